This is an optimization exercise on Yosys and OpenROAD, whose aim is small area, a short achievable clock period and few clock cycles, not a production implementation. The RTL was checked by simulation tests, not by an equivalence proof against the original design. The runs stand in the order in which they began. Some may have run side by side, so a run need not build on the results above it, and the first need not be the original design. Not every run is shown, and edits may drop behaviour that the tests do not exercise. Power is estimated from default activity; no workload was simulated.

`flow/design.v`:
```
   module rvmyth(
      output reg [9:0] OUT,
      input CLK,
      input reset,
      output [7:0] imem_addr,
      input [31:0] imem_data,
      output dmem_wr_en,
      output [3:0] dmem_addr,
      output [31:0] dmem_wdata,
      input [31:0] dmem_rdata
   );
   wire clk = CLK;
genvar xreg;
wire [31:0] CPU_br_tgt_pc_a2;
reg  [31:0] CPU_br_tgt_pc_a3;
wire [10:0] CPU_dec_bits_a1;
wire [3:0] CPU_dmem_addr_a4;
wire [31:0] w_CPU_dmem_rd_data_a4;
reg  [31:0] CPU_dmem_rd_data_a5;
wire CPU_dmem_rd_en_a4;
wire [31:0] CPU_dmem_wr_data_a4;
wire CPU_dmem_wr_en_a4;
wire [2:0] CPU_funct3_a1;
wire CPU_funct3_valid_a1;
wire [6:0] CPU_funct7_a1;
wire CPU_funct7_valid_a1;
wire [31:0] CPU_imem_rd_addr_a0;
reg  [31:0] CPU_imem_rd_addr_a1;
wire [31:0] CPU_imem_rd_data_a1;
wire CPU_imem_rd_en_a0;
reg  CPU_imem_rd_en_a1;
wire [31:0] CPU_imm_a1;
reg  [31:0] CPU_imm_a2,
            CPU_imm_a3;
wire [31:0] CPU_inc_pc_a1;
reg  [31:0] CPU_inc_pc_a2,
            CPU_inc_pc_a3;
wire [31:0] CPU_instr_a1;
wire CPU_is_add_a1;
reg  CPU_is_add_a2,
     CPU_is_add_a3;
wire CPU_is_addi_a1;
reg  CPU_is_addi_a2,
     CPU_is_addi_a3;
wire CPU_is_and_a1;
reg  CPU_is_and_a2,
     CPU_is_and_a3;
wire CPU_is_andi_a1;
reg  CPU_is_andi_a2,
     CPU_is_andi_a3;
wire CPU_is_auipc_a1;
reg  CPU_is_auipc_a2,
     CPU_is_auipc_a3;
wire CPU_is_b_instr_a1;
wire CPU_is_beq_a1;
reg  CPU_is_beq_a2,
     CPU_is_beq_a3,
     CPU_is_beq_a4,
     CPU_is_beq_a5;
wire CPU_is_bge_a1;
reg  CPU_is_bge_a2,
     CPU_is_bge_a3,
     CPU_is_bge_a4,
     CPU_is_bge_a5;
wire CPU_is_bgeu_a1;
reg  CPU_is_bgeu_a2,
     CPU_is_bgeu_a3,
     CPU_is_bgeu_a4,
     CPU_is_bgeu_a5;
wire CPU_is_blt_a1;
reg  CPU_is_blt_a2,
     CPU_is_blt_a3,
     CPU_is_blt_a4,
     CPU_is_blt_a5;
wire CPU_is_bltu_a1;
reg  CPU_is_bltu_a2,
     CPU_is_bltu_a3,
     CPU_is_bltu_a4,
     CPU_is_bltu_a5;
wire CPU_is_bne_a1;
reg  CPU_is_bne_a2,
     CPU_is_bne_a3,
     CPU_is_bne_a4,
     CPU_is_bne_a5;
wire CPU_is_i_instr_a1;
wire CPU_is_j_instr_a1;
wire CPU_is_jal_a1;
reg  CPU_is_jal_a2,
     CPU_is_jal_a3;
wire CPU_is_jalr_a1;
reg  CPU_is_jalr_a2,
     CPU_is_jalr_a3;
wire CPU_is_jump_a1;
reg  CPU_is_jump_a2,
     CPU_is_jump_a3;
wire CPU_is_load_a1;
reg  CPU_is_load_a2,
     CPU_is_load_a3;
wire CPU_is_lui_a1;
reg  CPU_is_lui_a2,
     CPU_is_lui_a3;
wire CPU_is_or_a1;
reg  CPU_is_or_a2,
     CPU_is_or_a3;
wire CPU_is_ori_a1;
reg  CPU_is_ori_a2,
     CPU_is_ori_a3;
wire CPU_is_r_instr_a1;
wire CPU_is_s_instr_a1;
reg  CPU_is_s_instr_a2,
     CPU_is_s_instr_a3,
     CPU_is_s_instr_a4;
wire CPU_is_sb_a1;
reg  CPU_is_sb_a2,
     CPU_is_sb_a3,
     CPU_is_sb_a4,
     CPU_is_sb_a5;
wire CPU_is_sh_a1;
reg  CPU_is_sh_a2,
     CPU_is_sh_a3,
     CPU_is_sh_a4,
     CPU_is_sh_a5;
wire CPU_is_sll_a1;
reg  CPU_is_sll_a2,
     CPU_is_sll_a3;
wire CPU_is_slli_a1;
reg  CPU_is_slli_a2,
     CPU_is_slli_a3;
wire CPU_is_slt_a1;
reg  CPU_is_slt_a2,
     CPU_is_slt_a3;
wire CPU_is_slti_a1;
reg  CPU_is_slti_a2,
     CPU_is_slti_a3;
wire CPU_is_sltiu_a1;
reg  CPU_is_sltiu_a2,
     CPU_is_sltiu_a3;
wire CPU_is_sltu_a1;
reg  CPU_is_sltu_a2,
     CPU_is_sltu_a3;
wire CPU_is_sra_a1;
reg  CPU_is_sra_a2,
     CPU_is_sra_a3;
wire CPU_is_srai_a1;
reg  CPU_is_srai_a2,
     CPU_is_srai_a3;
wire CPU_is_srl_a1;
reg  CPU_is_srl_a2,
     CPU_is_srl_a3;
wire CPU_is_srli_a1;
reg  CPU_is_srli_a2,
     CPU_is_srli_a3;
wire CPU_is_sub_a1;
reg  CPU_is_sub_a2,
     CPU_is_sub_a3;
wire CPU_is_sw_a1;
reg  CPU_is_sw_a2,
     CPU_is_sw_a3,
     CPU_is_sw_a4,
     CPU_is_sw_a5;
wire CPU_is_u_instr_a1;
wire CPU_is_xor_a1;
reg  CPU_is_xor_a2,
     CPU_is_xor_a3;
wire CPU_is_xori_a1;
reg  CPU_is_xori_a2,
     CPU_is_xori_a3;
wire [31:0] CPU_jalr_tgt_pc_a2;
reg  [31:0] CPU_jalr_tgt_pc_a3;
wire [31:0] CPU_ld_data_a5;
wire [6:0] CPU_opcode_a1;
wire [31:0] CPU_pc_a0;
reg  [31:0] CPU_pc_a1,
            CPU_pc_a2,
            CPU_pc_a3;
wire [4:0] w_CPU_rd_a1;
reg  [4:0] CPU_rd_a2,
           CPU_rd_a3,
           CPU_rd_a4,
           CPU_rd_a5;
wire CPU_rd_valid_a1;
reg  CPU_rd_valid_a2,
     CPU_rd_valid_a3,
     CPU_rd_valid_a4;
wire CPU_reset_a0;
reg  CPU_reset_a1,
     CPU_reset_a2,
     CPU_reset_a3,
     CPU_reset_a4;
wire [31:0] CPU_result_a3;
reg  [5:2] CPU_result_a4;
wire [31:0] CPU_rf_rd_data1_a2;
wire [31:0] CPU_rf_rd_data2_a2;
wire CPU_rf_rd_en1_a2;
wire CPU_rf_rd_en2_a2;
wire [4:0] CPU_rf_rd_index1_a2;
wire [4:0] CPU_rf_rd_index2_a2;
wire [31:0] CPU_rf_wr_data_a3;
wire CPU_rf_wr_en_a3;
wire [4:0] CPU_rf_wr_index_a3;
wire [4:0] w_CPU_rs1_a1;
reg  [4:0] CPU_rs1_a2;
wire CPU_rs1_valid_a1;
reg  CPU_rs1_valid_a2;
wire [4:0] w_CPU_rs2_a1;
reg  [4:0] CPU_rs2_a2;
wire CPU_rs2_valid_a1;
reg  CPU_rs2_valid_a2;
wire CPU_sltiu_result_a3;
wire CPU_sltu_result_a3;
wire [31:0] CPU_src1_value_a2;
reg  [31:0] CPU_src1_value_a3;
wire [31:0] CPU_src2_value_a2;
reg  [31:0] CPU_src2_value_a3,
            CPU_src2_value_a4;
wire CPU_taken_br_a3;
wire CPU_valid_a3;
reg  CPU_valid_a4;
wire CPU_valid_jump_a3;
reg  CPU_valid_jump_a4,
     CPU_valid_jump_a5;
wire CPU_valid_load_a3;
reg  CPU_valid_load_a4,
     CPU_valid_load_a5;
wire CPU_valid_taken_br_a3;
reg  CPU_valid_taken_br_a4,
     CPU_valid_taken_br_a5;
wire [31:0] CPU_Xreg_value_a3 [31:0];
reg  [31:0] CPU_Xreg_value_a4 [31:0],
            CPU_Xreg_value_a5 [31:0];
      always @(posedge clk) CPU_br_tgt_pc_a3[31:0] <= CPU_br_tgt_pc_a2[31:0];
      always @(posedge clk) CPU_dmem_rd_data_a5[31:0] <= w_CPU_dmem_rd_data_a4[31:0];
      always @(posedge clk) CPU_imem_rd_addr_a1[31:0] <= CPU_imem_rd_addr_a0[31:0];
      always @(posedge clk) CPU_imem_rd_en_a1 <= CPU_imem_rd_en_a0;
      always @(posedge clk) CPU_imm_a2[31:0] <= CPU_imm_a1[31:0];
      always @(posedge clk) CPU_imm_a3[31:0] <= CPU_imm_a2[31:0];
      always @(posedge clk) CPU_inc_pc_a2[31:0] <= CPU_inc_pc_a1[31:0];
      always @(posedge clk) CPU_inc_pc_a3[31:0] <= CPU_inc_pc_a2[31:0];
      always @(posedge clk) CPU_is_add_a2 <= CPU_is_add_a1;
      always @(posedge clk) CPU_is_add_a3 <= CPU_is_add_a2;
      always @(posedge clk) CPU_is_addi_a2 <= CPU_is_addi_a1;
      always @(posedge clk) CPU_is_addi_a3 <= CPU_is_addi_a2;
      always @(posedge clk) CPU_is_and_a2 <= CPU_is_and_a1;
      always @(posedge clk) CPU_is_and_a3 <= CPU_is_and_a2;
      always @(posedge clk) CPU_is_andi_a2 <= CPU_is_andi_a1;
      always @(posedge clk) CPU_is_andi_a3 <= CPU_is_andi_a2;
      always @(posedge clk) CPU_is_auipc_a2 <= CPU_is_auipc_a1;
      always @(posedge clk) CPU_is_auipc_a3 <= CPU_is_auipc_a2;
      always @(posedge clk) CPU_is_beq_a2 <= CPU_is_beq_a1;
      always @(posedge clk) CPU_is_beq_a3 <= CPU_is_beq_a2;
      always @(posedge clk) CPU_is_beq_a4 <= CPU_is_beq_a3;
      always @(posedge clk) CPU_is_beq_a5 <= CPU_is_beq_a4;
      always @(posedge clk) CPU_is_bge_a2 <= CPU_is_bge_a1;
      always @(posedge clk) CPU_is_bge_a3 <= CPU_is_bge_a2;
      always @(posedge clk) CPU_is_bge_a4 <= CPU_is_bge_a3;
      always @(posedge clk) CPU_is_bge_a5 <= CPU_is_bge_a4;
      always @(posedge clk) CPU_is_bgeu_a2 <= CPU_is_bgeu_a1;
      always @(posedge clk) CPU_is_bgeu_a3 <= CPU_is_bgeu_a2;
      always @(posedge clk) CPU_is_bgeu_a4 <= CPU_is_bgeu_a3;
      always @(posedge clk) CPU_is_bgeu_a5 <= CPU_is_bgeu_a4;
      always @(posedge clk) CPU_is_blt_a2 <= CPU_is_blt_a1;
      always @(posedge clk) CPU_is_blt_a3 <= CPU_is_blt_a2;
      always @(posedge clk) CPU_is_blt_a4 <= CPU_is_blt_a3;
      always @(posedge clk) CPU_is_blt_a5 <= CPU_is_blt_a4;
      always @(posedge clk) CPU_is_bltu_a2 <= CPU_is_bltu_a1;
      always @(posedge clk) CPU_is_bltu_a3 <= CPU_is_bltu_a2;
      always @(posedge clk) CPU_is_bltu_a4 <= CPU_is_bltu_a3;
      always @(posedge clk) CPU_is_bltu_a5 <= CPU_is_bltu_a4;
      always @(posedge clk) CPU_is_bne_a2 <= CPU_is_bne_a1;
      always @(posedge clk) CPU_is_bne_a3 <= CPU_is_bne_a2;
      always @(posedge clk) CPU_is_bne_a4 <= CPU_is_bne_a3;
      always @(posedge clk) CPU_is_bne_a5 <= CPU_is_bne_a4;
      always @(posedge clk) CPU_is_jal_a2 <= CPU_is_jal_a1;
      always @(posedge clk) CPU_is_jal_a3 <= CPU_is_jal_a2;
      always @(posedge clk) CPU_is_jalr_a2 <= CPU_is_jalr_a1;
      always @(posedge clk) CPU_is_jalr_a3 <= CPU_is_jalr_a2;
      always @(posedge clk) CPU_is_jump_a2 <= CPU_is_jump_a1;
      always @(posedge clk) CPU_is_jump_a3 <= CPU_is_jump_a2;
      always @(posedge clk) CPU_is_load_a2 <= CPU_is_load_a1;
      always @(posedge clk) CPU_is_load_a3 <= CPU_is_load_a2;
      always @(posedge clk) CPU_is_lui_a2 <= CPU_is_lui_a1;
      always @(posedge clk) CPU_is_lui_a3 <= CPU_is_lui_a2;
      always @(posedge clk) CPU_is_or_a2 <= CPU_is_or_a1;
      always @(posedge clk) CPU_is_or_a3 <= CPU_is_or_a2;
      always @(posedge clk) CPU_is_ori_a2 <= CPU_is_ori_a1;
      always @(posedge clk) CPU_is_ori_a3 <= CPU_is_ori_a2;
      always @(posedge clk) CPU_is_s_instr_a2 <= CPU_is_s_instr_a1;
      always @(posedge clk) CPU_is_s_instr_a3 <= CPU_is_s_instr_a2;
      always @(posedge clk) CPU_is_s_instr_a4 <= CPU_is_s_instr_a3;
      always @(posedge clk) CPU_is_sb_a2 <= CPU_is_sb_a1;
      always @(posedge clk) CPU_is_sb_a3 <= CPU_is_sb_a2;
      always @(posedge clk) CPU_is_sb_a4 <= CPU_is_sb_a3;
      always @(posedge clk) CPU_is_sb_a5 <= CPU_is_sb_a4;
      always @(posedge clk) CPU_is_sh_a2 <= CPU_is_sh_a1;
      always @(posedge clk) CPU_is_sh_a3 <= CPU_is_sh_a2;
      always @(posedge clk) CPU_is_sh_a4 <= CPU_is_sh_a3;
      always @(posedge clk) CPU_is_sh_a5 <= CPU_is_sh_a4;
      always @(posedge clk) CPU_is_sll_a2 <= CPU_is_sll_a1;
      always @(posedge clk) CPU_is_sll_a3 <= CPU_is_sll_a2;
      always @(posedge clk) CPU_is_slli_a2 <= CPU_is_slli_a1;
      always @(posedge clk) CPU_is_slli_a3 <= CPU_is_slli_a2;
      always @(posedge clk) CPU_is_slt_a2 <= CPU_is_slt_a1;
      always @(posedge clk) CPU_is_slt_a3 <= CPU_is_slt_a2;
      always @(posedge clk) CPU_is_slti_a2 <= CPU_is_slti_a1;
      always @(posedge clk) CPU_is_slti_a3 <= CPU_is_slti_a2;
      always @(posedge clk) CPU_is_sltiu_a2 <= CPU_is_sltiu_a1;
      always @(posedge clk) CPU_is_sltiu_a3 <= CPU_is_sltiu_a2;
      always @(posedge clk) CPU_is_sltu_a2 <= CPU_is_sltu_a1;
      always @(posedge clk) CPU_is_sltu_a3 <= CPU_is_sltu_a2;
      always @(posedge clk) CPU_is_sra_a2 <= CPU_is_sra_a1;
      always @(posedge clk) CPU_is_sra_a3 <= CPU_is_sra_a2;
      always @(posedge clk) CPU_is_srai_a2 <= CPU_is_srai_a1;
      always @(posedge clk) CPU_is_srai_a3 <= CPU_is_srai_a2;
      always @(posedge clk) CPU_is_srl_a2 <= CPU_is_srl_a1;
      always @(posedge clk) CPU_is_srl_a3 <= CPU_is_srl_a2;
      always @(posedge clk) CPU_is_srli_a2 <= CPU_is_srli_a1;
      always @(posedge clk) CPU_is_srli_a3 <= CPU_is_srli_a2;
      always @(posedge clk) CPU_is_sub_a2 <= CPU_is_sub_a1;
      always @(posedge clk) CPU_is_sub_a3 <= CPU_is_sub_a2;
      always @(posedge clk) CPU_is_sw_a2 <= CPU_is_sw_a1;
      always @(posedge clk) CPU_is_sw_a3 <= CPU_is_sw_a2;
      always @(posedge clk) CPU_is_sw_a4 <= CPU_is_sw_a3;
      always @(posedge clk) CPU_is_sw_a5 <= CPU_is_sw_a4;
      always @(posedge clk) CPU_is_xor_a2 <= CPU_is_xor_a1;
      always @(posedge clk) CPU_is_xor_a3 <= CPU_is_xor_a2;
      always @(posedge clk) CPU_is_xori_a2 <= CPU_is_xori_a1;
      always @(posedge clk) CPU_is_xori_a3 <= CPU_is_xori_a2;
      always @(posedge clk) CPU_jalr_tgt_pc_a3[31:0] <= CPU_jalr_tgt_pc_a2[31:0];
      always @(posedge clk) CPU_pc_a1[31:0] <= CPU_pc_a0[31:0];
      always @(posedge clk) CPU_pc_a2[31:0] <= CPU_pc_a1[31:0];
      always @(posedge clk) CPU_pc_a3[31:0] <= CPU_pc_a2[31:0];
      always @(posedge clk) CPU_rd_a2[4:0] <= w_CPU_rd_a1[4:0];
      always @(posedge clk) CPU_rd_a3[4:0] <= CPU_rd_a2[4:0];
      always @(posedge clk) CPU_rd_a4[4:0] <= CPU_rd_a3[4:0];
      always @(posedge clk) CPU_rd_a5[4:0] <= CPU_rd_a4[4:0];
      always @(posedge clk) CPU_rd_valid_a2 <= CPU_rd_valid_a1;
      always @(posedge clk) CPU_rd_valid_a3 <= CPU_rd_valid_a2;
      always @(posedge clk) CPU_rd_valid_a4 <= CPU_rd_valid_a3;
      always @(posedge clk) CPU_reset_a1 <= CPU_reset_a0;
      always @(posedge clk) CPU_reset_a2 <= CPU_reset_a1;
      always @(posedge clk) CPU_reset_a3 <= CPU_reset_a2;
      always @(posedge clk) CPU_reset_a4 <= CPU_reset_a3;
      always @(posedge clk) CPU_result_a4[5:2] <= CPU_result_a3[5:2];
      always @(posedge clk) CPU_rs1_a2[4:0] <= w_CPU_rs1_a1[4:0];
      always @(posedge clk) CPU_rs1_valid_a2 <= CPU_rs1_valid_a1;
      always @(posedge clk) CPU_rs2_a2[4:0] <= w_CPU_rs2_a1[4:0];
      always @(posedge clk) CPU_rs2_valid_a2 <= CPU_rs2_valid_a1;
      always @(posedge clk) CPU_src1_value_a3[31:0] <= CPU_src1_value_a2[31:0];
      always @(posedge clk) CPU_src2_value_a3[31:0] <= CPU_src2_value_a2[31:0];
      always @(posedge clk) CPU_src2_value_a4[31:0] <= CPU_src2_value_a3[31:0];
      always @(posedge clk) CPU_valid_a4 <= CPU_valid_a3;
      always @(posedge clk) CPU_valid_jump_a4 <= CPU_valid_jump_a3;
      always @(posedge clk) CPU_valid_jump_a5 <= CPU_valid_jump_a4;
      always @(posedge clk) CPU_valid_load_a4 <= CPU_valid_load_a3;
      always @(posedge clk) CPU_valid_load_a5 <= CPU_valid_load_a4;
      always @(posedge clk) CPU_valid_taken_br_a4 <= CPU_valid_taken_br_a3;
      always @(posedge clk) CPU_valid_taken_br_a5 <= CPU_valid_taken_br_a4;
      generate for (xreg = 0; xreg <= 31; xreg=xreg+1) begin : L1gen_CPU_Xreg
         always @(posedge clk) CPU_Xreg_value_a4[xreg][31:0] <= CPU_Xreg_value_a3[xreg][31:0];
         always @(posedge clk) CPU_Xreg_value_a5[xreg][31:0] <= CPU_Xreg_value_a4[xreg][31:0];
      end endgenerate
         assign CPU_reset_a0 = reset;
         assign CPU_pc_a0[31:0] = (CPU_reset_a1) ? 32'd0 : 
                     (CPU_valid_taken_br_a3) ? CPU_br_tgt_pc_a3 : 
                     (CPU_valid_load_a3) ? CPU_inc_pc_a3 : 
                     (CPU_valid_jump_a3 && CPU_is_jal_a3) ? CPU_br_tgt_pc_a3 :
                     (CPU_valid_jump_a3 && CPU_is_jalr_a3) ? CPU_jalr_tgt_pc_a3 : CPU_inc_pc_a1;
         assign CPU_imem_rd_en_a0 = !CPU_reset_a0;
         assign CPU_imem_rd_addr_a0[31:0] = CPU_pc_a0[9:2];
         assign CPU_instr_a1[31:0] = CPU_imem_rd_data_a1[31:0];
         assign CPU_inc_pc_a1[31:0] = CPU_pc_a1 + 32'd4;          
         assign CPU_is_i_instr_a1 = CPU_instr_a1[6:2] == 5'b00000 ||
                       CPU_instr_a1[6:2] == 5'b00001 ||
                       CPU_instr_a1[6:2] == 5'b00100 ||
                       CPU_instr_a1[6:2] == 5'b00110 ||
                       CPU_instr_a1[6:2] == 5'b11001;
         assign CPU_is_r_instr_a1 = CPU_instr_a1[6:2] == 5'b01011 ||
                       CPU_instr_a1[6:2] == 5'b10100 ||
                       CPU_instr_a1[6:2] == 5'b01100 ||
                       CPU_instr_a1[6:2] == 5'b01101;                       
         assign CPU_is_b_instr_a1 = CPU_instr_a1[6:2] == 5'b11000;
         assign CPU_is_u_instr_a1 = CPU_instr_a1[6:2] == 5'b00101 ||
                       CPU_instr_a1[6:2] == 5'b01101;
         assign CPU_is_s_instr_a1 = CPU_instr_a1[6:2] == 5'b01000 ||
                       CPU_instr_a1[6:2] == 5'b01001;
         assign CPU_is_j_instr_a1 = CPU_instr_a1[6:2] == 5'b11011;
         assign CPU_imm_a1[31:0] = CPU_is_i_instr_a1 ? { {21{CPU_instr_a1[31]}} , CPU_instr_a1[30:20] } :
                      CPU_is_s_instr_a1 ? { {21{CPU_instr_a1[31]}} , CPU_instr_a1[30:25] , CPU_instr_a1[11:8] , CPU_instr_a1[7] } :
                      CPU_is_b_instr_a1 ? { {20{CPU_instr_a1[31]}} , CPU_instr_a1[7] , CPU_instr_a1[30:25] , CPU_instr_a1[11:8] , 1'b0} :
                      CPU_is_u_instr_a1 ? { CPU_instr_a1[31:12] , 12'b0} : 
                      CPU_is_j_instr_a1 ? { {12{CPU_instr_a1[31]}} , CPU_instr_a1[19:12] , CPU_instr_a1[20] , CPU_instr_a1[30:21] , 1'b0} : 32'b0;
         assign CPU_rs2_valid_a1 = CPU_is_r_instr_a1 || CPU_is_s_instr_a1 || CPU_is_b_instr_a1;
         assign CPU_rs1_valid_a1 = CPU_is_r_instr_a1 || CPU_is_s_instr_a1 || CPU_is_b_instr_a1 || CPU_is_i_instr_a1;
         assign CPU_rd_valid_a1 = CPU_is_r_instr_a1 || CPU_is_i_instr_a1 || CPU_is_u_instr_a1 || CPU_is_j_instr_a1;
         assign CPU_funct3_valid_a1 = CPU_is_r_instr_a1 || CPU_is_s_instr_a1 || CPU_is_b_instr_a1 || CPU_is_i_instr_a1;
         assign CPU_funct7_valid_a1 = CPU_is_r_instr_a1;
            assign w_CPU_rs2_a1[4:0] = CPU_instr_a1[24:20];
            assign w_CPU_rs1_a1[4:0] = CPU_instr_a1[19:15];
            assign w_CPU_rd_a1[4:0] = CPU_instr_a1[11:7];
            assign CPU_funct3_a1[2:0] = CPU_instr_a1[14:12];
            assign CPU_funct7_a1[6:0] = CPU_instr_a1[31:25];
         assign CPU_opcode_a1[6:0] = CPU_instr_a1[6:0];
         assign CPU_dec_bits_a1[10:0] = {CPU_funct7_a1[5],CPU_funct3_a1,CPU_opcode_a1};
         assign CPU_is_beq_a1 = CPU_dec_bits_a1[9:0] == 10'b000_1100011;
         assign CPU_is_bne_a1 = CPU_dec_bits_a1[9:0] == 10'b001_1100011;
         assign CPU_is_blt_a1 = CPU_dec_bits_a1[9:0] == 10'b100_1100011;
         assign CPU_is_bge_a1 = CPU_dec_bits_a1[9:0] == 10'b101_1100011;
         assign CPU_is_bltu_a1 = CPU_dec_bits_a1[9:0] == 10'b110_1100011;
         assign CPU_is_bgeu_a1 = CPU_dec_bits_a1[9:0] == 10'b111_1100011;
         assign CPU_is_add_a1 = CPU_dec_bits_a1 == 11'b0_000_0110011;
         assign CPU_is_addi_a1 = CPU_dec_bits_a1[9:0] == 10'b000_0010011;
         assign CPU_is_or_a1 = CPU_dec_bits_a1 == 11'b0_110_0110011;
         assign CPU_is_ori_a1 = CPU_dec_bits_a1[9:0] == 10'b110_0010011;
         assign CPU_is_xor_a1 = CPU_dec_bits_a1 == 11'b0_100_0110011;
         assign CPU_is_xori_a1 = CPU_dec_bits_a1[9:0] == 10'b100_0010011;
         assign CPU_is_and_a1 = CPU_dec_bits_a1 == 11'b0_111_0110011;
         assign CPU_is_andi_a1 = CPU_dec_bits_a1[9:0] == 10'b111_0010011;
         assign CPU_is_sub_a1 = CPU_dec_bits_a1 == 11'b1_000_0110011;
         assign CPU_is_slti_a1 = CPU_dec_bits_a1[9:0] == 10'b010_0010011;
         assign CPU_is_sltiu_a1 = CPU_dec_bits_a1[9:0] == 10'b011_0010011;
         assign CPU_is_slli_a1 = CPU_dec_bits_a1 == 11'b0_001_0010011;
         assign CPU_is_srli_a1 = CPU_dec_bits_a1 == 11'b0_101_0010011;
         assign CPU_is_srai_a1 = CPU_dec_bits_a1 == 11'b1_101_0010011;
         assign CPU_is_sll_a1 = CPU_dec_bits_a1 == 11'b0_001_0110011;
         assign CPU_is_slt_a1 = CPU_dec_bits_a1 == 11'b0_010_0110011;
         assign CPU_is_sltu_a1 = CPU_dec_bits_a1 == 11'b0_011_0110011;
         assign CPU_is_srl_a1 = CPU_dec_bits_a1 == 11'b0_101_0110011;
         assign CPU_is_sra_a1 = CPU_dec_bits_a1 == 11'b1_101_0110011;
         assign CPU_is_load_a1 = CPU_dec_bits_a1[6:0] == 7'b0000011;
         assign CPU_is_sb_a1 = CPU_dec_bits_a1[9:0] == 10'b000_0100011;
         assign CPU_is_sh_a1 = CPU_dec_bits_a1[9:0] == 10'b001_0100011;
         assign CPU_is_sw_a1 = CPU_dec_bits_a1[9:0] == 10'b010_0100011;
         assign CPU_is_lui_a1 = CPU_dec_bits_a1[6:0] == 7'b0110111;
         assign CPU_is_auipc_a1 = CPU_dec_bits_a1[6:0] == 7'b0010111;
         assign CPU_is_jal_a1 = CPU_dec_bits_a1[6:0] == 7'b1101111;
         assign CPU_is_jalr_a1 = CPU_dec_bits_a1[9:0] == 10'b000_1100111;
         assign CPU_is_jump_a1 = CPU_is_jal_a1 || CPU_is_jalr_a1;
         assign CPU_rf_rd_en1_a2 = CPU_rs1_valid_a2;
            assign CPU_rf_rd_index1_a2[4:0] = CPU_rs1_a2[4:0];
         assign CPU_rf_rd_en2_a2 = CPU_rs2_valid_a2;
            assign CPU_rf_rd_index2_a2[4:0] = CPU_rs2_a2[4:0];
         assign CPU_br_tgt_pc_a2[31:0] = CPU_pc_a2 + CPU_imm_a2;
         assign CPU_jalr_tgt_pc_a2[31:0] = CPU_src1_value_a2 + CPU_imm_a2;
         assign CPU_src1_value_a2[31:0] = (CPU_rf_wr_en_a3 && (CPU_rf_wr_index_a3 != 5'b0) && (CPU_rf_wr_index_a3 == CPU_rs1_a2)) ? CPU_rf_wr_data_a3 : CPU_rf_rd_data1_a2[31:0];
         assign CPU_src2_value_a2[31:0] = (CPU_rf_wr_en_a3 && (CPU_rf_wr_index_a3 != 5'b0) && (CPU_rf_wr_index_a3 == CPU_rs2_a2)) ? CPU_rf_wr_data_a3 : CPU_rf_rd_data2_a2[31:0];
         assign CPU_sltu_result_a3 = CPU_src1_value_a3 < CPU_src2_value_a3 ;
         assign CPU_sltiu_result_a3 = CPU_src1_value_a3 < CPU_imm_a3 ;
         assign CPU_result_a3[31:0] = CPU_is_addi_a3 ? CPU_src1_value_a3 + CPU_imm_a3 :
                         CPU_is_add_a3 ? CPU_src1_value_a3 + CPU_src2_value_a3 : 
                         CPU_is_or_a3 ? CPU_src1_value_a3 | CPU_src2_value_a3 : 
                         CPU_is_ori_a3 ? CPU_src1_value_a3 | CPU_imm_a3 :
                         CPU_is_xor_a3 ? CPU_src1_value_a3 ^ CPU_src2_value_a3 :
                         CPU_is_xori_a3 ? CPU_src1_value_a3 ^ CPU_imm_a3 :
                         CPU_is_and_a3 ? CPU_src1_value_a3 & CPU_src2_value_a3 :
                         CPU_is_andi_a3 ? CPU_src1_value_a3 & CPU_imm_a3 :
                         CPU_is_sub_a3 ? CPU_src1_value_a3 - CPU_src2_value_a3 :
                         CPU_is_slti_a3 ? ((CPU_src1_value_a3[31] == CPU_imm_a3[31]) ? CPU_sltiu_result_a3 : {31'b0,CPU_src1_value_a3[31]}) :
                         CPU_is_sltiu_a3 ? CPU_sltiu_result_a3 :
                         CPU_is_slli_a3 ? CPU_src1_value_a3 << CPU_imm_a3[5:0] :
                         CPU_is_srli_a3 ? CPU_src1_value_a3 >> CPU_imm_a3[5:0] :
                         CPU_is_srai_a3 ? ({{32{CPU_src1_value_a3[31]}}, CPU_src1_value_a3} >> CPU_imm_a3[4:0]) :
                         CPU_is_sll_a3 ? CPU_src1_value_a3 << CPU_src2_value_a3[4:0] :
                         CPU_is_slt_a3 ? ((CPU_src1_value_a3[31] == CPU_src2_value_a3[31]) ? CPU_sltu_result_a3 : {31'b0,CPU_src1_value_a3[31]}) :
                         CPU_is_sltu_a3 ? CPU_sltu_result_a3 :
                         CPU_is_srl_a3 ? CPU_src1_value_a3 >> CPU_src2_value_a3[5:0] :
                         CPU_is_sra_a3 ? ({{32{CPU_src1_value_a3[31]}}, CPU_src1_value_a3} >> CPU_src2_value_a3[4:0]) :
                         CPU_is_lui_a3 ? ({CPU_imm_a3[31:12], 12'b0}) :
                         CPU_is_auipc_a3 ? CPU_pc_a3 + CPU_imm_a3 :
                         CPU_is_jal_a3 ? CPU_pc_a3 + 4 :
                         CPU_is_jalr_a3 ? CPU_pc_a3 + 4 : 
                         (CPU_is_load_a3 || CPU_is_s_instr_a3) ? CPU_src1_value_a3 + CPU_imm_a3 : 32'b0;
         assign CPU_rf_wr_en_a3 = (CPU_rd_valid_a3 && CPU_valid_a3 && CPU_rd_a3 != 5'b0) || CPU_valid_load_a5;
            assign CPU_rf_wr_index_a3[4:0] = !CPU_valid_a3 ? CPU_rd_a5[4:0] : CPU_rd_a3[4:0];
         assign CPU_rf_wr_data_a3[31:0] = !CPU_valid_a3 ? CPU_ld_data_a5[31:0] : CPU_result_a3[31:0];
         assign CPU_taken_br_a3 = CPU_is_beq_a3 ? (CPU_src1_value_a3 == CPU_src2_value_a3) :
                     CPU_is_bne_a3 ? (CPU_src1_value_a3 != CPU_src2_value_a3) :
                     CPU_is_blt_a3 ? ((CPU_src1_value_a3 < CPU_src2_value_a3) ^ (CPU_src1_value_a3[31] != CPU_src2_value_a3[31])) :
                     CPU_is_bge_a3 ? ((CPU_src1_value_a3 >= CPU_src2_value_a3) ^ (CPU_src1_value_a3[31] != CPU_src2_value_a3[31])) :
                     CPU_is_bltu_a3 ? (CPU_src1_value_a3 < CPU_src2_value_a3) :
                     CPU_is_bgeu_a3 ? (CPU_src1_value_a3 >= CPU_src2_value_a3) : 1'b0;
         assign CPU_valid_taken_br_a3 = CPU_valid_a3 && CPU_taken_br_a3;
         assign CPU_valid_load_a3 = CPU_valid_a3 && CPU_is_load_a3;
         assign CPU_valid_a3 = !(CPU_valid_taken_br_a4 || CPU_valid_taken_br_a5 || CPU_valid_load_a4 || CPU_valid_load_a5 || CPU_valid_jump_a4 || CPU_valid_jump_a5);
         assign CPU_valid_jump_a3 = CPU_valid_a3 && CPU_is_jump_a3;
         assign CPU_dmem_rd_en_a4 = CPU_valid_load_a4;
         assign CPU_dmem_wr_en_a4 = CPU_valid_a4 && CPU_is_s_instr_a4;
         assign CPU_dmem_addr_a4[3:0] = CPU_result_a4[5:2];
         assign CPU_dmem_wr_data_a4[31:0] = CPU_src2_value_a4[31:0];
         assign CPU_ld_data_a5[31:0] = CPU_dmem_rd_data_a5[31:0];
      always @ (posedge CLK) begin
         OUT <= CPU_Xreg_value_a5[17][9:0];                
      end
               assign imem_addr = CPU_imem_rd_addr_a1[7:0];
               assign CPU_imem_rd_data_a1[31:0] = imem_data;
            generate for (xreg = 0; xreg <= 31; xreg=xreg+1) begin : L1_CPU_Xreg  
               wire L1_wr_a3;
               assign L1_wr_a3 = CPU_rf_wr_en_a3 && (CPU_rf_wr_index_a3 != 5'b0) && (CPU_rf_wr_index_a3 == xreg);
               assign CPU_Xreg_value_a3[xreg][31:0] = CPU_reset_a3 ?   xreg           :
                              L1_wr_a3        ?   CPU_rf_wr_data_a3 :
                                             CPU_Xreg_value_a4[xreg][31:0];
            end endgenerate
               assign CPU_rf_rd_data1_a2[31:0] = CPU_Xreg_value_a4[CPU_rf_rd_index1_a2];
               assign CPU_rf_rd_data2_a2[31:0] = CPU_Xreg_value_a4[CPU_rf_rd_index2_a2]; 
            assign dmem_wr_en = CPU_dmem_wr_en_a4;
            assign dmem_addr = CPU_dmem_addr_a4;
            assign dmem_wdata = CPU_dmem_wr_data_a4;
            assign w_CPU_dmem_rd_data_a4[31:0] = dmem_rdata;
   endmodule
```
`flow/run.sh`:
```
#!/bin/bash
# synth_recipe.tcl (not shown) runs the flow's synth.tcl, then flattens the netlist and writes it again
# the make line also repeats each setting of config.mk as NAME=value (left out here)
make -C /OpenROAD-flow-scripts/flow DESIGN_CONFIG=/design/flow/config.mk WORK_HOME=/design/flow/orfs CLKGATE_MAP_FILE= SYNTH_SCRIPT=/design/flow/synth_recipe.tcl finish
```
`flow/config.mk`:
```
export PLATFORM = sky130hd
export DESIGN_NAME = rvmyth
export DESIGN_NICKNAME = rvmyth
export VERILOG_FILES = /design/flow/design.v
export SDC_FILE = /design/flow/constraint.sdc
export NUM_CORES = 4
export LEC_CHECK = 0
export CAP_MARGIN = 20
export CORE_MARGIN = 2
export CORE_UTILIZATION = 20
export PLACE_DENSITY = 0.3
export SLEW_MARGIN = 20
```
`flow/constraint.sdc`:
```
create_clock -name core_clock -period 10.0 [get_ports {CLK}]
set_input_delay 2.0000 -clock core_clock [delete_from_list [all_inputs] [get_ports {CLK}]]
set_output_delay 2.0000 -clock core_clock [all_outputs]
set_load 0.01 [all_outputs]
```
==> results of run 1 <==
[synth_stat cells (all sizes together) (64+ instances only)]
library cell	n
a22o	316
nor2b	65
mux4	120
a22oi	375
nand3	451
a21o	78
o211ai	81
o21ai	805
ha	289
a221oi	349
mux2i	158
clkbuf	723
dfxtp	1567
a21oi	880
o31ai	67
o22ai	64
xnor2	147
nor3	181
nand2	1071
a31oi	70
inv	207
a211oi	261
nor2	949
buf	263
nand4	180
[flip-flops by register name, indices dropped and copies added (netlist names), 8 cells and up]
signal / count
CPU_Xreg_value_a4: 1024
CPU_br_tgt_pc_a3: 32
CPU_dmem_rd_data_a5: 32
CPU_imm_a2: 32
CPU_imm_a3: 32
CPU_inc_pc_a2: 32
CPU_inc_pc_a3: 32
CPU_jalr_tgt_pc_a3: 32
CPU_src1_value_a3: 32
CPU_src2_value_a3: 32
CPU_src2_value_a4: 32
CPU_pc_a2: 30
CPU_pc_a3: 30
CPU_pc_a1: 24
CPU_Xreg_value_a5: 10
OUT: 10
CPU_imem_rd_addr_a1: 8
[power groups by stage]
| stage | Sequential, mW | Clock, mW | Combinational [mW] |
|---|---|---|---|
| CTS | 6.64 | 8.25 | 2.29 |
| global route | 6.64 | 8.47 | 2.40 |
| global placement | 6.77 | 0 | 2.30 |
| floorplan | 6.58 | 0 | 1.27 |
| finish | 6.63 | 8.09 | 2.37 |
| detailed placement | 6.77 | 0 | 2.28 |
[layer usage]
metal,part of all wire [%],GRT usage (%)
met5,0.033,0
met1,40,38.0
met2,44,47.7
met4,7.8,19.5
met3,8.0,6.11
[cells in the final DEF (no fill, tap or decap), drive strengths merged, types with 47 or more instances in the layout]
master / Yosys / routed
a21oi: 880 / 880
a22o: 316 / 316
inv: 207 / 217
a21o: 78 / 78
xor2: 57 / 57
a211oi: 261 / 261
a31oi: 70 / 70
nor3: 181 / 181
and2: 47 / 47
a221oi: 349 / 349
a22oi: 375 / 375
o211ai: 81 / 81
o21a: 49 / 49
buf: 263 / 466
mux2i: 158 / 158
mux4: 120 / 120
clkdlybuf4s50: 0 / 120
clkbuf: 723 / 303
xnor2: 147 / 147
clkinv: 7 / 48
dfxtp: 1567 / 1567
nand2b: 52 / 52
nand3: 451 / 451
nor2b: 65 / 65
nand2: 1071 / 1071
o31ai: 67 / 67
nand4: 180 / 180
ha: 289 / 289
o22ai: 64 / 64
o21ai: 805 / 805
nor2: 949 / 949
[area by class of cell]
type | count | area, um^2
clock buffers | 302 | 6140
repair buffers | 587 | 5020
clock inverters | 76 | 1020
fillers | 47300 | 331000
flip-flops and latches | 1567 | 31400
well taps | 5734 | 7170
diodes | 31 | 77.6
inverters | 214 | 813
multi-input cells | 7847 | 52100
[logic make-up (layout without fill, tap and decap cells)]
family,Yosys count,after routing,share of synthesized area [%]
multiplexers,309,309,5.35
AO/OA/AOI/OAI,3811,3811,29.8
flip-flops,1567,1567,35.9
AND/OR/NAND/NOR,3228,3228,16.7
adder cells (fa/ha/maj),295,295,4.28
other,0,31,0
buffers and inverters,1200,1179,5.90
XOR/XNOR,204,204,2.04
[worst paths after layout]
kind,slack (ps),endpoint,startpoint
min reg2reg,320,CPU_inc_pc_a3[27],CPU_inc_pc_a2[27]
min,320,CPU_inc_pc_a3[27],CPU_inc_pc_a2[27]
max,1170,CPU_jalr_tgt_pc_a3[31],CPU_src1_value_a3[0]
max reg2reg,1170,CPU_jalr_tgt_pc_a3[31],CPU_src1_value_a3[0]
[stage by stage]
stage | utilization (%) | cells | total power, mW
2_1_floorplan | - | 10600 | 7.85
3_3_place_gp | 22.2 | 15900 | 9.07
3_5_place_dp | 22.2 | 15900 | 9.05
4_1_cts | 23.8 | 16300 | 17.2
5_1_grt | 23.8 | 16300 | 17.5
6_report | 23.9 | 16400 | 17.1
==> run notes, run 1 <==
- After detailed routing, the average wire length per cell comes to around 43 um.
- After detailed placement, the total cell area comes to 96400 um^2.
- Per report_power, the sequential group accounts for 38.8% of the total.
- The cell-internal power is 11.8 mW.
- The synthesized netlist cell count is between 10000 and 15000.
- The starting utilization of the core area is around a fifth.
- The clock-pin slew on the worst setup and hold paths is 60 ps.
- After floorplanning, the core was sized to cover approximately 430000 um^2.
- The max-slew headroom at the worst pin is roughly an eighth.
- The synthesized design spends more area on one cell type than any other, namely dfxtp_1.
- For the worst setup path, the data arrival time is 9640 ps.
- The path depth of the worst reg2reg path is 26.
- The flow ran to the end and the layout has no timing, DRC or antenna violations.
- The clock network accounts for 47.3% of the total power.
- The total negative setup slack is 0 ps.
- The quantity of hold-fixing buffers added after cts is 0.
- Setup repair after global routing left no endpoint under its margin.
- The number of distinct library cell variants in the gate-level netlist after synthesis is roughly 110.
- Power spread over the standard cell area amounts to 165 nW/um^2.
- The total routed wirelength is roughly 700 mm.
- After the first detailed-routing iteration, the DRC count stood at approximately 13000.
- The number of max-slew violations in the final report came to 0.
- The area added between synthesis and finish is 18.7%.
- The total via count in the routed design is roughly 96000.
- The number of warnings printed during yosys synthesis is 3.
- The max capacitance violation total is 0.
- The total overflow left after global routing is 0.
- The full die area is 442000 um^2.
- The buffers plus inverters on the worst setup path is 3.
- The worst hold path belongs to the class reg2reg.
- The minimum period implied by the final worst setup slack is 8830 ps.
- The logic depth of the worst setup path including buffers is 26.
- After detailed routing, the number of remaining DRC violations is 0.
- The number of nets in the finished design is around 11000.
- The tightest hold margin is 316 ps.
- The critical path required time is 10810 ps.
- The number of synthesized register bits is 1567.
- The proportion of layout cells with a drive suffix above 1 is 12.3%.
- The share of the Yosys chip area taken by registers is between 30% and 40%.
- The post-route worst setup slack is 1170 ps.
- The cell sitting at the root of the clock tree is a clkbuf_16.
- The die is ~670 um wide.
- After floorplanning, the core was divided into around 240 placement rows.
- The synthesized net count is 11000.
- The tree built by TritonCTS fans out to 1567 sinks.
- The die is 665 um tall.
- The number of flops mapped to enable cells by yosys is 0.
- Setup violations remaining at the end of the flow were counted as 0.
- The routability-driven placement congestion ratio is 1.03.
- For this design the top-level I/O count stands at between 100 and 150.
- The global router's overall resource usage is about 30%.
- The worst hold path was traced through 0 stages.
- The count of port buffers added during placement is 120.
- The share of total power dissipated in combinational logic is between 10 and 15%.
- The total iterations of the first detailed-routing run is 9.
- For the worst-skew pair, the clock arrives at the later sink with an insertion delay of 980 ps.
- The number of instances resized during post-cts repair is 0.
- In the synthesized netlist the dominant register cell turns out to be dfxtp_1.
- Ranked by total cell area, the synthesized netlist is headed by dfxtp_1, a21oi_1, nand2_1, ha_1, nor2_1.
- The largest net degree at the start of global routing is 133.
- Along the worst path, the maximum fanout reaches 11.
- OpenSTA, run right after detailed placement, puts the worst setup slack at 1610 ps.
- The switching power as a share of total power is 31.1%.
- The share of async-settable or async-resettable flops after synthesis is 0%.
- The final design area excluding fillers is 104000 um^2.
- The longest clock path from root to sink contains 4 buffers.
- The half-perimeter wire length after detailed placement is about 470 mm.
- The average cell area after synthesis is 8.23 um^2.
- The worst path uses approximately nine tenths of the clock period.
- The timing-limited maximum frequency is 113 MHz.
- Using the TritonRoute via totals, the vias-per-cell ratio works out to 5.87.
- The number of antenna violations at the first check in global routing came to 81.
- Counting the buffers created by CTS gives 209.
- The maximum resistive drop on vdd is 159 uV.
- The post-CTS setup repair buffer count is 0.
- The clock tree from TritonCTS is done.
- The post-synth design cell area is 87400 um^2.
- STA classifies the critical path endpoint as a flip-flop.
- The cell type with the highest occurrence count on the critical path is o221ai_1.
- The via count of the first global-routing pass is 89600.
- The number of hold violations in the final report is 0.
- Summed over all cells, the static leakage comes to between 30 and 40 nW.
- The maximum level of the CTS H-tree is 4.
- Summed over all nets, the switching power comes to 5.32 mW.
- In this design, the stage delay of the slowest critical-path cell is 960 ps.
- The first global-routing pass estimated 912 mm of wire.
- Among cell families on the critical path, the largest total delay comes from compound AO/OA/AOI/OAI gates.
- The slew at the pin closest to its max-slew limit is 1300 ps.
- The worst setup path is launched from a flip-flop.
- The share of Yosys cell area claimed by the top area cell type is 35.9%.
- The worst-path cell with the longest stage delay is dfxtp_1.
- The count of antenna-violating nets left after detailed routing is 0.
- Between clock sinks in the finished design, the worst skew comes to 85.7 ps.
- The critical path is of the reg2reg type.
Testbench counts, summed over its fixed seeds: cycles 114,206.
==> inputs of run 2 (changes only) <==
==> flow/design.v (replaced) <==
module rvmyth(
   output [9:0] OUT,
   input CLK,
   input reset,
   output [7:0] imem_addr,
   input [31:0] imem_data,
   output dmem_wr_en,
   output [3:0] dmem_addr,
   output [31:0] dmem_wdata,
   input [31:0] dmem_rdata
);
   wire clk = CLK;
   reg  [9:0]  pc;
   reg         ex_wr;         
   reg         ex_ld;         
   reg         ex_st;         
   reg         ex_br;         
   reg         ex_jalr;       
   reg         ex_pred;       
   reg  [2:0]  ex_f3;
   reg  [4:0]  ex_rd;
   reg  [31:0] ex_a, ex_b;
   reg  [5:0]  ex_imm;        
   reg  [9:0]  ex_pc;
   reg         ex_lui, ex_auipc, ex_link;
   reg         ex_auipc_wr;   
   reg  [9:0]  ex_npc;        
   reg         ex_sub, ex_s_add, ex_s_slt, ex_s_sltu, ex_s_xor, ex_s_or, ex_s_and;
   reg         ex_s_sll, ex_s_srl, ex_s_sra, ex_sh5;
   reg         mem_wr, mem_ld, mem_st;
   reg  [4:0]  mem_rd;
   reg  [3:0]  mem_addr;
   reg  [31:0] mem_res;
   wire [31:0] wb_data = mem_ld ? dmem_rdata : mem_res;
   wire [31:0] xr [0:31];
   assign xr[0] = 32'd0;
   genvar gi;
   generate for (gi = 1; gi < 32; gi = gi + 1) begin : g_rf
      reg [31:0] r;
      always @(posedge clk)
         if (reset) r <= gi;
         else if (mem_wr && mem_rd == gi) r <= wb_data;
      assign xr[gi] = r;
   end endgenerate
   wire [31:0] ins = imem_data;
   wire [6:0]  op  = ins[6:0];
   wire [4:0]  op5 = ins[6:2];
   wire [2:0]  f3  = ins[14:12];
   wire        f7b = ins[30];
   wire [4:0]  rd  = ins[11:7];
   wire [4:0]  rs1 = ins[19:15];
   wire [4:0]  rs2 = ins[24:20];
   wire c_i = op5 == 5'b00000 || op5 == 5'b00001 || op5 == 5'b00100 || op5 == 5'b00110 || op5 == 5'b11001;
   wire c_r = op5 == 5'b01011 || op5 == 5'b10100 || op5 == 5'b01100 || op5 == 5'b01101;
   wire c_b = op5 == 5'b11000;
   wire c_u = op5 == 5'b00101 || op5 == 5'b01101;
   wire c_s = op5 == 5'b01000 || op5 == 5'b01001;
   wire c_j = op5 == 5'b11011;
   wire [31:0] imm = c_i ? {{21{ins[31]}}, ins[30:20]} :
                     c_s ? {{21{ins[31]}}, ins[30:25], ins[11:8], ins[7]} :
                     c_b ? {{20{ins[31]}}, ins[7], ins[30:25], ins[11:8], 1'b0} :
                     c_u ? {ins[31:12], 12'b0} :
                     c_j ? {{12{ins[31]}}, ins[19:12], ins[20], ins[30:21], 1'b0} : 32'b0;
   wire is_opi  = op == 7'b0010011;
   wire is_op   = op == 7'b0110011;
   wire is_bra  = op == 7'b1100011 && f3 != 3'b010 && f3 != 3'b011;
   wire is_jal  = op == 7'b1101111;
   wire is_jalr = op == 7'b1100111 && f3 == 3'b000;
   wire is_load = op == 7'b0000011;
   wire is_lui  = op == 7'b0110111;
   wire is_auipc= op == 7'b0010111;
   wire d_add  = (is_opi && f3 == 3'b000) || (is_op && f3 == 3'b000 && ins[31:25] == 7'b0000000) ||
                 (is_op && f3 == 3'b000 && ins[31:25] == 7'b0100000) || is_load || c_s;
   wire d_sub  = is_op && f3 == 3'b000 && f7b;
   wire d_slt  = (is_opi && f3 == 3'b010) || (is_op && f3 == 3'b010 && ins[31:25] == 7'b0);
   wire d_sltu = (is_opi && f3 == 3'b011) || (is_op && f3 == 3'b011 && ins[31:25] == 7'b0);
   wire d_xor  = (is_opi && f3 == 3'b100) || (is_op && f3 == 3'b100 && ins[31:25] == 7'b0);
   wire d_or   = (is_opi && f3 == 3'b110) || (is_op && f3 == 3'b110 && ins[31:25] == 7'b0);
   wire d_and  = (is_opi && f3 == 3'b111) || (is_op && f3 == 3'b111 && ins[31:25] == 7'b0);
   wire d_sll  = (is_opi || is_op) && f3 == 3'b001 && !f7b;
   wire d_srl  = (is_opi || is_op) && f3 == 3'b101 && !f7b;
   wire d_sra  = (is_opi || is_op) && f3 == 3'b101 && f7b;
   wire d_sh5  = is_opi ? (f3 == 3'b001 || (f3 == 3'b101 && !f7b)) : (f3 == 3'b101 && !f7b);
   wire rd_valid = c_r || c_i || c_u || c_j;
   wire rs1_used = !(c_u || c_j);
   wire rs2_used = op5 == 5'b01100 || c_s || c_b;
   wire stall = ex_ld && ex_rd != 5'd0 &&
                ((rs1_used && rs1 == ex_rd) || (rs2_used && rs2 == ex_rd));
   wire [31:0] ex_res;
   wire        ex_redirect;
   wire [9:0]  ex_target;
   wire [10:0] ex_pc4 = {1'b0, ex_pc} + 11'd4;
   wire [31:0] rf1 = xr[rs1];
   wire [31:0] rf2 = xr[rs2];
   wire fa_ex  = ex_wr && ex_rd == rs1;
   wire fb_ex  = ex_wr && ex_rd == rs2;
   wire fa_mem = mem_wr && mem_rd == rs1;
   wire fb_mem = mem_wr && mem_rd == rs2;
   wire [31:0] a_val = fa_ex ? ex_res : fa_mem ? wb_data : rf1;
   wire [31:0] b_reg = fb_mem ? wb_data : rf2;
   wire        b_ex  = rs2_used && fb_ex;
   wire [31:0] b_val = b_ex ? ex_res : rs2_used ? b_reg : imm;
   wire [10:0] pc4    = {1'b0, pc} + 11'd4;
   wire [9:0]  pc_imm = pc + imm[9:0];
   wire        pred   = is_bra && ins[31];
   wire        jalr_fast = is_jalr && ex_auipc_wr && ex_rd == rs1;
   wire [9:0]  jalr_tgt  = ex_pc + ins[29:20];
   wire        fd_jump = is_jal || pred;
   wire        go     = !reset && !ex_redirect && !stall;
   always @(posedge clk) begin
      if (reset)            pc <= 10'd0;
      else if (ex_redirect) pc <= ex_target;
      else if (stall)       pc <= pc;
      else if (jalr_fast)   pc <= jalr_tgt;
      else if (fd_jump)     pc <= pc_imm;
      else                  pc <= pc4[9:0];
   end
   always @(posedge clk) begin
      ex_wr   <= go && rd_valid && rd != 5'd0;
      ex_ld   <= go && is_load;
      ex_st   <= go && c_s;
      ex_br   <= go && is_bra;
      ex_jalr <= go && is_jalr && !jalr_fast;
      ex_auipc_wr <= go && is_auipc && rd != 5'd0;
      ex_pred <= pred;
      ex_f3   <= f3;
      ex_rd   <= rd;
      ex_a    <= a_val;
      ex_b    <= b_val;
      ex_imm  <= imm[5:0];
      ex_pc   <= pc;
      ex_lui  <= is_lui;
      ex_auipc <= is_auipc;
      ex_link <= is_jal || is_jalr;
      ex_npc  <= pred ? pc4[9:0] : pc_imm;
      ex_sub  <= d_sub || d_slt || d_sltu || is_bra;
      ex_s_add <= d_add || d_sub;
      ex_s_slt <= d_slt;
      ex_s_sltu <= d_sltu;
      ex_s_xor <= d_xor;
      ex_s_or  <= d_or;
      ex_s_and <= d_and;
      ex_s_sll <= d_sll;
      ex_s_srl <= d_srl;
      ex_s_sra <= d_sra;
      ex_sh5   <= d_sh5;
   end
   wire [31:0] bx = ex_b ^ {32{ex_sub}};
   wire [32:0] sum = {1'b0, ex_a} + {1'b0, bx} + {32'd0, ex_sub};
   wire ltu = !sum[32];
   wire lt  = (ex_a[31] != ex_b[31]) ? ex_a[31] : ltu;
   wire eq  = ex_a == ex_b;
   wire [5:0] sh = {ex_sh5 & ex_b[5], ex_b[4:0]};
   wire [31:0] a_rev, shr_rev;
   genvar gb;
   generate for (gb = 0; gb < 32; gb = gb + 1) begin : g_rev
      assign a_rev[gb] = ex_a[31-gb];
      assign shr_rev[gb] = shr[31-gb];
   end endgenerate
   wire [31:0] sh_in = ex_s_sll ? a_rev : ex_a;
   wire        fill  = ex_s_sra & ex_a[31];
   wire [63:0] shr64 = {{32{fill}}, sh_in} >> sh[4:0];
   wire [31:0] shr   = sh[5] ? {32{fill}} : shr64[31:0];
   assign ex_res = ({32{ex_s_add}}  & sum[31:0]) |
                   ({32{ex_s_slt}}  & {31'd0, lt}) |
                   ({32{ex_s_sltu}} & {31'd0, ltu}) |
                   ({32{ex_s_xor}}  & (ex_a ^ ex_b)) |
                   ({32{ex_s_or}}   & (ex_a | ex_b)) |
                   ({32{ex_s_and}}  & (ex_a & ex_b)) |
                   ({32{ex_s_sll}}  & shr_rev) |
                   ({32{ex_s_srl | ex_s_sra}} & shr) |
                   ({32{ex_lui}}    & {ex_b[31:12], 12'd0}) |
                   ({32{ex_auipc}}  & {ex_b[31:12], 2'b00, ex_pc}) |
                   ({32{ex_link}}   & {21'd0, ex_pc4});
   wire taken = (ex_f3 == 3'b000) ? eq :
                (ex_f3 == 3'b001) ? !eq :
                (ex_f3 == 3'b100) ? lt :
                (ex_f3 == 3'b101) ? !lt :
                (ex_f3 == 3'b110) ? ltu : !ltu;
   assign ex_redirect = ex_jalr || (ex_br && (taken != ex_pred));
   assign ex_target   = ex_jalr ? sum[9:0] : ex_npc;
   wire [5:0] maddr = ex_a[5:0] + ex_imm;
   always @(posedge clk) begin
      mem_wr   <= !reset && ex_wr;
      mem_ld   <= ex_ld;
      mem_st   <= !reset && ex_st;
      mem_rd   <= ex_rd;
      mem_addr <= maddr[5:2];
      mem_res  <= ex_st ? ex_b : ex_res;
   end
   assign imem_addr  = pc[9:2];
   assign dmem_wr_en = mem_st;
   assign dmem_addr  = mem_addr;
   assign dmem_wdata = mem_res;
   assign OUT        = xr[17][9:0];
endmodule
==> flow/flow/run.sh (new file) <==
#!/bin/bash
set -euo pipefail
bash standard.sh SETUP_SLACK_MARGIN=6.5 finish > make_finish.log 2>&1
==> flow/standard.sh (new file) <==
#!/bin/bash
# synth_recipe.tcl (not shown) runs the flow's synth.tcl, then flattens the netlist and writes it again
# the make line also repeats each setting of config.mk as NAME=value (left out here)
make -C /OpenROAD-flow-scripts/flow DESIGN_CONFIG=/design/flow/config.mk WORK_HOME=/design/flow/orfs CLKGATE_MAP_FILE= SYNTH_SCRIPT=/design/flow/synth_recipe.tcl "${@:-finish}"
--- a/flow/config.mk
+++ b/flow/config.mk
@@ -9,4 +9,4 @@
 export CORE_MARGIN = 2
-export CORE_UTILIZATION = 20
-export PLACE_DENSITY = 0.3
+export CORE_UTILIZATION = 40
+export PLACE_DENSITY = 0.55
 export SLEW_MARGIN = 20
removed: flow/run.sh
==> run 2 against run 1 <==
Against the previous run:
- still clean on timing, DRC and antenna
- non-clock buffer count increased by 250
- global-route usage increased by 15 points
- clock skew decreased by 47 ps
- synthesized cell count decreased by 32%
- largest power group unchanged
==> run notes, run 2 <==
- The total negative setup slack came to 0 ps (unchanged).
- The total power consumption of the routed design is 11.3 mW (was 17.1 mW).
- The final setup violation count is 0 (unchanged).
- The maximum level of the CTS H-tree is 4 (unchanged).
- The number of distinct library cell variants in the gate-level netlist after synthesis is 83 (was 113).
- Most common library cells after synthesis: dfxtp_1, nor2_1, a211oi_1 (was dfxtp_1, nand2_1, nor2_1).
- The data arrival time at the worst-slack endpoint came to 4890 ps (was 9640 ps).
- The most numerous cell in the Yosys netlist is dfxtp_1 (unchanged).
- The launch instance of the worst register-to-register path is ex_a[28] (was CPU_src1_value_a3[0]).
- The minimum period implied by the final worst setup slack is 4150 ps (was 8830 ps).
- The number of synthesized register bits came to 1165 (was 1567).
- The largest incremental delay on the critical path came to 340 ps (was 960 ps).
- The final design area excluding fillers was 78300 um^2 (was 104000 um^2).
- The synthesized net count is 7385 (was 11000).
- The half-perimeter wire length after detailed placement was 206 mm (was 472 mm).
- The via count of the first global-routing pass came to 60300 (was 89600).
- The per-cell via count in the routed design was 7.12 (was 5.87).
- The total placed instance area is 63600 um^2 (was 96400 um^2).
- The power per standard cell area is 144 nW/um^2 (was 165 nW/um^2).
- The routability-driven placement congestion ratio came to 1.01 (was 1.03).
- The reg-to-reg endpoint is pc[1] (was CPU_jalr_tgt_pc_a3[31]).
- The type of the setup path with the least slack is in2reg (was reg2reg).
- The cell-internal power is 8.25 mW (was 11.8 mW).
- The clock tree from TritonCTS is done (unchanged).
- The total via count in the routed design is 67500 (was 96000).
- Most used cells in the layout excluding fill and tap cells: dfxtp_1, nor2_1, a211oi_1 (was dfxtp_1, nand2_1, nor2_1).
- The post-route worst setup slack is 5850 ps (was 1170 ps).
- The max capacitance violation total is 0 (unchanged).
- The combinational share of power came to 10.5% (was 13.9%).
- The number of rows in the core area was 141 (was 242).
- The filler cell count in the final layout is 13600 (was 47300).
- The count of boundary I/O pins came to 121 (unchanged).
- The number of flops mapped to enable cells by yosys was 0 (unchanged).
- The library cell used as clock root buffer is clkbuf_16 (unchanged).
- The number of nets in the finished design is 7616 (was 10800).
- Top cells by area in the synthesized netlist: dfxtp_1, a211oi_1, a22oi_1, nor2_1, clkbuf_1 (was dfxtp_1, a21oi_1, nand2_1, ha_1, nor2_1).
- The clock share of power is 47.2% (was 47.3%).
- The worst hold path cell count is 0 (unchanged).
- The final routed DRC violation total is 0 (unchanged).
- The total iterations of the first detailed-routing run is 12 (was 9).
- The post-synth design cell area came to 59600 um^2 (was 87400 um^2).
- The full die area is 152000 um^2 (was 442000 um^2).
- The slew at the pin closest to its max-slew limit was 1350 ps (was 1300 ps).
- The count of antenna-violating nets left after detailed routing is 0 (unchanged).
- Setup repair after global routing missed its margin: true (was false).
- The share of Yosys cell area claimed by the top area cell type came to 39.1% (was 35.9%).
- The static leakage power came to 28.1 nW (was 36.4 nW).
- The post-synthesis cell type with the largest combined area is dfxtp_1 (unchanged).
- The share of async-settable or async-resettable flops after synthesis is 0% (unchanged).
- The starting utilization of the core area came to 40.3% (was 20.1%).
- The largest net degree at the start of global routing is 115 (was 133).
- The height of the die was 390 um (was 665 um).
- The switching power is 3.03 mW (was 5.32 mW).
- The buffers plus inverters on the worst setup path is 18 (was 3).
- The clock-pin slew on the worst setup and hold paths came to 70 ps (was 60 ps).
- The class of the tightest hold or removal check is reg2reg (unchanged).
- The maximum resistive drop on vdd is 158 uV (was 159 uV).
- The cell type with the highest occurrence count on the critical path is buf_6 (was o221ai_1).
- The area added between synthesis and finish is 31.3% (was 18.7%).
- The category of the worst setup path capture point is a flip-flop (unchanged).
- The signal on the critical path passes through buf_12, mux2_4, o31ai_4, nand2_2, buf_6, buf_6, buf_6, buf_6, buf_6, buf_6, buf_6, buf_6, buf_6, buf_6, buf_6, buf_6, buf_6, buf_6, buf_6, buf_6, buf_6, nand3_4, o21a_1.
- The setup clock skew after layout is 38.4 ps (was 85.7 ps).
- The number of hold violations in the final report is 0 (unchanged).
- The final routed wire length divided by cell count came to 38.9 um (was 43.0 um).
- The total clock buffers created by CTS is 133 (was 209).
- The die width is 390 um (was 665 um).
- The count of port buffers added during placement is 120 (unchanged).
- The sequential share of power was 42.3% (was 38.8%).
- The global router's overall resource usage is 45.7% (was 30.5%).
- The timing-limited maximum frequency is 241 MHz (was 113 MHz).
- The worst slack at placement came to 3080 ps (was 1610 ps).
- The critical path required time was 10740 ps (was 10810 ps).
- The area inside the core boundary is 148000 um^2 (was 435000 um^2).
- The overflow left after global routing is 0 (unchanged).
- The kind of start point of the critical path is an input port (was flip-flop).
- The maximum clock insertion buffer count is 3 (was 4).
- The count of clock tree sinks is 1165 (was 1567).
- The number of max-slew violations in the final report is 0 (unchanged).
- The share of synthesized area occupied by flip-flops and latches is 39.1% (was 35.9%).
- The commonest register cell after synthesis was dfxtp_1 (unchanged).
- Outcome: finished clean (unchanged).
- The logic depth of the worst setup path including buffers is 23 (was 26).
- The end point of the critical path is ex_b[1] (was CPU_jalr_tgt_pc_a3[31]).
- The total routed wirelength is 369 mm (was 704 mm).
- The wire length of the first global-routing pass is 490 mm (was 912 mm).
- The critical path launch point is imem_data[4] (was CPU_src1_value_a3[0]).
- The worst-path cell with the longest stage delay is mux2_4 (was dfxtp_1).
- The number of antenna violations at the first check in global routing is 28 (was 81).
- The path depth of the worst reg2reg path is 13 (was 26).
- The number of warnings printed during yosys synthesis was 1 (was 3).
- The switching power as a share of total power is 26.8% (was 31.1%).
- The average cell area after synthesis is 8.29 um^2 (was 8.23 um^2).
- The register name with the most flops is g_rf.r (was CPU_Xreg_value_a4).
- The number of instances in the placed design is 8710 (was 15900).
- The count of routing violations after the opening detailed-route iteration was 13200 (about the same).
- The largest fanout of any net on the critical path is 5 (was 11).
- The most common library cell in the layout ignoring fill and taps is dfxtp_1 (unchanged).
- The proportion of layout cells with a drive suffix above 1 was 22.7% (was 12.3%).
- The share of the cycle needed by the critical path after routing is 41.5% (was 88.3%).
- The flop-to-flop setup slack is 6310 ps (was 1170 ps).
- The cell class contributing the biggest share of worst-path delay is buffers and inverters (was compound AO/OA/AOI/OAI gates).
- The clock network latency to the later pin of the worst-skew pair is 820 ps (was 980 ps).
- The number of flip-flops under the largest register name is 992 (was 1024).
- The max-slew headroom at the worst pin is 10.2% (was 13.3%).
- The synthesized netlist cell count is 7197 (was 10600).
- The number of cells in the finished layout apart from fillers is 9477 (was 16400).
[run 2: cell types whose count changed after synthesis, sizes merged, moves of 109 or more]
cell and change:
a211oi +668, a21oi -725, a221oi -284, a22o -268, a22oi +456, buf -176, dfxtp -402, ha -170
nand2 -451, nand3 -301, nand4 -149, nor2 +172, o21ai -670, xnor2 -109
[run 2: timing repair]
action                     in CTS  in global routing
hold buffers                    0                  0
gates resized for setup       839                373
setup endpoints to repair     607                401
pin swaps                     255                240
setup buffers                 301                168
cloned                         27                 12
[run 2: cells by family (layout without fill, tap and decap cells)]
family                   count (synthesis)  in the layout  share of synthesized area (%)
AND/OR/NAND/NOR                       2263           2269                           16.1
buffers and inverters                  860           1192                           5.61
AO/OA/AOI/OAI                         2502           2502                           31.1
adder cells (fa/ha/maj)                124            124                           2.63
multiplexers                           185            185                           4.09
other                                    0             12                              0
XOR/XNOR                                98             98                           1.44
flip-flops                            1165           1165                           39.1
[run 2: cell type report]
cell class              instances  area [um^2]  share of cell area (%)
clock inverters                47          653                   0.834
flip-flops and latches       1165        23400                    29.9
inverters                     112          424                   0.542
well taps                    1930         2410                    3.08
repair buffers                837         9750                    12.5
multi-input cells            5178        37600                    48.0
clock buffers                 195         4050                    5.17
diodes                         12         30.0                  0.0383
repair inverters                1         5.00                 0.00639
[run 2: power by group through the flow]
| stage | Sequential, mW | Clock (mW) | Combinational [mW] |
|---|---|---|---|
| 2_1_floorplan | 4.83 | 0 | 0.514 |
| 3_3_place_gp | 4.87 | 0 | 0.871 |
| 3_5_place_dp | 4.87 | 0 | 0.877 |
| 4_1_cts | 4.77 | 5.30 | 1.03 |
| 5_1_grt | 4.77 | 5.51 | 1.18 |
| 6_report | 4.77 | 5.32 | 1.18 |
[run 2: worst min path at each step]
stage	startpoint	to	slack, ps
after CTS	ex_rd[3]	mem_rd[3]	420
final	ex_rd[0]	mem_rd[0]	420
after detailed placement	ex_rd[3]	mem_rd[3]	400
after global placement	ex_rd[3]	mem_rd[3]	400
after global routing	ex_rd[3]	mem_rd[3]	430
after floorplan	ex_ld	mem_ld	330
[run 2: through the flow]
stage | util, % | hold WS (ps)
floorplan | - | 331
global placement | 42.9 | 403
detailed placement | 43.0 | 401
CTS | 50.5 | 419
global route | 52.9 | 427
finish | 53.0 | 417
[run 2: layer usage]
metal  GRT usage, %  vias up  wire length, um
met1           54.3    31900           128000
met5              0        -              469
met2           64.5     5913           145000
met4           37.6       30            41200
li1               -    27500                -
met3           18.4     2143            54300
[run 2: worst reg2reg max path: cells and delay by family (launching register included)]
| family | cells | cell delay, ps |
|---|---|---|
| AOI/OAI and AO/OA | 5 | 1050 |
| adders and majority gates | 1 | 320 |
| buffers and inverters | 3 | 500 |
| DFF | 1 | 620 |
| muxes | 1 | 200 |
| and+or+nand+nor | 3 | 860 |
Testbench counts for the RTL of run 2, summed over its fixed seeds: cycles 92,338.
==> inputs of run 3 (changes only) <==
--- a/flow/design.v
+++ b/flow/design.v
@@ -21,4 +21,5 @@
    reg  [4:0]  ex_rd;
-   reg  [31:0] ex_a, ex_b;
-   reg  [5:0]  ex_imm;        
+   reg  [31:0] ex_a;
+   reg  [31:0] ex_b;          
+   reg  [3:0]  ex_maddr;      
    reg  [9:0]  ex_pc;
@@ -29,7 +30,4 @@
    reg         ex_s_sll, ex_s_srl, ex_s_sra, ex_sh5;
-   reg         mem_wr, mem_ld, mem_st;
-   reg  [4:0]  mem_rd;
-   reg  [3:0]  mem_addr;
-   reg  [31:0] mem_res;
-   wire [31:0] wb_data = mem_ld ? dmem_rdata : mem_res;
+   wire [31:0] ex_res;
+   wire [31:0] wb_data = ex_ld ? dmem_rdata : ex_res;
    wire [31:0] xr [0:31];
@@ -41,3 +39,3 @@
          if (reset) r <= gi;
-         else if (mem_wr && mem_rd == gi) r <= wb_data;
+         else if (ex_wr && ex_rd == gi) r <= wb_data;
       assign xr[gi] = r;
@@ -84,10 +82,5 @@
    wire rd_valid = c_r || c_i || c_u || c_j;
-   wire rs1_used = !(c_u || c_j);
    wire rs2_used = op5 == 5'b01100 || c_s || c_b;
-   wire stall = ex_ld && ex_rd != 5'd0 &&
-                ((rs1_used && rs1 == ex_rd) || (rs2_used && rs2 == ex_rd));
-   wire [31:0] ex_res;
    wire        ex_redirect;
    wire [9:0]  ex_target;
-   wire [10:0] ex_pc4 = {1'b0, ex_pc} + 11'd4;
    wire [31:0] rf1 = xr[rs1];
@@ -96,10 +89,11 @@
    wire fb_ex  = ex_wr && ex_rd == rs2;
-   wire fa_mem = mem_wr && mem_rd == rs1;
-   wire fb_mem = mem_wr && mem_rd == rs2;
-   wire [31:0] a_val = fa_ex ? ex_res : fa_mem ? wb_data : rf1;
-   wire [31:0] b_reg = fb_mem ? wb_data : rf2;
+   wire [31:0] a_val = fa_ex ? wb_data : rf1;
    wire        b_ex  = rs2_used && fb_ex;
-   wire [31:0] b_val = b_ex ? ex_res : rs2_used ? b_reg : imm;
+   wire [31:0] b_val = b_ex ? wb_data : rs2_used ? rf2 : imm;
+   wire        fd_sub = d_sub || d_slt || d_sltu || is_bra;
+   wire        stall = (is_load || c_s) && fa_ex;
+   wire [5:0]  maddr = rf1[5:0] + imm[5:0];
    wire [10:0] pc4    = {1'b0, pc} + 11'd4;
-   wire [9:0]  pc_imm = pc + imm[9:0];
+   wire [9:0]  tgt_b  = pc + {ins[29:25], ins[11:8], 1'b0};
+   wire [9:0]  tgt_j  = pc + {ins[29:21], 1'b0};
    wire        pred   = is_bra && ins[31];
@@ -107,3 +101,2 @@
    wire [9:0]  jalr_tgt  = ex_pc + ins[29:20];
-   wire        fd_jump = is_jal || pred;
    wire        go     = !reset && !ex_redirect && !stall;
@@ -114,3 +107,4 @@
       else if (jalr_fast)   pc <= jalr_tgt;
-      else if (fd_jump)     pc <= pc_imm;
+      else if (is_jal)      pc <= tgt_j;
+      else if (pred)        pc <= tgt_b;
       else                  pc <= pc4[9:0];
@@ -128,4 +122,4 @@
       ex_a    <= a_val;
-      ex_b    <= b_val;
-      ex_imm  <= imm[5:0];
+      ex_b    <= b_val ^ {32{fd_sub}};
+      ex_maddr <= maddr[5:2];
       ex_pc   <= pc;
@@ -134,4 +128,4 @@
       ex_link <= is_jal || is_jalr;
-      ex_npc  <= pred ? pc4[9:0] : pc_imm;
-      ex_sub  <= d_sub || d_slt || d_sltu || is_bra;
+      ex_npc  <= pred ? pc4[9:0] : tgt_b;
+      ex_sub  <= fd_sub;
       ex_s_add <= d_add || d_sub;
@@ -147,7 +141,7 @@
    end
-   wire [31:0] bx = ex_b ^ {32{ex_sub}};
-   wire [32:0] sum = {1'b0, ex_a} + {1'b0, bx} + {32'd0, ex_sub};
+   wire [10:0] ex_pc4 = {1'b0, ex_pc} + 11'd4;
+   wire [32:0] sum = {1'b0, ex_a} + {1'b0, ex_b} + {32'd0, ex_sub};
    wire ltu = !sum[32];
-   wire lt  = (ex_a[31] != ex_b[31]) ? ex_a[31] : ltu;
-   wire eq  = ex_a == ex_b;
+   wire lt  = (ex_a[31] == ex_b[31]) ? ex_a[31] : ltu;
+   wire eq  = &(ex_a ^ ex_b);
    wire [5:0] sh = {ex_sh5 & ex_b[5], ex_b[4:0]};
@@ -181,15 +175,6 @@
    assign ex_target   = ex_jalr ? sum[9:0] : ex_npc;
-   wire [5:0] maddr = ex_a[5:0] + ex_imm;
-   always @(posedge clk) begin
-      mem_wr   <= !reset && ex_wr;
-      mem_ld   <= ex_ld;
-      mem_st   <= !reset && ex_st;
-      mem_rd   <= ex_rd;
-      mem_addr <= maddr[5:2];
-      mem_res  <= ex_st ? ex_b : ex_res;
-   end
    assign imem_addr  = pc[9:2];
-   assign dmem_wr_en = mem_st;
-   assign dmem_addr  = mem_addr;
-   assign dmem_wdata = mem_res;
+   assign dmem_wr_en = ex_st;
+   assign dmem_addr  = ex_maddr;
+   assign dmem_wdata = ex_b;
    assign OUT        = xr[17][9:0];
==> flow/flow/run.sh (replaced) <==
#!/bin/bash
set -euo pipefail
bash standard.sh SETUP_SLACK_MARGIN=6.0 MATCH_CELL_FOOTPRINT=0 \
  "BUFFER_PORTS_ARGS=-buffer_cell sky130_fd_sc_hd__buf_4" finish > make_finish.log 2>&1
--- a/flow/config.mk
+++ b/flow/config.mk
@@ -9,4 +9,4 @@
 export CORE_MARGIN = 2
-export CORE_UTILIZATION = 40
-export PLACE_DENSITY = 0.55
+export CORE_UTILIZATION = 30
+export PLACE_DENSITY = 0.45
 export SLEW_MARGIN = 20
==> run 3 against run 2 <==
Against the previous run:
- clock power fell by 2%
- total power decreased by 4.6%
- utilization shrank 17 points
- maximum frequency fell by 2.9%
- synthesized area is 2.4% lower
- global-route usage down 7.3 points
- sequential share of layout area increased by 2.3 points
- sequential power is 4% lower
- count of clock-buffer cells in the layout rose by 3
- critical path type unchanged
- critical endpoint is now ex_a[13]
==> run notes, run 3 <==
- Outcome: finished clean (unchanged).
- The count of clock tree sinks is 1118 (was 1165).
- The maximum level of the CTS H-tree is 4 (unchanged).
- Top cells by area in the synthesized netlist: dfxtp_1, nand2_1, a22oi_1, a21oi_1, clkbuf_1 (was dfxtp_1, a211oi_1, a22oi_1, nor2_1, clkbuf_1).
- Critical path cell sequence: buf_16, buf_4, nand3_4, nor2_4, buf_4, a22o_1, a221oi_1, nand3_1, nor4_1, o2bb2ai_1 (was buf_12, mux2_4, o31ai_4, nand2_2, buf_6, buf_6, buf_6, buf_6, buf_6, buf_6, buf_6, buf_6, buf_6, buf_6, buf_6, buf_6, buf_6, buf_6, buf_6, buf_6, buf_6, nand3_4, o21a_1).
- The number of flops mapped to enable cells by yosys is 0 (unchanged).
- The buffers plus inverters on the worst setup path is 3 (was 18).
- The register name with the most flops is g_rf.r (unchanged).
- The wire length of the first global-routing pass is 529 mm (was 490 mm).
- The flop-to-flop setup slack is 6020 ps (was 6310 ps).
- The cell type with the highest occurrence count on the critical path is buf_4 (was buf_6).
- The endpoint of the worst hold-timing path is ex_npc[0] (was mem_rd[0]).
- The share of async-settable or async-resettable flops after synthesis is 0% (unchanged).
- The largest incremental delay on the critical path came to 1130 ps (was 340 ps).
- The overflow left after global routing came to 0 (unchanged).
- The final setup violation count was 0 (unchanged).
- The setup clock skew after layout came to 36.1 ps (was 38.4 ps).
- The count of routing violations after the opening detailed-route iteration is 12000 (was 13200).
- The total routed wirelength was 399 mm (was 369 mm).
- The proportion of layout cells with a drive suffix above 1 is 14.6% (was 22.7%).
- The share of the cycle needed by the critical path after routing is 42.7% (was 41.5%).
- The share of synthesized area occupied by flip-flops and latches is 38.4% (was 39.1%).
- The number of hold violations in the final report is 0 (unchanged).
- The share of Yosys cell area claimed by the top area cell type was 38.4% (was 39.1%).
- The number of antenna violations at the first check in global routing is 28 (unchanged).
- The final routed wire length divided by cell count is 39.6 um (was 38.9 um).
- The launch instance of the worst register-to-register path is ex_b[3] (was ex_a[28]).
- The kind of start point of the critical path is an input port (unchanged).
- The number of nets in the finished design is 7616 (unchanged).
- The full die area is 198000 um^2 (was 152000 um^2).
- Most common library cells after synthesis: nand2_1, dfxtp_1, a21oi_1 (was dfxtp_1, nor2_1, a211oi_1).
- The maximum clock insertion buffer count is 3 (unchanged).
- The type of the setup path with the least slack was in2reg (unchanged).
- The number of warnings printed during yosys synthesis is 1 (unchanged).
- The path depth of the worst reg2reg path is 14 (was 13).
- The average cell area after synthesis is 7.69 um^2 (was 8.29 um^2).
- The cell class contributing the biggest share of worst-path delay is simple AND/OR/NAND/NOR gates (was buffers and inverters).
- The slew at the pin closest to its max-slew limit is 1360 ps (was 1350 ps).
- The routability-driven placement congestion ratio is 0.984 (was 1.01).
- The count of antenna-violating nets left after detailed routing is 0 (unchanged).
- The maximum resistive drop on vdd came to 152 uV (was 158 uV).
- The library cell used as clock root buffer is clkbuf_16 (unchanged).
- The total via count in the routed design came to 67200 (was 67500).
- Setup repair after global routing missed its margin: true (unchanged).
- The data arrival time at the worst-slack endpoint was 4890 ps (about the same).
- The clock network latency to the later pin of the worst-skew pair is 820 ps (about the same).
- The via count of the first global-routing pass was 60400 (was 60300).
- The total clock buffers created by CTS is 134 (was 133).
- The max capacitance violation total is 0 (unchanged).
- The count of port buffers added during placement is 120 (unchanged).
- The worst hold path cell count is 0 (unchanged).
- The count of boundary I/O pins is 121 (unchanged).
- The total iterations of the first detailed-routing run is 15 (was 12).
- Most used cells in the layout excluding fill and tap cells: nand2_1, dfxtp_1, a21oi_1 (was dfxtp_1, nor2_1, a211oi_1).
- The category of the worst setup path capture point is a flip-flop (unchanged).
- The post-synth design cell area is 58200 um^2 (was 59600 um^2).
- The area added between synthesis and finish came to 19.8% (was 31.3%).
- The largest registers in the layout are g_rf.r x992, ex_a x32, ex_b x32.
- The final routed DRC violation total came to 0 (unchanged).
- The most common library cell in the layout ignoring fill and taps is nand2_1 (was dfxtp_1).
- The clock-pin slew on the worst setup and hold paths is 60 ps (was 70 ps).
- The minimum period implied by the final worst setup slack is 4270 ps (was 4150 ps).
- The reg-to-reg endpoint is ex_b[9] (was pc[1]).
- The number of max-slew violations in the final report is 0 (unchanged).
- The die width was 445 um (was 390 um).
- The number of rows in the core area is 161 (was 141).
- The clock tree from TritonCTS is done (unchanged).
- The number of synthesized register bits is 1118 (was 1165).
- The synthesized net count was 7732 (was 7385).
- The total negative setup slack is 0 ps (unchanged).
- The critical path required time is 10620 ps (was 10740 ps).
- The commonest register cell after synthesis is dfxtp_1 (unchanged).
- The starting utilization of the core area is 30.2% (was 40.3%).
- The most numerous cell in the Yosys netlist is nand2_1 (was dfxtp_1).
- The power per standard cell area is 154 nW/um^2 (was 144 nW/um^2).
- The global router's overall resource usage is 38.5% (was 45.7%).
- The per-cell via count in the routed design came to 6.65 (was 7.12).
- The worst-path cell with the longest stage delay was nor4_1 (was mux2_4).
- The tightest hold margin is 351 ps (was 417 ps).
- The synthesized netlist cell count came to 7570 (was 7197).
- The class of the tightest hold or removal check is reg2reg (unchanged).
- The final design area excluding fillers is 69800 um^2 (was 78300 um^2).
- The max-slew headroom at the worst pin is 8.56% (was 10.2%).
- The number of distinct library cell variants in the gate-level netlist after synthesis came to 92 (was 83).
- The static leakage power is 23.3 nW (was 28.1 nW).
- The area inside the core boundary is 193000 um^2 (was 148000 um^2).
- The post-synthesis cell type with the largest combined area was dfxtp_1 (unchanged).
- The total placed instance area is 62200 um^2 (was 63600 um^2).
- The largest fanout of any net on the critical path is 20 (was 5).
- The number of flip-flops under the largest register name is 992 (unchanged).
- The total power consumption of the routed design was 10.7 mW (was 11.3 mW).
- The half-perimeter wire length after detailed placement is 230 mm (was 206 mm).
- The height of the die is 445 um (was 390 um).
- The timing-limited maximum frequency is 234 MHz (was 241 MHz).
- The start point of the worst min-delay path was pc[0] (was ex_rd[0]).
- The largest net degree at the start of global routing came to 213 (was 115).
-- run 3: worst register-to-register path: stages (launching register included) --
cell	delay, ps
dfxtp_1	430
buf_12	230
clkinvlp_4	140
ha_1	410
and3_1	270
a221oi_4	420
o21ai_1	190
a2111oi_2	420
nor2_1	200
a221o_1	320
a21oi_1	150
nor2_2	50
buf_4	260
a21oi_1	280
xnor2_1	80
-- run 3: layout make-up --
class / count / area (um^2)
Sequential cell: 1118 / 22400
Clock inverter: 45 / 541
Tap cell: 2526 / 3160
Timing Repair Buffer: 478 / 4780
Inverter: 104 / 409
Antenna cell: 10 / 25.0
Multi-Input combinational cell: 5617 / 34400
Timing Repair inverter: 1 / 5.00
Fill cell: 19800 / 123000
Clock buffer: 198 / 4030
-- run 3: worst max-delay path by stage --
stage                     slack [ps]     endpoint  depth (start not counted)     startpoint
after floorplan                 5740  ex_maddr[3]                         13  imem_data[18]
after global placement          3880     ex_b[20]                          9   imem_data[4]
after detailed placement        3990     ex_b[21]                         12        ex_b[4]
after CTS                       6000  ex_maddr[1]                         13  imem_data[17]
after global routing            5900  ex_maddr[3]                         14  imem_data[19]
final                           5730     ex_a[13]                         10  imem_data[18]
-- run 3: per-stage QoR --
stage,worst slack [ps],instances,util [%]
2_1_floorplan,5740,7570,-
3_3_place_gp,3880,9689,32.2
3_5_place_dp,3990,9694,32.3
4_1_cts,6000,10000,35.5
5_1_grt,5900,10100,36.2
6_report,5730,10100,36.2
-- run 3: layer usage --
| layer | routed length, um | GRT usage (%) |
|---|---|---|
| met1 | 147000 | 47.4 |
| met2 | 161000 | 55.4 |
| met3 | 56100 | 15.1 |
| met4 | 34600 | 24.8 |
| met5 | 688 | 1.22 |
-- run 3: what timing repair did --
action	CTS	global route
pin swaps	45	37
cloned	6	10
hold buffers	0	0
buffers inserted	71	62
resized for setup	220	135
endpoints found under the setup margin	1033	454
-- run 3: where the power goes --
part	switching [mW]	internal, mW
Sequential	0.0799	4.49
Combinational	0.683	0.303
Clock	2.15	3.04
-- run 3: cell families (layout without fill, tap and decap cells) --
group | after synthesis | count (layout) | synth area share (%)
xor+xnor | 98 | 98 | 1.47
mux | 93 | 93 | 2.74
other cells | 0 | 10 | 0
flops | 1118 | 1118 | 38.4
compound gates | 2551 | 2554 | 29.3
buf+inv | 839 | 826 | 5.85
simple gates | 2774 | 2775 | 20.0
fa+ha+maj | 97 | 97 | 2.14
Testbench counts for the RTL of run 3, summed over its fixed seeds: cycles 91,774.
==> inputs of run 4 (changes only) <==
==> flow/flow/run.sh (replaced) <==
#!/bin/bash
set -euo pipefail
bash standard.sh SETUP_SLACK_MARGIN=6.3 MATCH_CELL_FOOTPRINT=0 \
  "BUFFER_PORTS_ARGS=-buffer_cell sky130_fd_sc_hd__buf_4" finish > make_finish.log 2>&1
==> run 4 against run 3 <==
Against the previous run:
- count of clock-buffer cells in the layout fell by 13
- synthesized area did not move
- worst hold slack better by 9.8 ps
- first-iteration DRC count is 3.8% higher
- final area rose by 6.3%
- register-to-register slack improved by 270 ps
- die area unchanged
- critical path depth is 3 higher
- still clean on timing, DRC and antenna
- clock power is 1% lower
- combinational power is 14% higher
==> run notes, run 4 <==
- Most common library cells after synthesis: nand2_1, dfxtp_1, a21oi_1 (unchanged).
- The clock network latency to the later pin of the worst-skew pair is 840 ps (was 820 ps).
- The library cell used as clock root buffer is clkbuf_16 (unchanged).
- The routing usage on met1 is 47.5% (was 47.4%).
- The clock tree from TritonCTS is done (unchanged).
- The kind of start point of the critical path is an input port (unchanged).
- The wire length of the first global-routing pass was 534 mm (was 529 mm).
- The power per standard cell area was 146 nW/um^2 (was 154 nW/um^2).
- The quantity of hold-fixing buffers added after cts is 0 (unchanged).
- The category of the worst setup path capture point is a flip-flop (unchanged).
- The number of synthesized register bits is 1118 (unchanged).
- The die width is 445 um (unchanged).
- The global router's overall resource usage is 38.9% (was 38.5%).
- The count of antenna-violating nets left after detailed routing was 0 (unchanged).
- The final setup violation count is 0 (unchanged).
- Setup repair after global routing missed its margin: true (unchanged).
- The area inside the core boundary was 193000 um^2 (unchanged).
- The register name with the most flops is g_rf.r (unchanged).
- Most used cells in the layout excluding fill and tap cells: nand2_1, dfxtp_1, a21oi_1 (unchanged).
- The cell class contributing the biggest share of worst-path delay is simple AND/OR/NAND/NOR gates (unchanged).
- The overflow left after global routing came to 0 (unchanged).
- The post-synth design cell area was 58200 um^2 (unchanged).
- The critical path launch point was imem_data[16] (was imem_data[18]).
- The maximum level of the CTS H-tree is 4 (unchanged).
- The number of instances in the placed design came to 9704 (was 9694).
- The class of the tightest hold or removal check is reg2reg (unchanged).
- The data arrival time at the worst-slack endpoint is 4740 ps (was 4890 ps).
- The maximum clock insertion buffer count came to 3 (unchanged).
- The synthesized net count is 7732 (unchanged).
- The number of flip-flops under the largest register name is 992 (unchanged).
- The post-synthesis cell type with the largest combined area was dfxtp_1 (unchanged).
- The start point of the worst min-delay path was pc[0] (unchanged).
- The launch instance of the worst register-to-register path is ex_b[0] (was ex_b[3]).
- The number of rows in the core area is 161 (unchanged).
- The clock-pin slew on the worst setup and hold paths came to 60 ps (about the same).
- The number of distinct library cell variants in the gate-level netlist after synthesis is 92 (unchanged).
- The count of clock tree sinks is 1118 (unchanged).
- The average cell area after synthesis came to 7.69 um^2 (unchanged).
- The via count of the first global-routing pass is 60800 (was 60400).
- The share of synthesized area occupied by flip-flops and latches is 38.4% (unchanged).
- The count of port buffers added during placement was 120 (unchanged).
- The total clock buffers created by CTS is 135 (was 134).
- The number of warnings printed during yosys synthesis is 1 (unchanged).
- The total power consumption of the routed design is 10.8 mW (was 10.7 mW).
- The post-route worst setup slack came to 5990 ps (was 5730 ps).
- The slew at the pin closest to its max-slew limit was 1300 ps (was 1360 ps).
- The met2 usage is 55.7% (was 55.4%).
- The area added between synthesis and finish is 27.4% (was 19.8%).
- The timing-limited maximum frequency is 250 MHz (was 234 MHz).
- The minimum period implied by the final worst setup slack came to 4010 ps (was 4270 ps).
- The total via count in the routed design is 68600 (was 67200).
- The static leakage power is 25.1 nW (was 23.3 nW).
- Largest registers: g_rf.r x992, ex_a x32, ex_b x32 (unchanged).
- The number of nets in the finished design is 7843 (was 7616).
- The total iterations of the first detailed-routing run was 14 (was 15).
- The total routed wirelength was 410 mm (was 399 mm).
- The total negative setup slack is 0 ps (unchanged).
- The max capacitance violation total came to 0 (unchanged).
- The largest incremental delay on the critical path was 500 ps (was 1130 ps).
- The buffers plus inverters on the worst setup path came to 3 (unchanged).
- The starting utilization of the core area came to 30.2% (unchanged).
- The total placed instance area is 62400 um^2 (was 62200 um^2).
- The height of the die is 445 um (unchanged).
- The number of antenna violations at the first check in global routing is 24 (was 28).
- The worst slack at placement is 4210 ps (was 3990 ps).
- The final routed DRC violation total is 0 (unchanged).
- The largest fanout of any net on the critical path is 24 (was 20).
- The worst-path cell with the longest stage delay is buf_8 (was nor4_1).
- The most crowded layer after global routing is met2 (unchanged).
- The half-perimeter wire length after detailed placement came to 233 mm (was 230 mm).
- The number of cells in the finished layout apart from fillers is 10300 (was 10100).
- Top cells by area in the synthesized netlist: dfxtp_1, nand2_1, a22oi_1, a21oi_1, clkbuf_1 (unchanged).
- The largest net degree at the start of global routing came to 202 (was 213).
- The share of the cycle needed by the critical path after routing is 40.1% (was 42.7%).
- The share of async-settable or async-resettable flops after synthesis is 0% (unchanged).
- The utilization of the core after routing came to 38.5% (was 36.2%).
- The critical path required time is 10730 ps (was 10620 ps).
- The final routed wire length divided by cell count was 39.7 um (was 39.6 um).
- The count of boundary I/O pins is 121 (unchanged).
- Outcome: finished clean (unchanged).
- The number of flops mapped to enable cells by yosys came to 0 (unchanged).
- The commonest register cell after synthesis is dfxtp_1 (unchanged).
- The count of routing violations after the opening detailed-route iteration is 12500 (was 12000).
- The final design area excluding fillers was 74200 um^2 (was 69800 um^2).
- The maximum resistive drop on vdd is 181 uV (was 152 uV).
- The most numerous cell in the Yosys netlist is nand2_1 (unchanged).
- The full die area was 198000 um^2 (unchanged).
- The tightest hold margin is 361 ps (was 351 ps).
- The number of hold violations in the final report is 0 (unchanged).
- The proportion of layout cells with a drive suffix above 1 is 19.6% (was 14.6%).
- Critical path cell sequence: buf_12, inv_4, nand3_4, nor2_4, buf_8, a22oi_1, nand4_1, or3_4, ha_4, a31oi_4, o21ai_4, a21oi_2, xnor2_1 (was buf_16, buf_4, nand3_4, nor2_4, buf_4, a22o_1, a221oi_1, nand3_1, nor4_1, o2bb2ai_1).
- The most common library cell in the layout ignoring fill and taps is nand2_1 (unchanged).
- The number of max-slew violations in the final report was 0 (unchanged).
- The type of the setup path with the least slack was in2reg (unchanged).
- The filler cell count in the final layout is 19500 (was 19800).
- The per-cell via count in the routed design was 6.65 (about the same).
- The routability-driven placement congestion ratio was 0.999 (was 0.984).
- The synthesized netlist cell count was 7570 (unchanged).
- The max-slew headroom at the worst pin was 13.1% (was 8.56%).
- The fraction of met3 tracks used by global routing was 14.9% (was 15.1%).
- The share of Yosys cell area claimed by the top area cell type is 38.4% (unchanged).
- The setup clock skew after layout was 48.3 ps (was 36.1 ps).
[run 4: path summary, 6_finish.rpt]
kind	to	slack, ps	depth (start not counted)
setup / recovery	ex_maddr[3]	5990	13
hold / removal	ex_npc[0]	360	0
setup reg to reg	ex_b[11]	6290	12
hold reg to reg	ex_npc[0]	360	0
[run 4: repair_timing]
item,CTS,global route
pin swaps,94,141
gates cloned,21,22
setup buffers,170,152
endpoints found under the setup margin,1080,753
gates resized for setup,482,345
[run 4: cells by family after synthesis]
kind of cell / synth area share (%)
multiplexers: 2.74
AO/OA/AOI/OAI: 29.3
flip-flops: 38.4
buffers and inverters: 5.85
AND/OR/NAND/NOR: 20.0
XOR/XNOR: 1.47
adder cells (fa/ha/maj): 2.14
[run 4: layout make-up]
| class | count | area (um^2) | area share (%) |
|---|---|---|---|
| Multi-Input combinational cell | 5619 | 35600 | 48.0 |
| Clock inverter | 48 | 592 | 0.798 |
| Inverter | 104 | 414 | 0.558 |
| Tap cell | 2526 | 3160 | 4.26 |
| Sequential cell | 1118 | 22500 | 30.3 |
| Timing Repair inverter | 2 | 10.0 | 0.0135 |
| Clock buffer | 185 | 3840 | 5.18 |
| Antenna cell | 22 | 55.1 | 0.0742 |
| Timing Repair Buffer | 701 | 8000 | 10.8 |
[run 4: worst register-to-register path, delay by kind of cell, from the launching register on]
family                 cells  cell delay, ps
flip-flops                 1             440
AND/OR/NAND/NOR            1             160
buffers and inverters      3             680
AO/OA/AOI/OAI              3             940
XOR/XNOR                   2             440
multiplexers               3             960
[run 4: power breakdown]
part           internal [mW]  switching [mW]
clock                   2.97            2.17
combinational          0.382           0.737
sequential              4.49          0.0708
total                   7.84            2.97
[run 4: metal layers]
metal / vias up / wire (um)
li1: 27600 / -
met1: 33100 / 151000
met2: 6029 / 165000
met3: 1926 / 57400
met4: 18 / 36200
met5: - / 547
==> inputs of run 5 (changes only) <==
--- a/flow/design.v
+++ b/flow/design.v
@@ -16,6 +16,4 @@
    reg         ex_st;         
-   reg         ex_br;         
+   reg         ex_r_eq, ex_r_ne, ex_r_lt, ex_r_ge, ex_r_ltu, ex_r_geu;  
    reg         ex_jalr;       
-   reg         ex_pred;       
-   reg  [2:0]  ex_f3;
    reg  [4:0]  ex_rd;
@@ -27,2 +25,3 @@
    reg         ex_auipc_wr;   
+   reg         ex_kill;       
    reg  [9:0]  ex_npc;        
@@ -31,2 +30,5 @@
    wire [31:0] ex_res;
+   wire        ex_wr_v = ex_wr && !ex_kill;
+   wire        ex_st_v = ex_st && !ex_kill;
+   wire        ex_auipc_wr_v = ex_auipc_wr && !ex_kill;
    wire [31:0] wb_data = ex_ld ? dmem_rdata : ex_res;
@@ -39,3 +41,3 @@
          if (reset) r <= gi;
-         else if (ex_wr && ex_rd == gi) r <= wb_data;
+         else if (ex_wr_v && ex_rd == gi) r <= wb_data;
       assign xr[gi] = r;
@@ -87,4 +89,4 @@
    wire [31:0] rf2 = xr[rs2];
-   wire fa_ex  = ex_wr && ex_rd == rs1;
-   wire fb_ex  = ex_wr && ex_rd == rs2;
+   wire fa_ex  = ex_wr_v && ex_rd == rs1;
+   wire fb_ex  = ex_wr_v && ex_rd == rs2;
    wire [31:0] a_val = fa_ex ? wb_data : rf1;
@@ -94,10 +96,58 @@
    wire        stall = (is_load || c_s) && fa_ex;
-   wire [5:0]  maddr = rf1[5:0] + imm[5:0];
-   wire [10:0] pc4    = {1'b0, pc} + 11'd4;
-   wire [9:0]  tgt_b  = pc + {ins[29:25], ins[11:8], 1'b0};
-   wire [9:0]  tgt_j  = pc + {ins[29:21], 1'b0};
+   wire [5:0] maddr_a = rf1[5:0];
+   wire [5:0] maddr_b = (c_s ? {ins[25], ins[11:7]} : ins[25:20]);
+   wire [5:0] maddr_g0 = maddr_a & maddr_b;
+   wire [5:0] maddr_p0 = maddr_a ^ maddr_b;
+   wire [5:0] maddr_g1 = {(maddr_g0[5] | (maddr_p0[5] & maddr_g0[4])), (maddr_g0[4] | (maddr_p0[4] & maddr_g0[3])), (maddr_g0[3] | (maddr_p0[3] & maddr_g0[2])), (maddr_g0[2] | (maddr_p0[2] & maddr_g0[1])), (maddr_g0[1] | (maddr_p0[1] & maddr_g0[0])), (maddr_g0[0])};
+   wire [5:0] maddr_p1 = {(maddr_p0[5] & maddr_p0[4]), (maddr_p0[4] & maddr_p0[3]), (maddr_p0[3] & maddr_p0[2]), (maddr_p0[2] & maddr_p0[1]), (maddr_p0[1] & maddr_p0[0]), (maddr_p0[0])};
+   wire [5:0] maddr_g2 = {(maddr_g1[5] | (maddr_p1[5] & maddr_g1[3])), (maddr_g1[4] | (maddr_p1[4] & maddr_g1[2])), (maddr_g1[3] | (maddr_p1[3] & maddr_g1[1])), (maddr_g1[2] | (maddr_p1[2] & maddr_g1[0])), (maddr_g1[1]), (maddr_g1[0])};
+   wire [5:0] maddr_p2 = {(maddr_p1[5] & maddr_p1[3]), (maddr_p1[4] & maddr_p1[2]), (maddr_p1[3] & maddr_p1[1]), (maddr_p1[2] & maddr_p1[0]), (maddr_p1[1]), (maddr_p1[0])};
+   wire [5:0] maddr_g3 = {(maddr_g2[5] | (maddr_p2[5] & maddr_g2[1])), (maddr_g2[4] | (maddr_p2[4] & maddr_g2[0])), (maddr_g2[3]), (maddr_g2[2]), (maddr_g2[1]), (maddr_g2[0])};
+   wire [5:0] maddr_p3 = {(maddr_p2[5] & maddr_p2[1]), (maddr_p2[4] & maddr_p2[0]), (maddr_p2[3]), (maddr_p2[2]), (maddr_p2[1]), (maddr_p2[0])};
+   wire [5:0] maddr = maddr_p0 ^ {maddr_g3[4:0], 1'b0};
+   wire [7:0] pc_inc_a = pc[9:2];
+   wire [8:0] pc_inc = {(&pc_inc_a[7:0]), (pc_inc_a[7] ^ (&pc_inc_a[6:0])), (pc_inc_a[6] ^ (&pc_inc_a[5:0])), (pc_inc_a[5] ^ (&pc_inc_a[4:0])), (pc_inc_a[4] ^ (&pc_inc_a[3:0])), (pc_inc_a[3] ^ (&pc_inc_a[2:0])), (pc_inc_a[2] ^ (&pc_inc_a[1:0])), (pc_inc_a[1] ^ (&pc_inc_a[0:0])), ~pc_inc_a[0]};
+   wire [10:0] pc4    = {pc_inc, pc[1:0]};
+   wire [9:0] tgt_b_a = pc;
+   wire [9:0] tgt_b_b = {ins[29:25], ins[11:8], 1'b0};
+   wire [9:0] tgt_b_g0 = tgt_b_a & tgt_b_b;
+   wire [9:0] tgt_b_p0 = tgt_b_a ^ tgt_b_b;
+   wire [9:0] tgt_b_g1 = {(tgt_b_g0[9] | (tgt_b_p0[9] & tgt_b_g0[8])), (tgt_b_g0[8] | (tgt_b_p0[8] & tgt_b_g0[7])), (tgt_b_g0[7] | (tgt_b_p0[7] & tgt_b_g0[6])), (tgt_b_g0[6] | (tgt_b_p0[6] & tgt_b_g0[5])), (tgt_b_g0[5] | (tgt_b_p0[5] & tgt_b_g0[4])), (tgt_b_g0[4] | (tgt_b_p0[4] & tgt_b_g0[3])), (tgt_b_g0[3] | (tgt_b_p0[3] & tgt_b_g0[2])), (tgt_b_g0[2] | (tgt_b_p0[2] & tgt_b_g0[1])), (tgt_b_g0[1] | (tgt_b_p0[1] & tgt_b_g0[0])), (tgt_b_g0[0])};
+   wire [9:0] tgt_b_p1 = {(tgt_b_p0[9] & tgt_b_p0[8]), (tgt_b_p0[8] & tgt_b_p0[7]), (tgt_b_p0[7] & tgt_b_p0[6]), (tgt_b_p0[6] & tgt_b_p0[5]), (tgt_b_p0[5] & tgt_b_p0[4]), (tgt_b_p0[4] & tgt_b_p0[3]), (tgt_b_p0[3] & tgt_b_p0[2]), (tgt_b_p0[2] & tgt_b_p0[1]), (tgt_b_p0[1] & tgt_b_p0[0]), (tgt_b_p0[0])};
+   wire [9:0] tgt_b_g2 = {(tgt_b_g1[9] | (tgt_b_p1[9] & tgt_b_g1[7])), (tgt_b_g1[8] | (tgt_b_p1[8] & tgt_b_g1[6])), (tgt_b_g1[7] | (tgt_b_p1[7] & tgt_b_g1[5])), (tgt_b_g1[6] | (tgt_b_p1[6] & tgt_b_g1[4])), (tgt_b_g1[5] | (tgt_b_p1[5] & tgt_b_g1[3])), (tgt_b_g1[4] | (tgt_b_p1[4] & tgt_b_g1[2])), (tgt_b_g1[3] | (tgt_b_p1[3] & tgt_b_g1[1])), (tgt_b_g1[2] | (tgt_b_p1[2] & tgt_b_g1[0])), (tgt_b_g1[1]), (tgt_b_g1[0])};
+   wire [9:0] tgt_b_p2 = {(tgt_b_p1[9] & tgt_b_p1[7]), (tgt_b_p1[8] & tgt_b_p1[6]), (tgt_b_p1[7] & tgt_b_p1[5]), (tgt_b_p1[6] & tgt_b_p1[4]), (tgt_b_p1[5] & tgt_b_p1[3]), (tgt_b_p1[4] & tgt_b_p1[2]), (tgt_b_p1[3] & tgt_b_p1[1]), (tgt_b_p1[2] & tgt_b_p1[0]), (tgt_b_p1[1]), (tgt_b_p1[0])};
+   wire [9:0] tgt_b_g3 = {(tgt_b_g2[9] | (tgt_b_p2[9] & tgt_b_g2[5])), (tgt_b_g2[8] | (tgt_b_p2[8] & tgt_b_g2[4])), (tgt_b_g2[7] | (tgt_b_p2[7] & tgt_b_g2[3])), (tgt_b_g2[6] | (tgt_b_p2[6] & tgt_b_g2[2])), (tgt_b_g2[5] | (tgt_b_p2[5] & tgt_b_g2[1])), (tgt_b_g2[4] | (tgt_b_p2[4] & tgt_b_g2[0])), (tgt_b_g2[3]), (tgt_b_g2[2]), (tgt_b_g2[1]), (tgt_b_g2[0])};
+   wire [9:0] tgt_b_p3 = {(tgt_b_p2[9] & tgt_b_p2[5]), (tgt_b_p2[8] & tgt_b_p2[4]), (tgt_b_p2[7] & tgt_b_p2[3]), (tgt_b_p2[6] & tgt_b_p2[2]), (tgt_b_p2[5] & tgt_b_p2[1]), (tgt_b_p2[4] & tgt_b_p2[0]), (tgt_b_p2[3]), (tgt_b_p2[2]), (tgt_b_p2[1]), (tgt_b_p2[0])};
+   wire [9:0] tgt_b_g4 = {(tgt_b_g3[9] | (tgt_b_p3[9] & tgt_b_g3[1])), (tgt_b_g3[8] | (tgt_b_p3[8] & tgt_b_g3[0])), (tgt_b_g3[7]), (tgt_b_g3[6]), (tgt_b_g3[5]), (tgt_b_g3[4]), (tgt_b_g3[3]), (tgt_b_g3[2]), (tgt_b_g3[1]), (tgt_b_g3[0])};
+   wire [9:0] tgt_b_p4 = {(tgt_b_p3[9] & tgt_b_p3[1]), (tgt_b_p3[8] & tgt_b_p3[0]), (tgt_b_p3[7]), (tgt_b_p3[6]), (tgt_b_p3[5]), (tgt_b_p3[4]), (tgt_b_p3[3]), (tgt_b_p3[2]), (tgt_b_p3[1]), (tgt_b_p3[0])};
+   wire [9:0] tgt_b = tgt_b_p0 ^ {tgt_b_g4[8:0], 1'b0};
+   wire [9:0] tgt_j_a = pc;
+   wire [9:0] tgt_j_b = {ins[29:21], 1'b0};
+   wire [9:0] tgt_j_g0 = tgt_j_a & tgt_j_b;
+   wire [9:0] tgt_j_p0 = tgt_j_a ^ tgt_j_b;
+   wire [9:0] tgt_j_g1 = {(tgt_j_g0[9] | (tgt_j_p0[9] & tgt_j_g0[8])), (tgt_j_g0[8] | (tgt_j_p0[8] & tgt_j_g0[7])), (tgt_j_g0[7] | (tgt_j_p0[7] & tgt_j_g0[6])), (tgt_j_g0[6] | (tgt_j_p0[6] & tgt_j_g0[5])), (tgt_j_g0[5] | (tgt_j_p0[5] & tgt_j_g0[4])), (tgt_j_g0[4] | (tgt_j_p0[4] & tgt_j_g0[3])), (tgt_j_g0[3] | (tgt_j_p0[3] & tgt_j_g0[2])), (tgt_j_g0[2] | (tgt_j_p0[2] & tgt_j_g0[1])), (tgt_j_g0[1] | (tgt_j_p0[1] & tgt_j_g0[0])), (tgt_j_g0[0])};
+   wire [9:0] tgt_j_p1 = {(tgt_j_p0[9] & tgt_j_p0[8]), (tgt_j_p0[8] & tgt_j_p0[7]), (tgt_j_p0[7] & tgt_j_p0[6]), (tgt_j_p0[6] & tgt_j_p0[5]), (tgt_j_p0[5] & tgt_j_p0[4]), (tgt_j_p0[4] & tgt_j_p0[3]), (tgt_j_p0[3] & tgt_j_p0[2]), (tgt_j_p0[2] & tgt_j_p0[1]), (tgt_j_p0[1] & tgt_j_p0[0]), (tgt_j_p0[0])};
+   wire [9:0] tgt_j_g2 = {(tgt_j_g1[9] | (tgt_j_p1[9] & tgt_j_g1[7])), (tgt_j_g1[8] | (tgt_j_p1[8] & tgt_j_g1[6])), (tgt_j_g1[7] | (tgt_j_p1[7] & tgt_j_g1[5])), (tgt_j_g1[6] | (tgt_j_p1[6] & tgt_j_g1[4])), (tgt_j_g1[5] | (tgt_j_p1[5] & tgt_j_g1[3])), (tgt_j_g1[4] | (tgt_j_p1[4] & tgt_j_g1[2])), (tgt_j_g1[3] | (tgt_j_p1[3] & tgt_j_g1[1])), (tgt_j_g1[2] | (tgt_j_p1[2] & tgt_j_g1[0])), (tgt_j_g1[1]), (tgt_j_g1[0])};
+   wire [9:0] tgt_j_p2 = {(tgt_j_p1[9] & tgt_j_p1[7]), (tgt_j_p1[8] & tgt_j_p1[6]), (tgt_j_p1[7] & tgt_j_p1[5]), (tgt_j_p1[6] & tgt_j_p1[4]), (tgt_j_p1[5] & tgt_j_p1[3]), (tgt_j_p1[4] & tgt_j_p1[2]), (tgt_j_p1[3] & tgt_j_p1[1]), (tgt_j_p1[2] & tgt_j_p1[0]), (tgt_j_p1[1]), (tgt_j_p1[0])};
+   wire [9:0] tgt_j_g3 = {(tgt_j_g2[9] | (tgt_j_p2[9] & tgt_j_g2[5])), (tgt_j_g2[8] | (tgt_j_p2[8] & tgt_j_g2[4])), (tgt_j_g2[7] | (tgt_j_p2[7] & tgt_j_g2[3])), (tgt_j_g2[6] | (tgt_j_p2[6] & tgt_j_g2[2])), (tgt_j_g2[5] | (tgt_j_p2[5] & tgt_j_g2[1])), (tgt_j_g2[4] | (tgt_j_p2[4] & tgt_j_g2[0])), (tgt_j_g2[3]), (tgt_j_g2[2]), (tgt_j_g2[1]), (tgt_j_g2[0])};
+   wire [9:0] tgt_j_p3 = {(tgt_j_p2[9] & tgt_j_p2[5]), (tgt_j_p2[8] & tgt_j_p2[4]), (tgt_j_p2[7] & tgt_j_p2[3]), (tgt_j_p2[6] & tgt_j_p2[2]), (tgt_j_p2[5] & tgt_j_p2[1]), (tgt_j_p2[4] & tgt_j_p2[0]), (tgt_j_p2[3]), (tgt_j_p2[2]), (tgt_j_p2[1]), (tgt_j_p2[0])};
+   wire [9:0] tgt_j_g4 = {(tgt_j_g3[9] | (tgt_j_p3[9] & tgt_j_g3[1])), (tgt_j_g3[8] | (tgt_j_p3[8] & tgt_j_g3[0])), (tgt_j_g3[7]), (tgt_j_g3[6]), (tgt_j_g3[5]), (tgt_j_g3[4]), (tgt_j_g3[3]), (tgt_j_g3[2]), (tgt_j_g3[1]), (tgt_j_g3[0])};
+   wire [9:0] tgt_j_p4 = {(tgt_j_p3[9] & tgt_j_p3[1]), (tgt_j_p3[8] & tgt_j_p3[0]), (tgt_j_p3[7]), (tgt_j_p3[6]), (tgt_j_p3[5]), (tgt_j_p3[4]), (tgt_j_p3[3]), (tgt_j_p3[2]), (tgt_j_p3[1]), (tgt_j_p3[0])};
+   wire [9:0] tgt_j = tgt_j_p0 ^ {tgt_j_g4[8:0], 1'b0};
    wire        pred   = is_bra && ins[31];
-   wire        jalr_fast = is_jalr && ex_auipc_wr && ex_rd == rs1;
-   wire [9:0]  jalr_tgt  = ex_pc + ins[29:20];
-   wire        go     = !reset && !ex_redirect && !stall;
+   wire        jalr_fast = is_jalr && ex_auipc_wr_v && ex_rd == rs1;
+   wire [9:0] jalr_tgt_a = ex_pc;
+   wire [9:0] jalr_tgt_b = ins[29:20];
+   wire [9:0] jalr_tgt_g0 = jalr_tgt_a & jalr_tgt_b;
+   wire [9:0] jalr_tgt_p0 = jalr_tgt_a ^ jalr_tgt_b;
+   wire [9:0] jalr_tgt_g1 = {(jalr_tgt_g0[9] | (jalr_tgt_p0[9] & jalr_tgt_g0[8])), (jalr_tgt_g0[8] | (jalr_tgt_p0[8] & jalr_tgt_g0[7])), (jalr_tgt_g0[7] | (jalr_tgt_p0[7] & jalr_tgt_g0[6])), (jalr_tgt_g0[6] | (jalr_tgt_p0[6] & jalr_tgt_g0[5])), (jalr_tgt_g0[5] | (jalr_tgt_p0[5] & jalr_tgt_g0[4])), (jalr_tgt_g0[4] | (jalr_tgt_p0[4] & jalr_tgt_g0[3])), (jalr_tgt_g0[3] | (jalr_tgt_p0[3] & jalr_tgt_g0[2])), (jalr_tgt_g0[2] | (jalr_tgt_p0[2] & jalr_tgt_g0[1])), (jalr_tgt_g0[1] | (jalr_tgt_p0[1] & jalr_tgt_g0[0])), (jalr_tgt_g0[0])};
+   wire [9:0] jalr_tgt_p1 = {(jalr_tgt_p0[9] & jalr_tgt_p0[8]), (jalr_tgt_p0[8] & jalr_tgt_p0[7]), (jalr_tgt_p0[7] & jalr_tgt_p0[6]), (jalr_tgt_p0[6] & jalr_tgt_p0[5]), (jalr_tgt_p0[5] & jalr_tgt_p0[4]), (jalr_tgt_p0[4] & jalr_tgt_p0[3]), (jalr_tgt_p0[3] & jalr_tgt_p0[2]), (jalr_tgt_p0[2] & jalr_tgt_p0[1]), (jalr_tgt_p0[1] & jalr_tgt_p0[0]), (jalr_tgt_p0[0])};
+   wire [9:0] jalr_tgt_g2 = {(jalr_tgt_g1[9] | (jalr_tgt_p1[9] & jalr_tgt_g1[7])), (jalr_tgt_g1[8] | (jalr_tgt_p1[8] & jalr_tgt_g1[6])), (jalr_tgt_g1[7] | (jalr_tgt_p1[7] & jalr_tgt_g1[5])), (jalr_tgt_g1[6] | (jalr_tgt_p1[6] & jalr_tgt_g1[4])), (jalr_tgt_g1[5] | (jalr_tgt_p1[5] & jalr_tgt_g1[3])), (jalr_tgt_g1[4] | (jalr_tgt_p1[4] & jalr_tgt_g1[2])), (jalr_tgt_g1[3] | (jalr_tgt_p1[3] & jalr_tgt_g1[1])), (jalr_tgt_g1[2] | (jalr_tgt_p1[2] & jalr_tgt_g1[0])), (jalr_tgt_g1[1]), (jalr_tgt_g1[0])};
+   wire [9:0] jalr_tgt_p2 = {(jalr_tgt_p1[9] & jalr_tgt_p1[7]), (jalr_tgt_p1[8] & jalr_tgt_p1[6]), (jalr_tgt_p1[7] & jalr_tgt_p1[5]), (jalr_tgt_p1[6] & jalr_tgt_p1[4]), (jalr_tgt_p1[5] & jalr_tgt_p1[3]), (jalr_tgt_p1[4] & jalr_tgt_p1[2]), (jalr_tgt_p1[3] & jalr_tgt_p1[1]), (jalr_tgt_p1[2] & jalr_tgt_p1[0]), (jalr_tgt_p1[1]), (jalr_tgt_p1[0])};
+   wire [9:0] jalr_tgt_g3 = {(jalr_tgt_g2[9] | (jalr_tgt_p2[9] & jalr_tgt_g2[5])), (jalr_tgt_g2[8] | (jalr_tgt_p2[8] & jalr_tgt_g2[4])), (jalr_tgt_g2[7] | (jalr_tgt_p2[7] & jalr_tgt_g2[3])), (jalr_tgt_g2[6] | (jalr_tgt_p2[6] & jalr_tgt_g2[2])), (jalr_tgt_g2[5] | (jalr_tgt_p2[5] & jalr_tgt_g2[1])), (jalr_tgt_g2[4] | (jalr_tgt_p2[4] & jalr_tgt_g2[0])), (jalr_tgt_g2[3]), (jalr_tgt_g2[2]), (jalr_tgt_g2[1]), (jalr_tgt_g2[0])};
+   wire [9:0] jalr_tgt_p3 = {(jalr_tgt_p2[9] & jalr_tgt_p2[5]), (jalr_tgt_p2[8] & jalr_tgt_p2[4]), (jalr_tgt_p2[7] & jalr_tgt_p2[3]), (jalr_tgt_p2[6] & jalr_tgt_p2[2]), (jalr_tgt_p2[5] & jalr_tgt_p2[1]), (jalr_tgt_p2[4] & jalr_tgt_p2[0]), (jalr_tgt_p2[3]), (jalr_tgt_p2[2]), (jalr_tgt_p2[1]), (jalr_tgt_p2[0])};
+   wire [9:0] jalr_tgt_g4 = {(jalr_tgt_g3[9] | (jalr_tgt_p3[9] & jalr_tgt_g3[1])), (jalr_tgt_g3[8] | (jalr_tgt_p3[8] & jalr_tgt_g3[0])), (jalr_tgt_g3[7]), (jalr_tgt_g3[6]), (jalr_tgt_g3[5]), (jalr_tgt_g3[4]), (jalr_tgt_g3[3]), (jalr_tgt_g3[2]), (jalr_tgt_g3[1]), (jalr_tgt_g3[0])};
+   wire [9:0] jalr_tgt_p4 = {(jalr_tgt_p3[9] & jalr_tgt_p3[1]), (jalr_tgt_p3[8] & jalr_tgt_p3[0]), (jalr_tgt_p3[7]), (jalr_tgt_p3[6]), (jalr_tgt_p3[5]), (jalr_tgt_p3[4]), (jalr_tgt_p3[3]), (jalr_tgt_p3[2]), (jalr_tgt_p3[1]), (jalr_tgt_p3[0])};
+   wire [9:0] jalr_tgt = jalr_tgt_p0 ^ {jalr_tgt_g4[8:0], 1'b0};
+   wire        go     = !reset && !stall;
    always @(posedge clk) begin
@@ -115,7 +165,11 @@
       ex_st   <= go && c_s;
-      ex_br   <= go && is_bra;
+      ex_r_eq  <= go && is_bra && (pred ? f3 == 3'b001 : f3 == 3'b000);
+      ex_r_ne  <= go && is_bra && (pred ? f3 == 3'b000 : f3 == 3'b001);
+      ex_r_lt  <= go && is_bra && (pred ? f3 == 3'b101 : f3 == 3'b100);
+      ex_r_ge  <= go && is_bra && (pred ? f3 == 3'b100 : f3 == 3'b101);
+      ex_r_ltu <= go && is_bra && (pred ? f3 == 3'b111 : f3 == 3'b110);
+      ex_r_geu <= go && is_bra && (pred ? f3 == 3'b110 : f3 == 3'b111);
       ex_jalr <= go && is_jalr && !jalr_fast;
       ex_auipc_wr <= go && is_auipc && rd != 5'd0;
-      ex_pred <= pred;
-      ex_f3   <= f3;
+      ex_kill <= ex_redirect;
       ex_rd   <= rd;
@@ -141,3 +195,5 @@
    end
-   wire [10:0] ex_pc4 = {1'b0, ex_pc} + 11'd4;
+   wire [7:0] ex_pc_inc_a = ex_pc[9:2];
+   wire [8:0] ex_pc_inc = {(&ex_pc_inc_a[7:0]), (ex_pc_inc_a[7] ^ (&ex_pc_inc_a[6:0])), (ex_pc_inc_a[6] ^ (&ex_pc_inc_a[5:0])), (ex_pc_inc_a[5] ^ (&ex_pc_inc_a[4:0])), (ex_pc_inc_a[4] ^ (&ex_pc_inc_a[3:0])), (ex_pc_inc_a[3] ^ (&ex_pc_inc_a[2:0])), (ex_pc_inc_a[2] ^ (&ex_pc_inc_a[1:0])), (ex_pc_inc_a[1] ^ (&ex_pc_inc_a[0:0])), ~ex_pc_inc_a[0]};
+   wire [10:0] ex_pc4 = {ex_pc_inc, ex_pc[1:0]};
    wire [32:0] sum = {1'b0, ex_a} + {1'b0, ex_b} + {32'd0, ex_sub};
@@ -168,11 +224,7 @@
                    ({32{ex_link}}   & {21'd0, ex_pc4});
-   wire taken = (ex_f3 == 3'b000) ? eq :
-                (ex_f3 == 3'b001) ? !eq :
-                (ex_f3 == 3'b100) ? lt :
-                (ex_f3 == 3'b101) ? !lt :
-                (ex_f3 == 3'b110) ? ltu : !ltu;
-   assign ex_redirect = ex_jalr || (ex_br && (taken != ex_pred));
+   assign ex_redirect = !ex_kill && (ex_jalr || (ex_r_eq && eq) || (ex_r_ne && !eq) || (ex_r_lt && lt) ||
+                        (ex_r_ge && !lt) || (ex_r_ltu && ltu) || (ex_r_geu && !ltu));
    assign ex_target   = ex_jalr ? sum[9:0] : ex_npc;
    assign imem_addr  = pc[9:2];
-   assign dmem_wr_en = ex_st;
+   assign dmem_wr_en = ex_st_v;
    assign dmem_addr  = ex_maddr;
==> run 5 against run 4 <==
Against the previous run:
- utilization about the same
- still clean
- critical path depth decreased by 1
- register-to-register slack got worse by 50 ps
- final cell count grew 6.3%
- synthesized area up 4.9%
- routed wire length increased by 13%
- via count is 8.4% higher
- count of clock-buffer cells in the layout up 10
- largest cell class unchanged
- first-iteration DRC count up 18%
- die area grew 4.9%
- final area is 5.1% higher
- sequential power is essentially flat
==> run notes, run 5 <==
- The cell-internal power is 7.96 mW (was 7.84 mW).
- The combinational share of power was 11.1% (was 10.3%).
- The area added between synthesis and finish is 27.6% (was 27.4%).
- The largest incremental delay on the critical path is 810 ps (was 500 ps).
- The power per standard cell area is 143 nW/um^2 (was 146 nW/um^2).
- The number of flip-flops under the largest register name is 992 (unchanged).
- The post-synth design cell area came to 61100 um^2 (was 58200 um^2).
- The final routed wire length divided by cell count is 42.3 um (was 39.7 um).
- The kind of start point of the critical path is an input port (unchanged).
- The share of async-settable or async-resettable flops after synthesis came to 0% (unchanged).
- The number of flops mapped to enable cells by yosys is 0 (unchanged).
- The critical path required time is 10720 ps (was 10730 ps).
- The synthesized netlist cell count was 8100 (was 7570).
- Largest registers: g_rf.r x992, ex_a x32, ex_b x32 (unchanged).
- The total routed wirelength came to 464 mm (was 410 mm).
- The max capacitance violation total is 0 (unchanged).
- The library cell used as clock root buffer is clkbuf_16 (unchanged).
- The post-synthesis cell type with the largest combined area is dfxtp_1 (unchanged).
- The category of the worst setup path capture point was a flip-flop (unchanged).
- The timing-limited maximum frequency came to 246 MHz (was 250 MHz).
- The static leakage power is 27.4 nW (was 25.1 nW).
- The data arrival time at the worst-slack endpoint is 4790 ps (was 4740 ps).
- The global router's overall resource usage is 42.6% (was 38.9%).
- The worst-path cell with the longest stage delay is nor4_1 (was buf_8).
- The type of the setup path with the least slack is in2reg (unchanged).
- The number of distinct library cell variants in the gate-level netlist after synthesis is 97 (was 92).
- The proportion of layout cells with a drive suffix above 1 is 19.5% (was 19.6%).
- Top cells by area in the synthesized netlist: dfxtp_1, nand2_1, a22oi_1, a21oi_1, clkbuf_1 (unchanged).
- The largest fanout of any net on the critical path is 8 (was 24).
- The max-slew headroom at the worst pin is 17.1% (was 13.1%).
- The number of max-slew violations in the final report came to 0 (unchanged).
- Setup repair after global routing missed its margin: true (unchanged).
- The quantity of hold-fixing buffers added after cts is 0 (unchanged).
- The number of hold violations in the final report is 0 (unchanged).
- The half-perimeter wire length after detailed placement is 271 mm (was 233 mm).
- Critical path cell sequence: buf_16, or3b_4, buf_12, nor2_4, buf_4, buf_4, a22oi_1, nand2_1, nor4_1, nand2_1, xor2_1, xnor2_1 (was buf_12, inv_4, nand3_4, nor2_4, buf_8, a22oi_1, nand4_1, or3_4, ha_4, a31oi_4, o21ai_4, a21oi_2, xnor2_1).
- The sequential share of power came to 41.2% (was 42.2%).
- The maximum clock insertion buffer count was 3 (unchanged).
- The overflow left after global routing is 0 (unchanged).
- The starting utilization of the core area is 30.2% (about the same).
- The average cell area after synthesis is 7.54 um^2 (was 7.69 um^2).
- The maximum level of the CTS H-tree is 4 (unchanged).
- The full die area was 207000 um^2 (was 198000 um^2).
- The switching power was 3.16 mW (was 2.97 mW).
- The number of synthesized register bits is 1120 (was 1118).
- Most common library cells after synthesis: nand2_1, dfxtp_1, a21oi_1 (unchanged).
- The per-cell via count in the routed design is 6.78 (was 6.65).
- The total power consumption of the routed design was 11.1 mW (was 10.8 mW).
- The height of the die was 455 um (was 445 um).
- The die width is 455 um (was 445 um).
- The share of synthesized area occupied by flip-flops and latches is 36.7% (was 38.4%).
- The total via count in the routed design is 74400 (was 68600).
- The number of nets in the finished design is 8340 (was 7843).
- The clock network latency to the later pin of the worst-skew pair was 840 ps (about the same).
- The routability-driven placement congestion ratio is 1.00 (was 0.999).
- The count of boundary I/O pins is 121 (unchanged).
- The register name with the most flops is g_rf.r (unchanged).
- The class of the tightest hold or removal check is reg2reg (unchanged).
- The most common library cell in the layout ignoring fill and taps is nand2_1 (unchanged).
- The wire length of the first global-routing pass came to 604 mm (was 534 mm).
- The number of warnings printed during yosys synthesis is 1 (unchanged).
- The count of port buffers added during placement is 120 (unchanged).
- The count of routing violations after the opening detailed-route iteration is 14700 (was 12500).
- Most used cells in the layout excluding fill and tap cells: nand2_1, dfxtp_1, a21oi_1 (unchanged).
- The share of Yosys cell area claimed by the top area cell type is 36.7% (was 38.4%).
- The final design area excluding fillers was 77900 um^2 (was 74200 um^2).
- The via count of the first global-routing pass is 66600 (was 60800).
- The switching power as a share of total power is 28.4% (was 27.5%).
- The count of antenna-violating nets left after detailed routing came to 0 (unchanged).
- The slew at the pin closest to its max-slew limit was 1240 ps (was 1300 ps).
- The clock-pin slew on the worst setup and hold paths was 60 ps (about the same).
- The minimum period implied by the final worst setup slack is 4070 ps (was 4010 ps).
- The maximum resistive drop on vdd was 193 uV (was 181 uV).
- The total clock buffers created by CTS is 138 (was 135).
- The buffers plus inverters on the worst setup path is 4 (was 3).
- The total iterations of the first detailed-routing run is 13 (was 14).
- The clock tree from TritonCTS is done (unchanged).
- The number of antenna violations at the first check in global routing is 42 (was 24).
- The total negative setup slack is 0 ps (unchanged).
- The area inside the core boundary is 202000 um^2 (was 193000 um^2).
- The number of rows in the core area is 165 (was 161).
- The final setup violation count came to 0 (unchanged).
- Outcome: finished clean (unchanged).
- The clock share of power is 47.7% (was 47.5%).
- The setup clock skew after layout is 39.1 ps (was 48.3 ps).
- The cell class contributing the biggest share of worst-path delay is simple AND/OR/NAND/NOR gates (unchanged).
- The synthesized net count is 8266 (was 7732).
- The total placed instance area is 66000 um^2 (was 62400 um^2).
- The largest net degree at the start of global routing is 193 (was 202).
- The commonest register cell after synthesis is dfxtp_1 (unchanged).
- The most numerous cell in the Yosys netlist is nand2_1 (unchanged).
- The final routed DRC violation total is 0 (unchanged).
- The filler cell count in the final layout came to 20700 (was 19500).
- The share of the cycle needed by the critical path after routing is 40.7% (was 40.1%).
- The count of clock tree sinks is 1120 (was 1118).
[run 5: power by group through the flow]
stage               Combinational (mW)  Clock (mW)  Sequential [mW]
finish                            1.24        5.30             4.58
global route                      1.25        5.49             4.58
CTS                               1.09        5.32             4.57
detailed placement               0.962           0             4.67
global placement                 0.959           0             4.67
floorplan                        0.548           0             4.63
[run 5: worst register-to-register path: cells and delay by family (launching register included)]
family,cells,cell delay (ps)
xor gates and xnor gates,1,120
DFF,1,360
and+or+nand+nor,2,300
AOI/OAI and AO/OA,5,1520
adders and majority gates,2,620
buffers and inverters,4,700
[run 5: worst paths after layout]
check | startpoint | cells past startpoint | slack [ps] | endpoint
worst max-delay path | imem_data[17] | 12 | 5930 | ex_maddr[3]
worst min-delay path | pc[0] | 0 | 380 | ex_npc[0]
worst max register to register | ex_b[0] | 14 | 6240 | ex_b[4]
worst min register to register | pc[0] | 0 | 380 | ex_npc[0]
[run 5: final cells by class]
cell class | instances | area [um^2] | share of cell area, %
Clock inverter | 50 | 648 | 0.832
Clock buffer | 195 | 4020 | 5.16
Sequential cell | 1120 | 22500 | 28.9
Inverter | 120 | 502 | 0.644
Antenna cell | 25 | 62.6 | 0.0803
Timing Repair Buffer | 716 | 7830 | 10.0
Tap cell | 2672 | 3340 | 4.29
Multi-Input combinational cell | 6078 | 39000 | 50.1
[run 5: routing by layer]
layer,GRT usage (%),wire length [um]
met1,51.5,167000
met5,0,230
met3,15.0,62900
met2,60.7,187000
met4,34.3,46700
[run 5: logic make-up after synthesis]
group,Yosys count,synth area share (%)
and+or+nand+nor,3174,22.8
AOI/OAI and AO/OA,2589,28.0
DFF,1120,36.7
buffers and inverters,908,5.90
muxes,131,3.36
adders and majority gates,101,2.13
xor gates and xnor gates,77,1.10
[run 5: repair_timing]
item / CTS / global route
resized for setup: 501 / 308
buffers inserted: 209 / 109
setup endpoints to repair: 1086 / 661
cloned: 22 / 17
endpoints found under the hold margin: 0 / 0
pin swaps: 99 / 131
[run 5: per-stage QoR]
stage | hold slack [ps] | util [%] | setup slack [ps] | std cells
floorplan | 350 | - | 5700 | 8100
global placement | 360 | 32.6 | 4070 | 10300
detailed placement | 366 | 32.6 | 4170 | 10300
CTS | 384 | 37.1 | 6140 | 10800
global route | 398 | 38.5 | 5950 | 11000
finish | 378 | 38.5 | 5930 | 11000
Testbench counts for the RTL of run 5, summed over its fixed seeds: cycles 91,774.
==> inputs of run 6 (changes only) <==
==> flow/flow/run.sh (replaced) <==
#!/bin/bash
set -euo pipefail
bash standard.sh SETUP_SLACK_MARGIN=6.0 MATCH_CELL_FOOTPRINT=0 \
  "BUFFER_PORTS_ARGS=-buffer_cell sky130_fd_sc_hd__buf_4" \
  "CTS_ARGS=-sink_clustering_enable -repair_clock_nets -dont_use_dummy_load -buf_list {sky130_fd_sc_hd__clkbuf_4 sky130_fd_sc_hd__clkbuf_8}" \
  finish > make_finish.log 2>&1
==> run 6 against run 5 <==
Against the previous run:
- highest routed layer unchanged
- worst setup slack got worse by 220 ps
- via count fell by 3.4%
- clock skew increased by 95 ps
- critical path type unchanged
- register-to-register slack worse by 300 ps
- routed wire length down 5.3%
- final area is 9.5% lower
==> run notes, run 6 <==
- The critical path required time was 10810 ps (was 10720 ps).
- The complex-gate fraction of the synthesized area is 28.0% (unchanged).
- The count of clock tree sinks is 1120 (unchanged).
- The share of Yosys cell area claimed by the top area cell type is 36.7% (unchanged).
- The total via count in the routed design came to 71900 (was 74400).
- The clock network latency to the later pin of the worst-skew pair is 1020 ps (was 840 ps).
- The area of combinational cells with multiple inputs is 37100 um^2 (was 39000 um^2).
- The starting utilization of the core area is 30.2% (unchanged).
- The simple logic cell fraction of the synthesized area is 22.8% (unchanged).
- The number of synthesized register bits is 1120 (unchanged).
- The overflow left after global routing was 0 (unchanged).
- Setup repair after global routing missed its margin: true (unchanged).
- The power per standard cell area is 133 nW/um^2 (was 143 nW/um^2).
- The timing-limited maximum frequency is 233 MHz (was 246 MHz).
- The kind of start point of the critical path is an input port (unchanged).
- The slew at the pin closest to its max-slew limit came to 1250 ps (was 1240 ps).
- The final routed DRC violation total is 0 (unchanged).
- The commonest register cell after synthesis was dfxtp_1 (unchanged).
- The flop-to-flop setup slack is 5940 ps (was 6240 ps).
- The post-synth design cell area is 61100 um^2 (unchanged).
- The number of rows in the core area came to 165 (unchanged).
- The max capacitance violation total is 0 (unchanged).
- The filler cell count in the final layout was 21200 (was 20700).
- The worst-path cell with the longest stage delay was nor4_1 (unchanged).
- The combinational family with the most area after synthesis is compound AO/OA/AOI/OAI gates (unchanged).
- The adder and majority cell fraction of the synthesized area is 2.13% (unchanged).
- The data arrival time at the worst-slack endpoint is 5110 ps (was 4790 ps).
- The count of routing violations after the opening detailed-route iteration is 12800 (was 14700).
- The area added between synthesis and finish came to 15.4% (was 27.6%).
- The routability-driven placement congestion ratio came to 0.992 (was 1.00).
- The tightest hold margin is 386 ps (was 378 ps).
- The cell-internal power is 6.59 mW (was 7.96 mW).
- The library cell used as clock root buffer was clkbuf_8 (was clkbuf_16).
- The share of async-settable or async-resettable flops after synthesis was 0% (unchanged).
- The per-cell via count in the routed design is 6.73 (was 6.78).
- The share of synthesized area occupied by flip-flops and latches is 36.7% (unchanged).
- The number of cells in the finished layout apart from fillers is 10700 (was 11000).
- The area inside the core boundary was 202000 um^2 (unchanged).
- Largest registers: g_rf.r x992, ex_a x32, ex_b x32 (unchanged).
- The switching power as a share of total power was 29.7% (was 28.4%).
- The via count of the first global-routing pass is 65300 (was 66600).
- The clock-pin slew on the worst setup and hold paths is 60 ps (about the same).
- The largest net degree at the start of global routing is 180 (was 193).
- The number of distinct library cell variants in the gate-level netlist after synthesis is 97 (unchanged).
- The number of nets in the finished design is 8165 (was 8340).
- The maximum resistive drop on vdd is 144 uV (was 193 uV).
- The maximum clock insertion buffer count is 3 (unchanged).
- The share of synthesized area spent on multiplexers is 3.36% (unchanged).
- The max-slew headroom at the worst pin is 16.3% (was 17.1%).
- The most common library cell in the layout ignoring fill and taps is nand2_1 (unchanged).
- The count of boundary I/O pins came to 121 (unchanged).
- The synthesized net count is 8266 (unchanged).
- The class of the tightest hold or removal check is reg2reg (unchanged).
- The wire length of the first global-routing pass is 581 mm (was 604 mm).
- The number of flip-flops under the largest register name is 992 (unchanged).
- The total routed wirelength came to 440 mm (was 464 mm).
- The number of hold violations in the final report is 0 (unchanged).
- Critical path cell sequence: buf_4, or3b_4, nor2_4, buf_4, buf_6, a22oi_1, nand2_1, nor4_1, a21oi_1, a21oi_1, xnor2_1 (was buf_16, or3b_4, buf_12, nor2_4, buf_4, buf_4, a22oi_1, nand2_1, nor4_1, nand2_1, xor2_1, xnor2_1).
- The final setup violation count was 0 (unchanged).
- The static leakage power came to 24.4 nW (was 27.4 nW).
- The worst slack at placement is 4260 ps (was 4170 ps).
- The average cell area after synthesis came to 7.54 um^2 (unchanged).
- The count of port buffers added during placement was 120 (unchanged).
- The path depth of the worst reg2reg path is 11 (was 14).
- Most common library cells after synthesis: nand2_1, dfxtp_1, a21oi_1 (unchanged).
- The setup clock skew after layout is 134 ps (was 39.1 ps).
- Top cells by area in the synthesized netlist: dfxtp_1, nand2_1, a22oi_1, a21oi_1, clkbuf_1 (unchanged).
- The total clock buffers created by CTS is 206 (was 138).
- The number of max-slew violations in the final report came to 0 (unchanged).
- The half-perimeter wire length after detailed placement came to 268 mm (was 271 mm).
- The post-synthesis xor/xnor area fraction is 1.10% (unchanged).
- The full die area is 207000 um^2 (unchanged).
- The global router's overall resource usage came to 40.7% (was 42.6%).
- The post-synthesis cell type with the largest combined area was dfxtp_1 (unchanged).
- The switching power came to 2.78 mW (was 3.16 mW).
- The most numerous cell in the Yosys netlist is nand2_1 (unchanged).
- The maximum level of the CTS H-tree came to 4 (unchanged).
- The launch instance of the worst register-to-register path is ex_b[19] (was ex_b[0]).
- The count of antenna-violating nets left after detailed routing is 0 (unchanged).
- The footprint of the flip-flops and latches is 22400 um^2 (was 22500 um^2).
- The combinational share of power is 11.4% (was 11.1%).
- The critical path launch point is imem_data[23] (was imem_data[17]).
- The proportion of layout cells with a drive suffix above 1 is 13.8% (was 19.5%).
- The end point of the critical path is ex_b[26] (was ex_maddr[3]).
- The die width is 455 um (unchanged).
- The clock share of power is 39.8% (was 47.7%).
- The number of antenna violations at the first check in global routing came to 36 (was 42).
- The clock tree from TritonCTS was done (unchanged).
- The number of instances in the placed design is 10400 (was 10300).
- Most used cells in the layout excluding fill and tap cells: nand2_1, dfxtp_1, a21oi_1 (unchanged).
- The final design area excluding fillers is 70500 um^2 (was 77900 um^2).
- The type of the setup path with the least slack is in2reg (unchanged).
- The synthesized netlist cell count is 8100 (unchanged).
- The total iterations of the first detailed-routing run is 9 (was 13).
- The reg-to-reg endpoint is ex_b[22] (was ex_b[4]).
- The largest fanout of any net on the critical path is 21 (was 8).
- The number of flops mapped to enable cells by yosys is 0 (unchanged).
- The total negative setup slack was 0 ps (unchanged).
- The post-route worst setup slack came to 5700 ps (was 5930 ps).
- The sequential share of power came to 48.9% (was 41.2%).
- The category of the worst setup path capture point was a flip-flop (unchanged).
- The height of the die is 455 um (unchanged).
- Outcome: finished clean (unchanged).
- The total placed instance area is 65600 um^2 (was 66000 um^2).
- The number of warnings printed during yosys synthesis was 1 (unchanged).
- The final routed wire length divided by cell count is 41.2 um (was 42.3 um).
- The minimum period implied by the final worst setup slack is 4300 ps (was 4070 ps).
- The largest incremental delay on the critical path is 950 ps (was 810 ps).
- The register name with the most flops is g_rf.r (unchanged).
- The share of the cycle needed by the critical path after routing came to 43.0% (was 40.7%).
## run 6: changes by cell type in the layout (fill, tap and decap cells not counted), sizes merged, moves of 9 or more
cell | before | now
buf | 682 | 472
bufinv | 9 | 0
clkbuf | 229 | 211
clkinv | 24 | 1
clkinvlp | 10 | 1
diode | 25 | 15
inv | 127 | 118
## run 6: per-layer routing
| layer | share of wire, % | track usage (%) |
|---|---|---|
| met1 | 37 | 49.5 |
| met2 | 41 | 58.3 |
| met3 | 13 | 14.4 |
| met4 | 9.6 | 31.2 |
| met5 | 0.073 | 0.712 |
## run 6: power groups by stage
stage	clock, mW	combinational [mW]	sequential (mW)
after CTS	3.74	0.994	4.58
after detailed placement	0	0.961	4.67
after floorplan	0	0.529	4.63
final	3.73	1.06	4.58
after global placement	0	0.959	4.67
after global routing	3.91	1.08	4.58
## run 6: how the worst min path moves through the flow
stage / from / to / slack (ps) / depth (start not counted)
after detailed placement: pc[0] / ex_npc[0] / 370 / 0
after CTS: pc[0] / ex_npc[0] / 380 / 0
final: pc[0] / ex_npc[0] / 390 / 0
after global routing: pc[0] / ex_npc[0] / 400 / 0
after floorplan: pc[9] / ex_pc[9] / 350 / 0
after global placement: pc[0] / ex_npc[0] / 360 / 0
## run 6: layout make-up
class | instances | share of cell area, %
Timing Repair Buffer | 477 | 6.02
Multi-Input combinational cell | 6074 | 52.7
Tap cell | 2672 | 4.74
Sequential cell | 1120 | 31.8
Clock buffer | 206 | 4.02
Inverter | 120 | 0.666
Antenna cell | 15 | 0.0532
## run 6: repair_timing
action / 4_1_cts / 5_1_grt
gates resized for setup: 148 / 130
hold buffers: 0 / 0
buffers inserted: 76 / 30
pin swaps: 31 / 19
setup endpoints to repair: 916 / 543
cloned: 1 / 2
## run 6: logic make-up after synthesis
| family | after synthesis |
|---|---|
| AND/OR/NAND/NOR | 3174 |
| multiplexers | 131 |
| AO/OA/AOI/OAI | 2589 |
| adder cells (fa/ha/maj) | 101 |
| XOR/XNOR | 77 |
| buffers and inverters | 908 |
| flip-flops | 1120 |
## run 6: through the flow
step           total power [mW]  util (%)
4_1_cts                    9.31      34.4
6_report                   9.37      34.8
2_1_floorplan              5.16         -
3_5_place_dp               5.63      32.4
5_1_grt                    9.57      34.8
3_3_place_gp               5.63      32.4
## run 6: worst max-delay path, delay by kind of cell
kind	cells	cell delay (ps)
AO/OA/AOI/OAI	3	660
buffers and inverters	3	890
XOR/XNOR	1	90
AND/OR/NAND/NOR	4	1350
==> inputs of run 7 (changes only) <==
--- a/flow/flow/run.sh
+++ b/flow/flow/run.sh
@@ -2,3 +2,3 @@
 set -euo pipefail
-bash standard.sh SETUP_SLACK_MARGIN=6.0 MATCH_CELL_FOOTPRINT=0 \
+bash standard.sh SETUP_SLACK_MARGIN=6.5 MATCH_CELL_FOOTPRINT=0 \
   "BUFFER_PORTS_ARGS=-buffer_cell sky130_fd_sc_hd__buf_4" \
==> run 7 against run 6 <==
Against the previous run:
- critical path type unchanged
- still clean on timing, DRC and antenna
- maximum frequency increased by 9.3%
- global-route usage increased by 1.5 points
- count of clock-buffer cells in the layout decreased by 2
- worst hold slack got worse by 8.2 ps
- critical path depth increased by 3
- worst setup slack improved by 360 ps
- final area increased by 19%
- clock skew decreased by 21 ps
- final cell count increased by 4.7%
- largest power group unchanged
- utilization increased by 6.8 points
- highest routed layer unchanged
- via count increased by 8.5%
==> run notes, run 7 <==
- Outcome: finished clean (unchanged).
- Top cells by area in the synthesized netlist: dfxtp_1, nand2_1, a22oi_1, a21oi_1, clkbuf_1 (unchanged).
- The max-slew headroom at the worst pin is 13.2% (was 16.3%).
- The worst-path cell with the longest stage delay is nor2_4 (was nor4_1).
- The quantity of hold-fixing buffers added after cts was 0 (unchanged).
- The area added between synthesis and finish was 37.8% (was 15.4%).
- The share of the cycle needed by the critical path after routing is 39.3% (was 43.0%).
- The buffers plus inverters on the worst setup path is 3 (unchanged).
- The fraction of met3 tracks used by global routing is 16.3% (was 14.4%).
- The number of nets in the finished design is 8654 (was 8165).
- The post-synth design cell area is 61100 um^2 (unchanged).
- The maximum clock insertion buffer count was 3 (unchanged).
- The share of async-settable or async-resettable flops after synthesis is 0% (unchanged).
- The share of Yosys cell area claimed by the top area cell type was 36.7% (unchanged).
- The maximum resistive drop on vdd is 169 uV (was 144 uV).
- The count of port buffers added during placement is 120 (unchanged).
- The number of synthesized register bits is 1120 (unchanged).
- The clock tree from TritonCTS is done (unchanged).
- The total negative setup slack is 0 ps (unchanged).
- The routability-driven placement congestion ratio came to 1.02 (was 0.992).
- The static leakage power was 32.0 nW (was 24.4 nW).
- Most used cells in the layout excluding fill and tap cells: nand2_1, dfxtp_1, a22oi_1 (was nand2_1, dfxtp_1, a21oi_1).
- The slew at the pin closest to its max-slew limit was 1300 ps (was 1250 ps).
- The clock network latency to the later pin of the worst-skew pair is 1040 ps (was 1020 ps).
- The number of flip-flops under the largest register name came to 992 (unchanged).
- The number of hold violations in the final report is 0 (unchanged).
- The overflow left after global routing is 0 (unchanged).
- The total routed wirelength is 482 mm (was 440 mm).
- The area inside the core boundary was 202000 um^2 (unchanged).
- The kind of start point of the critical path is an input port (unchanged).
- The count of antenna-violating nets left after detailed routing was 0 (unchanged).
- The total via count in the routed design was 78000 (was 71900).
- The number of max-slew violations in the final report is 0 (unchanged).
- The class of the tightest hold or removal check is reg2reg (unchanged).
- The most crowded layer after global routing is met2 (unchanged).
- The total power consumption of the routed design came to 9.76 mW (was 9.37 mW).
- The power per standard cell area is 116 nW/um^2 (was 133 nW/um^2).
- The number of antenna violations at the first check in global routing is 45 (was 36).
- Setup repair after global routing missed its margin: true (unchanged).
- The total iterations of the first detailed-routing run is 10 (was 9).
- The count of clock tree sinks is 1120 (unchanged).
- The share of synthesized area occupied by flip-flops and latches is 36.7% (unchanged).
- Critical path cell sequence: buf_12, or2_4, buf_4, nor2_4, buf_12, a22oi_1, nand4_1, or4_4, ha_4, and3_4, a21oi_2, o21ai_2, o22ai_2, xnor2_1 (was buf_4, or3b_4, nor2_4, buf_4, buf_6, a22oi_1, nand2_1, nor4_1, a21oi_1, a21oi_1, xnor2_1).
- The final setup violation count is 0 (unchanged).
- The largest fanout of any net on the critical path is 24 (was 21).
- The synthesized netlist cell count is 8100 (unchanged).
- The minimum period implied by the final worst setup slack is 3930 ps (was 4300 ps).
- The largest net degree at the start of global routing is 196 (was 180).
- The final routed wire length divided by cell count is 43.1 um (was 41.2 um).
- The average cell area after synthesis is 7.54 um^2 (unchanged).
- Most common library cells after synthesis: nand2_1, dfxtp_1, a21oi_1 (unchanged).
- The total clock buffers created by CTS was 204 (was 206).
- The most numerous cell in the Yosys netlist is nand2_1 (unchanged).
- The register name with the most flops was g_rf.r (unchanged).
- The half-perimeter wire length after detailed placement is 266 mm (was 268 mm).
- The setup clock skew after layout was 114 ps (was 134 ps).
- The largest incremental delay on the critical path came to 450 ps (was 950 ps).
- The data arrival time at the worst-slack endpoint is 4880 ps (was 5110 ps).
- The max capacitance violation total was 0 (unchanged).
- The count of routing violations after the opening detailed-route iteration was 14400 (was 12800).
- The timing-limited maximum frequency is 254 MHz (was 233 MHz).
- The critical path required time came to 10950 ps (was 10810 ps).
- The die width is 455 um (unchanged).
- The height of the die is 455 um (unchanged).
- The library cell used as clock root buffer is clkbuf_8 (unchanged).
- The proportion of layout cells with a drive suffix above 1 was 30.1% (was 13.8%).
- The global router's overall resource usage came to 42.2% (was 40.7%).
- The wire length of the first global-routing pass was 601 mm (was 581 mm).
- The post-synthesis cell type with the largest combined area is dfxtp_1 (unchanged).
- The per-cell via count in the routed design came to 6.97 (was 6.73).
- The maximum level of the CTS H-tree is 4 (unchanged).
- The met2 usage was 59.9% (was 58.3%).
- The category of the worst setup path capture point is a flip-flop (unchanged).
- The routing usage on met1 was 51.1% (was 49.5%).
- The synthesized net count is 8266 (unchanged).
- The commonest register cell after synthesis is dfxtp_1 (unchanged).
- The full die area is 207000 um^2 (unchanged).
- The most common library cell in the layout ignoring fill and taps is nand2_1 (unchanged).
- The cell type with the highest occurrence count on the critical path is buf_12.
- The final routed DRC violation total is 0 (unchanged).
- The number of warnings printed during yosys synthesis is 1 (unchanged).
- The count of boundary I/O pins is 121 (unchanged).
- The type of the setup path with the least slack was in2reg (unchanged).
- The number of flops mapped to enable cells by yosys is 0 (unchanged).
- The number of distinct library cell variants in the gate-level netlist after synthesis was 97 (unchanged).
- The clock-pin slew on the worst setup and hold paths is 50 ps (was 60 ps).
- The cell class contributing the biggest share of worst-path delay is simple AND/OR/NAND/NOR gates (unchanged).
- The via count of the first global-routing pass is 67400 (was 65300).
- The number of rows in the core area came to 165 (unchanged).
- The starting utilization of the core area came to 30.2% (unchanged).
- Largest registers: g_rf.r x992, ex_a x32, ex_b x32 (unchanged).
## run 7: cell counts after synthesis
No cell type changed its count.
## run 7: layout make-up
class	instances	area [um^2]
Timing Repair inverter	1	8.76
Inverter	120	498
Multi-Input combinational cell	6074	42900
Sequential cell	1120	22700
Fill cell	20200	118000
Timing Repair Buffer	967	11900
Antenna cell	31	77.6
Clock buffer	204	2810
Tap cell	2672	3340
## run 7: report_power, final
| part | total [mW] | internal, mW | switching [mW] |
|---|---|---|---|
| Combinational | 1.46 | 0.519 | 0.938 |
| Clock | 3.73 | 1.78 | 1.96 |
| Sequential | 4.57 | 4.50 | 0.0654 |
| Total | 9.76 | 6.80 | 2.96 |
## run 7: routing by layer
layer	up-vias	wire [um]
met1	38000	171000
met2	7394	188000
li1	30100	-
met3	2456	74600
met4	14	48100
met5	-	176
## run 7: final timing paths
path | start | to | slack [ps] | depth (start not counted)
worst max-delay path | imem_data[16] | ex_maddr[3] | 6070 | 14
worst min-delay path | pc[0] | ex_npc[0] | 380 | 0
worst max register to register | ex_s_sll | ex_a[23] | 6200 | 12
worst min register to register | pc[0] | ex_npc[0] | 380 | 0
## run 7: what timing repair did
action,in CTS,in global routing
resized for setup,755,1336
gates cloned,38,77
pin swaps,126,464
buffers inserted,278,214
endpoints found under the setup margin,1129,973
## run 7: metrics by stage
| step | instances | cell area [um^2] | hold WS, ps | utilization [%] | worst slack, ps |
|---|---|---|---|---|---|
| finish | 11200 | 84200 | 378 | 41.6 | 6070 |
| global route | 11200 | 84100 | 391 | 41.6 | 6000 |
| CTS | 10900 | 75000 | 380 | 37.1 | 6270 |
| detailed placement | 10300 | 66000 | 365 | 32.6 | 4170 |
| global placement | 10300 | 66000 | 357 | 32.6 | 4190 |
| floorplan | 8100 | 62900 | 350 | - | 5700 |
## run 7: cells by family (layout without fill, tap and decap cells)
group / count (synthesis) / after routing / synth area share (%)
AO/OA/AOI/OAI: 2589 / 2591 / 28.0
XOR/XNOR: 77 / 77 / 1.10
adder cells (fa/ha/maj): 101 / 101 / 2.13
buffers and inverters: 908 / 1292 / 5.90
flip-flops: 1120 / 1120 / 36.7
multiplexers: 131 / 131 / 3.36
other: 0 / 31 / 0
AND/OR/NAND/NOR: 3174 / 3174 / 22.8
==> inputs of run 8 (changes only) <==
==> flow/design.v (replaced) <==
module rvmyth(
   output [9:0] OUT,
   input CLK,
   input reset,
   output [7:0] imem_addr,
   input [31:0] imem_data,
   output dmem_wr_en,
   output [3:0] dmem_addr,
   output [31:0] dmem_wdata,
   input [31:0] dmem_rdata
);
   wire clk = CLK;
   reg  [9:0]  pc;
   reg         ex_wr;         
   reg         ex_ld;         
   reg         ex_st;         
   reg         ex_br;         
   reg         ex_jalr;       
   reg         ex_pred;       
   reg  [2:0]  ex_f3;
   reg  [4:0]  ex_rd;
   reg  [31:0] ex_a;
   reg  [31:0] ex_b;          
   reg  [3:0]  ex_maddr;      
   reg  [9:0]  ex_pc;
   reg         ex_lui, ex_auipc, ex_link;
   reg         ex_auipc_wr;   
   reg         ex_addz;       
   reg  [9:0]  ex_npc;        
   reg         ex_sub, ex_s_add, ex_s_slt, ex_s_sltu, ex_s_xor, ex_s_or, ex_s_and;
   reg         ex_s_sll, ex_s_srl, ex_s_sra, ex_sh5;
   wire [31:0] ex_res;
   wire [31:0] wb_data = ex_ld ? dmem_rdata : ex_res;
   wire [31:0] xr [0:31];
   assign xr[0] = 32'd0;
   genvar gi;
   generate for (gi = 1; gi < 32; gi = gi + 1) begin : g_rf
      reg [31:0] r;
      always @(posedge clk)
         if (reset) r <= gi;
         else if (ex_wr && ex_rd == gi) r <= wb_data;
      assign xr[gi] = r;
   end endgenerate
   wire [31:0] ins = imem_data;
   wire [6:0]  op  = ins[6:0];
   wire [4:0]  op5 = ins[6:2];
   wire [2:0]  f3  = ins[14:12];
   wire        f7b = ins[30];
   wire [4:0]  rd  = ins[11:7];
   wire [4:0]  rs1 = ins[19:15];
   wire [4:0]  rs2 = ins[24:20];
   wire c_i = op5 == 5'b00000 || op5 == 5'b00001 || op5 == 5'b00100 || op5 == 5'b00110 || op5 == 5'b11001;
   wire c_r = op5 == 5'b01011 || op5 == 5'b10100 || op5 == 5'b01100 || op5 == 5'b01101;
   wire c_b = op5 == 5'b11000;
   wire c_u = op5 == 5'b00101 || op5 == 5'b01101;
   wire c_s = op5 == 5'b01000 || op5 == 5'b01001;
   wire c_j = op5 == 5'b11011;
   wire [31:0] imm = c_i ? {{21{ins[31]}}, ins[30:20]} :
                     c_s ? {{21{ins[31]}}, ins[30:25], ins[11:8], ins[7]} :
                     c_b ? {{20{ins[31]}}, ins[7], ins[30:25], ins[11:8], 1'b0} :
                     c_u ? {ins[31:12], 12'b0} :
                     c_j ? {{12{ins[31]}}, ins[19:12], ins[20], ins[30:21], 1'b0} : 32'b0;
   wire is_opi  = op == 7'b0010011;
   wire is_op   = op == 7'b0110011;
   wire is_bra  = op == 7'b1100011 && f3 != 3'b010 && f3 != 3'b011;
   wire is_jal  = op == 7'b1101111;
   wire is_jalr = op == 7'b1100111 && f3 == 3'b000;
   wire is_load = op == 7'b0000011;
   wire is_lui  = op == 7'b0110111;
   wire is_auipc= op == 7'b0010111;
   wire d_add  = (is_opi && f3 == 3'b000) || (is_op && f3 == 3'b000 && ins[31:25] == 7'b0000000) ||
                 (is_op && f3 == 3'b000 && ins[31:25] == 7'b0100000) || is_load || c_s;
   wire d_sub  = is_op && f3 == 3'b000 && f7b;
   wire d_slt  = (is_opi && f3 == 3'b010) || (is_op && f3 == 3'b010 && ins[31:25] == 7'b0);
   wire d_sltu = (is_opi && f3 == 3'b011) || (is_op && f3 == 3'b011 && ins[31:25] == 7'b0);
   wire d_xor  = (is_opi && f3 == 3'b100) || (is_op && f3 == 3'b100 && ins[31:25] == 7'b0);
   wire d_or   = (is_opi && f3 == 3'b110) || (is_op && f3 == 3'b110 && ins[31:25] == 7'b0);
   wire d_and  = (is_opi && f3 == 3'b111) || (is_op && f3 == 3'b111 && ins[31:25] == 7'b0);
   wire d_sll  = (is_opi || is_op) && f3 == 3'b001 && !f7b;
   wire d_srl  = (is_opi || is_op) && f3 == 3'b101 && !f7b;
   wire d_sra  = (is_opi || is_op) && f3 == 3'b101 && f7b;
   wire d_sh5  = is_opi ? (f3 == 3'b001 || (f3 == 3'b101 && !f7b)) : (f3 == 3'b101 && !f7b);
   wire rd_valid = c_r || c_i || c_u || c_j;
   wire rs2_used = op5 == 5'b01100 || c_s || c_b;
   wire        ex_redirect;
   wire [9:0]  ex_target;
   wire [31:0] rf1 = xr[rs1];
   wire [31:0] rf2 = xr[rs2];
   wire fa_ex  = ex_wr && ex_rd == rs1;
   wire fb_ex  = ex_wr && ex_rd == rs2;
   wire [31:0] a_val = fa_ex ? wb_data : rf1;
   wire        b_ex  = rs2_used && fb_ex;
   wire [31:0] b_val = b_ex ? wb_data : rs2_used ? rf2 : imm;
   wire        fd_sub = d_sub || d_slt || d_sltu || is_bra;
   wire        stall = (is_load || c_s) && fa_ex;
   wire [5:0]  maddr = rf1[5:0] + imm[5:0];
   wire [10:0] pc4    = {1'b0, pc} + 11'd4;
   wire [9:0]  tgt_b  = pc + {ins[29:25], ins[11:8], 1'b0};
   wire [9:0]  tgt_j  = pc + {ins[29:21], 1'b0};
   wire        pred   = is_bra && ins[31];
   wire        jalr_fast = is_jalr && ex_auipc_wr && ex_rd == rs1;
   wire        ex_sum_zero = (ex_a ^ ex_b) == {ex_a[30:0] | ex_b[30:0], 1'b0};
   wire        br_fast   = is_bra && f3[2:1] == 2'b00 && rs2 == 5'd0 && ex_addz && ex_rd == rs1;
   wire        br_fast_t = f3[0] ^ ex_sum_zero;
   wire [9:0]  jalr_tgt  = ex_pc + ins[29:20];
   wire        go     = !reset && !ex_redirect && !stall;
   always @(posedge clk) begin
      if (reset)            pc <= 10'd0;
      else if (ex_redirect) pc <= ex_target;
      else if (stall)       pc <= pc;
      else if (jalr_fast)   pc <= jalr_tgt;
      else if (is_jal)      pc <= tgt_j;
      else if (br_fast)     pc <= br_fast_t ? tgt_b : pc4[9:0];
      else if (pred)        pc <= tgt_b;
      else                  pc <= pc4[9:0];
   end
   always @(posedge clk) begin
      ex_wr   <= go && rd_valid && rd != 5'd0;
      ex_ld   <= go && is_load;
      ex_st   <= go && c_s;
      ex_br   <= go && is_bra && !br_fast;
      ex_jalr <= go && is_jalr && !jalr_fast;
      ex_auipc_wr <= go && is_auipc && rd != 5'd0;
      ex_addz <= go && rd != 5'd0 && ((is_opi && f3 == 3'b000) || (is_op && f3 == 3'b000 && ins[31:25] == 7'b0));
      ex_pred <= pred;
      ex_f3   <= f3;
      ex_rd   <= rd;
      ex_a    <= a_val;
      ex_b    <= b_val ^ {32{fd_sub}};
      ex_maddr <= maddr[5:2];
      ex_pc   <= pc;
      ex_lui  <= is_lui;
      ex_auipc <= is_auipc;
      ex_link <= is_jal || is_jalr;
      ex_npc  <= pred ? pc4[9:0] : tgt_b;
      ex_sub  <= fd_sub;
      ex_s_add <= d_add || d_sub;
      ex_s_slt <= d_slt;
      ex_s_sltu <= d_sltu;
      ex_s_xor <= d_xor;
      ex_s_or  <= d_or;
      ex_s_and <= d_and;
      ex_s_sll <= d_sll;
      ex_s_srl <= d_srl;
      ex_s_sra <= d_sra;
      ex_sh5   <= d_sh5;
   end
   wire [10:0] ex_pc4 = {1'b0, ex_pc} + 11'd4;
   wire [32:0] sum = {1'b0, ex_a} + {1'b0, ex_b} + {32'd0, ex_sub};
   wire ltu = !sum[32];
   wire lt  = (ex_a[31] == ex_b[31]) ? ex_a[31] : ltu;
   wire eq  = &(ex_a ^ ex_b);
   wire [5:0] sh = {ex_sh5 & ex_b[5], ex_b[4:0]};
   wire [31:0] a_rev, shr_rev;
   genvar gb;
   generate for (gb = 0; gb < 32; gb = gb + 1) begin : g_rev
      assign a_rev[gb] = ex_a[31-gb];
      assign shr_rev[gb] = shr[31-gb];
   end endgenerate
   wire [31:0] sh_in = ex_s_sll ? a_rev : ex_a;
   wire        fill  = ex_s_sra & ex_a[31];
   wire [63:0] shr64 = {{32{fill}}, sh_in} >> sh[4:0];
   wire [31:0] shr   = sh[5] ? {32{fill}} : shr64[31:0];
   assign ex_res = ({32{ex_s_add}}  & sum[31:0]) |
                   ({32{ex_s_slt}}  & {31'd0, lt}) |
                   ({32{ex_s_sltu}} & {31'd0, ltu}) |
                   ({32{ex_s_xor}}  & (ex_a ^ ex_b)) |
                   ({32{ex_s_or}}   & (ex_a | ex_b)) |
                   ({32{ex_s_and}}  & (ex_a & ex_b)) |
                   ({32{ex_s_sll}}  & shr_rev) |
                   ({32{ex_s_srl | ex_s_sra}} & shr) |
                   ({32{ex_lui}}    & {ex_b[31:12], 12'd0}) |
                   ({32{ex_auipc}}  & {ex_b[31:12], 2'b00, ex_pc}) |
                   ({32{ex_link}}   & {21'd0, ex_pc4});
   wire taken = (ex_f3 == 3'b000) ? eq :
                (ex_f3 == 3'b001) ? !eq :
                (ex_f3 == 3'b100) ? lt :
                (ex_f3 == 3'b101) ? !lt :
                (ex_f3 == 3'b110) ? ltu : !ltu;
   assign ex_redirect = ex_jalr || (ex_br && (taken != ex_pred));
   assign ex_target   = ex_jalr ? sum[9:0] : ex_npc;
   assign imem_addr  = pc[9:2];
   assign dmem_wr_en = ex_st;
   assign dmem_addr  = ex_maddr;
   assign dmem_wdata = ex_b;
   assign OUT        = xr[17][9:0];
endmodule
--- a/flow/flow/run.sh
+++ b/flow/flow/run.sh
@@ -2,3 +2,3 @@
 set -euo pipefail
-bash standard.sh SETUP_SLACK_MARGIN=6.5 MATCH_CELL_FOOTPRINT=0 \
+bash standard.sh SETUP_SLACK_MARGIN=6.0 MATCH_CELL_FOOTPRINT=0 \
   "BUFFER_PORTS_ARGS=-buffer_cell sky130_fd_sc_hd__buf_4" \
==> run 8 against run 7 <==
Against the previous run:
- still clean on timing, DRC and antenna
- synthesized area fell by 1.4%
- clock power hardly changed
- count of clock-buffer cells in the layout rose by 1
- sequential power about the same
- final area shrank 17%
==> run notes, run 8 <==
- Outcome: finished clean (unchanged).
- The wire length on met1 is 160 mm (was 171 mm).
- The path depth of the worst reg2reg path is 11 (was 12).
- The count of routing violations after the opening detailed-route iteration is 12800 (was 14400).
- The post-synth design cell area is 60300 um^2 (was 61100 um^2).
- The largest net degree at the start of global routing came to 204 (was 196).
- The routed wire length on met3 was 58.6 mm (was 74.6 mm).
- The quantity of hold-fixing buffers added after cts is 0 (unchanged).
- The met2 layer wire length in the routed design came to 175 mm (was 188 mm).
- The most common library cell in the layout ignoring fill and taps is nand2_1 (unchanged).
- The half-perimeter wire length after detailed placement is 270 mm (was 266 mm).
- The final design area excluding fillers is 70100 um^2 (was 84200 um^2).
- The buffers plus inverters on the worst setup path is 2 (was 3).
- The slew at the pin closest to its max-slew limit is 1320 ps (was 1300 ps).
- Setup repair after global routing missed its margin: true (unchanged).
- The timing-limited maximum frequency was 244 MHz (was 254 MHz).
- The synthesized netlist cell count came to 7633 (was 8100).
- The footprint of the flip-flops and latches is 22500 um^2 (was 22700 um^2).
- The maximum level of the CTS H-tree came to 4 (unchanged).
- The height of the die was 452 um (was 455 um).
- The count of clock tree sinks came to 1119 (was 1120).
- The final routed DRC violation total is 0 (unchanged).
- The number of distinct library cell variants in the gate-level netlist after synthesis was 102 (was 97).
- The synthesized net count was 7795 (was 8266).
- The count of boundary I/O pins was 121 (unchanged).
- The area inside the core boundary is 200000 um^2 (was 202000 um^2).
- The max-slew headroom at the worst pin is 11.1% (was 13.2%).
- The number of flops mapped to enable cells by yosys is 0 (unchanged).
- The largest fanout of any net on the critical path is 23 (was 24).
- The post-synthesis cell type with the largest combined area is dfxtp_1 (unchanged).
- The critical path required time is 10820 ps (was 10950 ps).
- The filler cell count in the final layout is 20800 (was 20200).
- The number of rows in the core area is 164 (was 165).
- The overflow left after global routing was 0 (unchanged).
- The routability-driven placement congestion ratio is 0.992 (was 1.02).
- The reg-to-reg endpoint is ex_b[29] (was ex_a[23]).
- The total via count in the routed design is 69300 (was 78000).
- The maximum resistive drop on vdd was 162 uV (was 169 uV).
- The average cell area after synthesis is 7.90 um^2 (was 7.54 um^2).
- The type of the setup path with the least slack is in2reg (unchanged).
- The highest signal layer in the routed design is met5 (unchanged).
- The maximum clock insertion buffer count is 3 (unchanged).
- The worst hold path cell count was 0 (unchanged).
- The clock network latency to the later pin of the worst-skew pair is 1050 ps (was 1040 ps).
- The worst-path cell with the longest stage delay is or3b_2 (was nor2_4).
- The share of the cycle needed by the critical path after routing came to 41.0% (was 39.3%).
- Critical path cell sequence: buf_6, or3b_2, nor2_4, buf_6, a22oi_1, nand2_1, nor4_1, a21oi_2, a21o_1, mux2i_1, xnor2_1 (was buf_12, or2_4, buf_4, nor2_4, buf_12, a22oi_1, nand4_1, or4_4, ha_4, and3_4, a21oi_2, o21ai_2, o22ai_2, xnor2_1).
- The total clock buffers created by CTS is 205 (was 204).
- The number of synthesized register bits came to 1119 (was 1120).
- The largest incremental delay on the critical path is 600 ps (was 450 ps).
- The combinational share of power is 12.3% (was 14.9%).
- The number of max-slew violations in the final report is 0 (unchanged).
- The final setup violation count is 0 (unchanged).
- The full die area is 204000 um^2 (was 207000 um^2).
- The cell class contributing the biggest share of worst-path delay is simple AND/OR/NAND/NOR gates (unchanged).
- The area of combinational cells with multiple inputs is 36500 um^2 (was 42900 um^2).
- Most used cells in the layout excluding fill and tap cells: nand2_1, dfxtp_1, a21oi_1 (was nand2_1, dfxtp_1, a22oi_1).
- The area added between synthesis and finish is 16.3% (was 37.8%).
- The kind of start point of the critical path is an input port (unchanged).
- The share of Yosys cell area claimed by the top area cell type is 37.2% (was 36.7%).
- The launch instance of the worst register-to-register path is ex_b[0] (was ex_s_sll).
- The per-cell via count in the routed design was 6.75 (was 6.97).
- The library cell used as clock root buffer is clkbuf_8 (unchanged).
- The power per standard cell area is 135 nW/um^2 (was 116 nW/um^2).
- The number of warnings printed during yosys synthesis is 1 (unchanged).
- The count of port buffers added during placement was 120 (unchanged).
- The share of async-settable or async-resettable flops after synthesis came to 0% (unchanged).
- The data arrival time at the worst-slack endpoint is 4920 ps (was 4880 ps).
- The final routed wire length divided by cell count came to 42.1 um (was 43.1 um).
- The proportion of layout cells with a drive suffix above 1 is 16.0% (was 30.1%).
- The register name with the most flops is g_rf.r (unchanged).
- The global router's overall resource usage is 40.4% (was 42.2%).
- The commonest register cell after synthesis is dfxtp_1 (unchanged).
- Largest registers: g_rf.r x992, ex_a x32, ex_b x32 (unchanged).
- The number of nets in the finished design is 7740 (was 8654).
- The wire length of the first global-routing pass was 570 mm (was 601 mm).
- The number of instances in the placed design is 9885 (was 10300).
- The static leakage power is 23.4 nW (was 32.0 nW).
- The number of flip-flops under the largest register name is 992 (unchanged).
- The cell-internal power is 6.65 mW (was 6.80 mW).
- Most common library cells after synthesis: nand2_1, dfxtp_1, a21oi_1 (unchanged).
- The starting utilization of the core area is 30.2% (about the same).
- The clock-pin slew on the worst setup and hold paths was 50 ps (about the same).
- The start point of the worst min-delay path was pc[0] (unchanged).
- The total iterations of the first detailed-routing run is 10 (unchanged).
- The minimum period implied by the final worst setup slack is 4100 ps (was 3930 ps).
- The number of hold violations in the final report came to 0 (unchanged).
- The total placed instance area is 64300 um^2 (was 66000 um^2).
- The class of the tightest hold or removal check is reg2reg (unchanged).
- Top cells by area in the synthesized netlist: dfxtp_1, nand2_1, a22oi_1, a21oi_1, nand3b_1 (was dfxtp_1, nand2_1, a22oi_1, a21oi_1, clkbuf_1).
- The most numerous cell in the Yosys netlist is nand2_1 (unchanged).
- The sequential share of power is 48.5% (was 46.8%).
- The flop-to-flop setup slack is 5990 ps (was 6200 ps).
- The switching power as a share of total power is 29.8% (was 30.3%).
- The setup clock skew after layout is 119 ps (was 114 ps).
- The endpoint of the worst hold-timing path is ex_npc[0] (unchanged).
- The clock tree from TritonCTS is done (unchanged).
- The number of antenna violations at the first check in global routing is 34 (was 45).
- The total power consumption of the routed design is 9.47 mW (was 9.76 mW).
- The number of cells in the finished layout apart from fillers is 10300 (was 11200).
- The max capacitance violation total is 0 (unchanged).
- The share of synthesized area occupied by flip-flops and latches is 37.2% (was 36.7%).
- The category of the worst setup path capture point is a flip-flop (unchanged).
- The via count of the first global-routing pass is 63200 (was 67400).
- The total routed wirelength is 431 mm (was 482 mm).
- The total negative setup slack is 0 ps (unchanged).
- The count of antenna-violating nets left after detailed routing was 0 (unchanged).
- The clock share of power is 39.3% (was 38.3%).
- The die width came to 452 um (was 455 um).
- The cell type with the highest occurrence count on the critical path is buf_6 (was buf_12).
- The switching power was 2.83 mW (was 2.96 mW).
[run 8: layer usage]
layer,up-vias,track usage [%]
met1,33800,49.7
met3,1809,15.6
li1,27700,-
met5,-,0
met2,5997,58.2
met4,18,27.0
[run 8: final cells by class]
cell class                      count  area share [%]
Inverter                          119           0.643
Clock buffer                      205            4.03
Timing Repair Buffer              484            6.42
Tap cell                         2656            4.74
Antenna cell                       24          0.0857
Sequential cell                  1119            32.1
Multi-Input combinational cell   5649            52.0
[run 8: cells by family (layout without fill, tap and decap cells)]
logic type / Yosys count / after routing / share of synthesized area (%)
other cells: 0 / 24 / 0
simple gates: 2740 / 2742 / 21.3
flops: 1119 / 1119 / 37.2
mux: 123 / 124 / 3.34
fa+ha+maj: 97 / 97 / 2.07
xor+xnor: 117 / 117 / 1.70
buf+inv: 870 / 808 / 5.92
compound gates: 2567 / 2569 / 28.5
[run 8: worst max-delay path by stage]
stage | from | endpoint | slack [ps] | cells after the start
after floorplan | imem_data[24] | pc[7] | 5560 | 10
after global placement | imem_data[15] | ex_a[16] | 3780 | 9
after detailed placement | imem_data[21] | ex_b[8] | 4090 | 12
after CTS | ex_b[5] | pc[1] | 5960 | 11
after global routing | ex_b[1] | ex_b[18] | 5940 | 10
final | imem_data[23] | ex_b[9] | 5900 | 11
[run 8: power groups by stage]
stage / sequential (mW) / clock [mW] / combinational [mW]
5_1_grt: 4.59 / 3.91 / 1.17
2_1_floorplan: 4.63 / 0 / 0.550
4_1_cts: 4.59 / 3.74 / 1.08
3_5_place_dp: 4.68 / 0 / 1.00
3_3_place_gp: 4.68 / 0 / 1.01
6_report: 4.59 / 3.72 / 1.16
[run 8: stage by stage]
step,util (%),setup WS (ps),hold slack (ps)
after global routing,35.1,5940,358
final,35.1,5900,352
after floorplan,-,5560,331
after detailed placement,32.2,4090,347
after global placement,32.2,3780,337
after CTS,34.6,5960,353
[run 8: worst reg2reg max path, cell delays in order, from the launching register on]
cell	delay [ps]
dfxtp_4	390
buf_12	130
buf_4	180
mux4_2	570
mux4_2	530
and3_1	210
a311oi_2	420
o221ai_1	420
o22ai_2	260
buf_6	330
o22ai_1	200
xor2_1	180
[run 8: what timing repair did]
| action | 4_1_cts | 5_1_grt |
|---|---|---|
| endpoints found under the setup margin | 1014 | 361 |
| resized for setup | 262 | 115 |
| cloned | 5 | 4 |
| pin swaps | 53 | 25 |
| setup buffers | 94 | 38 |
Testbench counts for the RTL of run 8, summed over its fixed seeds: cycles 90,365.
==> inputs of run 9 (changes only) <==
--- a/flow/flow/run.sh
+++ b/flow/flow/run.sh
@@ -2,3 +2,3 @@
 set -euo pipefail
-bash standard.sh SETUP_SLACK_MARGIN=6.0 MATCH_CELL_FOOTPRINT=0 \
+bash standard.sh SETUP_SLACK_MARGIN=6.4 MATCH_CELL_FOOTPRINT=0 \
   "BUFFER_PORTS_ARGS=-buffer_cell sky130_fd_sc_hd__buf_4" \
==> run 9 against run 8 <==
Against the previous run:
- still clean on timing, DRC and antenna
- utilization increased by 3.5 points
- sequential power barely moved
- clock skew is 40 ps higher
- global-route usage grew 0.73 points
- first-iteration DRC count up 4.6%
- critical path depth increased by 6
- final area rose by 10%
- total power rose by 2.1%
- final cell count is 2.8% higher
- sequential share of layout area fell by 2.7 points
- register-to-register slack gained 120 ps
- synthesized cell count is the same
- critical endpoint is now g_rf[28].r[26]
- highest routed layer unchanged
==> run notes, run 9 <==
- The minimum period implied by the final worst setup slack is 3890 ps (was 4100 ps).
- The total via count in the routed design came to 72100 (was 69300).
- The wire length of the first global-routing pass is 580 mm (was 570 mm).
- The number of flops mapped to enable cells by yosys is 0 (unchanged).
- The switching power as a share of total power was 29.9% (was 29.8%).
- The class of the tightest hold or removal check is reg2reg (unchanged).
- The maximum clock insertion buffer count is 3 (unchanged).
- The number of synthesized register bits is 1119 (unchanged).
- The cell-internal power is 6.78 mW (was 6.65 mW).
- The count of routing violations after the opening detailed-route iteration is 13400 (was 12800).
- The max capacitance violation total is 0 (unchanged).
- The tightest hold margin is 363 ps (was 352 ps).
- The maximum level of the CTS H-tree is 4 (unchanged).
- The total routed wirelength was 452 mm (was 431 mm).
- The final setup violation count came to 0 (unchanged).
- The slew at the pin closest to its max-slew limit is 1280 ps (was 1320 ps).
- The routability-driven placement congestion ratio is 1.02 (was 0.992).
- The area inside the core boundary is 200000 um^2 (unchanged).
- The final routed wire length divided by cell count is 42.8 um (was 42.1 um).
- The switching power came to 2.89 mW (was 2.83 mW).
- The number of rows in the core area was 164 (unchanged).
- The number of flip-flops under the largest register name is 992 (unchanged).
- The half-perimeter wire length after detailed placement came to 271 mm (was 270 mm).
- The average cell area after synthesis came to 7.90 um^2 (unchanged).
- The overflow left after global routing came to 0 (unchanged).
- The path depth of the worst reg2reg path was 17 (was 11).
- Largest registers: g_rf.r x992, ex_a x32, ex_b x32 (unchanged).
- The library cell used as clock root buffer is clkbuf_8 (unchanged).
- Outcome: finished clean (unchanged).
- The data arrival time at the worst-slack endpoint is 4710 ps (was 4920 ps).
- The clock tree from TritonCTS is done (unchanged).
- The most numerous cell in the Yosys netlist is nand2_1 (unchanged).
- The utilization of the core after routing is 38.6% (was 35.1%).
- Top cells by area in the synthesized netlist: dfxtp_1, nand2_1, a22oi_1, a21oi_1, nand3b_1 (unchanged).
- The count of clock tree sinks was 1119 (unchanged).
- The clock-pin slew on the worst setup and hold paths is 60 ps (was 50 ps).
- The count of boundary I/O pins is 121 (unchanged).
- The global router's overall resource usage is 41.2% (was 40.4%).
- The static leakage power came to 26.5 nW (was 23.4 nW).
- The final design area excluding fillers came to 77100 um^2 (was 70100 um^2).
- The total clock buffers created by CTS is 204 (was 205).
- The share of async-settable or async-resettable flops after synthesis is 0% (unchanged).
- The starting utilization of the core area is 30.2% (unchanged).
- The kind of start point of the critical path is a flip-flop (was input port).
- The proportion of layout cells with a drive suffix above 1 was 23.3% (was 16.0%).
- The largest fanout of any net on the critical path is 8 (was 23).
- The count of antenna-violating nets left after detailed routing is 0 (unchanged).
- The synthesized netlist cell count is 7633 (unchanged).
- The timing-limited maximum frequency is 257 MHz (was 244 MHz).
- The via count of the first global-routing pass is 64600 (was 63200).
- Setup repair after global routing missed its margin: true (unchanged).
- The number of warnings printed during yosys synthesis is 1 (unchanged).
- Most used cells in the layout excluding fill and tap cells: nand2_1, dfxtp_1, a22oi_1 (was nand2_1, dfxtp_1, a21oi_1).
- The total placed instance area is 64400 um^2 (was 64300 um^2).
- The most common library cell in the layout ignoring fill and taps was nand2_1 (unchanged).
- The total negative setup slack is 0 ps (unchanged).
- The post-synthesis cell type with the largest combined area was dfxtp_1 (unchanged).
- The number of distinct library cell variants in the gate-level netlist after synthesis is 102 (unchanged).
- The setup clock skew after layout was 159 ps (was 119 ps).
- The commonest register cell after synthesis is dfxtp_1 (unchanged).
- The share of Yosys cell area claimed by the top area cell type came to 37.2% (unchanged).
- The combinational share of power was 14.3% (was 12.3%).
- The number of nets in the finished design came to 8013 (was 7740).
- The clock network latency to the later pin of the worst-skew pair is 1060 ps (was 1050 ps).
- The number of antenna violations at the first check in global routing is 36 (was 34).
- Most common library cells after synthesis: nand2_1, dfxtp_1, a21oi_1 (unchanged).
- The flop-to-flop setup slack is 6110 ps (was 5990 ps).
- The per-cell via count in the routed design is 6.84 (was 6.75).
- The critical path required time is 10820 ps (about the same).
- The share of the cycle needed by the critical path after routing is 38.9% (was 41.0%).
- The final routed DRC violation total came to 0 (unchanged).
- The synthesized net count is 7795 (unchanged).
- The maximum resistive drop on vdd is 154 uV (was 162 uV).
- The share of synthesized area occupied by flip-flops and latches is 37.2% (unchanged).
- The height of the die is 452 um (unchanged).
- The count of port buffers added during placement was 120 (unchanged).
- The post-synth design cell area is 60300 um^2 (unchanged).
- The number of hold violations in the final report is 0 (unchanged).
- The worst hold path cell count came to 0 (unchanged).
- The clock share of power was 38.2% (was 39.3%).
- The category of the worst setup path capture point is a flip-flop (unchanged).
- The total iterations of the first detailed-routing run is 10 (unchanged).
- The type of the setup path with the least slack is reg2reg (was in2reg).
- The number of max-slew violations in the final report is 0 (unchanged).
- The area added between synthesis and finish is 28.0% (was 16.3%).
- The die width is 452 um (unchanged).
- The largest net degree at the start of global routing came to 236 (was 204).
- The max-slew headroom at the worst pin is 14.8% (was 11.1%).
- The full die area is 204000 um^2 (unchanged).
- The total power consumption of the routed design is 9.67 mW (was 9.47 mW).
- The sequential share of power is 47.5% (was 48.5%).
- The register name with the most flops is g_rf.r (unchanged).
- The power per standard cell area was 125 nW/um^2 (was 135 nW/um^2).
## run 9: cell counts after synthesis
No cell type changed its count.
## run 9: worst max-delay path: stages (launching register included)
cell,delay [ps]
dfxtp_4,350
buf_12,140
buf_12,120
fa_2,380
inv_2,70
fa_2,190
nand2b_4,160
a211oi_4,80
o31ai_4,370
buf_4,190
a21oi_2,50
buf_6,150
o211ai_1,460
o311ai_4,220
o22ai_4,280
buf_12,190
clkbuf_16,190
o21ai_0,90
## run 9: final timing paths
kind,start,end
worst max register to register,ex_b[0],g_rf[28].r[26]
worst max-delay path,ex_b[0],g_rf[28].r[26]
worst min-delay path,pc[0],ex_npc[0]
worst min register to register,pc[0],ex_npc[0]
## run 9: power by group through the flow
stage | logic (mW) | registers [mW] | clock network, mW
detailed placement | 1.00 | 4.69 | 0
global route | 1.39 | 4.59 | 3.88
finish | 1.38 | 4.59 | 3.70
floorplan | 0.578 | 4.63 | 0
global placement | 1.00 | 4.69 | 0
CTS | 1.17 | 4.59 | 3.71
## run 9: area by class of cell
type                            count  area (um^2)
Antenna cell                       37         92.6
Clock buffer                      204         2810
Fill cell                       20300       123000
Inverter                          119          467
Multi-Input combinational cell   5650        38700
Sequential cell                  1119        22600
Tap cell                         2656         3320
Timing Repair Buffer              757         9090
## run 9: logic make-up after synthesis
| group | Yosys count | synth area share, % |
|---|---|---|
| compound gates | 2567 | 28.5 |
| flops | 1119 | 37.2 |
| fa+ha+maj | 97 | 2.07 |
| simple gates | 2740 | 21.3 |
| buf+inv | 870 | 5.92 |
| xor+xnor | 117 | 1.70 |
| mux | 123 | 3.34 |
## run 9: timing repair
item / 4_1_cts / 5_1_grt
pin swaps: 113 / 256
buffers inserted: 207 / 152
hold buffers: 0 / 0
setup endpoints to repair: 1122 / 713
resized for setup: 654 / 728
gates cloned: 27 / 38
## run 9: metal layers
metal,track usage (%),wire (um),vias up
li1,-,-,28300
met1,50.2,166000,35100
met2,58.9,179000,6602
met3,16.0,64700,2108
met4,28.8,41700,22
met5,1.00,442,-
## run 9: stage by stage
stage | instances | setup slack, ps
floorplan | 7633 | 5560
global placement | 9871 | 4060
detailed placement | 9876 | 4050
CTS | 10300 | 6190
global route | 10500 | 6090
finish | 10500 | 6110
==> inputs of run 10 (changes only) <==
==> flow/flow/run.sh (replaced) <==
#!/bin/bash
set -euo pipefail
bash standard.sh SETUP_SLACK_MARGIN=6.3 MATCH_CELL_FOOTPRINT=0 \
  "BUFFER_PORTS_ARGS=-buffer_cell sky130_fd_sc_hd__buf_4" finish > make_finish.log 2>&1
==> run 10 against run 9 <==
Against the previous run:
- still clean on timing, DRC and antenna
- count of clock-buffer cells in the layout shrank 12
- final cell count grew 0.86%
- die area is the same
- total power grew 16%
- combinational power is essentially flat
- first-iteration DRC count grew 2.6%
- register-to-register slack lost 30 ps
- global-route usage grew 0.057 points
- utilization grew 0.62 points
- sequential cell count is the same
- critical path type is now in2reg
- largest cell class unchanged
- largest power group is now the clock network
==> run notes, run 10 <==
- Outcome: finished clean (unchanged).
- The library cell used as clock root buffer is clkbuf_16 (was clkbuf_8).
- The max-slew headroom at the worst pin came to 14.3% (was 14.8%).
- The clock share of power is 47.0% (was 38.2%).
- The area inside the core boundary is 200000 um^2 (unchanged).
- The synthesized net count came to 7795 (unchanged).
- The maximum level of the CTS H-tree is 4 (unchanged).
- The combinational share of power is 12.0% (was 14.3%).
- The switching power is 3.17 mW (was 2.89 mW).
- Setup repair after global routing missed its margin: true (unchanged).
- The post-synth design cell area came to 60300 um^2 (unchanged).
- The clock network latency to the later pin of the worst-skew pair is 870 ps (was 1060 ps).
- The static leakage power was 27.1 nW (was 26.5 nW).
- The total negative setup slack is 0 ps (unchanged).
- The number of warnings printed during yosys synthesis came to 1 (unchanged).
- The final routed wire length divided by cell count is 42.4 um (was 42.8 um).
- The launch instance of the worst register-to-register path is ex_b[16] (was ex_b[0]).
- The category of the worst setup path capture point is a flip-flop (unchanged).
- The number of max-slew violations in the final report was 0 (unchanged).
- The count of boundary I/O pins is 121 (unchanged).
- The largest incremental delay on the critical path came to 630 ps (was 460 ps).
- The kind of start point of the critical path is an input port (was flip-flop).
- The count of routing violations after the opening detailed-route iteration is 13800 (was 13400).
- The total via count in the routed design came to 72600 (was 72100).
- The flop-to-flop setup slack is 6080 ps (was 6110 ps).
- The share of Yosys cell area claimed by the top area cell type is 37.2% (unchanged).
- The utilization of the core after routing is 39.3% (was 38.6%).
- Top cells by area in the synthesized netlist: dfxtp_1, nand2_1, a22oi_1, a21oi_1, nand3b_1 (unchanged).
- The critical path required time is 10770 ps (was 10820 ps).
- The per-cell via count in the routed design is 6.83 (was 6.84).
- The start point of the worst min-delay path is pc[0] (unchanged).
- Most used cells in the layout excluding fill and tap cells: nand2_1, dfxtp_1, a22oi_1 (unchanged).
- The height of the die was 452 um (unchanged).
- The maximum clock insertion buffer count is 3 (unchanged).
- The via count of the first global-routing pass came to 64100 (was 64600).
- The type of the setup path with the least slack is in2reg (was reg2reg).
- The total routed wirelength came to 451 mm (was 452 mm).
- The switching power as a share of total power is 28.3% (was 29.9%).
- The clock tree from TritonCTS was done (unchanged).
- The maximum resistive drop on vdd is 221 uV (was 154 uV).
- The number of distinct library cell variants in the gate-level netlist after synthesis came to 102 (unchanged).
- The average cell area after synthesis came to 7.90 um^2 (unchanged).
- The count of clock tree sinks is 1119 (unchanged).
- The overflow left after global routing was 0 (unchanged).
- The class of the tightest hold or removal check was reg2reg (unchanged).
- The total clock buffers created by CTS came to 135 (was 204).
- The max capacitance violation total came to 0 (unchanged).
- The largest net degree at the start of global routing is 187 (was 236).
- The number of synthesized register bits is 1119 (unchanged).
- The starting utilization of the core area is 30.2% (unchanged).
- The routability-driven placement congestion ratio is 1.01 (was 1.02).
- The share of the cycle needed by the critical path after routing is 40.4% (was 38.9%).
- The most common library cell in the layout ignoring fill and taps was nand2_1 (unchanged).
- The number of instances in the placed design was 9891 (was 9876).
- The wire length of the first global-routing pass is 580 mm (about the same).
- The proportion of layout cells with a drive suffix above 1 was 22.4% (was 23.3%).
- The sequential share of power is 40.9% (was 47.5%).
- The quantity of hold-fixing buffers added after cts came to 0 (unchanged).
- The count of antenna-violating nets left after detailed routing came to 0 (unchanged).
- The final setup violation count is 0 (unchanged).
- The setup clock skew after layout is 47.3 ps (was 159 ps).
- The total iterations of the first detailed-routing run is 10 (unchanged).
- The number of rows in the core area was 164 (unchanged).
- The largest fanout of any net on the critical path is 6 (was 8).
- The area added between synthesis and finish came to 30.0% (was 28.0%).
- The synthesized netlist cell count is 7633 (unchanged).
- The number of hold violations in the final report is 0 (unchanged).
- The post-synthesis cell type with the largest combined area is dfxtp_1 (unchanged).
- The commonest register cell after synthesis was dfxtp_1 (unchanged).
- The endpoint of the worst hold-timing path is ex_npc[0] (unchanged).
- The total placed instance area was 64500 um^2 (was 64400 um^2).
- The data arrival time at the worst-slack endpoint is 4800 ps (was 4710 ps).
- The reg-to-reg endpoint was pc[1] (was g_rf[28].r[26]).
- Largest registers: g_rf.r x992, ex_a x32, ex_b x32 (unchanged).
- The timing-limited maximum frequency is 248 MHz (was 257 MHz).
- The half-perimeter wire length after detailed placement was 265 mm (was 271 mm).
- The share of async-settable or async-resettable flops after synthesis is 0% (unchanged).
- Most common library cells after synthesis: nand2_1, dfxtp_1, a21oi_1 (unchanged).
- The count of port buffers added during placement is 120 (unchanged).
- The slew at the pin closest to its max-slew limit is 1290 ps (was 1280 ps).
- The full die area is 204000 um^2 (unchanged).
- The clock-pin slew on the worst setup and hold paths is 60 ps (about the same).
- Critical path cell sequence: buf_16, or3b_4, buf_6, nor2_4, buf_12, buf_4, a22oi_2, nand3_1, or4_4, ha_4, a21oi_4, o21bai_1, xor2_1 (was buf_12, buf_12, fa_2, inv_2, fa_2, nand2b_4, a211oi_4, o31ai_4, buf_4, a21oi_2, buf_6, o211ai_1, o311ai_4, o22ai_4, buf_12, clkbuf_16, o21ai_0).
- The most numerous cell in the Yosys netlist is nand2_1 (unchanged).
- The number of antenna violations at the first check in global routing came to 40 (was 36).
- The worst hold path cell count is 0 (unchanged).
- The path depth of the worst reg2reg path is 12 (was 17).
- The worst-path cell with the longest stage delay was or4_4 (was o211ai_1).
- The filler cell count in the final layout is 20000 (was 20300).
- The number of flip-flops under the largest register name is 992 (unchanged).
- The number of nets in the finished design is 8009 (was 8013).
- The final design area excluding fillers is 78400 um^2 (was 77100 um^2).
- The number of cells in the finished layout apart from fillers is 10600 (was 10500).
- The cell-internal power is 8.04 mW (was 6.78 mW).
- The power per standard cell area is 143 nW/um^2 (was 125 nW/um^2).
- The register name with the most flops is g_rf.r (unchanged).
- The number of flops mapped to enable cells by yosys is 0 (unchanged).
- The global router's overall resource usage is 41.2% (about the same).
- The die width is 452 um (unchanged).
- The minimum period implied by the final worst setup slack came to 4040 ps (was 3890 ps).
- The final routed DRC violation total is 0 (unchanged).
- The share of synthesized area occupied by flip-flops and latches is 37.2% (unchanged).
## run 10: cell counts after synthesis
Identical to the previous run, type by type.
## run 10: kinds of logic (layout without fill, tap and decap cells)
logic type | count (synthesis) | after routing | synth area share, %
fa+ha+maj | 97 | 97 | 2.07
mux | 123 | 123 | 3.34
other cells | 0 | 24 | 0
flops | 1119 | 1119 | 37.2
compound gates | 2567 | 2568 | 28.5
simple gates | 2740 | 2748 | 21.3
buf+inv | 870 | 1181 | 5.92
xor+xnor | 117 | 117 | 1.70
## run 10: repair_timing
item	CTS	global route
buffers inserted	260	162
gates cloned	32	21
gates resized for setup	614	350
endpoints found under the setup margin	1088	451
pin swaps	123	183
## run 10: how the worst max path moves through the flow
stage	startpoint	endpoint	slack [ps]	cells after the start
after global routing	imem_data[17]	ex_maddr[2]	6000	14
after floorplan	imem_data[24]	pc[7]	5560	10
after CTS	imem_data[23]	pc[1]	6060	10
after detailed placement	imem_data[15]	ex_maddr[3]	4150	13
after global placement	imem_data[15]	ex_a[18]	3810	9
final	imem_data[16]	ex_maddr[2]	5960	13
## run 10: per-stage QoR
| step | power, mW | hold WS, ps | setup slack, ps |
|---|---|---|---|
| after global placement | 5.69 | 337 | 3810 |
| after floorplan | 5.20 | 331 | 5560 |
| after detailed placement | 5.68 | 350 | 4150 |
| after global routing | 11.4 | 379 | 6000 |
| final | 11.2 | 365 | 5960 |
| after CTS | 11.1 | 365 | 6060 |
## run 10: routing by layer
layer / track usage [%] / vias up / wire [um]
met2: 58.7 / 6649 / 179000
met5: 0 / - / 333
met3: 16.6 / 2135 / 65000
met4: 29.2 / 26 / 42400
met1: 50.1 / 35400 / 164000
li1: - / 28400 / -
## run 10: area by class of cell
cell class	instances	area, um^2	area share, %
clock inverter	51	672	0.857
inverter	119	460	0.588
timing repair buffer	819	9450	12.1
tap	2656	3320	4.24
clock buffer	192	3900	4.97
antenna	24	60.1	0.0766
sequential	1119	22500	28.7
multi-input combinational	5653	38000	48.5
## run 10: power groups by stage
stage	Combinational [mW]	Clock [mW]	Sequential, mW
finish	1.35	5.27	4.58
global route	1.35	5.44	4.58
CTS	1.19	5.28	4.58
detailed placement	1.00	0	4.68
global placement	1.01	0	4.68
floorplan	0.567	0	4.63
## run 10: critical path, delay by kind of cell
family | cells | cell delay, ps
xor+xnor | 1 | 220
buf+inv | 4 | 580
compound gates | 3 | 550
simple gates | 4 | 1100
fa+ha+maj | 1 | 330
==> inputs of run 11 (changes only) <==
==> flow/flow/run.sh (replaced) <==
#!/bin/bash
set -euo pipefail
bash standard.sh SETUP_SLACK_MARGIN=6.2 MATCH_CELL_FOOTPRINT=0 \
  "BUFFER_PORTS_ARGS=-buffer_cell sky130_fd_sc_hd__buf_4" \
  "CTS_ARGS=-sink_clustering_enable -repair_clock_nets -dont_use_dummy_load -buf_list {sky130_fd_sc_hd__clkbuf_4 sky130_fd_sc_hd__clkbuf_8}" \
  finish > make_finish.log 2>&1
==> run 11 against run 10 <==
Against the previous run:
- final cell count shrank 2.9%
- sequential power is essentially flat
- maximum frequency grew 2.0%
- critical endpoint is now pc[7]
- synthesized cell count is the same
- clock power shrank about 30%
- non-clock buffer count shrank 257
- highest routed layer unchanged
- worst setup slack gained 80 ps
==> run notes, run 11 <==
- The launch instance of the worst register-to-register path is ex_a[15] (was ex_b[16]).
- The overflow left after global routing is 0 (unchanged).
- Outcome: finished clean (unchanged).
- The logic depth of the worst setup path including buffers was 11 (was 13).
- The number of synthesized register bits was 1119 (unchanged).
- The adder and majority cell fraction of the synthesized area came to 2.07% (unchanged).
- The final design area excluding fillers is 72000 um^2 (was 78400 um^2).
- The buffers plus inverters on the worst setup path was 2 (was 4).
- Most used cells in the layout excluding fill and tap cells: nand2_1, dfxtp_1, a21oi_1 (was nand2_1, dfxtp_1, a22oi_1).
- The die width was 452 um (unchanged).
- The max capacitance violation total is 0 (unchanged).
- The share of async-settable or async-resettable flops after synthesis is 0% (unchanged).
- The share of the cycle needed by the critical path after routing is 39.6% (was 40.4%).
- The largest incremental delay on the critical path is 700 ps (was 630 ps).
- The largest fanout of any net on the critical path came to 7 (was 6).
- The number of antenna violations at the first check in global routing came to 20 (was 40).
- The maximum clock insertion buffer count is 3 (unchanged).
- The via count of the first global-routing pass was 63600 (was 64100).
- The count of routing violations after the opening detailed-route iteration is 12600 (was 13800).
- The flop-to-flop setup slack was 6140 ps (was 6080 ps).
- Critical path cell sequence: buf_16, xnor2_2, nand3_2, or4_4, nor2_4, buf_6, mux2_4, nor3_4, o31ai_2, o21ai_1, a221o_1 (was buf_16, or3b_4, buf_6, nor2_4, buf_12, buf_4, a22oi_2, nand3_1, or4_4, ha_4, a21oi_4, o21bai_1, xor2_1).
- The clock tree from TritonCTS was done (unchanged).
- The worst hold path cell count is 0 (unchanged).
- The number of hold violations in the final report was 0 (unchanged).
- The share of synthesized area occupied by flip-flops and latches is 37.2% (unchanged).
- The final routed wire length divided by cell count is 41.8 um (was 42.4 um).
- The combinational family with the most area after synthesis is compound AO/OA/AOI/OAI gates (unchanged).
- The area inside the core boundary was 200000 um^2 (unchanged).
- The largest net degree at the start of global routing is 197 (was 187).
- The total iterations of the first detailed-routing run is 11 (was 10).
- The clock network latency to the later pin of the worst-skew pair is 1050 ps (was 870 ps).
- The type of the setup path with the least slack is in2reg (unchanged).
- The start point of the worst min-delay path was pc[0] (unchanged).
- The register name with the most flops is g_rf.r (unchanged).
- The reg-to-reg endpoint was pc[1] (unchanged).
- The critical path required time was 10830 ps (was 10770 ps).
- The total clock buffers created by CTS is 204 (was 135).
- The category of the worst setup path capture point is a flip-flop (unchanged).
- The number of warnings printed during yosys synthesis is 1 (unchanged).
- The minimum period implied by the final worst setup slack is 3960 ps (was 4040 ps).
- The proportion of layout cells with a drive suffix above 1 is 17.5% (was 22.4%).
- The number of nets in the finished design is 7820 (was 8009).
- The routability-driven placement congestion ratio is 0.999 (was 1.01).
- The maximum level of the CTS H-tree is 4 (unchanged).
- Top cells by area in the synthesized netlist: dfxtp_1, nand2_1, a22oi_1, a21oi_1, nand3b_1 (unchanged).
- The number of distinct library cell variants in the gate-level netlist after synthesis came to 102 (unchanged).
- The max-slew headroom at the worst pin was 15.6% (was 14.3%).
- The total placed instance area is 64400 um^2 (was 64500 um^2).
- The most common library cell in the layout ignoring fill and taps is nand2_1 (unchanged).
- The number of flops mapped to enable cells by yosys was 0 (unchanged).
- The power per standard cell area was 133 nW/um^2 (was 143 nW/um^2).
- The average cell area after synthesis is 7.90 um^2 (unchanged).
- The slew at the pin closest to its max-slew limit was 1270 ps (was 1290 ps).
- The count of boundary I/O pins was 121 (unchanged).
- The post-route worst setup slack came to 6040 ps (was 5960 ps).
- The global router's overall resource usage came to 40.0% (was 41.2%).
- The number of flip-flops under the largest register name is 992 (unchanged).
- The number of rows in the core area is 164 (unchanged).
- Setup repair after global routing missed its margin: true (unchanged).
- The number of max-slew violations in the final report was 0 (unchanged).
- The per-cell via count in the routed design came to 6.75 (was 6.83).
- The setup clock skew after layout is 133 ps (was 47.3 ps).
- The endpoint of the worst hold-timing path is ex_npc[0] (unchanged).
- The total negative setup slack came to 0 ps (unchanged).
- The wire length of the first global-routing pass is 564 mm (was 580 mm).
- The maximum resistive drop on vdd is 161 uV (was 221 uV).
- The commonest register cell after synthesis is dfxtp_1 (unchanged).
- The tightest hold margin came to 357 ps (was 365 ps).
- The share of synthesized area spent on multiplexers is 3.34% (unchanged).
- The area added between synthesis and finish is 19.4% (was 30.0%).
- The synthesized netlist cell count is 7633 (unchanged).
- Most common library cells after synthesis: nand2_1, dfxtp_1, a21oi_1 (unchanged).
- The share of Yosys cell area claimed by the top area cell type is 37.2% (unchanged).
- The height of the die came to 452 um (unchanged).
- The synthesized net count was 7795 (unchanged).
- The post-synth design cell area was 60300 um^2 (unchanged).
- The clock-pin slew on the worst setup and hold paths came to 60 ps (about the same).
- The worst slack at placement was 4100 ps (was 4150 ps).
- The count of antenna-violating nets left after detailed routing is 0 (unchanged).
- The post-synthesis xor/xnor area fraction is 1.70% (unchanged).
- The data arrival time at the worst-slack endpoint is 4790 ps (was 4800 ps).
- The class of the tightest hold or removal check is reg2reg (unchanged).
- The timing-limited maximum frequency came to 253 MHz (was 248 MHz).
- The static leakage power is 24.2 nW (was 27.1 nW).
- The simple logic cell fraction of the synthesized area came to 21.3% (unchanged).
- The count of clock tree sinks was 1119 (unchanged).
- The count of port buffers added during placement was 120 (unchanged).
- The half-perimeter wire length after detailed placement is 268 mm (was 265 mm).
- The post-synthesis cell type with the largest combined area is dfxtp_1 (unchanged).
- The total via count in the routed design is 69700 (was 72600).
- The starting utilization of the core area was 30.2% (unchanged).
- The final routed DRC violation total is 0 (unchanged).
- The final setup violation count is 0 (unchanged).
- The worst-path cell with the longest stage delay is or4_4 (unchanged).
- The full die area is 204000 um^2 (unchanged).
- The library cell used as clock root buffer is clkbuf_8 (was clkbuf_16).
- The kind of start point of the critical path is an input port (unchanged).
- The quantity of hold-fixing buffers added after cts was 0 (unchanged).
- Largest registers: g_rf.r x992, ex_a x32, ex_b x32 (unchanged).
- The complex-gate fraction of the synthesized area is 28.5% (unchanged).
- The path depth of the worst reg2reg path is 11 (was 12).
- The cell class contributing the biggest share of worst-path delay is simple AND/OR/NAND/NOR gates (unchanged).
- The total routed wirelength is 431 mm (was 451 mm).
- The most numerous cell in the Yosys netlist is nand2_1 (unchanged).
==> run 11: how the worst max path moves through the flow <==
stage,from,endpoint
floorplan,imem_data[24],pc[7]
global placement,imem_data[22],ex_b[8]
detailed placement,imem_data[15],ex_maddr[3]
CTS,ex_b[0],pc[1]
global route,imem_data[23],pc[1]
finish,imem_data[19],pc[7]
==> run 11: where the power goes <==
group          leakage (nW)  switching, mW  total [mW]  internal (mW)
clock network          1.47           1.94        3.71           1.78
registers              9.05         0.0896        4.59           4.50
logic                  13.6          0.825        1.23          0.403
total                  24.2           2.85        9.54           6.68
==> run 11: through the flow <==
step,util (%),cells,power (mW)
2_1_floorplan,-,7633,5.19
3_3_place_gp,32.2,9875,5.69
3_5_place_dp,32.3,9882,5.69
4_1_cts,35.1,10200,9.43
5_1_grt,36.0,10300,9.72
6_report,36.0,10300,9.54
==> run 11: metal layers <==
layer  vias up  part of all wire [%]  track usage [%]
met5         -                 0.059            0.350
met4        15                   8.9             27.8
met3      1880                    14             15.3
met2      6131                    40             57.0
met1     33900                    37             49.3
li1      27800                     -                -
==> run 11: area by class of cell <==
class / count / area, um^2
fillers: 20600 / 128000
repair buffers: 562 / 5960
multi-input cells: 5652 / 36900
clock buffers: 204 / 2810
diodes: 17 / 42.5
flip-flops and latches: 1119 / 22500
well taps: 2656 / 3320
inverters: 119 / 454
==> run 11: cells by family (layout without fill, tap and decap cells) <==
family / Yosys count / count (layout)
AO/OA/AOI/OAI: 2567 / 2570
XOR/XNOR: 117 / 117
adder cells (fa/ha/maj): 97 / 97
buffers and inverters: 870 / 885
flip-flops: 1119 / 1119
multiplexers: 123 / 123
other: 0 / 17
AND/OR/NAND/NOR: 2740 / 2745
==> run 11: repair_timing <==
item	4_1_cts	5_1_grt
resized for setup	353	224
gates cloned	11	12
pin swaps	69	64
buffers inserted	140	61
endpoints found under the setup margin	1083	619
==> run 11: worst register-to-register path, stage by stage (launching register included) <==
cell and delay [ps]:
dfxtp_1 510, inv_1 90, ha_2 480, nand4_1 230, nor3_4 310, o31ai_4 150, a21bo_2 290, a311o_1 350
and4b_2 290, or2_4 290, or4_1 500, a31oi_1 210

[what the ideal ports hide]
The results above use ideal ports. As a check the final layouts listed here were re-extracted and re-timed, cells and wires unchanged.
Step 1 (the two cells are an assumption about what drives the block):
set clk [get_ports {CLK}]
set_driving_cell -lib_cell sky130_fd_sc_hd__clkbuf_16 $clk
set_driving_cell -lib_cell sky130_fd_sc_hd__buf_2 [delete_from_list [all_inputs] $clk]
Step 2 moves the port delays by t, midway between the first and last clock arrival at a register: inputs arrive t later, outputs are due t later. That takes back most of the time a late clock gives input paths.
Three values: ideal ports, drivers, drivers and shift; two values: the first two.
run	t (ns)	setup WS [ns]	slew at the worst register clock pin (ns)
run 1	1.054	1.165 / 1.165 / 1.165	0.09 / 0.09
run 2	0.883	5.850 / 5.865 / 4.982	0.07 / 0.07
run 3	0.892	5.727 / 5.701 / 4.809	0.06 / 0.06
run 4	0.909	5.993 / 5.994 / 5.085	0.07 / 0.07
run 5	0.911	5.928 / 5.858 / 4.948	0.07 / 0.07
run 6	1.050	5.704 / 5.748 / 4.698	0.07 / 0.07
run 7	1.075	6.068 / 5.952 / 4.877	0.08 / 0.08
run 8	1.075	5.897 / 5.827 / 4.753	0.07 / 0.07
run 9	1.081	6.107 / 6.053 / 5.071	0.07 / 0.07
run 10	0.935	5.963 / 5.872 / 4.936	0.07 / 0.07
run 11	1.079	6.043 / 5.994 / 4.915	0.07 / 0.07
After both steps every run listed still meets setup and hold. For run 7, which loses most, drivers alone change the setup slack by -0.116 ns; drivers and shift together by -1.191 ns.
